This is an optimization exercise on Yosys and OpenROAD, whose aim is small area, not a production implementation.
RTL that was checked went through simulation tests only; none was proved equivalent to the original.
The runs stand in the order in which they began. Some may have run side by side, so a run need not build on the results above it, and the first need not be the original design.
Not every run is shown, and edits may drop behaviour that the tests do not exercise.
No functional check of the RTL was part of runs 2 to 7.
In run 16 the design's own scripts or RTL, not TritonCTS, make the clock network.
No driver is modelled on the clock port, so clock power and skew are understated where the tree is cut down; a real chip needs a root buffer or a tree.
No activity file was given, so power comes from the tool's default toggle rates.

==> flow/design.v <==
`timescale 1ns / 1ps
module BCD_to_sevenseg(
    input logic [3:0] BCD,
    output logic [6:0] sevenseg
    );
    always_comb begin        
        case(BCD)
            4'd0: sevenseg = ~7'b1111110;  
            4'd1: sevenseg = ~7'b0110000;
            4'd2: sevenseg = ~7'b1101101;
            4'd3: sevenseg = ~7'b1111001;
            4'd4: sevenseg = ~7'b0110011;
            4'd5: sevenseg = ~7'b1011011;
            4'd6: sevenseg = ~7'b1011111;
            4'd7: sevenseg = ~7'b1110000;
            4'd8: sevenseg = ~7'b1111111;
            4'd9: sevenseg = ~7'b1111011;
            4'd10: sevenseg =~7'b1110111;
            4'd11: sevenseg =~7'b0011111;
            4'd12: sevenseg =~7'b1001110;
            4'd13: sevenseg =~7'b0111101;
            4'd14: sevenseg =~7'b1001111;
            4'd15: sevenseg =~7'b1000111;
            default: sevenseg = ~7'b0000000;
        endcase
    end
endmodule
`timescale 1ns / 1ps
module TDM(
    input logic [3:0] d1,d2,d3,d4,d5,d6,d7,d8,
    input logic [2:0] count,
    output logic [7:0] anodos,
    output logic [3:0] BCD
    );
    always_comb begin    
        case (count)
            3'd0: begin
                anodos = ~8'b00000001;   
                BCD = d1;                
                end
            3'd1: begin
                anodos = ~8'b00000010;
                BCD = d2;
                end
            3'd2: begin
                anodos = ~8'b00000100;
                BCD = d3;
                end
            3'd3: begin
                anodos = ~8'b00001000;
                BCD = d4;
                end    
            3'd4: begin
                anodos = ~8'b00010000;
                BCD = d5;
                end
            3'd5: begin
                anodos = ~8'b00100000;
                BCD = d6;
                end
            3'd6: begin
                anodos = ~8'b01000000;
                BCD = d7;
                end
            3'd7: begin
                anodos = ~8'b10000000;
                BCD = d8;
                end    
            default: begin
                anodos = ~8'b00000000;
                BCD = 'd0;
            end
        endcase
    end
endmodule
`timescale 1ns / 1ps
module separador#(parameter N = 32)(
    input logic [N-1:0] BCD,
    output logic [3:0] d1,d2,d3,d4,d5,d6,d7,d8
    );
   assign d1 = BCD[3:0], d2 = BCD[7:4], d3 = BCD[11:8], d4 = BCD[15:12], d5 = BCD[19:16], d6 = BCD[23:20], d7 = BCD[27:24],
             d8 = BCD[31:28];
endmodule
`timescale 1ns / 1ps
module counter_Nbits
#(parameter N=4)  
(
    input  logic            clk, reset, en,
    output logic [N-1:0] 	count
    );
    always_ff @(posedge clk) begin
        if (reset || (en && count == 3'd7))begin
            count <= 'b0;   
            end
        else if (en) begin
            count <= count+1;
            end
    end
endmodule
`timescale 1ns / 1ps
module NumToSeven(
    input logic [31:0] BCD_in,           
    input logic clock,reset,en,
    output logic [6:0] segments,
    output logic [7:0] anodos
    );
    logic [3:0] d1,d2,d3,d4,d5,d6,d7,d8;       
    logic [2:0] count1;
    logic [3:0] BCD;
    separador sep(.BCD(BCD_in),.d1(d1),.d2(d2),.d3(d3),.d4(d4),.d5(d5),.d6(d6),.d7(d7),.d8(d8)); 
    counter_Nbits #(3) count(.clk(clock),.reset(reset),.en(en),.count(count1));  
    TDM multiplex(.d1(d1),.d2(d2),.d3(d3),.d4(d4),.d5(d5),.d6(d6),.d7(d7),.d8(d8),.count(count1),.anodos(anodos),.BCD(BCD));
    BCD_to_sevenseg toseven(.BCD(BCD),.sevenseg(segments));  
endmodule
`timescale 1ns / 1ps
module clock_divider #(parameter N = 100)(
    input logic clk, reset,
    output logic divided_clk,
    output logic rise,
    output logic fall
    );
    assign rise = (counter_value == N) && !divided_clk;
    assign fall = (counter_value == N) && divided_clk;
    logic [31:0] counter_value;
    always_ff@(posedge clk)
        if(reset || counter_value == N)
            counter_value <= 0;
        else
            counter_value <= counter_value +1;
    always_ff@(posedge clk)
    begin
        if(reset) divided_clk <= 0;
        else if(counter_value == N)
            divided_clk <= ~divided_clk;
        else
            divided_clk <= divided_clk;
    end
endmodule
`timescale 1ns / 1ps
module pb_debouncer#(
    parameter DELAY=1                  
    )(
    input 	logic clk,                  
    input 	logic en_rise,              
    input 	logic en_fall,              
	input 	logic rst,                  
	input 	logic PB,                   
	output 	logic PB_pressed_status,    
	output  logic PB_pressed_pulse,     
	output  logic PB_released_pulse     
    );
    logic    PB_sync_aux, PB_sync;
 always_ff @(posedge clk) begin
     if (rst) begin
         PB_sync_aux <= 1'b0;
         PB_sync     <= 1'b0;
     end
     else if (en_rise) begin
         PB_sync_aux <= PB;
         PB_sync     <= PB_sync_aux;
     end
 end
	localparam DELAY_WIDTH = $clog2(DELAY);
	logic [DELAY_WIDTH-1:0]    delay_timer; 
    enum logic[5:0] {PB_IDLE, PB_COUNT, PB_PRESSED, waitt, PB_STABLE, PB_RELEASED} state, next_state;
  always_ff @(posedge clk) begin
	if (rst) delay_timer <= 0;
	else if (en_rise && state != next_state) delay_timer <= 0;  
	else if (en_rise) delay_timer <= delay_timer + 1;
  end
    always_comb begin
        next_state          = PB_IDLE;
        PB_pressed_status   = 1'b0;
        PB_pressed_pulse    = 1'b0;
        PB_released_pulse   = 1'b0;
        case (state)
            PB_IDLE:        begin
                                if(PB_sync) begin    
                                    next_state= PB_COUNT;
                                end
                            end
            PB_COUNT:       begin
                                if ((PB_sync && (delay_timer >= DELAY-1))) begin
                                    next_state = PB_PRESSED;
                                end 
                                else if (PB_sync)
                                    next_state = PB_COUNT;
                            end
             PB_PRESSED:    begin
                                PB_pressed_pulse = 1'b1;
                                if (PB_sync)
                                    next_state = PB_STABLE;
                            end
            waitt: begin
                PB_pressed_pulse = 1'b1;
                next_state = PB_STABLE;
            end
             PB_STABLE:     begin
                                PB_pressed_status=1'b1;
                                next_state = PB_STABLE;
                                if (~PB_sync)
                                    next_state = PB_RELEASED;
                            end
              PB_RELEASED:  begin
                                PB_released_pulse = 1'b1;
                                next_state = PB_IDLE;
                            end    
         endcase
    end    
    always_ff @(posedge clk) begin
        if(rst) 
            state <= PB_IDLE;
        else if (en_fall)
            state <= next_state;
    end
endmodule
`timescale 1ns / 1ps
module uart_sm_rx(
    input logic clk, reset, en,
    input logic rx,
    output logic [7:0] byte_out,
    output logic byte_end
    );
    logic [4:0] count;
    logic [4:0] pre_count;
    always_ff@(posedge clk) begin
        if(reset) begin
            count <= 0;
        end
        else if (en) count <= pre_count;
    end
    logic [3:0] bit_count;
    logic [3:0] pre_bit_count;
    always_ff@(posedge clk) begin
        if(reset) bit_count <= 0;
        else if (en) bit_count <= pre_bit_count;
    end
    logic [7:0] pre_byte_out;
    always_ff@(posedge clk) begin
        if(reset) byte_out <= 0;
        else if (en) byte_out <= pre_byte_out;
    end
    logic [1:0] state;
    logic [1:0] next_state;
    localparam IDLE = 0;
    localparam START = 1;
    localparam WAIT_FRONT = 2;
    localparam WAIT_BACK = 3;
    always_ff@(posedge clk) begin
        if(reset) state <= IDLE;
        else if (en) state <= next_state;
    end
    always_comb begin
        next_state = state;
        pre_count = count;
        pre_bit_count = bit_count;
        pre_byte_out = byte_out;
        byte_end = 0;
        case(state)
            IDLE: begin
                next_state = START;
            end
            START: begin
                if(rx==0) begin
                    next_state = WAIT_FRONT;
                    pre_bit_count = 0;
                end
            end
            WAIT_FRONT: begin
                pre_count = count + 1;
                if(count==15) begin
                    pre_bit_count = bit_count + 1; 
                    pre_count = 0;
                    next_state = WAIT_BACK;
                    case(bit_count)
                        1: pre_byte_out[0] = rx;
                        2: pre_byte_out[1] = rx;
                        3: pre_byte_out[2] = rx;
                        4: pre_byte_out[3] = rx;
                        5: pre_byte_out[4] = rx;
                        6: pre_byte_out[5] = rx;
                        7: pre_byte_out[6] = rx;
                        8: pre_byte_out[7] = rx;
                        9: begin
                            next_state = IDLE;
                            byte_end = 1;
                        end
                    endcase
                end
            end
            WAIT_BACK: begin
                pre_count = count + 1;
                if(count==15) begin
                    next_state = WAIT_FRONT;
                    pre_count = 0;
                end
            end
        endcase
    end
endmodule
`timescale 1ns / 1ps
module uart_sm_tx(
    input logic clk, en,
    input logic reset,
    input logic send_pulse,
    input logic [7:0] byte_in,
    output logic tx,
    output logic byte_end
    );
    logic pre_tx;
    always_ff@(posedge clk) begin
        if(reset) tx <= 1;
        else if (en) tx <= pre_tx;
    end
    logic [4:0] count;
    logic [4:0] pre_count;
    always_ff@(posedge clk) begin
        if(reset) count <= 0;
        else if (en) count <= pre_count;
    end
    logic [3:0] bit_count;
    logic [3:0] pre_bit_count;
    always_ff@(posedge clk) begin
        if(reset) bit_count <= 0;
        else if (en) bit_count <= pre_bit_count;
    end
    localparam IDLE = 0;
    localparam SEND = 1;
    localparam WAITB = 2;
    logic [1:0] state;
    logic [1:0] next_state;
    always_ff@(posedge clk) begin
        if(reset) state<= IDLE;
        else if (en) state <= next_state;
    end
    always_comb begin
        next_state = state;
        pre_count = count;
        pre_bit_count = bit_count;
        pre_tx = tx;
        byte_end = 0;
        case(state)
            IDLE: begin
                pre_tx = 1;
                if(send_pulse == 1) begin
                    pre_bit_count = 0;
                    pre_count = 0;
                    next_state = SEND;
                end
            end
            SEND: begin
                pre_count = count + 1;
                if(count == 31) begin
                    pre_bit_count = bit_count + 1;
                    pre_count = 0;
                end
                case(bit_count)
                    0: begin
                        pre_tx = 0;
                    end
                    1: begin
                        pre_tx = byte_in[0];
                    end
                    2: begin
                        pre_tx = byte_in[1];
                    end
                    3: begin
                        pre_tx = byte_in[2];
                    end
                    4: begin
                        pre_tx = byte_in[3];
                    end
                    5: begin
                        pre_tx = byte_in[4];
                    end
                    6: begin
                        pre_tx = byte_in[5];
                    end
                    7: begin
                        pre_tx = byte_in[6];
                    end
                    8: begin
                        pre_tx = byte_in[7];
                    end
                    9: begin
                        pre_tx = 1;
                    end
                    10: begin
                        next_state = IDLE;
                        byte_end = 1;
                    end
                endcase
            end
        endcase
    end
endmodule
`timescale 1ns / 1ps
module word_32_bit_uart_rx(
    input logic clk, reset, en,
    input logic rx,
    output logic [31:0] instr
    );
    logic [7:0] byte_in;
    logic byte_end;
    uart_sm_rx byte_rx(clk,reset,en,rx,byte_in,byte_end);
    logic [31:0] pre_instr;
    always_ff@(posedge clk) begin
        if(reset) instr <= 0;
        else if (en) instr <= pre_instr;
    end
    localparam WAITB1 = 0;
    localparam BYTE1 = 1;
    localparam WAITB2 = 2;
    localparam BYTE2 = 3;
    localparam WAITB3 = 4;
    localparam BYTE3 = 5;
    localparam WAITB4 = 6;
    localparam BYTE4 = 7;
    logic [2:0] state;
    logic [2:0] next_state;
    always_ff@(posedge clk) begin
        if(reset) state <= WAITB1;
        else if (en) state <= next_state;
    end
    always_comb begin
        next_state =  state;
        pre_instr = instr;
        case(state)
            WAITB1: begin
                if(byte_in == 1) begin
                    if(byte_end) next_state = BYTE1;
                end 
            end
            BYTE1: begin
                if(byte_end) next_state = WAITB2;
                else pre_instr[7:0] = byte_in;
            end
            WAITB2: begin
                if(byte_in == 2) begin
                    if(byte_end) next_state = BYTE2;
                end
            end
            BYTE2: begin
                if(byte_end) next_state = WAITB3;
                else pre_instr[15:8] = byte_in;
            end
            WAITB3: begin
                if(byte_in == 3) begin
                    if(byte_end) next_state = BYTE3;
                end
            end
            BYTE3: begin
                if(byte_end) next_state = WAITB4;
                else pre_instr[23:16] = byte_in;
            end
            WAITB4: begin
                if(byte_in == 4) begin
                    if(byte_end) next_state = BYTE4;
                end
            end
            BYTE4: begin
                if(byte_end) next_state = WAITB1;
                else pre_instr[31:24] = byte_in;
            end
        endcase
    end
endmodule
`timescale 1ns / 1ps
module word_32bit_uart_tx(
    input logic clk, reset, en,
    input logic addr_query,
    input logic [31:0] addr,
    output logic tx
    );
    logic byte_query;
    logic byte_end;
    logic [7:0] byte_data;
    logic [7:0] pre_byte_data;
    always_ff@(posedge clk) begin
        if(reset) byte_data <= 0;
        else if (en) byte_data <= pre_byte_data;
    end
    uart_sm_tx byte_tx(clk,en,reset,byte_query,byte_data,tx,byte_end);
    logic [2:0] byte_contador;
    logic [2:0] pre_byte_contador;
    always_ff@(posedge clk) begin
        if(reset) byte_contador <= 0;
        else if (en) byte_contador <= pre_byte_contador;
    end
    localparam IDLE = 0;
    localparam START = 1;
    localparam SEND1 = 2;
    localparam SEND2 = 3;
    localparam WAITT = 4;
    logic [2:0] state;
    logic [2:0] next_state;
    always_ff@(posedge clk) begin
        if(reset) state <= IDLE;
        else if (en) state <= next_state;
    end
    always_comb begin
        next_state= state;
        pre_byte_contador = byte_contador;
        byte_query = 0;
        pre_byte_data = byte_data;
        case(state)
            IDLE: begin
                if(addr_query) begin
                    next_state = START;
                    pre_byte_contador = 0;
                end
            end
            START: begin
                pre_byte_contador = byte_contador + 1;
                case(byte_contador)
                    0: begin
                        pre_byte_data = addr[7:0];
                        next_state = SEND1;
                    end
                    1: begin
                        pre_byte_data = addr[15:8];
                        next_state = SEND1;
                    end
                    2: begin
                        pre_byte_data = addr[23:16];
                        next_state = SEND1;
                    end
                    3: begin
                        pre_byte_data = addr[31:24];
                        next_state = SEND1;
                    end
                    4: begin
                        next_state = IDLE;
                    end
                endcase
            end
            SEND1: begin
                byte_query = 1;
                next_state = SEND2;
            end
            SEND2: begin
                byte_query = 1;
                next_state = WAITT;
            end
            WAITT: begin
                if(byte_end) next_state = START;
            end
        endcase
    end
endmodule
`timescale 1ns / 1ps
module UART_interface(
    input logic clk,reset,
    input logic instr_query,
    input logic [31:0] addr,
    input logic rx,
    output logic tx,
    output logic [31:0] Instr
    );
    logic div_clk, div_rise, div_fall;
    clock_divider #(163) div(clk,reset, div_clk, div_rise, div_fall);
    word_32bit_uart_tx instruction_query(clk,reset,div_rise,instr_query,addr,tx);
    word_32_bit_uart_rx get_instruction(clk,reset,div_rise,rx,Instr); 
endmodule
`timescale 1ns / 1ps
module uart_get_32bit_word(
    input logic clk, reset,
    input logic addr_query,
    input logic [15:0] addr,
    input logic rx,
    output logic tx,
    output logic tx_debug,
    output logic div_clk_debug,
    output logic rx_debug,
    output logic query_debug,
    output logic [6:0] segments,
    output logic [7:0] anodos
    );
    logic div_clk, div_rise, div_fall;
    logic div_clk1, div1_rise, div1_fall;
    clock_divider #(163) div(clk, ~reset, div_clk, div_rise, div_fall);  
    clock_divider #(49999) div1(clk, ~reset, div_clk1, div1_rise, div1_fall);
    logic PB_pressed_status,PB_pressed_pulse,PB_released_pulse;
    pb_debouncer #(1) db1(clk,div_rise,div_fall,~reset,addr_query,PB_pressed_status,PB_pressed_pulse,PB_released_pulse); 
    logic [31:0] addr_a;
    assign addr_a = {16'd0, addr};
    logic [31:0] Instr;
    UART_interface inter(clk,~reset,PB_pressed_pulse,addr_a,rx,tx,Instr);         
    NumToSeven svn(Instr,clk,~reset,div1_rise,segments,anodos);  
    assign tx_debug = tx;
    assign rx_debug = rx;
    assign div_clk_debug = div_clk;
    assign query_debug = PB_pressed_pulse;  
endmodule
==> flow/run.sh <==
#!/bin/bash
# synth_recipe.tcl (not shown) runs the flow's synth.tcl, then flattens the netlist and writes it again
# the make line also repeats each setting of config.mk as NAME=value (left out here)
make -C /OpenROAD-flow-scripts/flow DESIGN_CONFIG=/design/flow/config.mk WORK_HOME=/design/flow/orfs CLKGATE_MAP_FILE= SYNTH_SCRIPT=/design/flow/synth_recipe.tcl finish
==> flow/config.mk <==
export PLATFORM = sky130hd
export DESIGN_NAME = uart_get_32bit_word
export DESIGN_NICKNAME = uart_get_32bit_word
export VERILOG_FILES = /design/flow/design.v
export SDC_FILE = /design/flow/constraint.sdc
export NUM_CORES = 4
export LEC_CHECK = 0
export CAP_MARGIN = 20
export CORE_MARGIN = 2
export CORE_UTILIZATION = 40
export SLEW_MARGIN = 20
==> flow/constraint.sdc <==
create_clock -name core_clock -period 10.0 [get_ports {clk}]
set_input_delay 2.0000 -clock core_clock [delete_from_list [all_inputs] [get_ports {clk}]]
set_output_delay 2.0000 -clock core_clock [all_outputs]
set_load 0.01 [all_outputs]
==> results of run 1 <==
[power groups by stage]
| stage | Sequential (mW) | Clock [mW] | Combinational [mW] |
|---|---|---|---|
| after floorplan | 0.763 | 0 | 0.0177 |
| after global placement | 0.764 | 0 | 0.0311 |
| after detailed placement | 0.764 | 0 | 0.0312 |
| after CTS | 0.747 | 0.677 | 0.0313 |
| after global routing | 0.748 | 0.709 | 0.0344 |
| final | 0.747 | 0.660 | 0.0306 |
[tightest hold or removal path, cell delays in order, from the launching register on]
cell	delay [ns]
dfxtp_1	0.32
nand2_1	0.05
a41oi_1	0.04
[stage by stage]
stage	hold slack [ns]	cell area, um^2	power [mW]
6_report	0.452	10800	1.44
5_1_grt	0.493	10800	1.49
4_1_cts	0.454	10800	1.45
3_5_place_dp	0.442	10200	0.796
3_3_place_gp	0.431	10200	0.795
2_1_floorplan	0.419	9590	0.781
[how the worst max path moves through the flow]
| stage | start | to | slack, ns | cells after the start |
|---|---|---|---|---|
| 2_1_floorplan | svn.count.count[1]$_SDFFE_PP0P_ | segments[6] | 5.64 | 10 |
| 3_3_place_gp | svn.count.count[1]$_SDFFE_PP0P_ | segments[6] | 4.93 | 10 |
| 3_5_place_dp | svn.count.count[1]$_SDFFE_PP0P_ | segments[6] | 4.86 | 10 |
| 4_1_cts | svn.count.count[1]$_SDFFE_PP0P_ | segments[6] | 4.39 | 10 |
| 5_1_grt | svn.count.count[1]$_SDFFE_PP0P_ | segments[6] | 4.15 | 10 |
| 6_report | svn.count.count[1]$_SDFFE_PP0P_ | segments[6] | 4.43 | 10 |
[per-layer routing]
layer	GRT usage [%]	vias up	share of wire, %
met1	22.8	3650	51
met2	26.6	99	45
met4	4.92	0	1.3
met3	2.61	15	2.5
li1	-	4073	-
met5	0	-	0
[cell usage in the layout, fill, tap and decap left out, types with 8 or more instances in the layout]
master / netlist / layout
dfxtp_1: 186 / 186
clkbuf_16: 0 / 17
nor4_1: 35 / 35
and4_1: 16 / 16
or3_1: 37 / 37
inv_1: 46 / 45
clkdlybuf4s50_1: 0 / 38
xor2_1: 21 / 21
nor3_1: 33 / 33
o21ai_0: 44 / 43
nor2b_1: 9 / 9
nand2_1: 95 / 95
mux2i_1: 55 / 55
xnor2_1: 55 / 55
a22oi_1: 10 / 10
and3_1: 16 / 16
nand3_1: 57 / 57
ha_1: 36 / 36
nor4_2: 8 / 8
a21oi_1: 53 / 53
nor2_1: 120 / 120
nand4_1: 35 / 35
o21a_1: 9 / 9
[cell type report]
class | count | share of cell area [%]
timing repair buffer | 43 | 3.86
sequential | 186 | 34.6
tap | 319 | 3.71
clock buffer | 17 | 3.95
clock inverter | 14 | 1.42
inverter | 47 | 1.64
multi-input combinational | 842 | 50.8
[sequential cells by signal (all words and copies together), names as in the netlist, 4 cells and up]
| name | flops |
|---|---|
| div.counter_value | 32 |
| div1.counter_value | 32 |
| inter.div.counter_value | 32 |
| inter.get_instruction.byte_rx.bit_count | 4 |
| inter.get_instruction.byte_rx.byte_out | 8 |
| inter.get_instruction.byte_rx.count | 5 |
| inter.get_instruction.instr | 32 |
| inter.instruction_query.byte_data | 8 |
| inter.instruction_query.byte_tx.bit_count | 4 |
| inter.instruction_query.byte_tx.count | 5 |
[logic make-up (layout without fill, tap and decap cells)]
| family | count (synthesis) | count (layout) | share of synthesized area [%] |
|---|---|---|---|
| XOR/XNOR | 76 | 76 | 6.94 |
| multiplexers | 58 | 58 | 6.10 |
| buffers and inverters | 102 | 121 | 4.20 |
| AND/OR/NAND/NOR | 496 | 496 | 27.5 |
| flip-flops | 186 | 186 | 38.8 |
| adder cells (fa/ha/maj) | 36 | 36 | 4.70 |
| AO/OA/AOI/OAI | 176 | 176 | 11.7 |
[cell usage after synthesis, types with 10 or more instances]
master	count
a21oi_1	53
a22oi_1	10
and3_1	16
and4_1	16
buf_2	10
clkbuf_1	42
dfxtp_1	186
ha_1	36
inv_1	46
mux2i_1	55
nand2_1	95
nand3_1	57
nand4_1	35
nor2_1	120
nor3_1	33
nor4_1	35
o21ai_0	44
or3_1	37
xnor2_1	55
xor2_1	21
==> summary.md, run 1 <==
| Metric | Value |
|---|---|
| Run status | `timing/DRC/antenna clean` |
| Antenna violations before repair | `0` |
| WL/cell | `14.0 um` |
| Arrival @ worst endpoint | `3.57 ns` |
| Worst reg-to-reg setup slack | `6.51 ns` |
| Max Slew Vio Count | `0` |
| Hpwl dp | `14300 um` |
| Switching Share | `24.2%` |
| Family with the most delay on the worst path | `simple AND/OR/NAND/NOR gates` |
| Cell Chain, Critical Path | `inv_1 > ha_1 > or3_1 > nor2_1 > a21o_1 > inv_1 > ha_1 > nor3b_1 > a211o_1 > clkdlybuf4s50_1` |
| Fin util | `45.9%` |
| Max Cap Viol | `0` |
| Critical-path top delay cell | `or3_1` |
| Hold Crit Depth | `2` |
| Setup violations, final | `0` |
| Die area | `0.0252 mm^2` |
| CTS sink cnt | `186` |
| Top Ports | `40` |
| Fin. Hold Viols | `0` |
| H-tree depth | `4` |
| FF-to-FF Start | `inter.div.counter_value[29]$_SDFF_PP0_` |
| Post-synth net total | `1186` |
| Vias in the first global route | `7240` |
| Routed Antenna Nets | `0` |
| Routed vias | `7837` |
| Share of cells above drive strength 1 | `5.66%` |
| Synth Flop Type | `dfxtp_1` |
| Worst VDD drop | `108 uV` |
| Row cnt | `56` |
| Area leader, netlist | `dfxtp_1` |
| Crit end category | `output pin` |
| Iteration-0 DRC Markers | `462` |
| Routed WL | `20600 um` |
| Worst-path maximum fanout | `12` |
| Pint | `1.09 mW` |
| Fmax | `180 MHz` |
| Sequential power share | `52.0%` |
| Multi-input gate area | `0.00547 mm^2` |
| Port Buffer Count | `39` |
| Post-cts resize count | `0` |
| DRC | `0` |
| Hold buffers post-CTS | `0` |
| Pin count of the biggest net entering global routing | `58` |
| RSZ-0062 raised after global routing | `no` |
| Pre-CTS setup slack | `4.86 ns` |
| Synth Area per Inst | `8.48 um^2` |
| Ant diodes | `0` |
| FF-to-FF End | `inter.get_instruction.instr[11]$_SDFFE_PN0P_` |
| Final Skew | `0.0193 ns` |
| Die X | `159 um` |
| Core box area | `0.0235 mm^2` |
| Synth Warn # | `10` |
| Register area | `0.00372 mm^2` |
| Worst slew margin | `29.9%` |
| Crit path buf inv count | `3` |
| Final cell count without fillers | `1468` |
| Clock tree buffer depth | `2` |
| Syn Inst Count | `1130` |
| Synth top area cells | `dfxtp_1, mux2i_1, xnor2_1, ha_1, nor2_1` |
| Worst-Margin Slew | `1.05 ns` |
| Slowest stage delay, CP | `0.51 ns` |
| Mapped Area | `0.00959 mm^2` |
| Synthesized flop and latch total | `186` |
| NumNets Final | `1193` |
| Clock latency (worst-skew pair) | `0.44 ns` |
| Gr ovfl total | `0` |
| RePlAce Congestion | `0.783` |
| Filler cell count | `2286` |
| Reg2reg path depth | `5` |
| Hold wc startpoint | `inter.get_instruction.byte_rx.count[4]$_SDFFE_PN0P_` |
| Worst-path clk slew | `0.08 ns` |
| Fin worst setup slack | `4.43 ns` |
| Leak Pwr | `3.63 nW` |
| PD cells | `134 mW/mm^2` |
| Worst Hold End | `inter.get_instruction.byte_rx.count[4]$_SDFFE_PN0P_` |
| Top cell type's share of synthesized area | `38.8%` |
| Min cycle time layout | `5.57 ns` |
| Synthesis-to-layout area growth | `12.3%` |
| First-pass GRT wire length | `35300 um` |
| Number of flops mapped to enable cells by yosys | `0` |
| CP required | `8.00 ns` |
| Root buf cell | `clkbuf_16` |
| HP Class | `reg2reg` |
| Gr usage total | `16.5%` |
| Synth unique cells | `71` |
| Clk pwr share | `45.9%` |
| Crit path launch type | `flip-flop` |
| Drt via density | `5.34` |
| CP Class | `reg2out` |
| Initial Util | `40.8%` |
| Sequential element share of the synthesized area | `38.8%` |
| Final setup TNS | `0 ns` |
| Final period utilization | `55.7%` |
| Setup Buffers After CTS | `0` |
| CTS tree | `yes` |
| Placed cells | `1437` |
| Cts bufs inserted | `17` |
| DR pass1 iterations | `5` |
| Vert. Die Dim | `159 um` |
| Combinational Power Share | `2.1%` |
| Sw power | `0.348 mW` |
| Asr flop ratio synth | `0%` |
==> run 2, diff against run 1 <==
==> flow/design.v (replaced) <==
`timescale 1ns / 1ps
module uart_get_32bit_word(
    input  logic        clk, reset,
    input  logic        addr_query,
    input  logic [15:0] addr,
    input  logic        rx,
    output logic        tx,
    output logic        tx_debug,
    output logic        div_clk_debug,
    output logic        rx_debug,
    output logic        query_debug,
    output logic [6:0]  segments,
    output logic [7:0]  anodos
    );
    logic rst;
    assign rst = ~reset;
    logic [7:0] c;
    logic       d;
    logic       c_end, tick, fall;
    assign c_end = c[7] & c[5] & c[1] & c[0];      
    assign tick  = c_end & ~d;
    assign fall  = c_end & d;
    always_ff @(posedge clk) begin
        if (rst | c_end) c <= 8'd0;
        else             c <= c + 8'd1;
        if (rst)         d <= 1'b0;
        else if (c_end)  d <= ~d;
    end
    logic [15:0] e;
    logic        d1, e_end, step;
    logic [2:0]  digit;
    assign e_end = e[15] & e[14] & e[9] & e[8] & e[6] & e[3] & e[2] & e[1] & e[0];  
    assign step  = e_end & ~d1;
    always_ff @(posedge clk) begin
        if (rst | e_end) e <= 16'd0;
        else             e <= e + 16'd1;
        if (rst)         d1 <= 1'b0;
        else if (e_end)  d1 <= ~d1;
        if (rst)         digit <= 3'd0;
        else if (step)   digit <= digit + 3'd1;
    end
    logic       pb_aux, pb_sync;
    logic [2:0] ps, ps_n;
    logic       pulse;
    assign ps_n[0] = pb_sync & (ps[0] | ~ps[1]);
    assign ps_n[1] = ps[0] & (pb_sync | ps[2]);
    assign ps_n[2] = ps[1] & ps[0] & (pb_sync | ps[2]);
    assign pulse   = ps[1] & ~ps[2];
    always_ff @(posedge clk) begin
        if (rst) begin
            pb_aux  <= 1'b0;
            pb_sync <= 1'b0;
        end else if (tick) begin
            pb_aux  <= addr_query;
            pb_sync <= pb_aux;
        end
        if (rst)       ps <= 3'd0;
        else if (fall) ps <= ps_n;
    end
    localparam logic [3:0] T_STOP = 4'd0, T_FINAL = 4'd1, T_IDLE = 4'd2,
                           T_LOAD = 4'd4, T_PRE = 4'd6;
    logic [3:0] tc;
    logic [4:0] tcnt;
    logic [1:0] tb;
    logic [7:0] tdata;
    logic       tbit_end;
    assign tbit_end = &tcnt;
    always_ff @(posedge clk) begin
        if (rst) tc <= T_IDLE;
        else if (tick) begin
            case (tc)
                T_IDLE:  if (pulse) tc <= T_LOAD;
                T_FINAL, T_LOAD, 4'd5, T_PRE: tc <= tc + 4'd1;
                T_STOP:  if (tbit_end) tc <= (tb == 2'd3) ? T_FINAL : T_LOAD;
                default: if (tbit_end) tc <= tc + 4'd1;
            endcase
        end
        if (tick) begin
            tcnt <= (tc == T_PRE) ? 5'd0 : tcnt + 5'd1;
            if (tc == T_IDLE) tb <= 2'd0;
            else if (tc == T_STOP && tbit_end) tb <= tb + 2'd1;
            if (tc == T_LOAD)
                tdata <= (tb == 2'd0) ? addr[7:0] : (tb == 2'd1) ? addr[15:8] : 8'd0;
        end
    end
    assign tx = tc[3] ? tdata[tc[2:0]] : ~(tc[2] & tc[1] & tc[0]);
    localparam logic [8:0] R_IDLE = 9'd304;
    logic [8:0] rp;
    logic       r_wait, r_samp, r_end;
    logic [7:0] rbyte;
    assign r_wait = rp[8] & rp[5] & rp[4] & rp[0];           
    assign r_samp = tick & (rp[4:0] == 5'd15);
    assign r_end  = r_samp & rp[8] & rp[5];                  
    always_ff @(posedge clk) begin
        if (rst) rp <= R_IDLE;
        else if (tick) begin
            if (r_wait) begin
                if (~rx) rp <= 9'd0;
            end else rp <= rp + 9'd1;
        end
        for (int i = 0; i < 8; i++)
            if (r_samp && rp[8:5] == 4'(i + 1)) rbyte[i] <= rx;
    end
    logic [2:0]  ws;
    logic [31:0] word;
    always_ff @(posedge clk) begin
        if (rst) ws <= 3'd0;
        else if (r_end && (ws[0] || rbyte == {6'd0, ws[2:1]} + 8'd1)) ws <= ws + 3'd1;
        for (int k = 0; k < 4; k++)
            if (rst) word[8*k +: 8] <= 8'd0;
            else if (tick && !r_end && ws == 3'(2*k + 1)) word[8*k +: 8] <= rbyte;
    end
    logic [3:0] nib;
    assign nib = word[4*digit +: 4];
    always_comb begin
        case (nib)
            4'd0:  segments = ~7'b1111110;
            4'd1:  segments = ~7'b0110000;
            4'd2:  segments = ~7'b1101101;
            4'd3:  segments = ~7'b1111001;
            4'd4:  segments = ~7'b0110011;
            4'd5:  segments = ~7'b1011011;
            4'd6:  segments = ~7'b1011111;
            4'd7:  segments = ~7'b1110000;
            4'd8:  segments = ~7'b1111111;
            4'd9:  segments = ~7'b1111011;
            4'd10: segments = ~7'b1110111;
            4'd11: segments = ~7'b0011111;
            4'd12: segments = ~7'b1001110;
            4'd13: segments = ~7'b0111101;
            4'd14: segments = ~7'b1001111;
            default: segments = ~7'b1000111;
        endcase
    end
    assign anodos = ~(8'd1 << digit);
    assign tx_debug      = tx;
    assign rx_debug      = rx;
    assign div_clk_debug = d;
    assign query_debug   = pulse;
endmodule
==> run 2 against run 1 <==
  * Still clean
  * Area after synthesis fell by 44%
  * Sequential power fell by 41%
  * First-iteration DRC count fell by 77%
  * Critical path type is now in2out
  * Largest power group unchanged
==> summary.md, run 2 <==
| Metric | Value |
|---|---|
| Fmax | `190 MHz (+5.6%)` |
| Critical-path top delay cell | `clkdlybuf4s50_1` |
| Setup Buffers After CTS | `0 (unchanged)` |
| Gr usage total | `14.9% (-1.6 points)` |
| Iteration-0 DRC Markers | `106 (-77%)` |
| Worst VDD drop | `86.3 uV (-20%)` |
| Syn Inst Count | `542 (-52%)` |
| Combinational Power Share | `2.6% (+0.5 points)` |
| H-tree depth | `3 (-1)` |
| Cell mode on critical path | `clkdlybuf4s50_1` |
| Cell Chain, Critical Path | `clkdlybuf4s50_1 > clkdlybuf4s50_1` |
| Fin. Hold Viols | `0 (unchanged)` |
| Synth Warn # | `1 (-9)` |
| NumNets Final | `616 (-48%)` |
| Final Skew | `0.00753 ns (-0.0117 ns)` |
| Crit path launch type | `input pin` |
| Area leader, netlist | `dfxtp_1` |
| Worst slew margin | `55.5% (+26 points)` |
| Ant diodes | `0 (unchanged)` |
| CTS tree | `yes` |
| Top cell type's share of synthesized area | `30.5% (-8.3 points)` |
| Cts bufs inserted | `9 (-8)` |
| CTS sink cnt | `105 (-44%)` |
| Drt via density | `5.10 (-4.5%)` |
| Most common cell after layout, fill and taps aside | `dfxtp_1` |
| Slowest stage delay, CP | `0.67 ns (+0.16 ns)` |
| Clock latency (worst-skew pair) | `0.35 ns (-0.09 ns)` |
| RSZ-0062 raised after global routing | `no` |
| CP required | `8.00 ns (about the same)` |
| Routed WL | `10100 um (-51%)` |
| Gr ovfl total | `0 (unchanged)` |
| Vert. Die Dim | `120 um (-24%)` |
| Final period utilization | `52.7% (-2.9 points)` |
| HP Class | `reg2reg` |
| Synth top area cells | `dfxtp_1, edfxtp_1, mux2i_1, ha_1, nor2b_1` |
| Arrival @ worst endpoint | `3.27 ns (-0.30 ns)` |
| Most frequent cell after synthesis | `dfxtp_1` |
| Antenna violations before repair | `0 (unchanged)` |
| First-pass GRT wire length | `17700 um (-50%)` |
| RePlAce Congestion | `0.833 (+6.4%)` |
| DR pass1 iterations | `4 (-1)` |
| Synth Flop Type | `dfxtp_1` |
| Run status | `timing/DRC/antenna clean` |
| Synth cell count leaders | `dfxtp_1, nand2_1, nor2_1` |
| Leak Pwr | `2.38 nW (-35%)` |
| CP Class | `in2out` |
| Most frequent cells in the layout | `dfxtp_1, nand2_1, nor2_1, mux2i_1, clkdlybuf4s50_1` |
| Core box area | `0.0132 mm^2 (-44%)` |
| Worst-Margin Slew | `0.655 ns (-0.397 ns)` |
| Clock tree buffer depth | `2 (unchanged)` |
| Synthesis-to-layout area growth | `14.7%` |
| Biggest regs | `word: 32 flops, e: 16 flops, rp: 9 flops` |
| Top Ports | `40 (unchanged)` |
| Sequential power share | `53.8% (+1.8 points)` |
| Max Slew Vio Count | `0 (unchanged)` |
| Synth Area per Inst | `9.92 um^2 (+17%)` |
| Crit end category | `output pin` |
| Final setup TNS | `0 ns (unchanged)` |
| Pint | `0.647 mW (-41%)` |
| Post-cts resize count | `0 (unchanged)` |
| Total power | `0.816 mW (-43%)` |
| Routed vias | `3809 (-51%)` |
| Sequential element share of the synthesized area | `43.4% (+4.5 points)` |
| Family with the most delay on the worst path | `buffers and inverters` |
| Share of cells above drive strength 1 | `4.90% (-0.75 points)` |
| Port Buffer Count | `39 (unchanged)` |
| Pin count of the biggest net entering global routing | `56 (-3.4%)` |
| Synth unique cells | `57 (-20%)` |
| Max Cap Viol | `0 (unchanged)` |
| Hpwl dp | `7120 um (-50%)` |
| Asr flop ratio synth | `0% (unchanged)` |
| Final cell count without fillers | `747 (-49%)` |
| Routed Antenna Nets | `0 (unchanged)` |
| Row cnt | `42 (-25%)` |
| Mapped Area | `0.00538 mm^2 (-44%)` |
| Max reg flops | `32` |
| WL/cell | `13.5 um (-3.6%)` |
| Number of flops mapped to enable cells by yosys | `23 (+23)` |
| Die area | `0.0144 mm^2 (-43%)` |
| Switching Share | `20.7% (-3.5 points)` |
| Crit path buf inv count | `2 (-1)` |
| Setup violations, final | `0 (unchanged)` |
| Worst-path clk slew | `0.07 ns (about the same)` |
| Sw power | `0.169 mW (-52%)` |
| Synthesized flop and latch total | `105 (-44%)` |
| PD cells | `132 mW/mm^2 (-0.89%)` |
| Biggest register | `word` |
| Fin util | `46.7% (+0.89 points)` |
| Post-synth net total | `592 (-50%)` |
| Root buf cell | `clkbuf_16` |
| Worst-path maximum fanout | `11 (-1)` |
| Hold_ws | `0.452 ns (-0.000845 ns)` |
| Die X | `120 um (-24%)` |
| Vias in the first global route | `3821 (-47%)` |
| DRC | `0 (unchanged)` |
| Min cycle time layout | `5.27 ns (-0.295 ns)` |
| Hold buffers post-CTS | `0 (unchanged)` |
| Placed cells | `731 (-49%)` |
| Clk pwr share | `43.6% (-2.3 points)` |
| Initial Util | `40.8% (-0.086 points)` |
-- run 2: kinds of logic (layout without fill, tap and decap cells) --
group | after synthesis | in the layout | share of synthesized area [%]
buf+inv | 49 | 78 | 4.10
mux | 55 | 55 | 13.3
xor+xnor | 26 | 26 | 4.24
simple gates | 215 | 215 | 20.6
flops | 105 | 105 | 43.4
compound gates | 62 | 62 | 7.40
fa+ha+maj | 30 | 30 | 6.98
-- run 2: metal layers --
| metal | track usage [%] | share of wire, % | vias up |
|---|---|---|---|
| met2 | 26.0 | 48 | 52 |
| met3 | 2.85 | 2.7 | 12 |
| met1 | 18.4 | 48 | 1797 |
| met4 | 5.22 | 1.3 | 0 |
| li1 | - | - | 1948 |
| met5 | 0 | 0 | - |
-- run 2: layout make-up --
| class | count | area (um^2) |
|---|---|---|
| Clock buffer | 12 | 279 |
| Inverter | 22 | 82.6 |
| Fill cell | 1246 | 7020 |
| Clock inverter | 4 | 31.3 |
| Sequential cell | 105 | 2330 |
| Tap cell | 176 | 220 |
| Timing Repair Buffer | 40 | 398 |
| Multi-Input combinational cell | 388 | 2820 |
-- run 2: final timing paths --
check | from | endpoint | slack (ns) | cells after the start
hold / removal | pb_aux$_SDFFE_PN0N_ | pb_sync$_SDFFE_PN0N_ | 0.45 | 2
setup reg to reg | rp[0]$_SDFFE_PN0P_ | word[23]$_SDFFE_PN0P_ | 7.38 | 8
hold reg to reg | pb_aux$_SDFFE_PN0N_ | pb_sync$_SDFFE_PN0N_ | 0.45 | 2
setup / recovery | rx | rx_debug | 4.73 | 2
-- run 2: power by group through the flow --
stage | registers (mW) | clock network [mW] | logic [mW]
2_1_floorplan | 0.447 | 0 | 0.0118
3_3_place_gp | 0.448 | 0 | 0.0210
3_5_place_dp | 0.449 | 0 | 0.0218
4_1_cts | 0.439 | 0.364 | 0.0218
5_1_grt | 0.439 | 0.379 | 0.0240
6_report | 0.439 | 0.356 | 0.0214
-- run 2: stage by stage --
stage / instance area, um^2 / setup WS (ns)
after floorplan: 5380 / 5.88
after global placement: 5860 / 4.72
after detailed placement: 5860 / 4.71
after CTS: 6170 / 4.69
after global routing: 6170 / 4.51
final: 6170 / 4.73
==> run 3, diff against run 2 <==
--- a/flow/design.v
+++ b/flow/design.v
@@ -106,10 +106,12 @@
     always_ff @(posedge clk) begin
         if (rst) ws <= 3'd0;
         else if (r_end && (ws[0] || rbyte == {6'd0, ws[2:1]} + 8'd1)) ws <= ws + 3'd1;
+    end
+    logic [7:0] wdata;
+    assign wdata = rbyte & {8{reset}};
+    always_ff @(posedge clk)
         for (int k = 0; k < 4; k++)
-            if (rst) word[8*k +: 8] <= 8'd0;
-            else if (tick && !r_end && ws == 3'(2*k + 1)) word[8*k +: 8] <= rbyte;
-    end
+            if (rst || (tick && !r_end && ws == 3'(2*k + 1))) word[8*k +: 8] <= wdata;
     logic [3:0] nib;
     assign nib = word[4*digit +: 4];
     always_comb begin
--- a/flow/config.mk
+++ b/flow/config.mk
@@ -8,4 +8,5 @@
 export CAP_MARGIN = 20
 export CORE_MARGIN = 2
 export CORE_UTILIZATION = 40
+export CTS_BUF_LIST = sky130_fd_sc_hd__clkbuf_8
 export SLEW_MARGIN = 20
==> run 3 against run 2 <==
  * Flip-flop and latch count is the same
  * Critical endpoint is now segments[3]
  * Count of clock-buffer cells in the layout decreased by 2
  * Power grew 0.63%
  * Clock skew is 0.0082 ns higher
  * Still clean
  * Via count shrank 10%
  * Combinational power grew 110%
  * Design area down 4.4%
  * Final cell count down 7.8%
  * Sequential share of layout area up 7.2 points
  * Worst hold slack gained 0.020 ns
  * Non-clock buffer count up 2
  * Highest routed layer unchanged
==> summary.md, run 3 <==
| Metric | Value |
|---|---|
| Min cycle time layout | `5.40 ns (+0.130 ns)` |
| Final Skew | `0.0157 ns (+0.00817 ns)` |
| Worst slew margin | `56.0% (+0.55 points)` |
| Combinational Power Share | `5.6% (+3.0 points)` |
| Iteration-0 DRC Markers | `128 (+21%)` |
| Worst-Margin Slew | `0.659 ns (+0.00377 ns)` |
| NumNets Final | `562 (-8.8%)` |
| Synth Flop Type | `edfxtp_1` |
| Synth Area in Adders | `7.34% (+0.36 points)` |
| Hold_ws | `0.472 ns (+0.0204 ns)` |
| Top cell type's share of synthesized area | `32.3% (+1.8 points)` |
| Register area | `0.00265 mm^2 (+14%)` |
| Fmax | `185 MHz (-2.4%)` |
| WL/cell | `12.7 um (-6.2%)` |
| Synth Warn # | `1 (unchanged)` |
| Crit path launch type | `flip-flop` |
| Die area | `0.0137 mm^2 (-4.7%)` |
| Reg2reg path depth | `6 (-2)` |
| Max reg flops | `32 (unchanged)` |
| Synth cell count leaders | `nand2_1, edfxtp_1, nor2_1` |
| Ant diodes | `0 (unchanged)` |
| Hpwl dp | `6300 um (-11%)` |
| Crit end category | `output pin` |
| Setup violations, final | `0 (unchanged)` |
| Vias in the first global route | `3279 (-14%)` |
| H-tree depth | `3 (unchanged)` |
| Run status | `timing/DRC/antenna clean` |
| RSZ-0062 raised after global routing | `no` |
| Post-synthesis share of cell area spent on xor and xnor gates | `5.31% (+1.1 points)` |
| Synthesis-to-layout area growth | `15.4%` |
| DRC | `0 (unchanged)` |
| Row cnt | `41 (-2.4%)` |
| Switching Share | `19.8% (-0.82 points)` |
| Clock latency (worst-skew pair) | `0.37 ns (+0.02 ns)` |
| CP Class | `reg2out` |
| Routed WL | `8740 um (-13%)` |
| Final period utilization | `54.0% (+1.3 points)` |
| Root buf cell | `clkbuf_8` |
| Core box area | `0.0126 mm^2 (-4.7%)` |
| Hold buffers post-CTS | `0 (unchanged)` |
| Initial Util | `40.7% (-0.084 points)` |
| Max Slew Vio Count | `0 (unchanged)` |
| Asr flop ratio synth | `0% (unchanged)` |
| Most common cell after layout, fill and taps aside | `nand2_1` |
| Fin util | `46.9% (+0.17 points)` |
| Biggest register | `word` |
| PD cells | `139 mW/mm^2 (+5.2%)` |
| Post-cts resize count | `0 (unchanged)` |
| Port Buffer Count | `39 (unchanged)` |
| Clock tree buffer depth | `2 (unchanged)` |
| Max Cap Viol | `0 (unchanged)` |
| Worst-path clk slew | `0.10 ns (+0.03 ns)` |
| Complex-gate fraction of the synthesized area | `6.83% (-0.57 points)` |
| Cts bufs inserted | `9 (unchanged)` |
| Pin count of the biggest net entering global routing | `31 (-45%)` |
| Post-synth net total | `526 (-11%)` |
| Fin. Hold Viols | `0 (unchanged)` |
| Worst VDD drop | `77.1 uV (-11%)` |
| Multi-input gate area | `0.00228 mm^2 (-19%)` |
| Gr usage total | `13.6% (-1.3 points)` |
| Biggest regs | `word: 32 flops, e: 16 flops, rp: 9 flops` |
| Synth top area cells | `edfxtp_1, dfxtp_1, ha_1, mux4_2, nand2_1` |
| FF-to-FF Start | `c[0]$_SDFF_PP0_` |
| Leak Pwr | `2.14 nW (-9.9%)` |
| DR pass1 iterations | `4 (unchanged)` |
| Top Ports | `40 (unchanged)` |
| Die X | `117 um (-2.4%)` |
| Drt via density | `4.96 (-2.7%)` |
| Sw power | `0.163 mW (-3.4%)` |
| Arrival @ worst endpoint | `3.40 ns (+0.13 ns)` |
| CP required | `8.00 ns (about the same)` |
| Setup Buffers After CTS | `0 (unchanged)` |
| CTS tree | `yes` |
| Routed vias | `3420 (-10%)` |
| Antenna violations before repair | `0 (unchanged)` |
| Area leader, netlist | `edfxtp_1` |
| Pint | `0.658 mW (+1.7%)` |
| Syn Inst Count | `476 (-12%)` |
| Clk pwr share | `37.6% (-6.0 points)` |
| First-pass GRT wire length | `14800 um (-16%)` |
| HP Class | `reg2reg` |
| RePlAce Congestion | `0.813 (-2.4%)` |
| CP endpoint | `segments[3]` |
| Most frequent cell after synthesis | `nand2_1` |
| Worst-path maximum fanout | `12 (+1)` |
| FF-to-FF End | `word[8]$_DFFE_PP_` |
| Synthesized flop and latch total | `105 (unchanged)` |
| Vert. Die Dim | `117 um (-2.4%)` |
| Post-synthesis mux area share | `7.15% (-6.1 points)` |
| Sequential power share | `56.8% (+3.0 points)` |
| Main combinational cell family by area after synthesis | `simple AND/OR/NAND/NOR gates` |
| Synth Area per Inst | `10.7 um^2 (+8.3%)` |
| CTS sink cnt | `105 (unchanged)` |
| Number of flops mapped to enable cells by yosys | `55 (+140%)` |
| Worst reg-to-reg setup slack | `7.49 ns (+0.11 ns)` |
| Synth unique cells | `53 (-7.0%)` |
| Simple-Gate Fraction of Synth Area | `18.0% (-2.6 points)` |
| Filler cell count | `1157 (-7.1%)` |
| Most frequent cells in the layout | `nand2_1, edfxtp_1, nor2_1, dfxtp_1, clkdlybuf4s50_1` |
| Gr ovfl total | `0 (unchanged)` |
| Share of cells above drive strength 1 | `7.16% (+2.3 points)` |
| Mapped Area | `0.00511 mm^2 (-4.9%)` |
| Final setup TNS | `0 ns (unchanged)` |
| Sequential element share of the synthesized area | `51.9% (+8.5 points)` |
| Routed Antenna Nets | `0 (unchanged)` |
| Critical Path Source | `digit[0]$_SDFFE_PN0P_` |
## run 3: worst max-delay path: stages, from the launching register on
cell and delay, ns:
dfxtp_1 0.76, mux4_2 0.58, mux2i_1 0.42, inv_1 0.16, ha_1 0.23, inv_1 0.07
nor2_1 0.05, nand3b_1 0.18, o21a_1 0.11, clkdlybuf4s50_1 0.47
## run 3: cell type report
cell class	count	share of cell area, %
clock inverters	6	1.82
flip-flops and latches	105	45.0
inverters	24	1.53
clock buffers	10	2.33
multi-input cells	330	38.7
well taps	172	3.65
repair buffers	42	7.00
## run 3: worst min path at each step
stage | start | endpoint | slack [ns] | depth (start not counted)
finish | pb_aux$_SDFFE_PN0P_ | pb_sync$_SDFFE_PN0P_ | 0.47 | 2
global route | e[0]$_SDFF_PP0_ | e[0]$_SDFF_PP0_ | 0.50 | 1
CTS | pb_aux$_SDFFE_PN0P_ | pb_aux$_SDFFE_PN0P_ | 0.47 | 2
detailed placement | e[0]$_SDFF_PP0_ | e[0]$_SDFF_PP0_ | 0.46 | 1
global placement | pb_aux$_SDFFE_PN0P_ | pb_sync$_SDFFE_PN0P_ | 0.44 | 2
floorplan | e[0]$_SDFF_PP0_ | e[0]$_SDFF_PP0_ | 0.43 | 1
## run 3: routing by layer
layer  part of all wire [%]  vias up  wire length (um)  track usage [%]
met3                    3.1       11               273             2.06
met4                    1.9        0               163             5.65
li1                       -     1741                 -                -
met5                      0        -                 0                0
met1                     47     1609              4120             17.0
met2                     48       59              4180             23.5
## run 3: logic make-up after synthesis
| logic type | count (synthesis) |
|---|---|
| buffers and inverters | 41 |
| XOR/XNOR | 31 |
| adder cells (fa/ha/maj) | 30 |
| flip-flops | 105 |
| AND/OR/NAND/NOR | 195 |
| multiplexers | 21 |
| AO/OA/AOI/OAI | 53 |
## run 3: per-stage QoR
step / total power [mW] / std cells / cell area (um^2) / setup slack, ns
after floorplan: 0.501 / 476 / 5110 / 5.88
after global placement: 0.521 / 673 / 5650 / 4.70
after detailed placement: 0.522 / 673 / 5650 / 4.67
after CTS: 0.831 / 689 / 5900 / 4.54
after global routing: 0.849 / 689 / 5900 / 4.26
final: 0.821 / 689 / 5900 / 4.60
## run 3: power by group through the flow
stage	Sequential, mW	Combinational, mW	Clock, mW
2_1_floorplan	0.475	0.0260	0
3_3_place_gp	0.476	0.0447	0
3_5_place_dp	0.477	0.0460	0
4_1_cts	0.467	0.0460	0.318
5_1_grt	0.468	0.0501	0.332
6_report	0.466	0.0456	0.309
==> run 4, diff against run 3 <==
==> flow/flow/run.sh (new file) <==
#!/bin/bash
# Standard ORFS layout with smaller port buffers and no CTS dummy loads.
set -e
ls -la > ls.log
cat standard.sh > standard_copy.log
export BUFFER_PORTS_ARGS="-buffer_cell sky130_fd_sc_hd__buf_1"
export CTS_ARGS="-sink_clustering_enable -repair_clock_nets -buf_list sky130_fd_sc_hd__clkbuf_8 -dont_use_dummy_load"
bash standard.sh > standard.log 2>&1
==> flow/standard.sh (new file) <==
#!/bin/bash
# synth_recipe.tcl (not shown) runs the flow's synth.tcl, then flattens the netlist and writes it again
# the make line also repeats each setting of config.mk as NAME=value (left out here)
make -C /OpenROAD-flow-scripts/flow DESIGN_CONFIG=/design/flow/config.mk WORK_HOME=/design/flow/orfs CLKGATE_MAP_FILE= SYNTH_SCRIPT=/design/flow/synth_recipe.tcl "${@:-finish}"
removed: flow/run.sh
==> run 4 against run 3 <==
  * Core utilization shrank 2.9 points
  * Sequential power about the same
  * Global-route usage fell by 0.42 points
  * Via count fell by 1.1%
  * Die area did not move
  * Wire length down 3.8%
  * Highest routed layer unchanged
  * First-iteration DRC count increased by 11%
  * Final cell count is 1.0% lower
  * Power shrank 14%
  * Area after synthesis did not move
  * Combinational power fell by about 20%
==> summary.md, run 4 <==
| Metric | Value |
|---|---|
| Post-synth net total | `526 (unchanged)` |
| Pin count of the biggest net entering global routing | `31 (unchanged)` |
| Clock tree buffer depth | `2 (unchanged)` |
| Arrival @ worst endpoint | `2.98 ns (-0.42 ns)` |
| Worst-Margin Slew | `0.679 ns (+0.0197 ns)` |
| Clk pwr share | `28.3% (-9.3 points)` |
| RePlAce Congestion | `0.742 (-8.7%)` |
| Crit end category | `output pin` |
| Synthesis-to-layout area growth | `8.18%` |
| Setup Buffers After CTS | `0 (unchanged)` |
| H-tree depth | `3 (unchanged)` |
| Clock latency (worst-skew pair) | `0.34 ns (-0.03 ns)` |
| Leak Pwr | `1.97 nW (-8.0%)` |
| Most common cell after layout, fill and taps aside | `nand2_1` |
| Die area | `0.0137 mm^2 (unchanged)` |
| Gr usage total | `13.2% (-0.42 points)` |
| Synth unique cells | `53 (unchanged)` |
| Final Skew | `0.0225 ns (+0.00682 ns)` |
| Critical-path top delay cell | `dfxtp_1` |
| Worst slew margin | `54.7% (-1.3 points)` |
| Drt via density | `4.96 (about the same)` |
| Share of cells above drive strength 1 | `6.08% (-1.1 points)` |
| Synthesized flop and latch total | `105 (unchanged)` |
| Placed cells | `673 (unchanged)` |
| Synth top area cells | `edfxtp_1, dfxtp_1, ha_1, mux4_2, nand2_1` |
| Root buf cell | `clkbuf_8` |
| Final cell count without fillers | `682 (-1.0%)` |
| Antenna violations before repair | `0 (unchanged)` |
| Hpwl dp | `6150 um (-2.3%)` |
| PD cells | `127 mW/mm^2 (-8.8%)` |
| Min cycle time layout | `4.98 ns (-0.425 ns)` |
| Syn Inst Count | `476 (unchanged)` |
| Max reg flops | `32 (unchanged)` |
| Synth Flop Type | `edfxtp_1` |
| Fin. Hold Viols | `0 (unchanged)` |
| Vert. Die Dim | `117 um (unchanged)` |
| Core box area | `0.0126 mm^2 (unchanged)` |
| Filler cell count | `1216 (+5.1%)` |
| Iteration-0 DRC Markers | `142 (+11%)` |
| Most frequent cells in the layout | `nand2_1, edfxtp_1, nor2_1, dfxtp_1, buf_1` |
| Final period utilization | `49.8% (-4.3 points)` |
| Fmax | `201 MHz (+8.5%)` |
| Cell mode on critical path | `inv_1` |
| Pint | `0.558 mW (-15%)` |
| Biggest regs | `word: 32 flops, e: 16 flops, rp: 9 flops` |
| Biggest register | `word` |
| Routed WL | `8410 um (-3.8%)` |
| NumNets Final | `562 (unchanged)` |
| Max Cap Viol | `0 (unchanged)` |
| Crit path launch type | `flip-flop` |
| Sequential element share of the synthesized area | `51.9% (unchanged)` |
| Post-cts resize count | `0 (unchanged)` |
| Ant diodes | `0 (unchanged)` |
| DR pass1 iterations | `4 (unchanged)` |
| Run status | `timing/DRC/antenna clean` |
| Initial Util | `40.7% (unchanged)` |
| Synth Area per Inst | `10.7 um^2 (unchanged)` |
| Max Slew Vio Count | `0 (unchanged)` |
| Top cell type's share of synthesized area | `32.3% (unchanged)` |
| Top Ports | `40 (unchanged)` |
| Worst-path maximum fanout | `12 (unchanged)` |
| Asr flop ratio synth | `0% (unchanged)` |
| RSZ-0062 raised after global routing | `no` |
| Row cnt | `41 (unchanged)` |
| Number of flops mapped to enable cells by yosys | `55 (unchanged)` |
| Die X | `117 um (unchanged)` |
| Hold buffers post-CTS | `0 (unchanged)` |
| Gr ovfl total | `0 (unchanged)` |
| Combinational Power Share | `5.2% (-0.4 points)` |
| First-pass GRT wire length | `14600 um (-0.75%)` |
| Synth Warn # | `1 (unchanged)` |
| CTS tree | `yes` |
| WL/cell | `12.3 um (-2.8%)` |
| Vias in the first global route | `3234 (-1.4%)` |
| Setup violations, final | `0 (unchanged)` |
| Cell Chain, Critical Path | `mux4_2 > mux2i_1 > inv_1 > ha_1 > inv_1 > nor2_1 > nand3b_1 > o21a_1 > buf_1` |
| Routed Antenna Nets | `0 (unchanged)` |
| Routed vias | `3382 (-1.1%)` |
| Worst VDD drop | `65.6 uV (-15%)` |
| Sequential power share | `66.5% (+9.7 points)` |
| Switching Share | `20.5% (+0.68 points)` |
| CP required | `8.00 ns (about the same)` |
| CTS sink cnt | `105 (unchanged)` |
| Worst-path clk slew | `0.08 ns (-0.02 ns)` |
| DRC | `0 (unchanged)` |
| Slowest stage delay, CP | `0.76 ns (about the same)` |
| Sw power | `0.144 mW (-12%)` |
| Cts bufs inserted | `9 (unchanged)` |
| Port Buffer Count | `39 (unchanged)` |
| CP Class | `reg2out` |
| Synth cell count leaders | `nand2_1, edfxtp_1, nor2_1` |
| Final setup TNS | `0 ns (unchanged)` |
| Mapped Area | `0.00511 mm^2 (unchanged)` |
| Most frequent cell after synthesis | `nand2_1` |
| Area leader, netlist | `edfxtp_1` |
| HP Class | `reg2reg` |
run 4: kinds of logic (layout without fill, tap and decap cells):
| kind of cell | after synthesis | in the layout | synth area share [%] |
|---|---|---|---|
| AO/OA/AOI/OAI | 53 | 53 | 6.83 |
| AND/OR/NAND/NOR | 195 | 195 | 18.0 |
| flip-flops | 105 | 105 | 51.9 |
| buffers and inverters | 41 | 75 | 3.48 |
| multiplexers | 21 | 21 | 7.15 |
| adder cells (fa/ha/maj) | 30 | 30 | 7.34 |
| XOR/XNOR | 31 | 31 | 5.31 |
run 4: area by class of cell:
cell class | count | area, um^2 | share of cell area [%]
inverter | 24 | 90.1 | 1.63
timing repair buffer | 42 | 166 | 3.01
tap | 172 | 215 | 3.89
sequential | 105 | 2650 | 48.0
clock buffer | 9 | 124 | 2.24
multi-input combinational | 330 | 2280 | 41.3
run 4: path summary, 6_finish.rpt:
path,startpoint,endpoint,slack (ns),cells past startpoint
worst min-delay path,pb_aux$_SDFFE_PN0P_,pb_sync$_SDFFE_PN0P_,0.46,2
worst min register to register,pb_aux$_SDFFE_PN0P_,pb_sync$_SDFFE_PN0P_,0.46,2
worst max register to register,c[0]$_SDFF_PP0_,word[16]$_DFFE_PP_,7.17,7
worst max-delay path,digit[0]$_SDFFE_PN0P_,segments[3],5.02,9
run 4: worst max-delay path, delay by kind of cell, from the launching register on:
family	cells	cell delay [ns]
buffers and inverters	3	0.34
AND/OR/NAND/NOR	2	0.23
AO/OA/AOI/OAI	1	0.10
adder cells (fa/ha/maj)	1	0.22
multiplexers	2	0.98
flip-flops	1	0.76
run 4: power by group through the flow:
| stage | Combinational (mW) | Clock (mW) | Sequential, mW |
|---|---|---|---|
| finish | 0.0365 | 0.199 | 0.467 |
| global route | 0.0410 | 0.224 | 0.468 |
| CTS | 0.0368 | 0.207 | 0.467 |
| detailed placement | 0.0368 | 0 | 0.477 |
| global placement | 0.0353 | 0 | 0.477 |
| floorplan | 0.0260 | 0 | 0.475 |
run 4: through the flow:
stage	hold slack [ns]	utilization [%]	setup WS [ns]	total power, mW	instance area [um^2]
2_1_floorplan	0.430	-	5.88	0.501	5110
3_3_place_gp	0.438	43.0	5.43	0.512	5400
3_5_place_dp	0.449	43.0	5.33	0.514	5410
4_1_cts	0.461	44.0	4.95	0.710	5530
5_1_grt	0.475	44.0	4.77	0.733	5530
6_report	0.464	44.0	5.02	0.702	5530
run 4: per-layer routing:
layer	GRT usage (%)	vias to the layer above	share of wire (%)
met4	2.82	0	0.56
met5	0	-	0
met2	21.6	60	46
met1	18.3	1582	50
met3	2.63	7	3.0
li1	-	1733	-
==> run 5, diff against run 4 <==
==> flow/flow/run.sh (replaced) <==
#!/bin/bash
# Standard ORFS layout with smaller port buffers and no CTS dummy loads.
set -e
ls -la > ls.log
cat standard.sh > standard_copy.log
export BUFFER_PORTS_ARGS="-buffer_cell sky130_fd_sc_hd__buf_1"
export CTS_ARGS="-sink_clustering_enable -repair_clock_nets -buf_list sky130_fd_sc_hd__clkbuf_8 -sink_clustering_size 25 -sink_clustering_max_diameter 80 -dont_use_dummy_load"
bash standard.sh > standard.log 2>&1
==> run 5 against run 4 <==
  * Critical path type unchanged
  * Register-to-register slack about the same
  * Count of clock-buffer cells in the layout unchanged
  * Combinational power about the same
  * Still clean
  * Non-clock buffer count unchanged
==> summary.md, run 5 <==
| Metric | Value |
|---|---|
| Run status | `timing/DRC/antenna clean` |
| Post-cts resize count | `0 (unchanged)` |
| Cell Chain, Critical Path | `mux4_2 > mux2i_1 > inv_1 > ha_1 > inv_1 > nor2_1 > nand3b_1 > o21a_1 > buf_1` |
| Final Skew | `0.0225 ns (unchanged)` |
| Most common cell after layout, fill and taps aside | `nand2_1` |
| Max reg flops | `32 (unchanged)` |
| Routed vias | `3382 (unchanged)` |
| CP required | `8.00 ns (about the same)` |
| Initial Util | `40.7% (unchanged)` |
| PD cells | `127 mW/mm^2 (unchanged)` |
| Total power | `0.702 mW (unchanged)` |
| Pint | `0.558 mW (unchanged)` |
| Synth Area in Adders | `7.34% (unchanged)` |
| RSZ-0062 raised after global routing | `no` |
| Max Cap Viol | `0 (unchanged)` |
| Cell mode on critical path | `inv_1` |
| Ant diodes | `0 (unchanged)` |
| Root buf cell | `clkbuf_8` |
| Met2 wire length | `3890 um (unchanged)` |
| Number of flops mapped to enable cells by yosys | `55 (unchanged)` |
| Port Buffer Count | `39 (unchanged)` |
| Synth unique cells | `53 (unchanged)` |
| Clock tree buffer depth | `2 (unchanged)` |
| CP Class | `reg2out` |
| Asr flop ratio synth | `0% (unchanged)` |
| Pin count of the biggest net entering global routing | `31 (unchanged)` |
| Switching Share | `20.5% (unchanged)` |
| Biggest regs | `word: 32 flops, e: 16 flops, rp: 9 flops` |
| Max Slew Vio Count | `0 (unchanged)` |
| Fin. Hold Viols | `0 (unchanged)` |
| Post-synth net total | `526 (unchanged)` |
| Worst VDD drop | `65.6 uV (unchanged)` |
| Drt via density | `4.96 (unchanged)` |
| Setup violations, final | `0 (unchanged)` |
| Setup Buffers After CTS | `0 (unchanged)` |
| Clk pwr share | `28.3% (about the same)` |
| Uppermost layer routed | `met4` |
| Top cell type's share of synthesized area | `32.3% (unchanged)` |
| Synthesized flop and latch total | `105 (unchanged)` |
| Die X | `117 um (unchanged)` |
| Vert. Die Dim | `117 um (unchanged)` |
| First-pass GRT wire length | `14600 um (unchanged)` |
| Worst-Margin Slew | `0.679 ns (unchanged)` |
| Vias in the first global route | `3234 (unchanged)` |
| Complex-gate fraction of the synthesized area | `6.83% (unchanged)` |
| Worst-path clk slew | `0.08 ns (about the same)` |
| Area leader, netlist | `edfxtp_1` |
| Worst-path maximum fanout | `12 (unchanged)` |
| Most frequent cells in the layout | `nand2_1, edfxtp_1, nor2_1, dfxtp_1, buf_1` |
| DRC | `0 (unchanged)` |
| Routed WL | `8410 um (unchanged)` |
| Iteration-0 DRC Markers | `142 (unchanged)` |
| Synth Warn # | `1 (unchanged)` |
| Die area | `0.0137 mm^2 (unchanged)` |
| Hold buffers post-CTS | `0 (unchanged)` |
| H-tree depth | `3 (unchanged)` |
| Cts bufs inserted | `9 (unchanged)` |
| Core box area | `0.0126 mm^2 (unchanged)` |
| Gr ovfl total | `0 (unchanged)` |
| Mapped Area | `0.00511 mm^2 (unchanged)` |
| Sequential element share of the synthesized area | `51.9% (unchanged)` |
| Crit path launch type | `flip-flop` |
| HP Class | `reg2reg` |
| CTS sink cnt | `105 (unchanged)` |
| Worst slew margin | `54.7% (unchanged)` |
| Post-synthesis mux area share | `7.15% (unchanged)` |
| Arrival @ worst endpoint | `2.98 ns (about the same)` |
| Hpwl dp | `6150 um (unchanged)` |
| Sequential power share | `66.5% (about the same)` |
| Routed Antenna Nets | `0 (unchanged)` |
| Final setup TNS | `0 ns (unchanged)` |
| NumNets Final | `562 (unchanged)` |
| WL/cell | `12.3 um (unchanged)` |
| DR pass1 iterations | `4 (unchanged)` |
| Biggest register | `word` |
| Synth Flop Type | `edfxtp_1` |
| Combinational Power Share | `5.2% (about the same)` |
| Most frequent cell after synthesis | `nand2_1` |
| Met3 wire len | `254 um (unchanged)` |
| Slowest stage delay, CP | `0.76 ns (about the same)` |
| Share of cells above drive strength 1 | `6.08% (unchanged)` |
| Final period utilization | `49.8% (unchanged)` |
| Crit end category | `output pin` |
| Synth top area cells | `edfxtp_1, dfxtp_1, ha_1, mux4_2, nand2_1` |
| Leak Pwr | `1.97 nW (unchanged)` |
| Synth cell count leaders | `nand2_1, edfxtp_1, nor2_1` |
| Sw power | `0.144 mW (unchanged)` |
| Syn Inst Count | `476 (unchanged)` |
| Post-synthesis share of cell area spent on xor and xnor gates | `5.31% (unchanged)` |
| Min cycle time layout | `4.98 ns (unchanged)` |
| CTS tree | `yes` |
| Family with the most delay on the worst path | `multiplexers` |
| Clock latency (worst-skew pair) | `0.34 ns (about the same)` |
| Gr usage total | `13.2% (unchanged)` |
| Synthesis-to-layout area growth | `8.18% (unchanged)` |
| Fmax | `201 MHz (unchanged)` |
| RePlAce Congestion | `0.742 (unchanged)` |
| Crit path buf inv count | `3 (unchanged)` |
| Antenna violations before repair | `0 (unchanged)` |
| Top Ports | `40 (unchanged)` |
| Met1 Routed Length | `4210 um (unchanged)` |
| Main combinational cell family by area after synthesis | `simple AND/OR/NAND/NOR gates` |
| Synth Area per Inst | `10.7 um^2 (unchanged)` |
| Simple-Gate Fraction of Synth Area | `18.0% (unchanged)` |
| Critical-path top delay cell | `dfxtp_1` |
| Row cnt | `41 (unchanged)` |
==> run 5: cell counts after synthesis <==
No cell type changed its count.
==> run 5: cell type report <==
class                           count  area, um^2
Multi-Input combinational cell    330        2280
Inverter                           24        90.1
Sequential cell                   105        2650
Clock buffer                        9         124
Timing Repair Buffer               42         166
Tap cell                          172         215
Fill cell                        1216        7040
==> run 5: worst register-to-register path, cell delays in order, from the launching register on <==
cell and delay [ns]:
dfxtp_1 0.44, nand4_1 0.26, or2_1 0.47, clkinv_1 0.34, and2_1 0.23, nand2_1 0.08, o21ai_0 0.45, buf_2 0.28
==> run 5: stage by stage <==
step	worst slack [ns]	util, %	hold WS, ns	cells	area [um^2]
3_5_place_dp	5.33	43.0	0.449	673	5410
5_1_grt	4.77	44.0	0.475	682	5530
2_1_floorplan	5.88	-	0.430	476	5110
4_1_cts	4.95	44.0	0.461	682	5530
3_3_place_gp	5.43	43.0	0.438	672	5400
6_report	5.02	44.0	0.464	682	5530
==> run 5: power by group through the flow <==
stage	clock (mW)	sequential [mW]	combinational (mW)
floorplan	0	0.475	0.0260
global placement	0	0.477	0.0353
detailed placement	0	0.477	0.0368
CTS	0.207	0.467	0.0368
global route	0.224	0.468	0.0410
finish	0.199	0.467	0.0365
==> run 5: path summary, 6_finish.rpt <==
path,slack (ns),depth (start not counted),end,start
setup / recovery,5.02,9,segments[3],digit[0]$_SDFFE_PN0P_
hold / removal,0.46,2,pb_sync$_SDFFE_PN0P_,pb_aux$_SDFFE_PN0P_
setup reg to reg,7.17,7,word[16]$_DFFE_PP_,c[0]$_SDFF_PP0_
hold reg to reg,0.46,2,pb_sync$_SDFFE_PN0P_,pb_aux$_SDFFE_PN0P_
==> run 5: layer usage <==
metal | up-vias | global-route usage [%]
met2 | 60 | 21.6
met4 | 0 | 2.82
met1 | 1582 | 18.3
li1 | 1733 | -
met3 | 7 | 2.63
met5 | - | 0
==> run 5: cells by family (layout without fill, tap and decap cells) <==
| family | count (synthesis) | after routing |
|---|---|---|
| buffers and inverters | 41 | 75 |
| and+or+nand+nor | 195 | 195 |
| xor gates and xnor gates | 31 | 31 |
| adders and majority gates | 30 | 30 |
| DFF | 105 | 105 |
| AOI/OAI and AO/OA | 53 | 53 |
| muxes | 21 | 21 |
==> run 6, diff against run 5 <==
==> flow/flow/run.sh (replaced) <==
#!/bin/bash
# Standard ORFS layout with smaller port buffers and no CTS dummy loads.
set -e
ls -la > ls.log
cat standard.sh > standard_copy.log
export BUFFER_PORTS_ARGS="-buffer_cell sky130_fd_sc_hd__buf_1"
export CTS_ARGS="-sink_clustering_enable -repair_clock_nets -buf_list sky130_fd_sc_hd__clkbuf_4 -root_buf sky130_fd_sc_hd__clkbuf_8 -dont_use_dummy_load"
bash standard.sh > standard.log 2>&1
==> run 6 against run 5 <==
  * Count of clock-buffer cells in the layout is the same
  * Via count is the same
  * Non-clock buffer count is the same
  * Area after synthesis is the same
  * Highest routed layer unchanged
==> summary.md, run 6 <==
| Metric | Value |
|---|---|
| Run status | `timing/DRC/antenna clean` |
| Most frequent cell after synthesis | `nand2_1` |
| Max Cap Viol | `0 (unchanged)` |
| Clock tree buffer depth | `2 (unchanged)` |
| Leak Pwr | `1.97 nW (unchanged)` |
| Antenna violations before repair | `0 (unchanged)` |
| Crit path buf inv count | `3 (unchanged)` |
| Synth top area cells | `edfxtp_1, dfxtp_1, ha_1, mux4_2, nand2_1` |
| Routed WL | `8410 um (unchanged)` |
| Asr flop ratio synth | `0% (unchanged)` |
| Min cycle time layout | `4.98 ns (unchanged)` |
| Post-synthesis mux area share | `7.15% (unchanged)` |
| Synth unique cells | `53 (unchanged)` |
| CP required | `8.00 ns (about the same)` |
| Crit end category | `output pin` |
| Die area | `0.0137 mm^2 (unchanged)` |
| Port Buffer Count | `39 (unchanged)` |
| Number of flops mapped to enable cells by yosys | `55 (unchanged)` |
| Worst-path clk slew | `0.08 ns (about the same)` |
| Mapped Area | `0.00511 mm^2 (unchanged)` |
| Biggest regs | `word: 32 flops, e: 16 flops, rp: 9 flops` |
| Simple-Gate Fraction of Synth Area | `18.0% (unchanged)` |
| CP endpoint | `segments[3]` |
| Synth Warn # | `1 (unchanged)` |
| Stages on the worst setup path | `9 (unchanged)` |
| Top cell type's share of synthesized area | `32.3% (unchanged)` |
| DRC | `0 (unchanged)` |
| Main combinational cell family by area after synthesis | `simple AND/OR/NAND/NOR gates` |
| Top Ports | `40 (unchanged)` |
| Synth Flop Type | `edfxtp_1` |
| Share of cells above drive strength 1 | `6.08% (unchanged)` |
| Worst slew margin | `54.7% (unchanged)` |
| Pin count of the biggest net entering global routing | `31 (unchanged)` |
| Hold buffers post-CTS | `0 (unchanged)` |
| Reg2reg path depth | `7 (unchanged)` |
| DR pass1 iterations | `4 (unchanged)` |
| Worst VDD drop | `65.6 uV (unchanged)` |
| Most common cell after layout, fill and taps aside | `nand2_1` |
| Hold Crit Depth | `2 (unchanged)` |
| Area leader, netlist | `edfxtp_1` |
| Ant diodes | `0 (unchanged)` |
| Drt via density | `4.96 (unchanged)` |
| Biggest register | `word` |
| Core box area | `0.0126 mm^2 (unchanged)` |
| Critical-path top delay cell | `dfxtp_1` |
| Synth Area per Inst | `10.7 um^2 (unchanged)` |
| Max reg flops | `32 (unchanged)` |
| NumNets Final | `562 (unchanged)` |
| Fin. Hold Viols | `0 (unchanged)` |
| H-tree depth | `3 (unchanged)` |
| FF-to-FF End | `word[16]$_DFFE_PP_` |
| Gr usage total | `13.2% (unchanged)` |
| Iteration-0 DRC Markers | `142 (unchanged)` |
| Setup Buffers After CTS | `0 (unchanged)` |
| Cell Chain, Critical Path | `mux4_2 > mux2i_1 > inv_1 > ha_1 > inv_1 > nor2_1 > nand3b_1 > o21a_1 > buf_1` |
| FF-to-FF Start | `c[0]$_SDFF_PP0_` |
| Syn Inst Count | `476 (unchanged)` |
| Routed vias | `3382 (unchanged)` |
| Cell mode on critical path | `inv_1` |
| Slowest stage delay, CP | `0.76 ns (about the same)` |
| Fin util | `44.0% (unchanged)` |
| CTS tree | `yes` |
| Complex-gate fraction of the synthesized area | `6.83% (unchanged)` |
| Routed Antenna Nets | `0 (unchanged)` |
| Final setup TNS | `0 ns (unchanged)` |
| Most frequent cells in the layout | `nand2_1, edfxtp_1, nor2_1, dfxtp_1, buf_1` |
| Synth Area in Adders | `7.34% (unchanged)` |
| Root buf cell | `clkbuf_8` |
| Post-synth net total | `526 (unchanged)` |
| RSZ-0062 raised after global routing | `no` |
| Hpwl dp | `6150 um (unchanged)` |
| Max Slew Vio Count | `0 (unchanged)` |
| HP Class | `reg2reg` |
| Critical Path Source | `digit[0]$_SDFFE_PN0P_` |
| Post-synthesis share of cell area spent on xor and xnor gates | `5.31% (unchanged)` |
| Post-cts resize count | `0 (unchanged)` |
| M3 GR Usage | `2.63% (unchanged)` |
| Cts bufs inserted | `9 (unchanged)` |
| RePlAce Congestion | `0.742 (unchanged)` |
| Synthesis-to-layout area growth | `8.18% (unchanged)` |
| CP Class | `reg2out` |
| Fmax | `201 MHz (unchanged)` |
| Final Skew | `0.0225 ns (unchanged)` |
| GRT busiest layer | `met2` |
| Arrival @ worst endpoint | `2.98 ns (about the same)` |
| Setup violations, final | `0 (unchanged)` |
| Worst-Margin Slew | `0.679 ns (unchanged)` |
| Clock latency (worst-skew pair) | `0.34 ns (about the same)` |
| Synth cell count leaders | `nand2_1, edfxtp_1, nor2_1` |
| Family with the most delay on the worst path | `multiplexers` |
| Vert. Die Dim | `117 um (unchanged)` |
| Die X | `117 um (unchanged)` |
| Crit path launch type | `flip-flop` |
| WL/cell | `12.3 um (unchanged)` |
| Sequential element share of the synthesized area | `51.9% (unchanged)` |
| Final period utilization | `49.8% (unchanged)` |
| CTS sink cnt | `105 (unchanged)` |
| GR Layer Usage met1 | `18.3% (unchanged)` |
| Met2 GRT Util | `21.6% (unchanged)` |
| First-pass GRT wire length | `14600 um (unchanged)` |
| Row cnt | `41 (unchanged)` |
| PD cells | `127 mW/mm^2 (unchanged)` |
| Worst-path maximum fanout | `12 (unchanged)` |
| Synthesized flop and latch total | `105 (unchanged)` |
| Worst reg-to-reg setup slack | `7.17 ns (about the same)` |
| Gr ovfl total | `0 (unchanged)` |
| Vias in the first global route | `3234 (unchanged)` |
| Initial Util | `40.7% (unchanged)` |
-- run 6: cells by family after synthesis --
group                      count (synthesis)
muxes                                     21
adders and majority gates                 30
AOI/OAI and AO/OA                         53
xor gates and xnor gates                  31
and+or+nand+nor                          195
DFF                                      105
buffers and inverters                     41
-- run 6: report_power, final --
group	leakage, nW	switching, mW	internal [mW]
registers	0.909	0.00453	0.462
clock network	0.0647	0.118	0.0811
logic	0.996	0.0217	0.0148
-- run 6: layout make-up --
class,count,area [um^2]
fill,1216,7040
inverter,24,90.1
timing repair buffer,42,166
clock buffer,9,124
tap,172,215
multi-input combinational,330,2280
sequential,105,2650
-- run 6: how the worst min path moves through the flow --
stage | from | end
floorplan | e[0]$_SDFF_PP0_ | e[0]$_SDFF_PP0_
global placement | pb_aux$_SDFFE_PN0P_ | pb_sync$_SDFFE_PN0P_
detailed placement | pb_aux$_SDFFE_PN0P_ | pb_sync$_SDFFE_PN0P_
CTS | pb_aux$_SDFFE_PN0P_ | pb_sync$_SDFFE_PN0P_
global route | pb_aux$_SDFFE_PN0P_ | pb_sync$_SDFFE_PN0P_
finish | pb_aux$_SDFFE_PN0P_ | pb_sync$_SDFFE_PN0P_
-- run 6: per-layer routing --
metal / vias up / wire, um / part of all wire (%)
met2: 60 / 3890 / 46
li1: 1733 / - / -
met1: 1582 / 4210 / 50
met5: - / 0 / 0
met3: 7 / 254 / 3.0
met4: 0 / 47 / 0.56
-- run 6: per-stage QoR --
stage	std cells	hold WS (ns)	setup slack (ns)	area [um^2]	total power, mW
floorplan	476	0.430	5.88	5110	0.501
global placement	672	0.438	5.43	5400	0.512
detailed placement	673	0.449	5.33	5410	0.514
CTS	682	0.461	4.95	5530	0.710
global route	682	0.475	4.77	5530	0.733
finish	682	0.464	5.02	5530	0.702
-- run 6: worst reg2reg max path, stage by stage (launching register included) --
cell	delay (ns)
dfxtp_1	0.44
nand4_1	0.26
or2_1	0.47
clkinv_1	0.34
and2_1	0.23
nand2_1	0.08
o21ai_0	0.45
buf_2	0.28
==> run 7, diff against run 6 <==
--- a/flow/design.v
+++ b/flow/design.v
@@ -17,23 +17,24 @@
     logic [7:0] c;
     logic       d;
     logic       c_end, tick, fall;
-    assign c_end = c[7] & c[5] & c[1] & c[0];      
+    assign c_end = c[7] & c[6] & c[4] & c[1] & c[0];    
     assign tick  = c_end & ~d;
     assign fall  = c_end & d;
     always_ff @(posedge clk) begin
-        if (rst | c_end) c <= 8'd0;
-        else             c <= c + 8'd1;
+        if (rst | c_end) c <= 8'd142;
+        else             c <= {c[6:0], c[7] ^ c[2]};
         if (rst)         d <= 1'b0;
         else if (c_end)  d <= ~d;
     end
     logic [15:0] e;
     logic        d1, e_end, step;
     logic [2:0]  digit;
-    assign e_end = e[15] & e[14] & e[9] & e[8] & e[6] & e[3] & e[2] & e[1] & e[0];  
+    assign e_end = ~e[15] & ~e[13] & ~e[12] & ~e[11] & ~e[10] & ~e[8] & ~e[6] & ~e[4]
+                 & ~e[3] & ~e[2] & ~e[1] & e[0];                  
     assign step  = e_end & ~d1;
     always_ff @(posedge clk) begin
-        if (rst | e_end) e <= 16'd0;
-        else             e <= e + 16'd1;
+        if (rst | e_end) e <= 16'd59750;
+        else             e <= {e[14:0], e[15] ^ e[6]};
         if (rst)         d1 <= 1'b0;
         else if (e_end)  d1 <= ~d1;
         if (rst)         digit <= 3'd0;
==> flow/flow/run.sh (replaced) <==
#!/bin/bash
# Layout flow: the standard flow, with three changes:
#  - the combinational logic of the standard synthesis is re-mapped by ABC for
#    area (flip-flops untouched: same instances, names and cell types);
#  - ports are buffered with sky130_fd_sc_hd__buf_1;
#  - CTS inserts no dummy loads.
# Each tool writes its own log in this folder.
set -euo pipefail
LIB=$FLOW_HOME/platforms/$FLOW_PLATFORM/lib/sky130_fd_sc_hd__tt_025C_1v80.lib
YOSYS=$FLOW_HOME/../tools/install/yosys/bin/yosys
[ -x "$YOSYS" ] || YOSYS=yosys
export BUFFER_PORTS_ARGS="-buffer_cell sky130_fd_sc_hd__buf_1"
export CTS_ARGS="-sink_clustering_enable -repair_clock_nets -buf_list sky130_fd_sc_hd__clkbuf_8 -dont_use_dummy_load"
R=orfs/results/$FLOW_PLATFORM/uart_get_32bit_word/base
bash standard.sh synth > standard_synth.log 2>&1
cp $R/1_2_yosys.v $R/1_2_yosys_std.v
python3 flow/genmodels.py $LIB comb_models.v > genmodels.log 2>&1
sed -e "s|@LIB@|$LIB|g" -e "s|@IN@|$R/1_2_yosys_std.v|" -e "s|@OUT@|$R/1_2_yosys.v|" -e "s|@TOP@|$FLOW_TOP|" flow/reabc.ys.in > reabc.ys
$YOSYS -l reabc.log -q reabc.ys > reabc_stdout.log 2>&1
rm -f $R/1_synth.odb $R/1_synth.sdc
bash standard.sh > standard.log 2>&1
==> flow/flow/genmodels.py (new file) <==
# Writes a Verilog model (assign of the liberty function) for every combinational
# cell of a liberty file: python3 genmodels.py LIB OUT.v
import re
import sys
lib=open(sys.argv[1]).read()
out=[]
# split into cells
for m in re.finditer(r'\n\s*cell\s*\(\s*"?(sky130_fd_sc_hd__\w+)"?\s*\)\s*\{', lib):
    name=m.group(1); start=m.end()
    # find matching brace
    depth=1;i=start
    while depth:
        c=lib[i]
        if c=='{':depth+=1
        elif c=='}':depth-=1
        i+=1
    body=lib[start:i]
    if re.search(r'\b(ff|latch|statetable)\s*\(',body): continue
    pins=re.findall(r'pin\s*\(\s*"?(\w+)"?\s*\)\s*\{(.*?)\n\s{8}\}',body,re.S)
    ins=[];outs=[]
    for pn,pb in re.finditer(r'pin\s*\(\s*"?(\w+)"?\s*\)\s*\{',body) and []: pass
    for pm in re.finditer(r'pin\s*\(\s*"?(\w+)"?\s*\)\s*\{',body):
        pn=pm.group(1); j=pm.end(); d=1
        while d:
            if body[j]=='{':d+=1
            elif body[j]=='}':d-=1
            j+=1
        pb=body[pm.end():j]
        dirm=re.search(r'direction\s*:\s*"?(\w+)"?',pb)
        if not dirm: continue
        if dirm.group(1)=='input': ins.append(pn)
        elif dirm.group(1)=='output':
            f=re.search(r'function\s*:\s*"([^"]*)"',pb)
            if not f: outs=None;break
            outs.append((pn,f.group(1)))
    if not outs: continue
    def conv(f):
        f=f.replace('!','~').replace('+','|').replace('*','&')
        f=re.sub(r'\)\s*\(',')&(',f)
        f=re.sub(r'(\w)\s+(?=[\w(~])',r'\1&',f)
        f=re.sub(r'\)\s+(?=[\w(~])',')&',f)
        return f
    s='module %s(%s);\n'%(name,', '.join(ins+[o for o,_ in outs]))
    for p in ins: s+='  input %s;\n'%p
    for o,f in outs: s+='  output %s;\n  assign %s = %s;\n'%(o,o,conv(f))
    s+='endmodule\n'
    out.append(s)
open(sys.argv[2],'w').write('\n'.join(out))
print('models:',len(out))
==> flow/flow/reabc.ys.in (new file) <==
# Re-map the combinational logic of the standard synthesis for area; the
# flip-flops (blackboxes here) keep their instances, names and cell types.
read_liberty -lib @LIB@
read_verilog comb_models.v
read_verilog @IN@
hierarchy -top @TOP@
flatten
delete t:$scopeinfo
techmap
opt -fast
abc -liberty @LIB@ -script +strash;&get,-n;&deepsyn,-J,100,-T,60;&put;dch,-f;amap;strash;dch,-f;amap -dont_use sky130_fd_sc_hd__probe_* -dont_use sky130_fd_sc_hd__lpflow_*
opt_clean -purge
hilomap -singleton -hicell sky130_fd_sc_hd__conb_1 HI -locell sky130_fd_sc_hd__conb_1 LO
insbuf -buf sky130_fd_sc_hd__buf_4 A X
splitnets
opt_clean -purge
tee -o reabc_stat.log stat -liberty @LIB@
write_verilog -noexpr -noattr -nohex -nodec @OUT@
==> run 7 against run 6 <==
  * Global-route usage grew 1.8 points
  * Power grew 0.18%
  * Register-to-register slack lost 0.08 ns
  * Largest cell class unchanged
  * Critical path depth grew 4
  * Flip-flop and latch count is the same
  * Area after synthesis shrank 18%
  * Clock power is essentially flat
  * Sequential share of layout area grew 8.6 points
==> summary.md, run 7 <==
| Metric | Value |
|---|---|
| Run status | `timing/DRC/antenna clean` |
| Placed cells | `584 (-13%)` |
| Hold buffers post-CTS | `0 (unchanged)` |
| Worst VDD drop | `73.9 uV (+13%)` |
| Row cnt | `37 (-9.8%)` |
| Drt via density | `5.21 (+5.1%)` |
| Most common cell after layout, fill and taps aside | `nor2_1` |
| Routed vias | `3091 (-8.6%)` |
| CTS tree | `yes` |
| Post-synth net total | `422 (-20%)` |
| Syn Inst Count | `402 (-16%)` |
| Mapped Area | `0.00420 mm^2 (-18%)` |
| CP required | `8.00 ns (about the same)` |
| Routed Antenna Nets | `0 (unchanged)` |
| NumNets Final | `479 (-15%)` |
| HP Class | `reg2reg` |
| Hpwl dp | `5950 um (-3.3%)` |
| Max Slew Vio Count | `0 (unchanged)` |
| Hold Crit Depth | `1 (-1)` |
| Cell Chain, Critical Path | `clkinv_1 > nand3_1 > o22ai_1 > nor4_1 > nor2_1 > and2_0 > or2_0 > nand2_1 > o31ai_1 > o21ai_0 > clkinv_1 > o32ai_1 > buf_1` |
| Leak Pwr | `1.56 nW (-21%)` |
| Top Ports | `40 (unchanged)` |
| Port Buffer Count | `39 (unchanged)` |
| Hold_ws | `0.412 ns (-0.0524 ns)` |
| Most frequent cells in the layout | `nor2_1, edfxtp_1, dfxtp_1, clkinv_1, buf_1` |
| Post-cts resize count | `0 (unchanged)` |
| Crit path buf inv count | `3 (unchanged)` |
| Biggest regs | `word: 32 flops, e: 16 flops, rp: 9 flops` |
| Critical Path Source | `digit[2]$_SDFFE_PN0P_` |
| Synthesis-to-layout area growth | `11.8%` |
| Total power | `0.703 mW (+0.18%)` |
| FF-to-FF Start | `c[7]$_SDFF_PP1_` |
| Die area | `0.0113 mm^2 (-17%)` |
| Filler cell count | `1003 (-18%)` |
| CP Class | `reg2out` |
| Reg2reg path depth | `11 (+4)` |
| Cts bufs inserted | `9 (unchanged)` |
| Family with the most delay on the worst path | `simple AND/OR/NAND/NOR gates` |
| Final cell count without fillers | `593 (-13%)` |
| First-pass GRT wire length | `13400 um (-8.2%)` |
| DR pass1 iterations | `4 (unchanged)` |
| Root buf cell | `clkbuf_8` |
| Crit end category | `output pin` |
| Final period utilization | `56.8% (+7.0 points)` |
| Fin. Hold Viols | `0 (unchanged)` |
| H-tree depth | `3 (unchanged)` |
| Fmax | `176 MHz (-12%)` |
| Fin worst setup slack | `4.32 ns (-0.704 ns)` |
| Critical-path top delay cell | `nor4_1` |
| Met2 GRT Util | `25.7% (+4.1 points)` |
| GR Layer Usage met1 | `18.7% (+0.47 points)` |
| Synth Area per Inst | `10.4 um^2 (-2.8%)` |
| CTS sink cnt | `105 (unchanged)` |
| M3 GR Usage | `2.39% (-0.23 points)` |
| Final setup TNS | `0 ns (unchanged)` |
| DRC | `0 (unchanged)` |
| GRT busiest layer | `met2` |
| PD cells | `150 mW/mm^2 (+18%)` |
| Share of cells above drive strength 1 | `3.94% (-2.1 points)` |
| Slowest stage delay, CP | `0.74 ns (-0.02 ns)` |
| Routed WL | `7930 um (-5.6%)` |
| Worst slew margin | `39.8% (-15 points)` |
| Worst reg-to-reg setup slack | `7.09 ns (-0.08 ns)` |
| Worst-path maximum fanout | `10 (-2)` |
| Setup Buffers After CTS | `0 (unchanged)` |
| Worst-Margin Slew | `0.896 ns (+0.217 ns)` |
| Core box area | `0.0103 mm^2 (-18%)` |
| WL/cell | `13.4 um (+8.5%)` |
| Stages on the worst setup path | `13 (+4)` |
| Vert. Die Dim | `106 um (-9.1%)` |
| Arrival @ worst endpoint | `3.68 ns (+0.70 ns)` |
| Gr ovfl total | `0 (unchanged)` |
| Worst Hold End | `e[13]$_SDFF_PP1_` |
| Biggest register | `word` |
| Iteration-0 DRC Markers | `153 (+7.7%)` |
| Synth Warn # | `1 (unchanged)` |
| RSZ-0062 raised after global routing | `no` |
| Ant diodes | `0 (unchanged)` |
| Vias in the first global route | `2980 (-7.9%)` |
| Initial Util | `40.8% (+0.17 points)` |
| Min cycle time layout | `5.68 ns (+0.704 ns)` |
| Pre-CTS setup slack | `4.74 ns (-0.584 ns)` |
| Setup violations, final | `0 (unchanged)` |
| Final Skew | `0.0311 ns (+0.00858 ns)` |
| Pin count of the biggest net entering global routing | `31 (unchanged)` |
| RePlAce Congestion | `0.803 (+8.2%)` |
| Antenna violations before repair | `0 (unchanged)` |
| Worst-path clk slew | `0.10 ns (+0.02 ns)` |
| Clock tree buffer depth | `2 (unchanged)` |
| Cell mode on critical path | `clkinv_1` |
| Gr usage total | `14.9% (+1.8 points)` |
| Hold wc startpoint | `e[12]$_SDFF_PP0_` |
| FF-to-FF End | `word[23]$_DFFE_PP_` |
| Max reg flops | `32 (unchanged)` |
| Max Cap Viol | `0 (unchanged)` |
| Die X | `106 um (-9.1%)` |
| Crit path launch type | `flip-flop` |
| Clock latency (worst-skew pair) | `0.36 ns (+0.02 ns)` |
==> run 7: cell type report <==
type / instances / area, um^2 / share of cell area [%]
sequential: 105 / 2650 / 56.5
clock buffer: 9 / 124 / 2.64
multi-input combinational: 249 / 1360 / 28.9
inverter: 46 / 173 / 3.68
timing repair buffer: 48 / 214 / 4.56
tap: 136 / 170 / 3.63
==> run 7: worst reg2reg max path: cells and delay by family, from the launching register on <==
| family | cells | cell delay (ns) |
|---|---|---|
| DFF | 1 | 0.37 |
| and+or+nand+nor | 8 | 1.63 |
| buffers and inverters | 2 | 0.46 |
| AOI/OAI and AO/OA | 1 | 0.22 |
==> run 7: how the worst max path moves through the flow <==
stage | endpoint | slack (ns)
2_1_floorplan | segments[5] | 4.95
3_3_place_gp | segments[4] | 4.99
3_5_place_dp | segments[4] | 4.74
4_1_cts | segments[4] | 4.37
5_1_grt | segments[5] | 3.86
6_report | segments[5] | 4.32
==> run 7: per-stage QoR <==
stage,util [%],area (um^2)
2_1_floorplan,-,4200
4_1_cts,45.6,4690
3_5_place_dp,44.4,4570
6_report,45.6,4690
3_3_place_gp,44.4,4570
5_1_grt,45.6,4690
==> run 7: where the power goes <==
part	leakage, nW	switching, mW	internal, mW	total, mW
clock network	0.0647	0.118	0.0810	0.199
registers	0.935	0.00522	0.466	0.471
logic	0.558	0.0210	0.0131	0.0341
total	1.56	0.144	0.560	0.703
==> run 7: layer usage <==
layer	vias up	wire length, um
met5	-	0
met4	0	161
met3	15	275
met2	62	3820
met1	1444	3680
li1	1570	-
==> run 8, diff against run 7 <==
--- a/flow/design.v
+++ b/flow/design.v
@@ -38,7 +38,7 @@
         if (rst)         d1 <= 1'b0;
         else if (e_end)  d1 <= ~d1;
         if (rst)         digit <= 3'd0;
-        else if (step)   digit <= digit + 3'd1;
+        else             digit <= digit + {2'd0, step};
     end
     logic       pb_aux, pb_sync;
     logic [2:0] ps, ps_n;
@@ -76,10 +76,11 @@
                 default: if (tbit_end) tc <= tc + 4'd1;
             endcase
         end
+        if (tick && tc == T_PRE) tcnt <= 5'd0;
+        else                     tcnt <= tcnt + {4'd0, tick};
+        if (tick && tc == T_IDLE) tb <= 2'd0;
+        else                      tb <= tb + {1'b0, tick && tc == T_STOP && tbit_end};
         if (tick) begin
-            tcnt <= (tc == T_PRE) ? 5'd0 : tcnt + 5'd1;
-            if (tc == T_IDLE) tb <= 2'd0;
-            else if (tc == T_STOP && tbit_end) tb <= tb + 2'd1;
             if (tc == T_LOAD)
                 tdata <= (tb == 2'd0) ? addr[7:0] : (tb == 2'd1) ? addr[15:8] : 8'd0;
         end
@@ -93,12 +94,9 @@
     assign r_samp = tick & (rp[4:0] == 5'd15);
     assign r_end  = r_samp & rp[8] & rp[5];                  
     always_ff @(posedge clk) begin
-        if (rst) rp <= R_IDLE;
-        else if (tick) begin
-            if (r_wait) begin
-                if (~rx) rp <= 9'd0;
-            end else rp <= rp + 9'd1;
-        end
+        if (rst)                        rp <= R_IDLE;
+        else if (tick && r_wait && ~rx) rp <= 9'd0;
+        else                            rp <= rp + {8'd0, tick & ~r_wait};
         for (int i = 0; i < 8; i++)
             if (r_samp && rp[8:5] == 4'(i + 1)) rbyte[i] <= rx;
     end
@@ -106,7 +104,7 @@
     logic [31:0] word;
     always_ff @(posedge clk) begin
         if (rst) ws <= 3'd0;
-        else if (r_end && (ws[0] || rbyte == {6'd0, ws[2:1]} + 8'd1)) ws <= ws + 3'd1;
+        else     ws <= ws + {2'd0, r_end && (ws[0] || rbyte == {6'd0, ws[2:1]} + 8'd1)};
     end
     logic [7:0] wdata;
     assign wdata = rbyte & {8{reset}};
==> run 8 against run 7 <==
  * Area after synthesis decreased by 1.4%
  * Fmax increased by 10%
  * Critical endpoint is now segments[1]
  * Flip-flop and latch count unchanged
  * Non-clock buffer count decreased by 5
  * Largest cell class unchanged
  * Combinational power increased by about 20%
  * Still clean
==> summary.md, run 8 <==
| Metric | Value |
|---|---|
| Post-synth net total | `426 (+0.95%)` |
| CTS sink cnt | `105 (unchanged)` |
| CP Class | `reg2out` |
| Share of cells above drive strength 1 | `3.07% (-0.87 points)` |
| Cell mode on critical path | `nor2_1` |
| Worst reg-to-reg setup slack | `7.02 ns (-0.07 ns)` |
| Antenna violations before repair | `0 (unchanged)` |
| Drt via density | `5.25 (+0.78%)` |
| Die X | `106 um (-0.68%)` |
| Clock latency (worst-skew pair) | `0.36 ns (about the same)` |
| Port Buffer Count | `39 (unchanged)` |
| Mapped Area | `0.00414 mm^2 (-1.4%)` |
| Hold Crit Depth | `1 (unchanged)` |
| Syn Inst Count | `406 (+1.0%)` |
| Setup Buffers After CTS | `0 (unchanged)` |
| Cell Chain, Critical Path | `clkinv_1 > nand3_1 > o22ai_1 > nor4_1 > clkinv_1 > nor2_1 > nor2_1 > nor2_1 > nor2_1 > nand2_1 > o21ai_0 > buf_1` |
| CTS tree | `yes` |
| Row cnt | `37 (unchanged)` |
| Iteration-0 DRC Markers | `136 (-11%)` |
| Routed Antenna Nets | `0 (unchanged)` |
| Synthesis-to-layout area growth | `11.1%` |
| H-tree depth | `3 (unchanged)` |
| First-pass GRT wire length | `13300 um (-1.4%)` |
| RSZ-0062 raised after global routing | `no` |
| Final period utilization | `51.6% (-5.2 points)` |
| Placed cells | `583 (-0.17%)` |
| Biggest regs | `word: 32 flops, e: 16 flops, rp: 9 flops` |
| Root buf cell | `clkbuf_8` |
| DR pass1 iterations | `4 (unchanged)` |
| Total power | `0.714 mW (+1.5%)` |
| Final Skew | `0.0282 ns (-0.00295 ns)` |
| Setup violations, final | `0 (unchanged)` |
| Post-cts resize count | `0 (unchanged)` |
| Synth Warn # | `1 (unchanged)` |
| Crit end category | `output pin` |
| Most common cell after layout, fill and taps aside | `nor2_1` |
| Critical-path top delay cell | `nor4_1` |
| Synth Area per Inst | `10.2 um^2 (-2.4%)` |
| Hold wc startpoint | `e[7]$_SDFF_PP0_` |
| FF-to-FF End | `word[24]$_DFFE_PP_` |
| Max reg flops | `32 (unchanged)` |
| Family with the most delay on the worst path | `simple AND/OR/NAND/NOR gates` |
| Fmax | `194 MHz (+10%)` |
| DRC | `0 (unchanged)` |
| Multi-input gate area | `0.00138 mm^2 (+1.9%)` |
| Final cell count without fillers | `592 (-0.17%)` |
| HP Class | `reg2reg` |
| Ant diodes | `0 (unchanged)` |
| Routed vias | `3110 (+0.61%)` |
| Biggest register | `word` |
| Leak Pwr | `1.54 nW (-0.88%)` |
| CP required | `8.00 ns (about the same)` |
| Run status | `timing/DRC/antenna clean` |
| Slowest stage delay, CP | `0.65 ns (-0.09 ns)` |
| Clock tree buffer depth | `2 (unchanged)` |
| Worst-Margin Slew | `0.921 ns (+0.0257 ns)` |
| Reg2reg path depth | `11 (unchanged)` |
| Core box area | `0.0102 mm^2 (-0.90%)` |
| WL/cell | `13.4 um (about the same)` |
| Vert. Die Dim | `106 um (-0.68%)` |
| Worst VDD drop | `57.3 uV (-22%)` |
| Arrival @ worst endpoint | `3.16 ns (-0.52 ns)` |
| Final setup TNS | `0 ns (unchanged)` |
| Die area | `0.0112 mm^2 (-1.3%)` |
| FF-to-FF Start | `c[7]$_SDFF_PP1_` |
| Worst Hold End | `e[8]$_SDFF_PP1_` |
| Crit path launch type | `flip-flop` |
| Worst slew margin | `38.2% (-1.6 points)` |
| Max Slew Vio Count | `0 (unchanged)` |
| Most frequent cells in the layout | `nor2_1, dfxtp_1, edfxtp_1, clkinv_1, buf_1` |
| Crit path buf inv count | `3 (unchanged)` |
| Vias in the first global route | `2948 (-1.1%)` |
| NumNets Final | `478 (-0.21%)` |
| PD cells | `155 mW/mm^2 (+3.6%)` |
| Register area | `0.00258 mm^2 (-2.6%)` |
| Filler cell count | `977 (-2.6%)` |
| Cts bufs inserted | `9 (unchanged)` |
| Worst-path maximum fanout | `11 (+1)` |
| Gr usage total | `14.7% (-0.21 points)` |
| Top Ports | `40 (unchanged)` |
| Max Cap Viol | `0 (unchanged)` |
| Initial Util | `40.6% (-0.21 points)` |
| Hpwl dp | `5790 um (-2.7%)` |
| RePlAce Congestion | `0.863 (+7.4%)` |
| Gr ovfl total | `0 (unchanged)` |
| Hold buffers post-CTS | `0 (unchanged)` |
| Worst-path clk slew | `0.09 ns (about the same)` |
| Pin count of the biggest net entering global routing | `40 (+29%)` |
| Min cycle time layout | `5.16 ns (-0.522 ns)` |
| Routed WL | `7920 um (-0.18%)` |
| Fin. Hold Viols | `0 (unchanged)` |
-- run 8: worst max path at each step --
stage / start / end / cells after the start
2_1_floorplan: digit[2]$_SDFF_PN0_ / segments[1] / 8
4_1_cts: digit[2]$_SDFF_PN0_ / segments[1] / 12
5_1_grt: digit[2]$_SDFF_PN0_ / segments[1] / 9
3_5_place_dp: digit[2]$_SDFF_PN0_ / segments[1] / 12
6_report: digit[2]$_SDFF_PN0_ / segments[1] / 12
3_3_place_gp: digit[0]$_SDFF_PN0_ / segments[4] / 11
-- run 8: metal layers --
| layer | global-route usage [%] | part of all wire [%] |
|---|---|---|
| met1 | 18.5 | 48 |
| met2 | 23.9 | 47 |
| met3 | 3.71 | 4.0 |
| met4 | 6.58 | 1.6 |
| met5 | 0 | 0 |
-- run 8: report_power, final --
group	leakage (nW)	switching, mW	total [mW]	internal [mW]
sequential	0.924	0.00620	0.471	0.465
combinational	0.555	0.0251	0.0410	0.0159
clock	0.0647	0.121	0.202	0.0811
total	1.54	0.152	0.714	0.562
-- run 8: area by class of cell --
class / count / share of cell area [%]
Tap cell: 136 / 3.70
Clock buffer: 9 / 2.69
Sequential cell: 105 / 56.2
Multi-Input combinational cell: 256 / 30.1
Inverter: 43 / 3.51
Timing Repair Buffer: 43 / 3.84
-- run 8: through the flow --
step | hold slack (ns) | worst slack [ns] | instance area (um^2) | util [%]
final | 0.412 | 4.84 | 4600 | 45.1
after global routing | 0.431 | 4.58 | 4600 | 45.1
after CTS | 0.416 | 4.92 | 4590 | 45.1
after detailed placement | 0.392 | 5.32 | 4470 | 43.9
after global placement | 0.390 | 5.47 | 4470 | 43.9
after floorplan | 0.384 | 5.73 | 4140 | -
-- run 8: worst reg2reg max path, stage by stage (launching register included) --
cell and delay [ns]:
dfxtp_1 0.35, and3_1 0.16, nand3_1 0.16, nor2_1 0.53
nand2_1 0.20, nor3_1 0.38, clkinv_1 0.16, nor2_1 0.20
clkinv_1 0.16, nand4_1 0.12, o21ai_0 0.08, buf_4 0.22
==> run 9, diff against run 8 <==
--- a/flow/config.mk
+++ b/flow/config.mk
@@ -9,4 +9,5 @@
 export CORE_MARGIN = 2
 export CORE_UTILIZATION = 40
 export CTS_BUF_LIST = sky130_fd_sc_hd__clkbuf_8
+export GPL_TIMING_DRIVEN = 0
 export SLEW_MARGIN = 20
==> run 9 against run 8 <==
  * Fmax shrank 1.3%
  * Still clean
  * Combinational power grew 1%
  * Critical path depth is the same
  * Critical endpoint unchanged
  * Non-clock buffer count shrank 1
  * Sequential power is essentially flat
  * First-iteration DRC count grew 13%
  * Worst hold slack lost 0.016 ns
  * Critical path type unchanged
  * Register-to-register slack lost 0.15 ns
  * Sequential share of layout area shrank 0.15 points
==> summary.md, run 9 <==
| Metric | Value |
|---|---|
| Port Buffer Count | `39 (unchanged)` |
| Most frequent cells in the layout | `nor2_1, dfxtp_1, edfxtp_1, clkinv_1, buf_1` |
| Slowest stage delay, CP | `0.65 ns (about the same)` |
| Pre-CTS setup slack | `5.20 ns (-0.123 ns)` |
| RSZ-0062 raised after global routing | `no` |
| Arrival @ worst endpoint | `3.22 ns (+0.06 ns)` |
| Iteration-0 DRC Markers | `154 (+13%)` |
| Final Skew | `0.0221 ns (-0.00601 ns)` |
| Drt via density | `5.21 (-0.89%)` |
| Post-cts resize count | `0 (unchanged)` |
| Core box area | `0.0102 mm^2 (unchanged)` |
| Worst-path clk slew | `0.10 ns (about the same)` |
| Synthesis-to-layout area growth | `11.4%` |
| Combinational Power Share | `5.8% (about the same)` |
| Sw power | `0.150 mW (-1.1%)` |
| Top Ports | `40 (unchanged)` |
| Min cycle time layout | `5.22 ns (+0.0659 ns)` |
| Pint | `0.562 mW (about the same)` |
| Biggest register | `word` |
| Max Cap Viol | `0 (unchanged)` |
| Fin worst setup slack | `4.78 ns (-0.0659 ns)` |
| Register area | `0.00258 mm^2 (unchanged)` |
| Worst VDD drop | `74.0 uV (+29%)` |
| Mapped Area | `0.00414 mm^2 (unchanged)` |
| Cts bufs inserted | `9 (unchanged)` |
| Biggest regs | `word: 32 flops, e: 16 flops, rp: 9 flops` |
| Fin. Hold Viols | `0 (unchanged)` |
| CTS tree | `yes` |
| CP Class | `reg2out` |
| Pin count of the biggest net entering global routing | `40 (unchanged)` |
| Crit path launch type | `flip-flop` |
| Crit end category | `output pin` |
| DR pass1 iterations | `4 (unchanged)` |
| Max reg flops | `32 (unchanged)` |
| Multi-input gate area | `0.00138 mm^2 (unchanged)` |
| Die X | `106 um (unchanged)` |
| Worst-path maximum fanout | `9 (-2)` |
| Max Slew Vio Count | `0 (unchanged)` |
| Fmax | `191 MHz (-1.3%)` |
| Cell Chain, Critical Path | `clkinv_1 > nand3_1 > o22ai_1 > nor4_1 > clkinv_1 > nor2_1 > nor2_1 > nor2_1 > nor2_1 > nand2_1 > o21ai_0 > buf_1` |
| Vias in the first global route | `2987 (+1.3%)` |
| Ant diodes | `0 (unchanged)` |
| H-tree depth | `3 (unchanged)` |
| Worst slew margin | `45.0% (+6.8 points)` |
| Clock latency (worst-skew pair) | `0.35 ns (about the same)` |
| RePlAce Congestion | `0.843 (-2.2%)` |
| Gr ovfl total | `0 (unchanged)` |
| Initial Util | `40.6% (unchanged)` |
| Gr usage total | `15.0% (+0.26 points)` |
| HP Class | `reg2reg` |
| Row cnt | `37 (unchanged)` |
| DRC | `0 (unchanged)` |
| Critical-path top delay cell | `nor4_1` |
| CP required | `8.00 ns (about the same)` |
| WL/cell | `13.6 um (+1.4%)` |
| Setup violations, final | `0 (unchanged)` |
| Routed WL | `8020 um (+1.2%)` |
| Setup Buffers After CTS | `0 (unchanged)` |
| Antenna violations before repair | `0 (unchanged)` |
| Switching Share | `21.1% (-0.20 points)` |
| Cell mode on critical path | `nor2_1` |
| Final period utilization | `52.2% (+0.66 points)` |
| Die area | `0.0112 mm^2 (unchanged)` |
| Routed Antenna Nets | `0 (unchanged)` |
| Syn Inst Count | `406 (unchanged)` |
| Filler cell count | `982 (+0.51%)` |
| Clk pwr share | `28.2% (about the same)` |
| Post-synth net total | `426 (unchanged)` |
| Root buf cell | `clkbuf_8` |
| Clock tree buffer depth | `2 (unchanged)` |
| NumNets Final | `477 (-0.21%)` |
| Synth Warn # | `1 (unchanged)` |
| Sequential power share | `66.0% (about the same)` |
| Final setup TNS | `0 ns (unchanged)` |
| CTS sink cnt | `105 (unchanged)` |
| Vert. Die Dim | `106 um (unchanged)` |
| Run status | `timing/DRC/antenna clean` |
| Worst-Margin Slew | `0.819 ns (-0.102 ns)` |
| Most common cell after layout, fill and taps aside | `nor2_1` |
| Leak Pwr | `1.55 nW (+0.15%)` |
| Routed vias | `3077 (-1.1%)` |
| Hpwl dp | `5720 um (-1.3%)` |
| First-pass GRT wire length | `13600 um (+2.4%)` |
| PD cells | `155 mW/mm^2 (-0.48%)` |
| Share of cells above drive strength 1 | `2.86% (-0.21 points)` |
| Synth Area per Inst | `10.2 um^2 (unchanged)` |
| Hold buffers post-CTS | `0 (unchanged)` |
| Total power | `0.713 mW (-0.21%)` |
-- run 9: final timing paths --
path,from,end,slack (ns),depth (start not counted)
setup / recovery,digit[0]$_SDFF_PN0_,segments[1],4.78,12
hold / removal,e[14]$_SDFF_PP1_,e[15]$_SDFF_PP1_,0.40,1
setup reg to reg,c[7]$_SDFF_PP1_,word[23]$_DFFE_PP_,6.87,10
hold reg to reg,e[14]$_SDFF_PP1_,e[15]$_SDFF_PP1_,0.40,1
-- run 9: area by class of cell --
cell class / instances / share of cell area, %
buffer: 2 / 0.326
inverter: 43 / 3.50
clock buffer: 9 / 2.69
tap: 136 / 3.69
sequential: 105 / 56.0
timing repair buffer: 40 / 3.77
multi-input combinational: 256 / 30.0
-- run 9: metal layers --
metal	GRT usage [%]	part of all wire (%)	up-vias
li1	-	-	1574
met1	19.3	47	1438
met2	25.2	48	63
met3	3.96	4.2	2
met4	3.67	0.50	0
met5	0	0	-
-- run 9: critical path, delay by kind of cell, from the launching register on --
family / cells / cell delay (ns)
AOI/OAI and AO/OA: 2 / 0.21
buffers and inverters: 3 / 0.65
DFF: 1 / 0.50
and+or+nand+nor: 7 / 1.50
-- run 9: power groups by stage --
stage	Clock [mW]	Sequential (mW)	Combinational, mW
global route	0.222	0.472	0.0469
finish	0.201	0.471	0.0414
global placement	0	0.480	0.0386
CTS	0.208	0.471	0.0405
detailed placement	0	0.480	0.0404
floorplan	0	0.479	0.0271
-- run 9: metrics by stage --
stage                     cell area, um^2  hold slack (ns)  utilization, %  instances
after floorplan                      4140            0.384               -        406
after global placement               4450            0.399            43.7        581
after detailed placement             4450            0.395            43.7        581
after CTS                            4580            0.394            45.0        590
after global routing                 4610            0.419            45.3        591
final                                4610            0.396            45.3        591
==> run 10, diff against run 9 <==
--- a/flow/design.v
+++ b/flow/design.v
@@ -65,7 +65,11 @@
     logic [1:0] tb;
     logic [7:0] tdata;
     logic       tbit_end;
+    logic       t_ld, t_ld0, t_ld1;
     assign tbit_end = &tcnt;
+    assign t_ld  = tick & (tc == T_LOAD);           
+    assign t_ld0 = t_ld & (tb == 2'd0);
+    assign t_ld1 = t_ld & (tb == 2'd1);
     always_ff @(posedge clk) begin
         if (rst) tc <= T_IDLE;
         else if (tick) begin
@@ -80,10 +84,7 @@
         else                     tcnt <= tcnt + {4'd0, tick};
         if (tick && tc == T_IDLE) tb <= 2'd0;
         else                      tb <= tb + {1'b0, tick && tc == T_STOP && tbit_end};
-        if (tick) begin
-            if (tc == T_LOAD)
-                tdata <= (tb == 2'd0) ? addr[7:0] : (tb == 2'd1) ? addr[15:8] : 8'd0;
-        end
+        tdata <= (addr[7:0] & {8{t_ld0}}) | (addr[15:8] & {8{t_ld1}}) | (tdata & {8{~t_ld}});
     end
     assign tx = tc[3] ? tdata[tc[2:0]] : ~(tc[2] & tc[1] & tc[0]);
     localparam logic [8:0] R_IDLE = 9'd304;
@@ -106,11 +107,15 @@
         if (rst) ws <= 3'd0;
         else     ws <= ws + {2'd0, r_end && (ws[0] || rbyte == {6'd0, ws[2:1]} + 8'd1)};
     end
-    logic [7:0] wdata;
-    assign wdata = rbyte & {8{reset}};
+    logic [3:0] wload, whold;
+    always_comb
+        for (int k = 0; k < 4; k++) begin
+            wload[k] = reset & tick & !r_end & (ws == 3'(2*k + 1));
+            whold[k] = reset & ~wload[k];
+        end
     always_ff @(posedge clk)
         for (int k = 0; k < 4; k++)
-            if (rst || (tick && !r_end && ws == 3'(2*k + 1))) word[8*k +: 8] <= wdata;
+            word[8*k +: 8] <= (rbyte & {8{wload[k]}}) | (word[8*k +: 8] & {8{whold[k]}});
     logic [3:0] nib;
     assign nib = word[4*digit +: 4];
     always_comb begin
==> run 10 against run 9 <==
  * Die area down 0.43%
  * Sequential power fell by 7.9%
  * Worst setup slack worse by 0.27 ns
  * Clock power about the same
  * Non-clock buffer count shrank 1
  * Fmax decreased by 4.8%
  * Wire length increased by 8.1%
  * Critical path type unchanged
  * Largest cell class unchanged
==> summary.md, run 10 <==
| Metric | Value |
|---|---|
| Hold Crit Depth | `1 (unchanged)` |
| Most common cell after layout, fill and taps aside | `dfxtp_1` |
| PD cells | `143 mW/mm^2 (-7.3%)` |
| Biggest register | `word` |
| Gr ovfl total | `0 (unchanged)` |
| Vias in the first global route | `3274 (+9.6%)` |
| Mapped Area | `0.00412 mm^2 (-0.45%)` |
| Synth Warn # | `1 (unchanged)` |
| Hold buffers post-CTS | `0 (unchanged)` |
| Initial Util | `40.6% (about the same)` |
| Antenna violations before repair | `0 (unchanged)` |
| WL/cell | `12.9 um (-4.9%)` |
| Die area | `0.0111 mm^2 (-0.43%)` |
| Hold_ws | `0.416 ns (+0.0201 ns)` |
| Setup violations, final | `0 (unchanged)` |
| Most frequent cells in the layout | `dfxtp_1, clkinv_1, nor2_1, o22ai_1, buf_1` |
| Drt via density | `5.17 (-0.74%)` |
| Core box area | `0.0101 mm^2 (-0.45%)` |
| Synthesis-to-layout area growth | `10.7%` |
| Leak Pwr | `1.52 nW (-1.6%)` |
| RePlAce Congestion | `0.831 (-1.5%)` |
| Fmax | `182 MHz (-4.8%)` |
| Pin count of the biggest net entering global routing | `33 (-18%)` |
| Post-cts resize count | `0 (unchanged)` |
| Vert. Die Dim | `105 um (-0.22%)` |
| CTS tree | `yes` |
| Final cell count without fillers | `672 (+14%)` |
| Routed WL | `8670 um (+8.1%)` |
| Reg2reg path depth | `11 (+1)` |
| Min cycle time layout | `5.49 ns (+0.266 ns)` |
| Biggest regs | `word: 32 flops, e: 16 flops, rp: 9 flops` |
| Worst-path clk slew | `0.11 ns (about the same)` |
| Crit path launch type | `flip-flop` |
| Post-synth net total | `508 (+19%)` |
| CP Class | `reg2out` |
| HP Class | `reg2reg` |
| DR pass1 iterations | `4 (unchanged)` |
| First-pass GRT wire length | `15000 um (+11%)` |
| DRC | `0 (unchanged)` |
| Share of cells above drive strength 1 | `2.05% (-0.80 points)` |
| NumNets Final | `558 (+17%)` |
| Synth Area per Inst | `8.44 um^2 (-17%)` |
| Hpwl dp | `6190 um (+8.3%)` |
| Top Ports | `40 (unchanged)` |
| Arrival @ worst endpoint | `3.49 ns (+0.27 ns)` |
| Crit end category | `output pin` |
| Worst-Margin Slew | `1.00 ns (+0.182 ns)` |
| Iteration-0 DRC Markers | `129 (-16%)` |
| Worst slew margin | `33.1% (-12 points)` |
| H-tree depth | `3 (unchanged)` |
| Row cnt | `37 (unchanged)` |
| Gr usage total | `16.7% (+1.8 points)` |
| Max Cap Viol | `0 (unchanged)` |
| CP required | `8.00 ns (about the same)` |
| Port Buffer Count | `39 (unchanged)` |
| Clock tree buffer depth | `2 (unchanged)` |
| Filler cell count | `1043 (+6.2%)` |
| Routed Antenna Nets | `0 (unchanged)` |
| Clock latency (worst-skew pair) | `0.37 ns (+0.02 ns)` |
| Final period utilization | `54.9% (+2.7 points)` |
| Max reg flops | `32 (unchanged)` |
| Max Slew Vio Count | `0 (unchanged)` |
| Die X | `105 um (-0.22%)` |
| Syn Inst Count | `488 (+20%)` |
| Setup Buffers After CTS | `0 (unchanged)` |
| Run status | `timing/DRC/antenna clean` |
| Root buf cell | `clkbuf_8` |
| Worst-path maximum fanout | `9 (unchanged)` |
| Final Skew | `0.0370 ns (+0.0148 ns)` |
| CTS sink cnt | `105 (unchanged)` |
| Routed vias | `3473 (+13%)` |
| Cts bufs inserted | `9 (unchanged)` |
| RSZ-0062 raised after global routing | `no` |
| Final setup TNS | `0 ns (unchanged)` |
| Fin. Hold Viols | `0 (unchanged)` |
| Worst VDD drop | `61.5 uV (-17%)` |
| Placed cells | `663 (+14%)` |
| Ant diodes | `0 (unchanged)` |
[run 10: path summary, 6_finish.rpt]
path / start / end / slack [ns]
setup / recovery: digit[0]$_SDFF_PN0_ / segments[5] / 4.51
hold / removal: e[14]$_SDFF_PP1_ / e[15]$_SDFF_PP1_ / 0.42
setup reg to reg: c[7]$_SDFF_PP1_ / word[11]$_DFF_P_ / 6.12
hold reg to reg: e[14]$_SDFF_PP1_ / e[15]$_SDFF_PP1_ / 0.42
[run 10: metrics by stage]
stage	power (mW)	area, um^2	utilization, %	setup WS (ns)
finish	0.654	4560	45.0	4.51
global route	0.684	4560	45.0	4.10
CTS	0.661	4560	45.0	4.53
global placement	0.461	4440	43.7	5.09
floorplan	0.453	4120	-	5.67
detailed placement	0.461	4440	43.7	4.94
[run 10: worst max-delay path, cell delays in order (launching register included)]
cell	delay, ns
dfxtp_1	0.47
clkinv_1	0.29
nand2_1	0.34
o22ai_1	0.12
o41ai_1	0.81
clkinv_1	0.27
nor2_1	0.21
clkinv_1	0.13
nor2_1	0.17
o22a_1	0.15
buf_1	0.16
[run 10: layout make-up]
class,instances,area [um^2],share of cell area (%)
repair buffers,39,146,3.21
inverters,81,304,6.67
flip-flops and latches,105,2180,47.9
well taps,136,170,3.73
clock buffers,9,124,2.72
multi-input cells,300,1620,35.5
plain buffers,2,15.0,0.329
[run 10: routing by layer]
layer / up-vias / track usage [%] / wire length (um)
met3: 12 / 2.78 / 337
met5: - / 0 / 0
met4: 0 / 7.62 / 140
li1: 1803 / - / -
met1: 1595 / 21.5 / 4180
met2: 63 / 27.6 / 4020
[run 10: power by group]
part | total, mW | leakage [nW] | switching [mW] | internal, mW
clock network | 0.202 | 0.0647 | 0.121 | 0.0810
logic | 0.0172 | 0.596 | 0.0104 | 0.00684
registers | 0.434 | 0.861 | 0.00351 | 0.431
==> run 11, diff against run 10 <==
--- a/flow/config.mk
+++ b/flow/config.mk
@@ -5,9 +5,9 @@
 export SDC_FILE = /design/flow/constraint.sdc
 export NUM_CORES = 4
 export LEC_CHECK = 0
-export CAP_MARGIN = 20
+export CAP_MARGIN = 0
 export CORE_MARGIN = 2
-export CORE_UTILIZATION = 40
+export CORE_UTILIZATION = 65
 export CTS_BUF_LIST = sky130_fd_sc_hd__clkbuf_8
 export GPL_TIMING_DRIVEN = 0
-export SLEW_MARGIN = 20
+export SLEW_MARGIN = 0
==> run 11 against run 10 <==
  * Count of clock-buffer cells in the layout unchanged
  * Critical endpoint is now segments[6]
  * Still clean
  * Combinational power about the same
  * Largest cell class unchanged
  * Core utilization up 27 points
==> summary.md, run 11 <==
| Metric | Value |
|---|---|
| Initial Util | `66.0% (+25 points)` |
| Fin util | `71.9% (+27 points)` |
| Fin. Hold Viols | `0 (unchanged)` |
| Worst-path maximum fanout | `10 (+1)` |
| Pint | `0.518 mW (about the same)` |
| Clock latency (worst-skew pair) | `0.36 ns (about the same)` |
| Worst-Margin Slew | `1.07 ns (+0.0661 ns)` |
| Row cnt | `29 (-22%)` |
| Iteration-0 DRC Markers | `253 (+96%)` |
| Final period utilization | `54.2% (-0.69 points)` |
| Fmax | `184 MHz (+1.3%)` |
| Synth Area per Inst | `8.44 um^2 (unchanged)` |
| HP Class | `reg2reg` |
| Cts bufs inserted | `9 (unchanged)` |
| Vias in the first global route | `3224 (-1.5%)` |
| Synthesis-to-layout area growth | `8.90%` |
| Worst slew margin | `28.6% (-4.4 points)` |
| WL/cell | `13.3 um (+2.8%)` |
| Biggest regs | `word: 32 flops, e: 16 flops, rp: 9 flops` |
| CTS tree | `yes` |
| Post-route cell area | `0.00449 mm^2 (-1.6%)` |
| Root buf cell | `clkbuf_8` |
| Port Buffer Count | `39 (unchanged)` |
| Max Slew Vio Count | `0 (unchanged)` |
| Hold buffers post-CTS | `0 (unchanged)` |
| CTS sink cnt | `105 (unchanged)` |
| Switching Share | `20.5% (-0.19 points)` |
| Final setup TNS | `0 ns (unchanged)` |
| Crit path launch type | `flip-flop` |
| Die area | `0.00699 mm^2 (-37%)` |
| Worst VDD drop | `128 uV (+110%)` |
| Syn Inst Count | `488 (unchanged)` |
| Drt via density | `5.68 (+10%)` |
| Biggest register | `word` |
| RSZ-0062 raised after global routing | `no` |
| Clock tree buffer depth | `2 (unchanged)` |
| Max Cap Viol | `0 (unchanged)` |
| First-pass GRT wire length | `14100 um (-6.2%)` |
| DRC | `0 (unchanged)` |
| Most common cell after layout, fill and taps aside | `dfxtp_1` |
| Worst-path clk slew | `0.10 ns (about the same)` |
| Combinational Power Share | `2.6% (about the same)` |
| Clk pwr share | `30.8% (-0.2 points)` |
| Sequential power share | `66.5% (about the same)` |
| Hpwl dp | `5760 um (-7.0%)` |
| Crit end category | `output pin` |
| Met1 Routed Length | `3700 um (-11%)` |
| Final Skew | `0.0205 ns (-0.0165 ns)` |
| Run status | `timing/DRC/antenna clean` |
| Gr ovfl total | `0 (unchanged)` |
| Filler cell count | `495 (-53%)` |
| Min cycle time layout | `5.42 ns (-0.0689 ns)` |
| RePlAce Congestion | `0.872 (+4.9%)` |
| Synth Warn # | `1 (unchanged)` |
| Met2 wire length | `3920 um (-2.4%)` |
| Sw power | `0.134 mW (-1.2%)` |
| Setup Buffers After CTS | `0 (unchanged)` |
| Uppermost layer routed | `met4` |
| Share of cells above drive strength 1 | `2.05% (unchanged)` |
| Placed cell areas | `0.00436 mm^2 (-1.7%)` |
| Vert. Die Dim | `83.6 um (-21%)` |
| Met3 wire len | `384 um (+14%)` |
| NumNets Final | `558 (unchanged)` |
| Mapped Area | `0.00412 mm^2 (unchanged)` |
| Die X | `83.6 um (-21%)` |
| H-tree depth | `3 (unchanged)` |
| CP Class | `reg2out` |
| Top Ports | `40 (unchanged)` |
| Routed Antenna Nets | `0 (unchanged)` |
| Post-synth net total | `508 (unchanged)` |
| Routed WL | `8130 um (-6.2%)` |
| Routed vias | `3484 (+0.32%)` |
| Pin count of the biggest net entering global routing | `33 (unchanged)` |
| CP required | `8.00 ns (about the same)` |
| Max reg flops | `32 (unchanged)` |
| Ant diodes | `0 (unchanged)` |
| Most frequent cells in the layout | `dfxtp_1, clkinv_1, nor2_1, o22ai_1, buf_1` |
| PD cells | `145 mW/mm^2 (+1.4%)` |
| Gr usage total | `24.5% (+7.7 points)` |
| Setup violations, final | `0 (unchanged)` |
| Antenna violations before repair | `0 (unchanged)` |
| DR pass1 iterations | `5 (+1)` |
| Core box area | `0.00624 mm^2 (-38%)` |
| Leak Pwr | `1.52 nW (unchanged)` |
| Post-cts resize count | `0 (unchanged)` |
| Arrival @ worst endpoint | `3.42 ns (-0.07 ns)` |
==> run 11: path summary, 6_finish.rpt <==
| path | slack [ns] | start | endpoint | depth (start not counted) |
|---|---|---|---|---|
| max reg2reg | 6.13 | c[7]$_SDFF_PP1_ | word[9]$_DFF_P_ | 11 |
| min reg2reg | 0.41 | e[14]$_SDFF_PP1_ | e[15]$_SDFF_PP1_ | 1 |
| min | 0.41 | e[14]$_SDFF_PP1_ | e[15]$_SDFF_PP1_ | 1 |
| max | 4.58 | digit[1]$_SDFF_PN0_ | segments[6] | 11 |
==> run 11: worst max-delay path, cell delays in order, from the launching register on <==
cell	delay [ns]
dfxtp_1	0.53
clkinv_1	0.24
nand2_1	0.33
o22ai_1	0.11
o41ai_1	0.76
clkinv_1	0.27
nor2_1	0.20
clkinv_1	0.13
nor2_1	0.17
nor2_1	0.08
o21ai_0	0.07
buf_1	0.16
==> run 11: metal layers <==
metal,vias to the layer above,global-route usage [%]
met1,1568,31.7
met5,-,0
met4,0,7.33
met2,99,42.3
li1,1805,-
met3,12,3.86
==> run 11: final cells by class <==
type	count	area [um^2]	area share [%]
tap	77	96.3	2.15
buffer	2	15.0	0.335
clock buffer	9	124	2.76
inverter	81	304	6.78
multi-input combinational	300	1620	36.1
timing repair buffer	39	146	3.26
sequential	105	2180	48.6
==> run 11: power groups by stage <==
stage	combinational, mW	sequential (mW)	clock [mW]
2_1_floorplan	0.0100	0.443	0
3_3_place_gp	0.0163	0.444	0
3_5_place_dp	0.0171	0.444	0
4_1_cts	0.0170	0.434	0.206
5_1_grt	0.0192	0.435	0.221
6_report	0.0170	0.434	0.201
==> run 11: through the flow <==
stage	power (mW)	cells	setup WS, ns	hold slack (ns)
6_report	0.652	613	4.58	0.412
5_1_grt	0.675	613	4.24	0.433
4_1_cts	0.657	613	4.61	0.415
3_5_place_dp	0.461	604	5.03	0.391
3_3_place_gp	0.460	604	5.11	0.387
2_1_floorplan	0.453	488	5.67	0.384
==> run 12, diff against run 11 <==
--- a/flow/flow/reabc.ys.in
+++ b/flow/flow/reabc.ys.in
@@ -8,7 +8,7 @@
 delete t:$scopeinfo
 techmap
 opt -fast
-abc -liberty @LIB@ -script +strash;&get,-n;&deepsyn,-J,100,-T,60;&put;dch,-f;amap;strash;dch,-f;amap -dont_use sky130_fd_sc_hd__probe_* -dont_use sky130_fd_sc_hd__lpflow_*
+abc -liberty @LIB@ -script +strash;&get,-n;&deepsyn,-J,100,-T,60;&dch,-f;&nf,-a,-R,1000;&put -dont_use sky130_fd_sc_hd__probe_* -dont_use sky130_fd_sc_hd__lpflow_*
 opt_clean -purge
 hilomap -singleton -hicell sky130_fd_sc_hd__conb_1 HI -locell sky130_fd_sc_hd__conb_1 LO
 insbuf -buf sky130_fd_sc_hd__buf_4 A X
--- a/flow/config.mk
+++ b/flow/config.mk
@@ -5,9 +5,9 @@
 export SDC_FILE = /design/flow/constraint.sdc
 export NUM_CORES = 4
 export LEC_CHECK = 0
-export CAP_MARGIN = 0
+export CAP_MARGIN = 20
 export CORE_MARGIN = 2
-export CORE_UTILIZATION = 65
+export CORE_UTILIZATION = 40
 export CTS_BUF_LIST = sky130_fd_sc_hd__clkbuf_8
 export GPL_TIMING_DRIVEN = 0
-export SLEW_MARGIN = 0
+export SLEW_MARGIN = 20
==> run 12 against run 11 <==
  * Global-route usage down 8.4 points
  * Clock skew increased by 0.016 ns
  * Critical path depth fell by 2
  * Largest power group unchanged
  * Via count decreased by 7.0%
  * Non-clock buffer count did not move
  * Synthesized cell count decreased by 14%
  * First-iteration DRC count is 43% lower
==> summary.md, run 12 <==
| Metric | Value |
|---|---|
| Run status | `timing/DRC/antenna clean` |
| Crit path buf inv count | `1 (-3)` |
| Initial Util | `41.3% (-25 points)` |
| CP Class | `reg2out` |
| Crit path launch type | `flip-flop` |
| Final Skew | `0.0369 ns (+0.0164 ns)` |
| RSZ-0062 raised after global routing | `no` |
| PD cells | `145 mW/mm^2 (-0.15%)` |
| Most common cell after layout, fill and taps aside | `dfxtp_1` |
| Post-cts resize count | `0 (unchanged)` |
| Pin count of the biggest net entering global routing | `44 (+33%)` |
| H-tree depth | `3 (unchanged)` |
| Most frequent cells in the layout | `dfxtp_1, nand2_1, buf_1, a21oi_1, a22o_1` |
| Die X | `105 um (+25%)` |
| Hold buffers post-CTS | `0 (unchanged)` |
| Routed Antenna Nets | `0 (unchanged)` |
| First-pass GRT wire length | `14500 um (+3.1%)` |
| Die area | `0.0110 mm^2 (+57%)` |
| Filler cell count | `1003 (+100%)` |
| Fin. Hold Viols | `0 (unchanged)` |
| Clock latency (worst-skew pair) | `0.36 ns (about the same)` |
| Hold Crit Depth | `1 (unchanged)` |
| Placed cell areas | `0.00437 mm^2 (+0.14%)` |
| Worst slew margin | `32.0% (+3.4 points)` |
| Critical Path Source | `digit[1]$_SDFF_PN0_` |
| Share of cells above drive strength 1 | `2.79% (+0.74 points)` |
| Synthesis-to-layout area growth | `10.9%` |
| Row cnt | `36 (+24%)` |
| Critical-path top delay cell | `nor2b_1` |
| Stages on the worst setup path | `9 (-2)` |
| Reg2reg path depth | `12 (+1)` |
| Antenna violations before repair | `0 (unchanged)` |
| Synth Area per Inst | `9.70 um^2 (+15%)` |
| Cell Chain, Critical Path | `nor2b_1 > a222oi_1 > and3_1 > a21oi_1 > nor2b_1 > nor2_1 > o21ai_0 > a21oi_1 > buf_1` |
| Biggest register | `word` |
| Fmax | `197 MHz (+6.6%)` |
| Core box area | `0.00982 mm^2 (+57%)` |
| Post-route cell area | `0.00450 mm^2 (+0.25%)` |
| Setup Buffers After CTS | `0 (unchanged)` |
| Cts bufs inserted | `9 (unchanged)` |
| Max reg flops | `32 (unchanged)` |
| Hpwl dp | `5570 um (-3.3%)` |
| FF-to-FF Start | `c[7]$_SDFF_PP1_` |
| Routed vias | `3240 (-7.0%)` |
| Leak Pwr | `1.66 nW (+9.0%)` |
| Drt via density | `5.41 (-4.8%)` |
| Vert. Die Dim | `105 um (+25%)` |
| Setup violations, final | `0 (unchanged)` |
| Gr usage total | `16.0% (-8.4 points)` |
| Vias in the first global route | `3125 (-3.1%)` |
| Port Buffer Count | `39 (unchanged)` |
| Post-synth net total | `438 (-14%)` |
| Worst VDD drop | `64.7 uV (-49%)` |
| Worst-Margin Slew | `1.01 ns (-0.0554 ns)` |
| CTS tree | `yes` |
| DR pass1 iterations | `4 (-1)` |
| Syn Inst Count | `418 (-14%)` |
| Top Ports | `40 (unchanged)` |
| Max Slew Vio Count | `0 (unchanged)` |
| Routed WL | `8350 um (+2.8%)` |
| Root buf cell | `clkbuf_8` |
| Hold wc startpoint | `c[0]$_SDFF_PP0_` |
| Family with the most delay on the worst path | `simple AND/OR/NAND/NOR gates` |
| Iteration-0 DRC Markers | `144 (-43%)` |
| Clock tree buffer depth | `2 (unchanged)` |
| DRC | `0 (unchanged)` |
| WL/cell | `13.9 um (+5.2%)` |
| Worst-path maximum fanout | `10 (unchanged)` |
| Arrival @ worst endpoint | `3.09 ns (-0.33 ns)` |
| NumNets Final | `488 (-13%)` |
| RePlAce Congestion | `0.752 (-14%)` |
| Register area | `0.00218 mm^2 (unchanged)` |
| Slowest stage delay, CP | `0.73 ns (-0.03 ns)` |
| Ant diodes | `0 (unchanged)` |
| Final setup TNS | `0 ns (unchanged)` |
| Crit end category | `output pin` |
| Final period utilization | `50.9% (-3.3 points)` |
| Biggest regs | `word: 32 flops, e: 16 flops, rp: 9 flops` |
| CTS sink cnt | `105 (unchanged)` |
| Min cycle time layout | `5.09 ns (-0.334 ns)` |
| Gr ovfl total | `0 (unchanged)` |
| Multi-input gate area | `0.00180 mm^2 (+11%)` |
| Synth Warn # | `1 (unchanged)` |
| Max Cap Viol | `0 (unchanged)` |
| Mapped Area | `0.00405 mm^2 (-1.6%)` |
| CP required | `8.00 ns (about the same)` |
| Hold_ws | `0.421 ns (+0.00954 ns)` |
| HP Class | `reg2reg` |
| Worst-path clk slew | `0.11 ns (about the same)` |
==> run 12: worst reg2reg max path, cell delays in order (launching register included) <==
cell and delay, ns:
dfxtp_1 0.37, and3_1 0.16, nand3_1 0.20, nor2_1 0.66, nand2_1 0.20, or3_1 0.46
nor2_1 0.25, nor2b_1 0.10, nand3_1 0.16, clkinv_1 0.10, and3_1 0.30, nor2b_1 0.53
a22o_1 0.22
==> run 12: stage by stage <==
stage / setup WS (ns) / cells / total power, mW / util, %
final: 4.91 / 599 / 0.653 / 45.8
after floorplan: 5.88 / 418 / 0.451 / -
after global placement: 4.82 / 590 / 0.459 / 44.5
after detailed placement: 5.33 / 590 / 0.460 / 44.5
after CTS: 4.93 / 599 / 0.660 / 45.7
after global routing: 4.60 / 599 / 0.680 / 45.8
==> run 12: path summary, 6_finish.rpt <==
check                                   endpoint  slack [ns]
worst max-delay path                 segments[4]        4.91
worst min-delay path             c[1]$_SDFF_PP1_        0.42
worst min register to register   c[1]$_SDFF_PP1_        0.42
worst max register to register  word[25]$_DFF_P_        6.21
==> run 12: final cells by class <==
class | count | share of cell area, %
buffer | 2 | 0.334
clock buffer | 9 | 2.75
inverter | 16 | 1.34
multi-input combinational | 295 | 40.1
sequential | 105 | 48.5
tap | 133 | 3.70
timing repair buffer | 39 | 3.28
==> run 12: where the power goes <==
group | leakage (nW) | switching (mW) | total [mW] | internal [mW]
clock | 0.0647 | 0.122 | 0.203 | 0.0811
sequential | 0.860 | 0.00344 | 0.434 | 0.430
combinational | 0.733 | 0.00928 | 0.0163 | 0.00697
total | 1.66 | 0.134 | 0.653 | 0.518
==> run 12: routing by layer <==
| layer | up-vias | share of wire [%] | GRT usage, % |
|---|---|---|---|
| li1 | 1650 | - | - |
| met5 | - | 0 | 0 |
| met4 | 0 | 1.2 | 5.05 |
| met2 | 69 | 46 | 26.0 |
| met3 | 10 | 4.3 | 3.06 |
| met1 | 1511 | 49 | 21.6 |
==> run 13, diff against run 12 <==
--- a/flow/design.v
+++ b/flow/design.v
@@ -58,30 +58,23 @@
         if (rst)       ps <= 3'd0;
         else if (fall) ps <= ps_n;
     end
-    localparam logic [3:0] T_STOP = 4'd0, T_FINAL = 4'd1, T_IDLE = 4'd2,
-                           T_LOAD = 4'd4, T_PRE = 4'd6;
+    localparam logic [3:0] T_STOP = 4'd0, T_FINAL = 4'd1, T_IDLE = 4'd2, T_LEAD = 4'd6;
     logic [3:0] tc;
     logic [4:0] tcnt;
     logic [1:0] tb;
     logic [7:0] tdata;
-    logic       tbit_end;
-    logic       t_ld, t_ld0, t_ld1;
+    logic       tbit_end, t_go, t_ld, t_ld0, t_ld1;
     assign tbit_end = &tcnt;
-    assign t_ld  = tick & (tc == T_LOAD);           
+    assign t_go  = tick & ((tc == T_IDLE) ? pulse : (tc == T_STOP) & tbit_end & (tb != 2'd3));
+    assign t_ld  = tick & (tc == T_LEAD) & (tcnt[1:0] == 2'd1);    
     assign t_ld0 = t_ld & (tb == 2'd0);
     assign t_ld1 = t_ld & (tb == 2'd1);
     always_ff @(posedge clk) begin
         if (rst) tc <= T_IDLE;
-        else if (tick) begin
-            case (tc)
-                T_IDLE:  if (pulse) tc <= T_LOAD;
-                T_FINAL, T_LOAD, 4'd5, T_PRE: tc <= tc + 4'd1;
-                T_STOP:  if (tbit_end) tc <= (tb == 2'd3) ? T_FINAL : T_LOAD;
-                default: if (tbit_end) tc <= tc + 4'd1;
-            endcase
-        end
-        if (tick && tc == T_PRE) tcnt <= 5'd0;
-        else                     tcnt <= tcnt + {4'd0, tick};
+        else if (t_go) tc <= T_LEAD;
+        else if (tick && (tc == T_FINAL || (tc != T_IDLE && tbit_end))) tc <= tc + 4'd1;
+        if (t_go) tcnt <= 5'd29;
+        else      tcnt <= tcnt + {4'd0, tick};
         if (tick && tc == T_IDLE) tb <= 2'd0;
         else                      tb <= tb + {1'b0, tick && tc == T_STOP && tbit_end};
         tdata <= (addr[7:0] & {8{t_ld0}}) | (addr[15:8] & {8{t_ld1}}) | (tdata & {8{~t_ld}});
--- a/flow/flow/reabc.ys.in
+++ b/flow/flow/reabc.ys.in
@@ -8,7 +8,7 @@
 delete t:$scopeinfo
 techmap
 opt -fast
-abc -liberty @LIB@ -script +strash;&get,-n;&deepsyn,-J,100,-T,60;&dch,-f;&nf,-a,-R,1000;&put -dont_use sky130_fd_sc_hd__probe_* -dont_use sky130_fd_sc_hd__lpflow_*
+abc -liberty @LIB@ -script +strash;&get,-n;&deepsyn,-J,100,-T,60;&dch,-f;&nf,-a,-R,1000;&put;&get,-n;&deepsyn,-J,100,-T,60;&dch,-f;&nf,-a,-R,1000;&put;&get,-n;&deepsyn,-J,100,-T,60;&dch,-f;&nf,-a,-R,1000;&put -dont_use sky130_fd_sc_hd__probe_* -dont_use sky130_fd_sc_hd__lpflow_*
 opt_clean -purge
 hilomap -singleton -hicell sky130_fd_sc_hd__conb_1 HI -locell sky130_fd_sc_hd__conb_1 LO
 insbuf -buf sky130_fd_sc_hd__buf_4 A X
==> run 13 against run 12 <==
  * Wire length is 1.1% higher
  * Via count is 1.0% lower
  * Worst hold slack worse by 0.0083 ns
  * Clock power hardly changed
  * Clock skew is 0.0061 ns lower
  * Core utilization is 0.12 points lower
  * Global-route usage is 0.18 points lower
  * Design area is 0.72% lower
  * Sequential power hardly changed
  * Flip-flop and latch count stayed put
  * Critical path type unchanged
  * Largest cell class unchanged
==> summary.md, run 13 <==
| Metric | Value |
|---|---|
| Reg2reg path depth | `11 (-1)` |
| Final Skew | `0.0307 ns (-0.00612 ns)` |
| Root buf cell | `clkbuf_8` |
| Worst-path maximum fanout | `10 (unchanged)` |
| Synthesis-to-layout area growth | `11.2%` |
| Leak Pwr | `1.60 nW (-3.6%)` |
| Vert. Die Dim | `104 um (-0.48%)` |
| Worst Hold End | `e[15]$_SDFF_PP1_` |
| Gr usage total | `15.8% (-0.18 points)` |
| Worst VDD drop | `57.4 uV (-11%)` |
| Vias in the first global route | `2910 (-6.9%)` |
| Mapped Area | `0.00401 mm^2 (-0.99%)` |
| Worst slew margin | `39.6% (+7.6 points)` |
| Placed cell areas | `0.00434 mm^2 (-0.63%)` |
| Max Slew Vio Count | `0 (unchanged)` |
| Iteration-0 DRC Markers | `120 (-17%)` |
| Final period utilization | `50.3% (-0.58 points)` |
| Cts bufs inserted | `9 (unchanged)` |
| NumNets Final | `476 (-2.5%)` |
| RePlAce Congestion | `0.796 (+6.0%)` |
| Clock tree buffer depth | `2 (unchanged)` |
| Worst-Margin Slew | `0.899 ns (-0.113 ns)` |
| Die X | `104 um (-0.48%)` |
| DR pass1 iterations | `4 (unchanged)` |
| RSZ-0062 raised after global routing | `no` |
| Biggest register | `word` |
| Max Cap Viol | `0 (unchanged)` |
| Ant diodes | `0 (unchanged)` |
| First-pass GRT wire length | `14000 um (-3.8%)` |
| Filler cell count | `980 (-2.3%)` |
| CTS sink cnt | `105 (unchanged)` |
| Die area | `0.0109 mm^2 (-0.95%)` |
| Port Buffer Count | `39 (unchanged)` |
| Critical Path Source | `digit[0]$_SDFF_PN0_` |
| Post-route cell area | `0.00446 mm^2 (-0.72%)` |
| Crit end category | `output pin` |
| Setup violations, final | `0 (unchanged)` |
| Slowest stage delay, CP | `0.65 ns (-0.08 ns)` |
| Synth Area per Inst | `9.89 um^2 (+1.9%)` |
| Worst reg-to-reg setup slack | `6.35 ns (+0.14 ns)` |
| FF-to-FF End | `word[12]$_DFF_P_` |
| Routed Antenna Nets | `0 (unchanged)` |
| Total power | `0.656 mW (+0.47%)` |
| Setup Buffers After CTS | `0 (unchanged)` |
| Drt via density | `5.46 (+1.0%)` |
| CP Class | `reg2out` |
| Arrival @ worst endpoint | `3.03 ns (-0.06 ns)` |
| Critical-path top delay cell | `or4_1` |
| CP required | `8.00 ns (about the same)` |
| Crit path launch type | `flip-flop` |
| DRC | `0 (unchanged)` |
| Fmax | `199 MHz (+1.1%)` |
| HP Class | `reg2reg` |
| FF-to-FF Start | `c[1]$_SDFF_PP1_` |
| Initial Util | `41.1% (-0.22 points)` |
| PD cells | `147 mW/mm^2 (+1.2%)` |
| Fin. Hold Viols | `0 (unchanged)` |
| Antenna violations before repair | `0 (unchanged)` |
| Final setup TNS | `0 ns (unchanged)` |
| Most frequent cells in the layout | `dfxtp_1, buf_1, nor2_1, a22o_1, nand2_1` |
| Worst-path clk slew | `0.10 ns (about the same)` |
| Synth Warn # | `1 (unchanged)` |
| Post-cts resize count | `0 (unchanged)` |
| Final cell count without fillers | `587 (-2.0%)` |
| Hold wc startpoint | `e[14]$_SDFF_PP1_` |
| Hpwl dp | `5830 um (+4.6%)` |
| Most common cell after layout, fill and taps aside | `dfxtp_1` |
| Pin count of the biggest net entering global routing | `41 (-6.8%)` |
| Min cycle time layout | `5.03 ns (-0.0578 ns)` |
| Hold_ws | `0.413 ns (-0.00834 ns)` |
| Post-synth net total | `426 (-2.7%)` |
| Core box area | `0.00977 mm^2 (-0.46%)` |
| Clock latency (worst-skew pair) | `0.37 ns (about the same)` |
| Gr ovfl total | `0 (unchanged)` |
| Hold Crit Depth | `1 (unchanged)` |
| Cell Chain, Critical Path | `or3b_1 > o22ai_1 > or4_1 > nor2_1 > and2_0 > a21oi_1 > and2_0 > a21oi_1 > o21ai_0 > buf_1` |
| Routed vias | `3207 (-1.0%)` |
| Biggest regs | `word: 32 flops, e: 16 flops, rp: 9 flops` |
| Placed cells | `578 (-2.0%)` |
| Syn Inst Count | `406 (-2.9%)` |
| Row cnt | `36 (unchanged)` |
| CTS tree | `yes` |
| Hold buffers post-CTS | `0 (unchanged)` |
| Share of cells above drive strength 1 | `3.08% (+0.29 points)` |
| H-tree depth | `3 (unchanged)` |
| Top Ports | `40 (unchanged)` |
| Max reg flops | `32 (unchanged)` |
| WL/cell | `14.4 um (+3.2%)` |
| Routed WL | `8440 um (+1.1%)` |
| Run status | `timing/DRC/antenna clean` |
==> run 13: critical path: cells and delay by family (launching register included) <==
kind                   cells  cell delay, ns
buffers and inverters      1            0.14
and+or+nand+nor            5            1.50
DFF                        1            0.49
AOI/OAI and AO/OA          4            0.53
==> run 13: cell type report <==
type,instances,area [um^2],area share (%)
Clock buffer,9,124,2.77
Sequential cell,105,2180,48.9
Multi-Input combinational cell,283,1770,39.6
Timing Repair Buffer,39,148,3.31
Tap cell,133,166,3.73
Inverter,16,60.1,1.35
Buffer,2,15.0,0.336
==> run 13: how the worst max path moves through the flow <==
stage / endpoint / slack [ns] / depth (start not counted)
after floorplan: segments[1] / 5.74 / 9
after global placement: word[1]$_DFF_P_ / 4.70 / 5
after detailed placement: rx_debug / 5.40 / 3
after CTS: segments[6] / 4.99 / 10
after global routing: segments[6] / 4.70 / 10
final: segments[6] / 4.97 / 10
==> run 13: per-layer routing <==
metal / global-route usage, % / wire (um)
met4: 4.73 / 116
met2: 25.9 / 3910
met5: 0 / 0
met3: 4.32 / 340
met1: 20.4 / 4070
==> run 13: per-stage QoR <==
stage	setup slack (ns)	utilization, %
2_1_floorplan	5.74	-
3_3_place_gp	4.70	44.3
3_5_place_dp	5.40	44.4
4_1_cts	4.99	45.7
5_1_grt	4.70	45.7
6_report	4.97	45.7
==> run 13: report_power, final <==
part / internal (mW) / total [mW] / switching [mW]
clock: 0.0811 / 0.205 / 0.124
sequential: 0.430 / 0.434 / 0.00378
combinational: 0.00726 / 0.0168 / 0.00955
total: 0.518 / 0.656 / 0.137
==> run 14, diff against run 13 <==
--- a/flow/config.mk
+++ b/flow/config.mk
@@ -7,7 +7,8 @@
 export LEC_CHECK = 0
 export CAP_MARGIN = 20
 export CORE_MARGIN = 2
-export CORE_UTILIZATION = 40
+export CORE_UTILIZATION = 70
 export CTS_BUF_LIST = sky130_fd_sc_hd__clkbuf_8
 export GPL_TIMING_DRIVEN = 0
+export PLACE_DENSITY = 0.9
 export SLEW_MARGIN = 20
==> run 14 against run 13 <==
  * Largest cell class unchanged
  * Combinational power about the same
  * Die area decreased by 41%
  * Worst setup slack got worse by 0.063 ns
==> summary.md, run 14 <==
| Metric | Value |
|---|---|
| CP Class | `reg2out` |
| Post-synth net total | `426 (unchanged)` |
| Min cycle time layout | `5.09 ns (+0.0630 ns)` |
| Max reg flops | `32 (unchanged)` |
| Worst-path maximum fanout | `10 (unchanged)` |
| Reg2reg path depth | `11 (unchanged)` |
| H-tree depth | `3 (unchanged)` |
| Gr usage total | `27.5% (+12 points)` |
| Filler cell count | `357 (-64%)` |
| Max Cap Viol | `0 (unchanged)` |
| Die X | `79.7 um (-23%)` |
| Hpwl dp | `5740 um (-1.5%)` |
| Hold wc startpoint | `e[5]$_SDFF_PP1_` |
| Leak Pwr | `1.60 nW (+0.35%)` |
| Clock tree buffer depth | `2 (unchanged)` |
| Pre-CTS setup slack | `5.38 ns (-0.0187 ns)` |
| Clock latency (worst-skew pair) | `0.37 ns (about the same)` |
| Hold_ws | `0.427 ns (+0.0144 ns)` |
| CP endpoint | `segments[1]` |
| Gr ovfl total | `0 (unchanged)` |
| Pin count of the biggest net entering global routing | `41 (unchanged)` |
| NumNets Final | `477 (+0.21%)` |
| Antenna violations before repair | `0 (unchanged)` |
| Most common cell after layout, fill and taps aside | `dfxtp_1` |
| Synth Warn # | `1 (unchanged)` |
| Fin worst setup slack | `4.91 ns (-0.0630 ns)` |
| DR pass1 iterations | `5 (+1)` |
| Worst reg-to-reg setup slack | `6.43 ns (+0.08 ns)` |
| Vert. Die Dim | `79.7 um (-23%)` |
| Routed vias | `3345 (+4.3%)` |
| Core box area | `0.00551 mm^2 (-44%)` |
| Vias in the first global route | `2982 (+2.5%)` |
| Critical Path Source | `digit[0]$_SDFF_PN0_` |
| Crit end category | `output pin` |
| Top Ports | `40 (unchanged)` |
| PD cells | `149 mW/mm^2 (+1.5%)` |
| DRC | `0 (unchanged)` |
| Fin util | `79.7% (+34 points)` |
| Syn Inst Count | `406 (unchanged)` |
| Most frequent cells in the layout | `dfxtp_1, buf_1, nor2_1, a22o_1, nand2_1` |
| Cts bufs inserted | `9 (unchanged)` |
| Final cell count without fillers | `527 (-10%)` |
| Setup violations, final | `0 (unchanged)` |
| Post-route cell area | `0.00439 mm^2 (-1.7%)` |
| Post-cts resize count | `0 (unchanged)` |
| CTS tree | `yes` |
| RSZ-0062 raised after global routing | `no` |
| Hold buffers post-CTS | `0 (unchanged)` |
| Drt via density | `6.35 (+16%)` |
| Final period utilization | `50.9% (+0.63 points)` |
| Total power | `0.654 mW (-0.29%)` |
| CP required | `8.00 ns (about the same)` |
| Root buf cell | `clkbuf_8` |
| Die area | `0.00636 mm^2 (-41%)` |
| WL/cell | `15.8 um (+10%)` |
| Setup Buffers After CTS | `0 (unchanged)` |
| Crit path launch type | `flip-flop` |
| Final Skew | `0.0325 ns (+0.00179 ns)` |
| Ant diodes | `0 (unchanged)` |
| Iteration-0 DRC Markers | `318 (+170%)` |
| Run status | `timing/DRC/antenna clean` |
| Worst slew margin | `36.5% (-3.1 points)` |
| Routed Antenna Nets | `0 (unchanged)` |
| Arrival @ worst endpoint | `3.09 ns (+0.06 ns)` |
| CTS sink cnt | `105 (unchanged)` |
| Biggest regs | `word: 32 flops, e: 16 flops, rp: 9 flops` |
| Hold Crit Depth | `1 (unchanged)` |
| FF-to-FF End | `word[8]$_DFF_P_` |
| HP Class | `reg2reg` |
| Row cnt | `27 (-25%)` |
| FF-to-FF Start | `c[4]$_SDFF_PP0_` |
| Fmax | `196 MHz (-1.2%)` |
| Share of cells above drive strength 1 | `3.08% (-0.0068 points)` |
| Placed cells | `518 (-10%)` |
| Routed WL | `8340 um (-1.2%)` |
| Fin. Hold Viols | `0 (unchanged)` |
| Max Slew Vio Count | `0 (unchanged)` |
| Mapped Area | `0.00401 mm^2 (unchanged)` |
| Biggest register | `word` |
| Worst-Margin Slew | `0.945 ns (+0.0465 ns)` |
| Worst-path clk slew | `0.10 ns (about the same)` |
| Initial Util | `72.9% (+32 points)` |
| Synthesis-to-layout area growth | `9.29%` |
| RePlAce Congestion | `0.871 (+9.4%)` |
| Synth Area per Inst | `9.89 um^2 (unchanged)` |
| Placed cell areas | `0.00426 mm^2 (-1.8%)` |
| First-pass GRT wire length | `13600 um (-2.8%)` |
| Worst VDD drop | `137 uV (+140%)` |
| Port Buffer Count | `39 (unchanged)` |
| Final setup TNS | `0 ns (unchanged)` |
[run 14: power by group]
group          switching (mW)  internal (mW)  leakage, nW
clock network           0.122         0.0810       0.0647
registers             0.00402          0.430        0.860
logic                 0.00947        0.00725        0.679
total                   0.135          0.518         1.60
[run 14: area by class of cell]
class / count / area [um^2] / area share [%]
flip-flops and latches: 105 / 2180 / 49.7
repair buffers: 40 / 153 / 3.48
plain buffers: 2 / 15.0 / 0.342
multi-input cells: 283 / 1760 / 40.2
well taps: 72 / 90.1 / 2.05
clock buffers: 9 / 124 / 2.82
inverters: 16 / 60.1 / 1.37
[run 14: how the worst min path moves through the flow]
stage / endpoint / slack, ns
2_1_floorplan: e[15]$_SDFF_PP1_ / 0.39
3_3_place_gp: e[6]$_SDFF_PP1_ / 0.40
3_5_place_dp: e[15]$_SDFF_PP1_ / 0.40
4_1_cts: e[15]$_SDFF_PP1_ / 0.43
5_1_grt: e[6]$_SDFF_PP1_ / 0.44
6_report: e[6]$_SDFF_PP1_ / 0.43
[run 14: layer usage]
metal / GRT usage (%) / part of all wire, % / up-vias
met5: 0 / 0 / -
met4: 11.9 / 2.5 / 0
li1: - / - / 1614
met2: 44.1 / 48 / 142
met3: 6.45 / 7.0 / 27
met1: 35.6 / 42 / 1562
[run 14: critical path, stage by stage (launching register included)]
cell and delay [ns]:
dfxtp_1 0.48, or3b_1 0.31, o22ai_1 0.16, or4_1 0.66
nand2b_1 0.18, clkinv_1 0.10, a21oi_1 0.19, and2_0 0.20
a21oi_1 0.09, o21ai_0 0.17, buf_1 0.17
==> run 15, diff against run 14 <==
--- a/flow/flow/reabc.ys.in
+++ b/flow/flow/reabc.ys.in
@@ -11,7 +11,7 @@
 abc -liberty @LIB@ -script +strash;&get,-n;&deepsyn,-J,100,-T,60;&dch,-f;&nf,-a,-R,1000;&put;&get,-n;&deepsyn,-J,100,-T,60;&dch,-f;&nf,-a,-R,1000;&put;&get,-n;&deepsyn,-J,100,-T,60;&dch,-f;&nf,-a,-R,1000;&put -dont_use sky130_fd_sc_hd__probe_* -dont_use sky130_fd_sc_hd__lpflow_*
 opt_clean -purge
 hilomap -singleton -hicell sky130_fd_sc_hd__conb_1 HI -locell sky130_fd_sc_hd__conb_1 LO
-insbuf -buf sky130_fd_sc_hd__buf_4 A X
+insbuf -buf sky130_fd_sc_hd__buf_1 A X
 splitnets
 opt_clean -purge
 tee -o reabc_stat.log stat -liberty @LIB@
--- a/flow/config.mk
+++ b/flow/config.mk
@@ -7,8 +7,7 @@
 export LEC_CHECK = 0
 export CAP_MARGIN = 20
 export CORE_MARGIN = 2
-export CORE_UTILIZATION = 70
+export CORE_UTILIZATION = 40
 export CTS_BUF_LIST = sky130_fd_sc_hd__clkbuf_8
 export GPL_TIMING_DRIVEN = 0
-export PLACE_DENSITY = 0.9
 export SLEW_MARGIN = 20
==> run 15 against run 14 <==
  * Worst hold slack lost 0.019 ns
  * Sequential power is essentially flat
  * Combinational power about the same
  * Largest cell class unchanged
  * Via count shrank 3.2%
  * Still clean on timing, DRC and antenna
  * Global-route usage shrank 12 points
  * Design area increased by 1.6%
==> summary.md, run 15 <==
| Metric | Value |
|---|---|
| Run status | `timing/DRC/antenna clean` |
| DRC | `0 (unchanged)` |
| Max Slew Vio Count | `0 (unchanged)` |
| Post-route cell area | `0.00446 mm^2 (+1.6%)` |
| Die area | `0.0108 mm^2 (+70%)` |
| Leak Pwr | `1.59 nW (-0.76%)` |
| Hold buffers post-CTS | `0 (unchanged)` |
| Share of cells above drive strength 1 | `2.64% (-0.43 points)` |
| Pin count of the biggest net entering global routing | `41 (unchanged)` |
| Root buf cell | `clkbuf_8` |
| First-pass GRT wire length | `13900 um (+2.3%)` |
| Port Buffer Count | `39 (unchanged)` |
| Syn Inst Count | `406 (unchanged)` |
| Post-synth net total | `426 (unchanged)` |
| Worst VDD drop | `63.0 uV (-54%)` |
| Gr usage total | `15.6% (-12 points)` |
| Biggest register | `word` |
| CTS tree | `yes` |
| Max reg flops | `32 (unchanged)` |
| Cts bufs inserted | `9 (unchanged)` |
| Clock latency (worst-skew pair) | `0.36 ns (about the same)` |
| Worst-path clk slew | `0.10 ns (about the same)` |
| Die X | `104 um (+31%)` |
| Crit path launch type | `flip-flop` |
| Fmax | `199 MHz (+1.3%)` |
| Fin. Hold Viols | `0 (unchanged)` |
| HP Class | `reg2reg` |
| Biggest regs | `word: 32 flops, e: 16 flops, rp: 9 flops` |
| Ant diodes | `0 (unchanged)` |
| Final cell count without fillers | `587 (+11%)` |
| Routed vias | `3239 (-3.2%)` |
| Setup Buffers After CTS | `0 (unchanged)` |
| Synth Warn # | `1 (unchanged)` |
| Min cycle time layout | `5.03 ns (-0.0676 ns)` |
| Gr ovfl total | `0 (unchanged)` |
| Iteration-0 DRC Markers | `141 (-56%)` |
| Crit end category | `output pin` |
| Row cnt | `36 (+33%)` |
| Initial Util | `41.2% (-32 points)` |
| DR pass1 iterations | `5 (unchanged)` |
| Worst reg-to-reg setup slack | `6.48 ns (+0.05 ns)` |
| NumNets Final | `476 (-0.21%)` |
| Drt via density | `5.52 (-13%)` |
| CP Class | `reg2out` |
| Fin worst setup slack | `4.97 ns (+0.0676 ns)` |
| RSZ-0062 raised after global routing | `no` |
| RePlAce Congestion | `0.845 (-3.0%)` |
| PD cells | `147 mW/mm^2 (-1.4%)` |
| Core box area | `0.00973 mm^2 (+77%)` |
| Vert. Die Dim | `104 um (+31%)` |
| Hpwl dp | `5710 um (-0.44%)` |
| Worst-Margin Slew | `0.920 ns (-0.0251 ns)` |
| Final setup TNS | `0 ns (unchanged)` |
| CP required | `8.00 ns (about the same)` |
| Hold wc startpoint | `e[7]$_SDFF_PP0_` |
| Most frequent cells in the layout | `dfxtp_1, buf_1, nor2_1, a22o_1, nand2_1` |
| Top Ports | `40 (unchanged)` |
| Reg2reg path depth | `11 (unchanged)` |
| Vias in the first global route | `2903 (-2.6%)` |
| Final period utilization | `50.3% (-0.68 points)` |
| FF-to-FF Start | `c[4]$_SDFF_PP0_` |
| WL/cell | `14.0 um (-12%)` |
| Worst-path maximum fanout | `10 (unchanged)` |
| FF-to-FF End | `word[15]$_DFF_P_` |
| Worst slew margin | `38.5% (+2.1 points)` |
| Arrival @ worst endpoint | `3.03 ns (-0.06 ns)` |
| Routed Antenna Nets | `0 (unchanged)` |
| Antenna violations before repair | `0 (unchanged)` |
| Routed WL | `8200 um (-1.7%)` |
| Synthesis-to-layout area growth | `11.2%` |
| Most common cell after layout, fill and taps aside | `dfxtp_1` |
| Placed cells | `578 (+12%)` |
| Synth Area per Inst | `9.87 um^2 (-0.19%)` |
| H-tree depth | `3 (unchanged)` |
| Clock tree buffer depth | `2 (unchanged)` |
| CTS sink cnt | `105 (unchanged)` |
| Placed cell areas | `0.00433 mm^2 (+1.6%)` |
| Hold Crit Depth | `1 (unchanged)` |
| Final Skew | `0.0210 ns (-0.0115 ns)` |
| Pre-CTS setup slack | `5.41 ns (+0.0268 ns)` |
| Post-cts resize count | `0 (unchanged)` |
| Worst Hold End | `e[8]$_SDFF_PP1_` |
| Setup violations, final | `0 (unchanged)` |
| Mapped Area | `0.00401 mm^2 (-0.19%)` |
| Max Cap Viol | `0 (unchanged)` |
-- run 15: critical path: stages, from the launching register on --
cell and delay (ns):
dfxtp_1 0.48, or3b_1 0.27, o22ai_1 0.15, or4_1 0.65, nor2_1 0.19, and2_0 0.18
a21oi_1 0.07, and2_0 0.22, a21oi_1 0.20, o21ai_0 0.12, buf_1 0.14
-- run 15: area by class of cell --
| class | instances | area [um^2] |
|---|---|---|
| clock buffers | 9 | 124 |
| fillers | 967 | 5270 |
| plain buffers | 2 | 7.51 |
| well taps | 133 | 166 |
| inverters | 16 | 60.1 |
| repair buffers | 39 | 148 |
| multi-input cells | 283 | 1770 |
| flip-flops and latches | 105 | 2180 |
-- run 15: layer usage --
| layer | global-route usage (%) | vias to the layer above | wire (um) |
|---|---|---|---|
| li1 | - | 1610 | - |
| met1 | 20.4 | 1556 | 3950 |
| met2 | 25.5 | 64 | 3780 |
| met3 | 4.20 | 9 | 355 |
| met4 | 4.44 | 0 | 110 |
| met5 | 0 | - | 0 |
-- run 15: how the worst max path moves through the flow --
stage,startpoint,endpoint,depth (start not counted)
2_1_floorplan,digit[2]$_SDFF_PN0_,segments[1],9
3_3_place_gp,reset,word[3]$_DFF_P_,5
3_5_place_dp,digit[0]$_SDFF_PN0_,segments[6],10
4_1_cts,digit[0]$_SDFF_PN0_,segments[6],10
5_1_grt,digit[2]$_SDFF_PN0_,segments[6],10
6_report,digit[0]$_SDFF_PN0_,segments[6],10
-- run 15: report_power, final --
part	switching (mW)	total, mW	internal, mW
sequential	0.00374	0.434	0.430
combinational	0.00927	0.0164	0.00709
clock	0.124	0.205	0.0811
total	0.137	0.655	0.518
-- run 15: through the flow --
stage / utilization, % / hold WS [ns] / total power [mW]
6_report: 45.8 / 0.408 / 0.655
5_1_grt: 45.8 / 0.413 / 0.683
4_1_cts: 45.8 / 0.408 / 0.664
3_5_place_dp: 44.5 / 0.403 / 0.460
3_3_place_gp: 44.4 / 0.398 / 0.460
2_1_floorplan: - / 0.394 / 0.452
==> run 16, diff against run 15 <==
--- a/flow/flow/run.sh
+++ b/flow/flow/run.sh
@@ -3,7 +3,8 @@
 #  - the combinational logic of the standard synthesis is re-mapped by ABC for
 #    area (flip-flops untouched: same instances, names and cell types);
 #  - ports are buffered with sky130_fd_sc_hd__buf_1;
-#  - CTS inserts no dummy loads.
+#  - the clock tree is four clkbuf_16 buffers fed by the clock port, each
+#    driving a quarter of the flip-flops (flow/mtree.tcl), instead of CTS.
 # Each tool writes its own log in this folder.
 set -euo pipefail
 LIB=$FLOW_HOME/platforms/$FLOW_PLATFORM/lib/sky130_fd_sc_hd__tt_025C_1v80.lib
@@ -11,6 +12,7 @@
 [ -x "$YOSYS" ] || YOSYS=yosys
 export BUFFER_PORTS_ARGS="-buffer_cell sky130_fd_sc_hd__buf_1"
 export CTS_ARGS="-sink_clustering_enable -repair_clock_nets -buf_list sky130_fd_sc_hd__clkbuf_8 -dont_use_dummy_load"
+export PRE_CTS_TCL=$PWD/flow/mtree.tcl
 R=orfs/results/$FLOW_PLATFORM/uart_get_32bit_word/base
 bash standard.sh synth > standard_synth.log 2>&1
 cp $R/1_2_yosys.v $R/1_2_yosys_std.v
==> flow/flow/mtree.tcl (new file) <==
# Clock tree built by hand: the clock port drives a few buffers directly,
# each driving one of equal-sized groups of flip-flops (median splits of
# their placed locations), placed at the middle of its group.
proc mct_split { sinks parts } {
  if {$parts <= 1} { return [list $sinks] }
  set xs [lsort -real [lmap s $sinks {lindex $s 1}]]
  set ys [lsort -real [lmap s $sinks {lindex $s 2}]]
  set idx [expr {([lindex $xs end] - [lindex $xs 0]) >= ([lindex $ys end] - [lindex $ys 0]) ? 1 : 2}]
  set sorted [lsort -real -index $idx $sinks]
  set h [expr {[llength $sorted] / 2}]
  set p [expr {$parts / 2}]
  return [concat [mct_split [lrange $sorted 0 [expr {$h - 1}]] $p] [mct_split [lrange $sorted $h end] [expr {$parts - $p}]]]
}
proc manual_clock_tree { nb bufname } {
  set block [ord::get_db_block]
  set master [[ord::get_db] findMaster $bufname]
  set clknet [$block findNet clk]
  set sinks {}
  foreach it [$clknet getITerms] {
    set b [[$it getInst] getBBox]
    lappend sinks [list $it [expr {([$b xMin] + [$b xMax]) / 2.0}] [expr {([$b yMin] + [$b yMax]) / 2.0}]]
  }
  set k 0
  foreach grp [mct_split $sinks $nb] {
    set net [odb::dbNet_create $block "clknet_m$k"]
    $net setSigType CLOCK
    set inst [odb::dbInst_create $block $master "clkbuf_m$k"]
    [$inst findITerm A] connect $clknet
    [$inst findITerm X] connect $net
    set sx 0.0; set sy 0.0
    foreach s $grp {
      set it [lindex $s 0]
      $it disconnect
      $it connect $net
      set sx [expr {$sx + [lindex $s 1]}]; set sy [expr {$sy + [lindex $s 2]}]
    }
    set n [llength $grp]
    set w [[$inst getMaster] getWidth]; set hh [[$inst getMaster] getHeight]
    $inst setLocation [expr {int($sx / $n - $w / 2)}] [expr {int($sy / $n - $hh / 2)}]
    $inst setPlacementStatus PLACED
    puts "manual clock tree: clkbuf_m$k ($bufname) drives $n flip-flops"
    incr k
  }
}

# Used as PRE_CTS_TCL: the clock tree is built by hand in place of TritonCTS.
rename clock_tree_synthesis my_tritoncts
proc clock_tree_synthesis { args } {
  manual_clock_tree 4 sky130_fd_sc_hd__clkbuf_16
  set_propagated_clock [all_clocks]
}
==> run 16 against run 15 <==
  * Still clean on timing, DRC and antenna
  * Design area down 0.53%
  * Worst hold slack better by 0.016 ns
  * Flip-flop and latch count unchanged
  * Register-to-register slack worse by 0.05 ns
  * Clock skew down 0.014 ns
  * Final cell count down 0.85%
  * Global-route usage down 1.2 points
  * Critical path type unchanged
==> summary.md, run 16 <==
| Metric | Value |
|---|---|
| Run status | `timing/DRC/antenna clean` |
| Crit path launch type | `flip-flop` |
| Drt via density | `5.43 (-1.5%)` |
| Fmax | `207 MHz (+3.8%)` |
| Antenna violations before repair | `0 (unchanged)` |
| Worst-path maximum fanout | `10 (unchanged)` |
| Final period utilization | `48.4% (-1.9 points)` |
| PD cells | `141 mW/mm^2 (-3.8%)` |
| Port Buffer Count | `39 (unchanged)` |
| Critical Path Source | `digit[0]$_SDFF_PN0_` |
| Biggest register | `word` |
| Worst VDD drop | `85.1 uV (+35%)` |
| Post-cts resize count | `0 (unchanged)` |
| Total power | `0.627 mW (-4.3%)` |
| Routed Antenna Nets | `0 (unchanged)` |
| HP Class | `reg2reg` |
| Max Cap Viol | `0 (unchanged)` |
| CP required | `8.00 ns (about the same)` |
| Top Ports | `40 (unchanged)` |
| Gr ovfl total | `0 (unchanged)` |
| FF-to-FF Start | `c[4]$_SDFF_PP0_` |
| Core box area | `0.00973 mm^2 (unchanged)` |
| Routed vias | `3163 (-2.3%)` |
| Arrival @ worst endpoint | `2.84 ns (-0.19 ns)` |
| RePlAce Congestion | `0.845 (unchanged)` |
| Initial Util | `41.2% (unchanged)` |
| Gr usage total | `14.4% (-1.2 points)` |
| Crit end category | `output pin` |
| Fin. Hold Viols | `0 (unchanged)` |
| Hold buffers post-CTS | `0 (unchanged)` |
| Die area | `0.0108 mm^2 (unchanged)` |
| Worst-Margin Slew | `0.903 ns (-0.0176 ns)` |
| Most frequent cells in the layout | `dfxtp_1, buf_1, nor2_1, a22o_1, nand2_1` |
| Share of cells above drive strength 1 | `1.56% (-1.1 points)` |
| Most common cell after layout, fill and taps aside | `dfxtp_1` |
| Iteration-0 DRC Markers | `129 (-8.5%)` |
| Final setup TNS | `0 ns (unchanged)` |
| Hold_ws | `0.424 ns (+0.0164 ns)` |
| WL/cell | `13.8 um (-1.4%)` |
| CP endpoint | `segments[6]` |
| Die X | `104 um (unchanged)` |
| Row cnt | `36 (unchanged)` |
| DRC | `0 (unchanged)` |
| Pint | `0.511 mW (-1.4%)` |
| Clk pwr share | `28.2% (-3.0 points)` |
| Pin count of the biggest net entering global routing | `41 (unchanged)` |
| Vias in the first global route | `2827 (-2.6%)` |
| Post-route cell area | `0.00443 mm^2 (-0.53%)` |
| Setup Buffers After CTS | `0 (unchanged)` |
| Worst-path clk slew | `0.10 ns (about the same)` |
| Max Slew Vio Count | `0 (unchanged)` |
| Reg2reg path depth | `11 (unchanged)` |
| Vert. Die Dim | `104 um (unchanged)` |
| Post-synth net total | `426 (unchanged)` |
| Sequential power share | `69.2% (+2.9 points)` |
| Biggest regs | `word: 32 flops, e: 16 flops, rp: 9 flops` |
| Worst reg-to-reg setup slack | `6.43 ns (-0.05 ns)` |
| Placed cell areas | `0.00433 mm^2 (unchanged)` |
| Clock latency (worst-skew pair) | `0.16 ns (-0.20 ns)` |
| NumNets Final | `471 (-1.1%)` |
| DR pass1 iterations | `4 (-1)` |
| Final Skew | `0.00657 ns (-0.0145 ns)` |
| Leak Pwr | `1.58 nW (-0.97%)` |
| Mapped Area | `0.00401 mm^2 (unchanged)` |
| Switching Share | `18.5% (-2.4 points)` |
| Min cycle time layout | `4.84 ns (-0.185 ns)` |
| FF-to-FF End | `word[15]$_DFF_P_` |
| Routed WL | `8010 um (-2.2%)` |
| Hpwl dp | `5710 um (unchanged)` |
| Syn Inst Count | `406 (unchanged)` |
| Synthesis-to-layout area growth | `10.6%` |
| Synth Warn # | `1 (unchanged)` |
| CP Class | `reg2out` |
| Setup violations, final | `0 (unchanged)` |
| First-pass GRT wire length | `13600 um (-1.9%)` |
| Worst slew margin | `39.3% (+0.80 points)` |
| Combinational Power Share | `2.6% (about the same)` |
| Sw power | `0.116 mW (-15%)` |
| RSZ-0062 raised after global routing | `no` |
| Ant diodes | `0 (unchanged)` |
| Max reg flops | `32 (unchanged)` |
| Synth Area per Inst | `9.87 um^2 (unchanged)` |
-- run 16: layout make-up --
cell class,count,area (um^2)
Timing Repair Buffer,39,148
Multi-Input combinational cell,283,1770
Sequential cell,105,2180
Inverter,16,60.1
Tap cell,133,166
Buffer,6,108
Fill cell,968,5300
-- run 16: routing by layer --
metal | track usage [%] | wire length, um | up-vias
met5 | 0 | 0 | -
met4 | 1.83 | 104 | 0
met3 | 0.877 | 222 | 7
met2 | 24.6 | 3670 | 48
met1 | 20.7 | 4020 | 1504
li1 | - | - | 1604
-- run 16: power by group through the flow --
stage,sequential [mW],combinational [mW],clock (mW)
3_3_place_gp,0.444,0.0164,0
6_report,0.434,0.0164,0.176
5_1_grt,0.435,0.0186,0.198
2_1_floorplan,0.443,0.00935,0
4_1_cts,0.434,0.0166,0.183
3_5_place_dp,0.444,0.0165,0
-- run 16: worst min-delay path by stage --
stage                startpoint  slack (ns)  cells after the start          endpoint
6_report        e[7]$_SDFF_PP0_        0.42                      1   e[8]$_SDFF_PP1_
2_1_floorplan  e[14]$_SDFF_PP1_        0.39                      1  e[15]$_SDFF_PP1_
3_3_place_gp   e[14]$_SDFF_PP1_        0.40                      1  e[15]$_SDFF_PP1_
5_1_grt         e[7]$_SDFF_PP0_        0.44                      1   e[8]$_SDFF_PP1_
3_5_place_dp    e[5]$_SDFF_PP1_        0.40                      1   e[6]$_SDFF_PP1_
4_1_cts         e[7]$_SDFF_PP0_        0.43                      1   e[8]$_SDFF_PP1_
-- run 16: critical path, cell delays in order (launching register included) --
cell     delay (ns)
dfxtp_1        0.47
or3b_1         0.28
o22ai_1        0.15
or4_1          0.66
nor2_1         0.19
and2_0         0.18
a21oi_1        0.07
and2_0         0.22
a21oi_1        0.20
o21ai_0        0.13
buf_1          0.15
-- run 16: per-stage QoR --
step                      cells  worst slack (ns)  utilization, %
after floorplan             406              5.74               -
after global placement      578              4.59            44.4
after detailed placement    578              5.41            44.5
after CTS                   582              5.20            45.6
after global routing        582              4.99            45.6
final                       582              5.16            45.6

-- separate check: timing with driven ports --
Ports are ideal in the flow. The routed layouts listed here were re-timed in OpenROAD.
Step 1: set_driving_cell puts a clkbuf_16 on clk and a buf_2 on each other input, an assumption about the parent block.
Step 2 also shifts input and output timing later by t, the mid clock arrival at the registers, as if the neighbouring blocks saw the same clock.
a / b / c = ideal ports / drivers / drivers and shift; a / b = the first two.
| run | t (ns) | setup WS [ns] | hold slack, ns | clock arrival spread, ns | worst register clock-pin slew, ns |
|---|---|---|---|---|---|
| run 1 | 0.478 | 4.433 / 4.386 / 4.864 | 0.452 / 0.452 / 0.452 | 0.019 / 0.019 | 0.08 / 0.08 |
| run 2 | 0.380 | 4.728 / 4.705 / 4.706 | 0.452 / 0.452 / 0.452 | 0.011 / 0.010 | 0.07 / 0.07 |
| run 3 | 0.394 | 4.598 / 4.565 / 4.678 | 0.472 / 0.472 / 0.472 | 0.015 / 0.016 | 0.10 / 0.10 |
| run 4 | 0.363 | 5.023 / 4.991 / 5.354 | 0.464 / 0.464 / 0.464 | 0.024 / 0.024 | 0.09 / 0.09 |
| run 5 | 0.363 | 5.023 / 4.991 / 5.354 | 0.464 / 0.464 / 0.464 | 0.024 / 0.024 | 0.09 / 0.09 |
| run 6 | 0.363 | 5.023 / 4.991 / 5.354 | 0.464 / 0.464 / 0.464 | 0.024 / 0.024 | 0.09 / 0.09 |
| run 7 | 0.374 | 4.319 / 4.288 / 4.663 | 0.412 / 0.412 / 0.412 | 0.033 / 0.033 | 0.10 / 0.10 |
| run 8 | 0.374 | 4.841 / 4.808 / 5.183 | 0.412 / 0.412 / 0.412 | 0.028 / 0.029 | 0.10 / 0.10 |
| run 9 | 0.378 | 4.775 / 4.741 / 5.119 | 0.396 / 0.396 / 0.396 | 0.022 / 0.023 | 0.10 / 0.10 |
| run 10 | 0.387 | 4.509 / 4.476 / 4.863 | 0.416 / 0.416 / 0.416 | 0.038 / 0.038 | 0.11 / 0.11 |
| run 11 | 0.377 | 4.578 / 4.549 / 4.926 | 0.412 / 0.412 / 0.412 | 0.021 / 0.021 | 0.10 / 0.10 |
| run 12 | 0.375 | 4.913 / 4.881 / 5.256 | 0.421 / 0.421 / 0.421 | 0.039 / 0.040 | 0.11 / 0.11 |
| run 13 | 0.388 | 4.970 / 4.936 / 5.324 | 0.413 / 0.413 / 0.413 | 0.031 / 0.032 | 0.10 / 0.10 |
| run 14 | 0.380 | 4.907 / 4.880 / 5.259 | 0.427 / 0.427 / 0.427 | 0.033 / 0.033 | 0.10 / 0.10 |
| run 15 | 0.384 | 4.975 / 4.942 / 5.326 | 0.408 / 0.408 / 0.408 | 0.021 / 0.022 | 0.10 / 0.10 |
| run 16 | 0.234 | 5.160 / 5.084 / 5.318 | 0.424 / 0.424 / 0.424 | 0.007 / 0.007 | 0.10 / 0.10 |
After both steps setup and hold are still met in every run listed. For run 2, which loses most, drivers alone change the setup slack by -0.023 ns; drivers and shift together by -0.022 ns.
